This is an optimization exercise on Yosys and OpenROAD, whose aim is small area and a short achievable clock period, not a production implementation. The RTL was checked by simulation tests, not by an equivalence proof against the original design. Order is by start time. A run may have started before the one above it ended, and the first run may already hold edits. Not every run is shown, and edits may drop behaviour that the tests do not exercise. Power is estimated from default activity; no workload was simulated.

**design.v**
```verilog
module fetchStage2(clk, reset, rddata, rddataPosition, addr, next_stage_rdy, nz, nzposition, valid, 
					next_stage_rdy2, layer_done);
    input						clk, reset, next_stage_rdy, next_stage_rdy2;
    input [31:0]				rddata, rddataPosition;
    output logic [31:0]			nz, nzposition;
    output logic [15:0]			addr;
    output logic				valid, layer_done;
    logic [31:0]				prev_addr;
	integer i;
    always_ff @(posedge clk) begin
		if(reset) begin
			addr<=0;
			prev_addr<=0;
			layer_done<=0;
			nz<=0;
			nzposition<=0;
			valid<=0;
		end else begin
			if(!layer_done) begin
				if(next_stage_rdy & next_stage_rdy2) begin
					nz<=rddata;
					nzposition<=rddataPosition;
					addr<=addr+4;
					prev_addr<=addr;
					valid<=1;
					if(rddataPosition==32'hFFFFFFFF) begin 
						layer_done<=1;
					end
				end else begin
					valid<=0;
				end
			end
		end
	end
endmodule
module depthconv2(clk, reset, new_weight, weight_addr, next_stage_rdy, nz, nzposition, valid_out, rdy,
					outdata, outdataPosition, ksize_side, valid_in, datasize, inmap_out, numOfOutVals, 
					layer_done_in, layer_done_out);
    input						clk, reset, next_stage_rdy, valid_in, layer_done_in;
    input [31:0]				new_weight, nz, nzposition; 
    input [2:0]					ksize_side; 
    input [5:0]					datasize;
    output logic [5:0]			numOfOutVals;
    output logic				valid_out, rdy, layer_done_out;
    output logic [31:0]	outdata, outdataPosition;
    output logic [4:0]			inmap_out;
    output logic [11:0]			weight_addr;
    logic						load_weights, flag0, flag1, flag2, flag3, calculations,
    							k0en, k1en, k2en, k3en, calc_delay;
    logic [4:0]					inmap, prev_inmap;
    logic [26:0]				base_position, newposition;
    logic [16:0][31:0]			kvals; 
    logic [31:0]				k;
    logic [5:0]					prev_count, count, output_count; 
    logic [5:0]				ksize, datasize_reg; 
    logic [5:0]				dMinusK, dMinusKPlus1; 
    logic [11:0]			dMinusKPlus1TimesD;
    integer i;
    always_ff @(posedge clk) begin
		if(reset) begin
			k0en<=1; k1en<=1; k2en<=1; k3en<=1;
			load_weights<=1;
			prev_inmap<=0;
			weight_addr<=0;
			prev_count<=0;
			count<=0;
			output_count<=0;
			calc_delay<=0;
			layer_done_out<=0;
			numOfOutVals<=0;
		end else if(!layer_done_in) begin
			prev_count<=count;
			prev_inmap<=inmap;
			if(prev_inmap!=inmap & !(load_weights)) begin
				load_weights<=1;
				weight_addr<=(inmap | 0)*ksize*4;
				count<=0;
			end
			if(load_weights) begin
				weight_addr<=weight_addr+4;
				count<=count+1;
				if(!(count<ksize-1)) begin
					load_weights<=0;
				end
			end
			kvals[prev_count]<=new_weight;
			if((valid_in | (flag0 & k0en) | (flag1 & k1en) | (flag2 & k2en) | (flag3 & k3en)) & !(load_weights)) begin
				calc_delay<=1;
				if(ksize==4) begin
					if(flag0 & k0en) begin
						k0en<=0;
					end else if(flag1 & k1en) begin
						k1en<=0;
					end else if(flag2 & k2en) begin
						k2en<=0;
					end else if(flag3 & k3en) begin
						k3en<=0;
					end else begin
						calc_delay<=0;
						numOfOutVals<=1; 
					end
				end
			end else begin
				k0en<=1; k1en<=1; k2en<=1; k3en<=1;
				output_count<=0; calc_delay<=0;
			end
		end else
			layer_done_out<=1;
		ksize<=ksize_side*ksize_side;
		dMinusK<=datasize-ksize_side;
		dMinusKPlus1TimesD<=(dMinusK+1)*datasize;
		datasize_reg<=datasize;
	end
	always_comb begin
		base_position=nzposition[26:0];
		if(ksize_side==2) begin
			if((base_position%datasize_reg <= dMinusK) & base_position<dMinusKPlus1TimesD)
				flag0 = 1;
			else
				flag0 = 0;
			if((base_position%datasize_reg > 0) & base_position<dMinusKPlus1TimesD)
				flag1 = 1;
			else
				flag1 = 0;
			if((base_position%datasize_reg <= dMinusK) & base_position>=datasize_reg)
				flag2 = 1;
			else
				flag2 = 0;
			if((base_position%datasize_reg > 0) & base_position>=datasize_reg)
				flag3 = 1;
			else
				flag3 = 0;							
		end else begin
			flag0=0; flag1=0; flag2=0; flag3=0;
		end
		if(valid_in | (flag0 & k0en) | (flag1 & k1en) | (flag2 & k2en) | (flag3 & k3en))
			calculations=1;
		else
			calculations=0;
		inmap=nzposition[31:27];
		inmap_out=inmap;
		if(prev_inmap!=inmap | load_weights | calculations | valid_in) begin
			rdy=0;
		end else
			rdy=1;
		if(ksize==4) begin
			if(flag0 & k0en) begin
				newposition=0;
				k=kvals[0];
			end else if(flag1 & k1en) begin
				newposition=1;
				k=kvals[1];
			end else if(flag2 & k2en) begin
				newposition=datasize;
				k=kvals[2];
			end else if(flag3 & k3en) begin
				newposition=datasize+1;
				k=kvals[3];
			end else begin
				k=0; newposition=0;
			end
		end else begin
			k=0; newposition=0;
		end
		if(calculations) begin
			outdata=k*nz;
			outdataPosition=base_position-newposition;
			valid_out=1;
		end else begin
			outdata=0;
			outdataPosition=0;
			valid_out=0;
		end
	end
endmodule
module pointconv2(clk, reset, new_weight, weight_addr, valid_out, rdy,
					indata, indataPosition, numOfOutmaps, valid_in, inmap_in, numOfInVals, outdata, 
					outposition, layer_done_in, layer_done_out);
    input						clk, reset, valid_in, layer_done_in; 
    input [31:0]				new_weight; 
    input [6:0] 				numOfOutmaps; 
    input [5:0] 				numOfInVals;
    input [31:0]			indata, indataPosition;
    input [4:0]					inmap_in;
    output logic [31:0]			outposition;
    output logic [11:0]			weight_addr;
    output logic				valid_out, rdy, layer_done_out;
    output logic [7:0][31:0]			outdata;
    logic						load_weights, calculations, calc_delay;
    logic [4:0]					prev_inmap;
    logic [16:0][31:0]			outmapfilter; 
    logic [6:0]				prev_count, count, input_count;
    integer i;
    always_ff @(posedge clk) begin
		if(reset) begin
			load_weights<=1;
			prev_inmap<=0;
			weight_addr<=0;
			valid_out<=0;
			prev_count<=0;
			count<=0;
			calculations<=0;
			input_count<=0;
			calc_delay<=0;
			layer_done_out<=0;
		end else if(!layer_done_in) begin
			prev_count<=count;
			prev_inmap<=inmap_in;
			if(prev_inmap!=inmap_in & !(load_weights)) begin
				load_weights<=1;
				weight_addr<=(inmap_in | 0)*numOfOutmaps*4;
				count<=0;
			end
			if(load_weights) begin
				weight_addr<=weight_addr+4;
				count<=count+1;
				if(!(count<numOfOutmaps-1)) begin
					load_weights<=0;
				end
			end
			outmapfilter[prev_count]<=new_weight;
			if(valid_in & !(load_weights) & (prev_inmap==inmap_in)) begin
				outposition<=indataPosition;
				valid_out<=1;
				for(i=0; i<8; i=i+1) 
					outdata[i]<=indata*outmapfilter[i];
			end else
				valid_out<=0;
		end else
			layer_done_out<=1;
	end
	always_comb begin
		if(prev_inmap!=inmap_in | load_weights) begin
			rdy=0;
		end else
			rdy=1;
	end
endmodule
module dsconv_top(clk, reset, datasize, numOfOutmaps,
                  rddataF, rddataAddrF, addrF,
                  rddataweightD, addrweightD,
                  rddataweightP, addrweightP,
                  validP, outaddrP, outdataP, layer_doneP);
    input               clk, reset;
    input [5:0]         datasize;
    input [6:0]         numOfOutmaps;
    input [31:0]        rddataF, rddataAddrF, rddataweightD, rddataweightP;
    output logic [15:0] addrF;
    output logic [11:0] addrweightD, addrweightP;
    output logic        validP, layer_doneP;
    output logic [31:0] outaddrP;
    output logic [255:0] outdataP;
    logic               rdyD, rdyP, layer_doneF, layer_doneD;
    logic [31:0]        nzFD, nzpositionFD;
    logic               validF, validD;
    logic [31:0]        outdataD, outdataAddrD;
    logic [7:0][31:0]   outdataP_w;
    logic [4:0]         inmap_inDP;
    logic [5:0]         numOfOutVals;
    fetchStage2 f0(.clk(clk) , .reset(reset) , .rddata(rddataF) , .rddataPosition(rddataAddrF)
        , .addr(addrF) , .next_stage_rdy(rdyD) , .nz(nzFD) , .nzposition(nzpositionFD) , .valid(validF),
        .next_stage_rdy2(rdyP), .layer_done(layer_doneF));
    depthconv2 d0(.clk(clk) , .reset(reset) , .new_weight(rddataweightD) , .weight_addr(addrweightD) ,
        .next_stage_rdy(1'b0) , .nz(nzFD) , .nzposition(nzpositionFD) , .valid_out(validD) , .rdy(rdyD) ,
        .outdata(outdataD) , .outdataPosition(outdataAddrD) , .ksize_side(3'd2), .valid_in(validF),
        .datasize(datasize), .inmap_out(inmap_inDP), .numOfOutVals(numOfOutVals),
        .layer_done_in(layer_doneF), .layer_done_out(layer_doneD));
    pointconv2 p0(.clk(clk) , .reset(reset) , .new_weight(rddataweightP) ,
        .weight_addr(addrweightP) , .valid_out(validP) , .rdy(rdyP) ,
        .indata(outdataD) , .indataPosition(outdataAddrD) , .numOfOutmaps(numOfOutmaps) , .valid_in(validD) ,
        .inmap_in(inmap_inDP), .numOfInVals(numOfOutVals), .outposition(outaddrP), .outdata(outdataP_w),
        .layer_done_in(layer_doneD), .layer_done_out(layer_doneP));
    assign outdataP = outdataP_w;
endmodule
```
**run.sh**
```bash
#!/bin/bash
# synth_recipe.tcl (not shown) runs the flow's synth.tcl, then flattens the netlist and writes it again
# the make line also repeats each setting of config.mk as NAME=value (left out here)
make -C /OpenROAD-flow-scripts/flow DESIGN_CONFIG=/design/flow/config.mk WORK_HOME=/design/flow/orfs CLKGATE_MAP_FILE= SYNTH_SCRIPT=/design/flow/synth_recipe.tcl finish
```
**config.mk**
```make
export PLATFORM = sky130hd
export DESIGN_NAME = dsconv_top
export DESIGN_NICKNAME = dsconv_top
export VERILOG_FILES = /design/flow/design.v
export SDC_FILE = /design/flow/constraint.sdc
export NUM_CORES = 4
export LEC_CHECK = 0
export CAP_MARGIN = 20
export CORE_MARGIN = 2
export CORE_UTILIZATION = 45
export SLEW_MARGIN = 20
```
**constraint.sdc**
```tcl
create_clock -name core_clock -period 110.0 [get_ports {clk}]
set_input_delay 22.0000 -clock core_clock [delete_from_list [all_inputs] [get_ports {clk}]]
set_output_delay 22.0000 -clock core_clock [all_outputs]
set_load 0.01 [all_outputs]
```
==> impl_results.md, run 1 <==
- Yosys warnings: 3
- Crit end category: flop
- RSZ-0062 raised after global routing: no
- Final net count: around 28000
- Routed wire length: 697 mm
- Top flop regs: p0.outdata x256, p0.outmapfilter x256, d0.kvals x128
- Top delay family on crit path: compound AO/OA/AOI/OAI gates
- Max Clock Freq: about 9.9 MHz
- Slowest cell on crit path: or4_1
- I/O pin count: around 470
- Critical path's most frequent cell: o21a_1
- Count of cell types in the netlist: 154
- Area Overhead vs Synth: 7.28%
- Clk buf depth: 4
- Hold_sp: f0.nz[7]
- Pin count of the biggest net entering global routing: about 180
- Sequential share of the synthesized area: between 10% and 20%
- Yosys reg bits: about 840
- Via count: between 150k and 200k
- Hold-fix buffers, CTS: 0
- Core Footprint: between 400000 and 500000 µm²
- Vias per cell: 5.70
- Asr flop ratio synth: 0%
- Setup CP Type: reg2reg
- Die Y: a little under 700 µm
- Cell Rows: 249
- Final Slew Violations: 0
- RePlAce Congestion: approximately 0.92
- Total CTS buffers: approximately 120
- Top_reg_cell synth: edfxtp_1
- Commonest cells after routing, fill and taps aside: inv_1, fa_1, nand2_1
- Gr ovfl total: 0
- Critical path startpoint: d0.datasize_reg[0]
- Largest cells by area after synthesis: fa_1, edfxtp_1, ha_1
- Final Hold Viols: 0
- Gr usage total: 30.1%
- Setup TNS Final: 0 ns
- HP Class: reg2reg
- Clock latency on the worst-skew pair: 1.01 ns
- Commonest non-fill, non-tap cell in the layout: inv_1
- Router iterations before antenna repair: 6
- First-pass GRT wire length: about 1100 mm
- Final HPWL DP: a little over 500 mm
- Drc violations: 0
- Yosys top cell by area: fa_1
- Area of the multi-input gates: around 160000 µm²
- IO Port Bufs: about 470
- Fin crit period: roughly 100 ns
- Synth Instances: about 23000
- Post-synth EDFFs: between 600 and 700
- Vias in the first global route: approximately 170k
- Initial antenna violation count: 73
- Max-Cap Viols: 0
- Clk sink count: 836
- R2R Path Start: d0.datasize_reg[0]
- Fillers: about 44000
- Setup violators final: 0
- Worst-Margin Slew: about 1.3 ns
- Final period util: between 90 and 100%
- DIE AREA: roughly 470000 µm²
- Syn avg cell area: slightly below 9 µm²
- Share of post-route cells with drive strength above 1: around 6.3%
- Slew HR: between 10% and 20%
- DRT iter0 DRCs: around 15000
- Share of the synthesized area in the top cell type: 35.8%
- Initial Util: a little under half
- Max incr delay on CP: ~0.75 ns
- Max FO, Critical Path: 27
- Status: timing/DRC/antenna clean
- Wire length per cell: 23.9 µm
- Register area: about 23000 µm²
- Die Span X: 683 µm
- Antenna viol nets, final: 0
- CTS tree: done
- Synth Cell Area: 207000 µm²
- Clk slew on worst S/H paths: approximately 0.060 ns
- Worst EP required: between 100 and 150 ns
- CP bufs+invs: 24
- H-tree levels: 3
- Crit path DAT: 102.06 ns
- Root Buffer: clkbuf_16
- Clk_skew: roughly 0.12 ns
- Startpoint types: flop
==> final cells by class <==
| cell class | instances | share of cell area, % |
|---|---|---|
| multi-input cells | 16800 | 73.4 |
| clock buffers | 141 | 1.40 |
| clock inverters | 72 | 0.315 |
| well taps | 6149 | 3.46 |
| repair buffers | 893 | 3.66 |
| inverters | 4197 | 7.08 |
| flip-flops and latches | 836 | 10.5 |
| diodes | 96 | 0.108 |
==> final timing paths <==
path,endpoint,slack (ns),cells after the start
max,p0.outdata[191],8.59,388
min,f0.nz[7],0.46,2
min reg2reg,f0.nz[7],0.46,2
max reg2reg,p0.outdata[191],8.59,388
==> per-stage QoR <==
stage	cells	utilization (%)	hold slack, ns	setup WS [ns]	instance area (µm²)
after floorplan	23200	-	0.435	8.63	207000
after global placement	28900	47.5	0.446	12.08	218000
after detailed placement	28900	47.5	0.450	9.79	218000
after CTS	29100	48.4	0.459	9.39	222000
after global routing	29100	48.4	0.480	0.135	222000
final	29200	48.4	0.456	8.59	222000
==> repair_timing <==
action,4_1_cts,5_1_grt
buffers inserted,0,0
setup endpoints to repair,0,3
resized for setup,0,2
==> cell families (layout without fill, tap and decap cells) <==
| family | Yosys count | in the layout | synth area share, % |
|---|---|---|---|
| buffers and inverters | 5591 | 5303 | 10.2 |
| adder cells (fa/ha/maj) | 5225 | 5225 | 45.0 |
| XOR/XNOR | 1163 | 1163 | 5.02 |
| AND/OR/NAND/NOR | 7456 | 7456 | 17.6 |
| other | 1 | 107 | 0.00181 |
| AO/OA/AOI/OAI | 2385 | 2385 | 7.88 |
| flip-flops | 836 | 836 | 11.3 |
| multiplexers | 579 | 579 | 3.09 |
==> cell usage after synthesis, types with 19 or more instances <==
library cell	n
o31ai_1	112
xnor2_1	936
or3_1	75
o211a_1	26
buf_2	35
o21a_1	217
clkbuf_1	1224
edfxtp_1	668
buf_4	19
o21ai_1	48
and4_1	32
ha_1	1513
nand3_1	190
a211o_1	25
nand4_1	86
a211oi_1	58
or2_2	69
o21bai_1	235
inv_1	4195
nor2b_1	86
dfxtp_1	168
fa_1	3709
a21oi_1	688
o211ai_1	80
a21boi_0	27
a21o_1	115
mux2i_1	105
xor2_1	210
o22ai_1	25
nor3_1	320
buf_1	111
or4_1	39
nand2_1	3535
and3_1	1686
nand2b_1	86
o21ai_0	255
and2_1	357
nor4_1	68
mux2_2	467
nor2_1	637
o31a_1	31
a31oi_1	75
==> worst min-delay path, stage by stage (launching register included) <==
cell and delay, ns:
dfxtp_1 0.31, nand2_1 0.05, a21oi_1 0.05
==> per-layer routing <==
layer	share of wire, %	wire length [µm]	global-route usage, %
met3	9.0	62400	5.66
met1	40	275000	39.1
met5	0.014	95	0
met2	46	321000	48.6
met4	5.5	38300	14.1
Power of run 1 is not shown: default switching activity piles up to over one toggle a cycle in this logic, so the estimate is an artifact.
==> run 2: changes to the inputs <==
==> design.v (replaced) <==
module fetchStage2(clk, reset, rddata, rddataPosition, addr, go, nz, nzposition, valid, layer_done);
    input               clk, reset, go;
    input [31:0]        rddata, rddataPosition;
    output logic [31:0] nz, nzposition;
    output logic [15:0] addr;
    output logic        valid, layer_done;
    logic [13:0]        waddr;
    assign addr = {waddr, 2'b00};
    always_ff @(posedge clk) begin
        if (reset) begin
            waddr <= 0;
            layer_done <= 0;
            nz <= 0;
            nzposition <= 0;
            valid <= 0;
        end else if (!layer_done) begin
            if (go) begin
                nz <= rddata;
                nzposition <= rddataPosition;
                waddr <= waddr + 1'b1;
                valid <= 1;
                if (&rddataPosition) layer_done <= 1;
            end else
                valid <= 0;
        end
    end
endmodule
module depthconv2(clk, reset, new_weight, weight_addr, nz, nzposition, valid_in, datasize,
                  layer_done_in, layer_done_out, rdy, valid_out, outdata, outdataPosition);
    input               clk, reset, valid_in, layer_done_in;
    input [31:0]        new_weight, nz, nzposition;
    input [5:0]         datasize;
    output logic [11:0] weight_addr;
    output logic        rdy, valid_out, layer_done_out;
    output logic [31:0] outdata, outdataPosition;
    logic               load_weights;
    logic [4:0]         prev_inmap;
    logic [9:0]         waddr;
    logic [2:0]         count, prev_count;
    logic [3:0]         en;
    logic [31:0]        kv0, kv1, kv2, kv3;
    logic [5:0]         d;
    logic [6:0]         dp1;
    logic [5:0]         dm1;
    logic [11:0]        dm1d;
    assign weight_addr = {waddr, 2'b00};
    wire [4:0] inmap = nzposition[31:27];
    wire [26:0] pos = nzposition[26:0];
    logic [11:0] r5, r4, r3, r2, r1, r0;
    always_comb begin
        r5 = pos[11:0];
        r4 = (r5 >= {d, 5'b0}) ? r5 - {d, 5'b0} : r5;
        r3 = (r4 >= {1'b0, d, 4'b0}) ? r4 - {1'b0, d, 4'b0} : r4;
        r2 = (r3 >= {2'b0, d, 3'b0}) ? r3 - {2'b0, d, 3'b0} : r3;
        r1 = (r2 >= {3'b0, d, 2'b0}) ? r2 - {3'b0, d, 2'b0} : r2;
        r0 = (r1 >= {4'b0, d, 1'b0}) ? r1 - {4'b0, d, 1'b0} : r1;
    end
    wire [6:0] col = (r0[6:0] >= {1'b0, d}) ? r0[6:0] - {1'b0, d} : r0[6:0];
    wire colfirst = (col == 0);
    wire collast = (col == {1'b0, dm1});
    wire hi = |pos[26:12];
    wire top = !hi & (pos[11:0] < dm1d);
    wire bot = hi | (pos[11:0] >= {6'b0, d});
    wire [3:0] fl = {!colfirst & bot, !collast & bot, !colfirst & top, !collast & top} & en;
    wire s0 = fl[0];
    wire s1 = fl[1] & !fl[0];
    wire s2 = fl[2] & !fl[1] & !fl[0];
    wire s3 = fl[3] & !fl[2] & !fl[1] & !fl[0];
    wire calculations = valid_in | (|fl);
    assign valid_out = calculations;
    assign rdy = !((prev_inmap != inmap) | load_weights | calculations);
    wire [31:0] k = ({32{s0}} & kv0) | ({32{s1}} & kv1) | ({32{s2}} & kv2) | ({32{s3}} & kv3);
    wire [6:0] newposition = ({7{s1}} & 7'd1) | ({7{s2}} & {1'b0, d}) | ({7{s3}} & dp1);
    assign outdataPosition = {5'b0, pos} - {25'b0, newposition};
    bmul m0(.a(nz), .b(k), .p(outdata));
    always_ff @(posedge clk) begin
        if (reset) begin
            en <= 4'hF;
            load_weights <= 1;
            prev_inmap <= 0;
            waddr <= 0;
            prev_count <= 0;
            count <= 0;
            layer_done_out <= 0;
        end else if (!layer_done_in) begin
            prev_count <= count;
            prev_inmap <= inmap;
            if ((prev_inmap != inmap) & !load_weights) begin
                load_weights <= 1;
                waddr <= {3'b0, inmap, 2'b00};
                count <= 0;
            end
            if (load_weights) begin
                waddr <= waddr + 1'b1;
                count <= count + 1'b1;
                if (count >= 3) load_weights <= 0;
            end
            if (calculations & !load_weights) begin
                if (s0) en[0] <= 0;
                else if (s1) en[1] <= 0;
                else if (s2) en[2] <= 0;
                else if (s3) en[3] <= 0;
            end else
                en <= 4'hF;
        end else
            layer_done_out <= 1;
    end
    always_ff @(posedge clk) begin
        if (prev_count == 3'd0) kv0 <= new_weight;
        if (prev_count == 3'd1) kv1 <= new_weight;
        if (prev_count == 3'd2) kv2 <= new_weight;
        if (prev_count == 3'd3) kv3 <= new_weight;
    end
    always_ff @(posedge clk) begin
        d <= datasize;
        dp1 <= {1'b0, d} + 1'b1;
        dm1 <= d - 1'b1;
        dm1d <= ({6'b0, d} - 1'b1) * {6'b0, d};
    end
endmodule
module pointconv2(clk, reset, new_weight, weight_addr, numOfOutmaps, valid_in, indata,
                  indataPosition, inmap_in, layer_done_in, layer_done_out, rdy, valid_out,
                  outposition, outdata);
    input               clk, reset, valid_in, layer_done_in;
    input [31:0]        new_weight, indata, indataPosition;
    input [6:0]         numOfOutmaps;
    input [4:0]         inmap_in;
    output logic [11:0] weight_addr;
    output logic        rdy, valid_out, layer_done_out;
    output logic [31:0] outposition;
    output logic [7:0][31:0] outdata;
    logic               load_weights;
    logic [4:0]         prev_inmap;
    logic [9:0]         waddr;
    logic [6:0]         count, prev_count, nmaps;
    logic [7:0][31:0]   f;
    assign weight_addr = {waddr, 2'b00};
    assign rdy = !((prev_inmap != inmap_in) | load_weights);
    wire take = valid_in & !load_weights & (prev_inmap == inmap_in);
    always_ff @(posedge clk) begin
        if (reset) begin
            load_weights <= 1;
            prev_inmap <= 0;
            waddr <= 0;
            valid_out <= 0;
            prev_count <= 0;
            count <= 0;
            layer_done_out <= 0;
        end else if (!layer_done_in) begin
            prev_count <= count;
            prev_inmap <= inmap_in;
            if ((prev_inmap != inmap_in) & !load_weights) begin
                load_weights <= 1;
                waddr <= inmap_in * nmaps;
                count <= 0;
            end
            if (load_weights) begin
                waddr <= waddr + 1'b1;
                count <= count + 1'b1;
                if (!(count < nmaps - 1)) load_weights <= 0;
            end
            valid_out <= take;
        end else
            layer_done_out <= 1;
    end
    logic [7:0][31:0]   prod;
    for (genvar i = 0; i < 8; i++) begin : g_mul
        bmul m(.a(f[i]), .b(indata), .p(prod[i]));
    end
    always_ff @(posedge clk) begin
        outposition <= indataPosition;
        outdata <= prod;
    end
    always_ff @(posedge clk) begin
        for (int i = 0; i < 8; i++)
            if (prev_count == i) f[i] <= new_weight;
        nmaps <= numOfOutmaps;
    end
endmodule
module dsconv_top(clk, reset, datasize, numOfOutmaps,
                  rddataF, rddataAddrF, addrF,
                  rddataweightD, addrweightD,
                  rddataweightP, addrweightP,
                  validP, outaddrP, outdataP, layer_doneP);
    input               clk, reset;
    input [5:0]         datasize;
    input [6:0]         numOfOutmaps;
    input [31:0]        rddataF, rddataAddrF, rddataweightD, rddataweightP;
    output logic [15:0] addrF;
    output logic [11:0] addrweightD, addrweightP;
    output logic        validP, layer_doneP;
    output logic [31:0] outaddrP;
    output logic [255:0] outdataP;
    logic               rdyD, rdyP, layer_doneF, layer_doneD, validF, validD;
    logic [31:0]        nzFD, nzpositionFD, outdataD, outdataAddrD;
    logic [7:0][31:0]   outdataP_w;
    fetchStage2 f0(.clk(clk), .reset(reset), .rddata(rddataF), .rddataPosition(rddataAddrF),
        .addr(addrF), .go(rdyD & rdyP), .nz(nzFD), .nzposition(nzpositionFD), .valid(validF),
        .layer_done(layer_doneF));
    depthconv2 d0(.clk(clk), .reset(reset), .new_weight(rddataweightD), .weight_addr(addrweightD),
        .nz(nzFD), .nzposition(nzpositionFD), .valid_in(validF), .datasize(datasize),
        .layer_done_in(layer_doneF), .layer_done_out(layer_doneD), .rdy(rdyD),
        .valid_out(validD), .outdata(outdataD), .outdataPosition(outdataAddrD));
    pointconv2 p0(.clk(clk), .reset(reset), .new_weight(rddataweightP), .weight_addr(addrweightP),
        .numOfOutmaps(numOfOutmaps), .valid_in(validD), .indata(outdataD),
        .indataPosition(outdataAddrD), .inmap_in(nzpositionFD[31:27]),
        .layer_done_in(layer_doneD), .layer_done_out(layer_doneP), .rdy(rdyP),
        .valid_out(validP), .outposition(outaddrP), .outdata(outdataP_w));
    assign outdataP = outdataP_w;
endmodule
module bmul(input [31:0] a, input [31:0] b, output [31:0] p);
    logic [15:0][31:0] rows;
    logic [31:0]       negs;
    logic [32:0]       bb;
    always_comb begin
        negs = 0;
        bb = {b, 1'b0};
        for (int j = 0; j < 16; j++) begin
            logic a2, a1, a0, one, two, neg;
            a2 = a[2*j+1]; a1 = a[2*j]; a0 = (j == 0) ? 1'b0 : a[2*j-1];
            one = a1 ^ a0;
            two = (a2 & !a1 & !a0) | (!a2 & a1 & a0);
            neg = a2 & !(a1 & a0);
            rows[j] = 0;
            for (int i = 2*j; i < 32; i++)
                rows[j][i] = ((one & bb[i-2*j+1]) | (two & bb[i-2*j])) ^ neg;
            negs[2*j] = neg;
        end
    end
    assign p = rows[0] + rows[1] + rows[2] + rows[3] + rows[4] + rows[5] + rows[6] + rows[7] +
               rows[8] + rows[9] + rows[10] + rows[11] + rows[12] + rows[13] + rows[14] + rows[15] + negs;
endmodule
==> run 2 against run 1 <==
Effect of this change:
- still clean on timing, DRC and antenna
- hold slack got worse by 0.015 ns
- synthesized cell count fell by 36%
- area after synthesis fell by 32%
- critical path type unchanged
- critical endpoint is now p0.outdata[31]
==> impl_results.md, run 2 <==
- Status: timing/DRC/antenna clean (unchanged)
- Worst-Margin Slew: 1.24 ns (was 1.34 ns)
- Setup violators final: 0 (unchanged)
- Critical path's most frequent cell: xnor2_1 (was o21a_1)
- HP Class: reg2reg (unchanged)
- Share of the synthesized area in the top cell type: 25.9% (was 35.8%)
- WHS Endpoint: d0.en[3] (was f0.nz[7])
- Synth Cell Area: 140000 µm² (was 207000 µm²)
- Hold WS: 0.442 ns (was 0.456 ns)
- Top_reg_cell synth: dfxtp_1 (was edfxtp_1)
- Sequential share of the synthesized area: 14.8% (was 11.3%)
- Final Slew Violations: 0 (unchanged)
- Clk sink count: 843 (was 836)
- Gr usage total: 28.8% (was 30.1%)
- Startpoint types: flop (unchanged)
- Clock latency on the worst-skew pair: 0.91 ns (was 1.01 ns)
- Synth Instances: 14800 (was 23200)
- Top-count cell post-synth: a22oi_1 (was inv_1)
- Post-synth EDFFs: 384 (was 668)
- Setup CP Type: reg2reg (unchanged)
- Reg-to-reg slack, setup: 76.35 ns (was 8.59 ns)
- Syn avg cell area: 9.46 µm² (was 8.92 µm²)
- Max-Cap Viols: 0 (unchanged)
- Max incr delay on CP: 0.87 ns (was 0.75 ns)
- Leakage: 59.1 nW
- Die Y: 562 µm (was 683 µm)
- Clk buf depth: 4 (unchanged)
- Root Buffer: clkbuf_16 (unchanged)
- Max Clock Freq: 29.7 MHz (was 9.86 MHz)
- Router iterations before antenna repair: 8 (was 6)
- Final net count: 17600 (was 28200)
- Hold Crit Depth: 2 (unchanged)
- Vias in the first global route: 111000 (was 171000)
- Final core occ: 49.5% (was 48.4%)
- PD cells: approximately 22 nW/µm²
- First-pass GRT wire length: 700 mm (was 1060 mm)
- Clk slew on worst S/H paths: 0.06 ns (about the same)
- Clk_skew: 0.138 ns (was 0.120 ns)
- Top flop regs: p0.f x256, p0.outdata x256 (was p0.outdata x256, p0.outmapfilter x256, d0.kvals x128)
- RSZ-0062 raised after global routing: no (unchanged)
- RePlAce Congestion: 0.918 (was 0.919)
- Final Non-Filler Cells: 18800 (was 29200)
- R2R depth: 121 (was 388)
- Dpl cells: 18500 (was 28900)
- Die Span X: 562 µm (was 683 µm)
- Core Footprint: 309000 µm² (was 459000 µm²)
- DIE AREA: 316000 µm² (was 466000 µm²)
- Fin crit period: 33.65 ns (was 101.41 ns)
- Final Hold Viols: 0 (unchanged)
- Max FO, Critical Path: 24 (was 27)
- Crit end category: flop (unchanged)
- I/O pin count: 473 (unchanged)
- Reg-to-Reg End: p0.outdata[31] (was p0.outdata[191])
- Via count: 110000 (was 166000)
- Slew HR: 17.0% (was 10.5%)
- Commonest cells after routing, fill and taps aside: a22oi_1, xnor2_1, fa_1 (was inv_1, fa_1, nand2_1)
- H-tree levels: 3 (unchanged)
- IO Port Bufs: 466 (unchanged)
- CTS tree: done (unchanged)
- Initial Util: 45.3% (was 45.1%)
- Routed wire length: 457 mm (was 697 mm)
- Total CTS buffers: 110 (was 117)
- Vias per cell: 5.88 (was 5.70)
- Setup TNS Final: 0 ns (unchanged)
- Worst EP required: 110.77 ns (was 110.65 ns)
- Final period util: 30.6% (was 92.2%)
- R2R Path Start: d0.d[1] (was d0.datasize_reg[0])
- Post-synth top cells: a22oi_1, xnor2_1, fa_1 (was inv_1, fa_1, nand2_1)
- Cell Rows: 204 (was 249)
- Share of post-route cells with drive strength above 1: 5.82% (was 6.28%)
- Pin count of the biggest net entering global routing: 104 (was 177)
- Maximum VDD drop: slightly below 0.09 mV
- Post-CTS Resized: 0 (unchanged)
- Initial antenna violation count: 44 (was 73)
- Final HPWL DP: 324 mm (was 519 mm)
- Asr flop ratio synth: 0% (unchanged)
- Antenna viol nets, final: 0 (unchanged)
- Count of cell types in the netlist: 97 (was 154)
- Post-CTS Setup Bufs: 0 (unchanged)
- Commonest non-fill, non-tap cell in the layout: a22oi_1 (was inv_1)
- Hold_sp: d0.en[3] (was f0.nz[7])
- Largest cells by area after synthesis: fa_1, xnor2_1, a22oi_1 (was fa_1, edfxtp_1, ha_1)
- Wire length per cell: 24.4 µm (was 23.9 µm)
- DRT iter0 DRCs: 10700 (was 15000)
- Gr ovfl total: 0 (unchanged)
- Yosys warnings: 4 (was 3)
- Area Overhead vs Synth: 9.16% (was 7.28%)
- Slowest cell on crit path: xor2_2 (was or4_1)
- Yosys reg bits: 843 (was 836)
- Hold-fix buffers, CTS: 0 (unchanged)
- Drc violations: 0 (unchanged)
- Crit path DAT: 34.42 ns (was 102.06 ns)
- Yosys top cell by area: fa_1 (unchanged)
==> run 2: cell families after synthesis <==
| kind of cell | after synthesis | share of synthesized area, % |
|---|---|---|
| compound gates | 3445 | 17.3 |
| fa+ha+maj | 2927 | 35.9 |
| buf+inv | 2928 | 7.92 |
| other cells | 2 | 0.00536 |
| mux | 133 | 0.984 |
| simple gates | 1754 | 5.75 |
| xor+xnor | 2765 | 17.3 |
| flops | 843 | 14.8 |
==> run 2: stage by stage <==
step,worst slack [ns],power (W),cell area [µm²]
2_1_floorplan,82.00,0.00227,140000
3_3_place_gp,76.93,0.00298,149000
3_5_place_dp,76.55,0.00298,149000
4_1_cts,76.41,0.00340,153000
5_1_grt,73.68,0.00367,153000
6_report,76.35,0.00335,153000
==> run 2: worst max path at each step <==
| stage | start | slack (ns) | cells after the start | endpoint |
|---|---|---|---|---|
| 4_1_cts | d0.d[1] | 76.41 | 121 | p0.outdata[31] |
| 6_report | d0.d[1] | 76.35 | 121 | p0.outdata[31] |
| 3_3_place_gp | d0.d[1] | 76.93 | 120 | p0.outdata[31] |
| 5_1_grt | d0.d[1] | 73.68 | 117 | p0.outdata[31] |
| 3_5_place_dp | d0.d[1] | 76.55 | 119 | p0.outdata[31] |
| 2_1_floorplan | d0.d[4] | 82.00 | 124 | p0.outdata[31] |
==> run 2: final cells by class <==
type	instances	area (µm²)
clock buffers	138	3010
diodes	59	148
inverters	1625	6100
well taps	4120	5150
clock inverters	63	758
repair buffers	885	7930
multi-input cells	11000	109000
fillers	28900	156000
flip-flops and latches	843	20700
==> run 2: critical path: cells and delay by family (launching register included) <==
family                     cells  cell delay (ns)
AOI/OAI and AO/OA             47            11.73
xor gates and xnor gates      20             3.88
adders and majority gates     19             7.54
buffers and inverters          5             1.05
DFF                            1             0.70
muxes                          5             1.91
and+or+nand+nor               25             6.62
==> run 2: where the power goes <==
group / switching, W / internal [W]
clock: 0.000161 / 0.000224
sequential: 0.0000299 / 0.000421
combinational: 0.00138 / 0.00113
total: 0.00157 / 0.00178
==> run 2: routing by layer <==
layer	vias up	share of wire (%)	track usage [%]
li1	49100	-	-
met1	54800	40	38.0
met2	5539	45	45.1
met3	883	10	7.34
met4	20	4.0	11.2
met5	-	0.040	0
==> run 3: changes to the inputs <==
--- a/design.v
+++ b/design.v
@@ -43,3 +43,4 @@
     logic [6:0]         dp1;
-    logic [5:0]         dm1;
+    logic [7:0]         k3;
+    logic [8:0]         k5, k7;
     logic [11:0]        dm1d;
@@ -48,14 +49,31 @@
     wire [26:0] pos = nzposition[26:0];
-    logic [11:0] r5, r4, r3, r2, r1, r0;
+    wire [8:0] ph = pos[11:3];
+    wire [8:0] km [0:8];
+    assign km[0] = 9'd0;
+    assign km[1] = {3'b0, d};
+    assign km[2] = {2'b0, d, 1'b0};
+    assign km[3] = k3;
+    assign km[4] = {1'b0, d, 2'b0};
+    assign km[5] = k5;
+    assign km[6] = {k3[7:0], 1'b0};
+    assign km[7] = k7;
+    assign km[8] = {d, 3'b0};
+    logic [8:0] ksel;
     always_comb begin
-        r5 = pos[11:0];
-        r4 = (r5 >= {d, 5'b0}) ? r5 - {d, 5'b0} : r5;
-        r3 = (r4 >= {1'b0, d, 4'b0}) ? r4 - {1'b0, d, 4'b0} : r4;
-        r2 = (r3 >= {2'b0, d, 3'b0}) ? r3 - {2'b0, d, 3'b0} : r3;
-        r1 = (r2 >= {3'b0, d, 2'b0}) ? r2 - {3'b0, d, 2'b0} : r2;
-        r0 = (r1 >= {4'b0, d, 1'b0}) ? r1 - {4'b0, d, 1'b0} : r1;
-    end
-    wire [6:0] col = (r0[6:0] >= {1'b0, d}) ? r0[6:0] - {1'b0, d} : r0[6:0];
-    wire colfirst = (col == 0);
-    wire collast = (col == {1'b0, dm1});
+        ksel = 0;
+        for (int m = 1; m < 8; m++)
+            if (ph >= km[m]) ksel = km[m];
+    end
+    wire [5:0] r1hi = ph[5:0] - ksel[5:0];
+    wire [8:0] r1 = {r1hi, pos[2:0]};
+    wire [8:0] r1p = r1 + 1'b1;
+    logic colfirst, collast;
+    always_comb begin
+        colfirst = 0;
+        collast = 0;
+        for (int m = 0; m < 8; m++)
+            if (r1 == km[m]) colfirst = 1;
+        for (int m = 1; m < 9; m++)
+            if (r1p == km[m]) collast = 1;
+    end
     wire hi = |pos[26:12];
@@ -116,3 +134,5 @@
         dp1 <= {1'b0, d} + 1'b1;
-        dm1 <= d - 1'b1;
+        k3 <= {1'b0, d, 1'b0} + d;
+        k5 <= {1'b0, d, 2'b0} + d;
+        k7 <= {d, 3'b0} - d;
         dm1d <= ({6'b0, d} - 1'b1) * {6'b0, d};
@@ -211,22 +231,719 @@
 module bmul(input [31:0] a, input [31:0] b, output [31:0] p);
-    logic [15:0][31:0] rows;
-    logic [31:0]       negs;
-    logic [32:0]       bb;
-    always_comb begin
-        negs = 0;
-        bb = {b, 1'b0};
-        for (int j = 0; j < 16; j++) begin
-            logic a2, a1, a0, one, two, neg;
-            a2 = a[2*j+1]; a1 = a[2*j]; a0 = (j == 0) ? 1'b0 : a[2*j-1];
-            one = a1 ^ a0;
-            two = (a2 & !a1 & !a0) | (!a2 & a1 & a0);
-            neg = a2 & !(a1 & a0);
-            rows[j] = 0;
-            for (int i = 2*j; i < 32; i++)
-                rows[j][i] = ((one & bb[i-2*j+1]) | (two & bb[i-2*j])) ^ neg;
-            negs[2*j] = neg;
-        end
+    wire [32:0] bb = {b, 1'b0};
+    wire [32:0] aa = {a, 1'b0};
+    wire [15:0] one, two, neg;
+    for (genvar j = 0; j < 16; j++) begin : g_enc
+        assign one[j] = aa[2*j+1] ^ aa[2*j];
+        assign two[j] = (aa[2*j+2] & !aa[2*j+1] & !aa[2*j]) | (!aa[2*j+2] & aa[2*j+1] & aa[2*j]);
+        assign neg[j] = aa[2*j+2] & !(aa[2*j+1] & aa[2*j]);
     end
-    assign p = rows[0] + rows[1] + rows[2] + rows[3] + rows[4] + rows[5] + rows[6] + rows[7] +
-               rows[8] + rows[9] + rows[10] + rows[11] + rows[12] + rows[13] + rows[14] + rows[15] + negs;
+    wire pp0_0, pp0_1, pp0_2, pp0_3, pp0_4, pp0_5, pp0_6, pp0_7, pp0_8, pp0_9, pp0_10, pp0_11, pp0_12, pp0_13, pp0_14, pp0_15;
+    wire pp0_16, pp0_17, pp0_18, pp0_19, pp0_20, pp0_21, pp0_22, pp0_23, pp0_24, pp0_25, pp0_26, pp0_27, pp0_28, pp0_29, pp0_30, pp0_31;
+    wire pp1_2, pp1_3, pp1_4, pp1_5, pp1_6, pp1_7, pp1_8, pp1_9, pp1_10, pp1_11, pp1_12, pp1_13, pp1_14, pp1_15, pp1_16, pp1_17;
+    wire pp1_18, pp1_19, pp1_20, pp1_21, pp1_22, pp1_23, pp1_24, pp1_25, pp1_26, pp1_27, pp1_28, pp1_29, pp1_30, pp1_31, pp2_4, pp2_5;
+    wire pp2_6, pp2_7, pp2_8, pp2_9, pp2_10, pp2_11, pp2_12, pp2_13, pp2_14, pp2_15, pp2_16, pp2_17, pp2_18, pp2_19, pp2_20, pp2_21;
+    wire pp2_22, pp2_23, pp2_24, pp2_25, pp2_26, pp2_27, pp2_28, pp2_29, pp2_30, pp2_31, pp3_6, pp3_7, pp3_8, pp3_9, pp3_10, pp3_11;
+    wire pp3_12, pp3_13, pp3_14, pp3_15, pp3_16, pp3_17, pp3_18, pp3_19, pp3_20, pp3_21, pp3_22, pp3_23, pp3_24, pp3_25, pp3_26, pp3_27;
+    wire pp3_28, pp3_29, pp3_30, pp3_31, pp4_8, pp4_9, pp4_10, pp4_11, pp4_12, pp4_13, pp4_14, pp4_15, pp4_16, pp4_17, pp4_18, pp4_19;
+    wire pp4_20, pp4_21, pp4_22, pp4_23, pp4_24, pp4_25, pp4_26, pp4_27, pp4_28, pp4_29, pp4_30, pp4_31, pp5_10, pp5_11, pp5_12, pp5_13;
+    wire pp5_14, pp5_15, pp5_16, pp5_17, pp5_18, pp5_19, pp5_20, pp5_21, pp5_22, pp5_23, pp5_24, pp5_25, pp5_26, pp5_27, pp5_28, pp5_29;
+    wire pp5_30, pp5_31, pp6_12, pp6_13, pp6_14, pp6_15, pp6_16, pp6_17, pp6_18, pp6_19, pp6_20, pp6_21, pp6_22, pp6_23, pp6_24, pp6_25;
+    wire pp6_26, pp6_27, pp6_28, pp6_29, pp6_30, pp6_31, pp7_14, pp7_15, pp7_16, pp7_17, pp7_18, pp7_19, pp7_20, pp7_21, pp7_22, pp7_23;
+    wire pp7_24, pp7_25, pp7_26, pp7_27, pp7_28, pp7_29, pp7_30, pp7_31, pp8_16, pp8_17, pp8_18, pp8_19, pp8_20, pp8_21, pp8_22, pp8_23;
+    wire pp8_24, pp8_25, pp8_26, pp8_27, pp8_28, pp8_29, pp8_30, pp8_31, pp9_18, pp9_19, pp9_20, pp9_21, pp9_22, pp9_23, pp9_24, pp9_25;
+    wire pp9_26, pp9_27, pp9_28, pp9_29, pp9_30, pp9_31, pp10_20, pp10_21, pp10_22, pp10_23, pp10_24, pp10_25, pp10_26, pp10_27, pp10_28, pp10_29;
+    wire pp10_30, pp10_31, pp11_22, pp11_23, pp11_24, pp11_25, pp11_26, pp11_27, pp11_28, pp11_29, pp11_30, pp11_31, pp12_24, pp12_25, pp12_26, pp12_27;
+    wire pp12_28, pp12_29, pp12_30, pp12_31, pp13_26, pp13_27, pp13_28, pp13_29, pp13_30, pp13_31, pp14_28, pp14_29, pp14_30, pp14_31, pp15_30, pp15_31;
+    wire s1, c2, s3, c4, s5, c6, s7, c8, s9, c10, s11, c12, s13, c14, s15, c16;
+    wire s17, c18, s19, c20, s21, c22, s23, c24, s25, c26, s27, c28, s29, c30, s31, c32;
+    wire s33, c34, s35, c36, s37, c38, s39, c40, s41, c42, s43, c44, s45, c46, s47, c48;
+    wire s49, c50, s51, c52, s53, c54, s55, c56, s57, c58, s59, c60, s61, c62, s63, c64;
+    wire s65, c66, s67, c68, s69, c70, s71, c72, s73, c74, s75, c76, s77, c78, s79, c80;
+    wire s81, c82, s83, c84, s85, c86, s87, c88, s89, c90, s91, c92, s93, c94, s95, c96;
+    wire s97, c98, s99, c100, s101, c102, s103, c104, s105, c106, s107, c108, s109, c110, s111, c112;
+    wire s113, c114, s115, c116, s117, c118, s119, c120, s121, c122, s123, c124, s125, c126, s127, c128;
+    wire s129, c130, s131, c132, s133, c134, s135, c136, s137, c138, s139, c140, s141, c142, s143, c144;
+    wire s145, c146, s147, c148, s149, c150, s151, c152, s153, c154, s155, c156, s157, c158, s159, c160;
+    wire s161, c162, s163, c164, s165, c166, s167, c168, s169, c170, s171, c172, s173, c174, s175, c176;
+    wire s177, c178, s179, c180, s181, c182, s183, c184, s185, c186, s187, c188, s189, c190, s191, c192;
+    wire s193, c194, s195, c196, s197, c198, s199, c200, s201, c202, s203, c204, s205, c206, s207, c208;
+    wire s209, c210, s211, c212, s213, c214, s215, c216, s217, c218, s219, c220, s221, c222, s223, c224;
+    wire s225, c226, s227, c228, s229, c230, s231, c232, s233, c234, s235, c236, s237, c238, s239, c240;
+    wire s241, c242, s243, c244, s245, c246, s247, c248, s249, c250, s251, c252, s253, c254, s255, c256;
+    wire s257, c258, s259, c260, s261, c262, s263, c264, s265, c266, s267, c268, s269, c270, s271, c272;
+    wire s273, c274, s275, c276, s277, c278, s279, c280, s281, c282, s283, c284, s285, c286, s287, c288;
+    wire s289, c290, s291, c292, s293, c294, s295, c296, s297, c298, s299, c300, s301, c302, s303, c304;
+    wire s305, c306, s307, c308, s309, c310, s311, c312, s313, c314, s315, c316, s317, c318, s319, c320;
+    wire s321, c322, s323, c324, s325, c326, s327, c328, s329, c330, s331, c332, s333, c334, s335, c336;
+    wire s337, c338, s339, c340, s341, c342, s343, c344, s345, c346, s347, c348, s349, c350, s351, c352;
+    wire s353, c354, s355, c356, s357, c358, s359, c360, s361, c362, s363, c364, s365, c366, s367, c368;
+    wire s369, c370, s371, c372, s373, c374, s375, c376, s377, c378, s379, c380, s381, c382, s383, c384;
+    wire s385, c386, s387, c388, s389, c390, s391, c392, s393, c394, s395, c396, s397, c398, s399, c400;
+    wire s401, c402, s403, c404, s405, c406, s407, c408, s409, c410, s411, c412, s413, c414, s415, c416;
+    wire s417, c418, s419, c420, s421, c422, s423, c424, s425, c426, s427, c428, s429, c430, s431, c432;
+    wire s433, c434, s435, c436, s437, c438, s439, c440, s441, c442, s443, c444, s445, c446, s447, c448;
+    wire s449, c450, s451, c452, s453, c454, s455, c456, s457, c458, s459, c460, s461, c462, s463, c464;
+    wire s465, c466, s467, c468, s469, c470, s471, c472, s473, c474, s475, c476, s477, c478, s479, c480;
+    assign pp0_0 = ((one[0] & bb[1]) | (two[0] & bb[0])) ^ neg[0];
+    assign pp0_1 = ((one[0] & bb[2]) | (two[0] & bb[1])) ^ neg[0];
+    assign pp0_2 = ((one[0] & bb[3]) | (two[0] & bb[2])) ^ neg[0];
+    assign pp0_3 = ((one[0] & bb[4]) | (two[0] & bb[3])) ^ neg[0];
+    assign pp0_4 = ((one[0] & bb[5]) | (two[0] & bb[4])) ^ neg[0];
+    assign pp0_5 = ((one[0] & bb[6]) | (two[0] & bb[5])) ^ neg[0];
+    assign pp0_6 = ((one[0] & bb[7]) | (two[0] & bb[6])) ^ neg[0];
+    assign pp0_7 = ((one[0] & bb[8]) | (two[0] & bb[7])) ^ neg[0];
+    assign pp0_8 = ((one[0] & bb[9]) | (two[0] & bb[8])) ^ neg[0];
+    assign pp0_9 = ((one[0] & bb[10]) | (two[0] & bb[9])) ^ neg[0];
+    assign pp0_10 = ((one[0] & bb[11]) | (two[0] & bb[10])) ^ neg[0];
+    assign pp0_11 = ((one[0] & bb[12]) | (two[0] & bb[11])) ^ neg[0];
+    assign pp0_12 = ((one[0] & bb[13]) | (two[0] & bb[12])) ^ neg[0];
+    assign pp0_13 = ((one[0] & bb[14]) | (two[0] & bb[13])) ^ neg[0];
+    assign pp0_14 = ((one[0] & bb[15]) | (two[0] & bb[14])) ^ neg[0];
+    assign pp0_15 = ((one[0] & bb[16]) | (two[0] & bb[15])) ^ neg[0];
+    assign pp0_16 = ((one[0] & bb[17]) | (two[0] & bb[16])) ^ neg[0];
+    assign pp0_17 = ((one[0] & bb[18]) | (two[0] & bb[17])) ^ neg[0];
+    assign pp0_18 = ((one[0] & bb[19]) | (two[0] & bb[18])) ^ neg[0];
+    assign pp0_19 = ((one[0] & bb[20]) | (two[0] & bb[19])) ^ neg[0];
+    assign pp0_20 = ((one[0] & bb[21]) | (two[0] & bb[20])) ^ neg[0];
+    assign pp0_21 = ((one[0] & bb[22]) | (two[0] & bb[21])) ^ neg[0];
+    assign pp0_22 = ((one[0] & bb[23]) | (two[0] & bb[22])) ^ neg[0];
+    assign pp0_23 = ((one[0] & bb[24]) | (two[0] & bb[23])) ^ neg[0];
+    assign pp0_24 = ((one[0] & bb[25]) | (two[0] & bb[24])) ^ neg[0];
+    assign pp0_25 = ((one[0] & bb[26]) | (two[0] & bb[25])) ^ neg[0];
+    assign pp0_26 = ((one[0] & bb[27]) | (two[0] & bb[26])) ^ neg[0];
+    assign pp0_27 = ((one[0] & bb[28]) | (two[0] & bb[27])) ^ neg[0];
+    assign pp0_28 = ((one[0] & bb[29]) | (two[0] & bb[28])) ^ neg[0];
+    assign pp0_29 = ((one[0] & bb[30]) | (two[0] & bb[29])) ^ neg[0];
+    assign pp0_30 = ((one[0] & bb[31]) | (two[0] & bb[30])) ^ neg[0];
+    assign pp0_31 = ((one[0] & bb[32]) | (two[0] & bb[31])) ^ neg[0];
+    assign pp1_2 = ((one[1] & bb[1]) | (two[1] & bb[0])) ^ neg[1];
+    assign pp1_3 = ((one[1] & bb[2]) | (two[1] & bb[1])) ^ neg[1];
+    assign pp1_4 = ((one[1] & bb[3]) | (two[1] & bb[2])) ^ neg[1];
+    assign pp1_5 = ((one[1] & bb[4]) | (two[1] & bb[3])) ^ neg[1];
+    assign pp1_6 = ((one[1] & bb[5]) | (two[1] & bb[4])) ^ neg[1];
+    assign pp1_7 = ((one[1] & bb[6]) | (two[1] & bb[5])) ^ neg[1];
+    assign pp1_8 = ((one[1] & bb[7]) | (two[1] & bb[6])) ^ neg[1];
+    assign pp1_9 = ((one[1] & bb[8]) | (two[1] & bb[7])) ^ neg[1];
+    assign pp1_10 = ((one[1] & bb[9]) | (two[1] & bb[8])) ^ neg[1];
+    assign pp1_11 = ((one[1] & bb[10]) | (two[1] & bb[9])) ^ neg[1];
+    assign pp1_12 = ((one[1] & bb[11]) | (two[1] & bb[10])) ^ neg[1];
+    assign pp1_13 = ((one[1] & bb[12]) | (two[1] & bb[11])) ^ neg[1];
+    assign pp1_14 = ((one[1] & bb[13]) | (two[1] & bb[12])) ^ neg[1];
+    assign pp1_15 = ((one[1] & bb[14]) | (two[1] & bb[13])) ^ neg[1];
+    assign pp1_16 = ((one[1] & bb[15]) | (two[1] & bb[14])) ^ neg[1];
+    assign pp1_17 = ((one[1] & bb[16]) | (two[1] & bb[15])) ^ neg[1];
+    assign pp1_18 = ((one[1] & bb[17]) | (two[1] & bb[16])) ^ neg[1];
+    assign pp1_19 = ((one[1] & bb[18]) | (two[1] & bb[17])) ^ neg[1];
+    assign pp1_20 = ((one[1] & bb[19]) | (two[1] & bb[18])) ^ neg[1];
+    assign pp1_21 = ((one[1] & bb[20]) | (two[1] & bb[19])) ^ neg[1];
+    assign pp1_22 = ((one[1] & bb[21]) | (two[1] & bb[20])) ^ neg[1];
+    assign pp1_23 = ((one[1] & bb[22]) | (two[1] & bb[21])) ^ neg[1];
+    assign pp1_24 = ((one[1] & bb[23]) | (two[1] & bb[22])) ^ neg[1];
+    assign pp1_25 = ((one[1] & bb[24]) | (two[1] & bb[23])) ^ neg[1];
+    assign pp1_26 = ((one[1] & bb[25]) | (two[1] & bb[24])) ^ neg[1];
+    assign pp1_27 = ((one[1] & bb[26]) | (two[1] & bb[25])) ^ neg[1];
+    assign pp1_28 = ((one[1] & bb[27]) | (two[1] & bb[26])) ^ neg[1];
+    assign pp1_29 = ((one[1] & bb[28]) | (two[1] & bb[27])) ^ neg[1];
+    assign pp1_30 = ((one[1] & bb[29]) | (two[1] & bb[28])) ^ neg[1];
+    assign pp1_31 = ((one[1] & bb[30]) | (two[1] & bb[29])) ^ neg[1];
+    assign pp2_4 = ((one[2] & bb[1]) | (two[2] & bb[0])) ^ neg[2];
+    assign pp2_5 = ((one[2] & bb[2]) | (two[2] & bb[1])) ^ neg[2];
+    assign pp2_6 = ((one[2] & bb[3]) | (two[2] & bb[2])) ^ neg[2];
+    assign pp2_7 = ((one[2] & bb[4]) | (two[2] & bb[3])) ^ neg[2];
+    assign pp2_8 = ((one[2] & bb[5]) | (two[2] & bb[4])) ^ neg[2];
+    assign pp2_9 = ((one[2] & bb[6]) | (two[2] & bb[5])) ^ neg[2];
+    assign pp2_10 = ((one[2] & bb[7]) | (two[2] & bb[6])) ^ neg[2];
+    assign pp2_11 = ((one[2] & bb[8]) | (two[2] & bb[7])) ^ neg[2];
+    assign pp2_12 = ((one[2] & bb[9]) | (two[2] & bb[8])) ^ neg[2];
+    assign pp2_13 = ((one[2] & bb[10]) | (two[2] & bb[9])) ^ neg[2];
+    assign pp2_14 = ((one[2] & bb[11]) | (two[2] & bb[10])) ^ neg[2];
+    assign pp2_15 = ((one[2] & bb[12]) | (two[2] & bb[11])) ^ neg[2];
+    assign pp2_16 = ((one[2] & bb[13]) | (two[2] & bb[12])) ^ neg[2];
+    assign pp2_17 = ((one[2] & bb[14]) | (two[2] & bb[13])) ^ neg[2];
+    assign pp2_18 = ((one[2] & bb[15]) | (two[2] & bb[14])) ^ neg[2];
+    assign pp2_19 = ((one[2] & bb[16]) | (two[2] & bb[15])) ^ neg[2];
+    assign pp2_20 = ((one[2] & bb[17]) | (two[2] & bb[16])) ^ neg[2];
+    assign pp2_21 = ((one[2] & bb[18]) | (two[2] & bb[17])) ^ neg[2];
+    assign pp2_22 = ((one[2] & bb[19]) | (two[2] & bb[18])) ^ neg[2];
+    assign pp2_23 = ((one[2] & bb[20]) | (two[2] & bb[19])) ^ neg[2];
+    assign pp2_24 = ((one[2] & bb[21]) | (two[2] & bb[20])) ^ neg[2];
+    assign pp2_25 = ((one[2] & bb[22]) | (two[2] & bb[21])) ^ neg[2];
+    assign pp2_26 = ((one[2] & bb[23]) | (two[2] & bb[22])) ^ neg[2];
+    assign pp2_27 = ((one[2] & bb[24]) | (two[2] & bb[23])) ^ neg[2];
+    assign pp2_28 = ((one[2] & bb[25]) | (two[2] & bb[24])) ^ neg[2];
+    assign pp2_29 = ((one[2] & bb[26]) | (two[2] & bb[25])) ^ neg[2];
+    assign pp2_30 = ((one[2] & bb[27]) | (two[2] & bb[26])) ^ neg[2];
+    assign pp2_31 = ((one[2] & bb[28]) | (two[2] & bb[27])) ^ neg[2];
+    assign pp3_6 = ((one[3] & bb[1]) | (two[3] & bb[0])) ^ neg[3];
+    assign pp3_7 = ((one[3] & bb[2]) | (two[3] & bb[1])) ^ neg[3];
+    assign pp3_8 = ((one[3] & bb[3]) | (two[3] & bb[2])) ^ neg[3];
+    assign pp3_9 = ((one[3] & bb[4]) | (two[3] & bb[3])) ^ neg[3];
+    assign pp3_10 = ((one[3] & bb[5]) | (two[3] & bb[4])) ^ neg[3];
+    assign pp3_11 = ((one[3] & bb[6]) | (two[3] & bb[5])) ^ neg[3];
+    assign pp3_12 = ((one[3] & bb[7]) | (two[3] & bb[6])) ^ neg[3];
+    assign pp3_13 = ((one[3] & bb[8]) | (two[3] & bb[7])) ^ neg[3];
+    assign pp3_14 = ((one[3] & bb[9]) | (two[3] & bb[8])) ^ neg[3];
+    assign pp3_15 = ((one[3] & bb[10]) | (two[3] & bb[9])) ^ neg[3];
+    assign pp3_16 = ((one[3] & bb[11]) | (two[3] & bb[10])) ^ neg[3];
+    assign pp3_17 = ((one[3] & bb[12]) | (two[3] & bb[11])) ^ neg[3];
+    assign pp3_18 = ((one[3] & bb[13]) | (two[3] & bb[12])) ^ neg[3];
+    assign pp3_19 = ((one[3] & bb[14]) | (two[3] & bb[13])) ^ neg[3];
+    assign pp3_20 = ((one[3] & bb[15]) | (two[3] & bb[14])) ^ neg[3];
+    assign pp3_21 = ((one[3] & bb[16]) | (two[3] & bb[15])) ^ neg[3];
+    assign pp3_22 = ((one[3] & bb[17]) | (two[3] & bb[16])) ^ neg[3];
+    assign pp3_23 = ((one[3] & bb[18]) | (two[3] & bb[17])) ^ neg[3];
+    assign pp3_24 = ((one[3] & bb[19]) | (two[3] & bb[18])) ^ neg[3];
+    assign pp3_25 = ((one[3] & bb[20]) | (two[3] & bb[19])) ^ neg[3];
+    assign pp3_26 = ((one[3] & bb[21]) | (two[3] & bb[20])) ^ neg[3];
+    assign pp3_27 = ((one[3] & bb[22]) | (two[3] & bb[21])) ^ neg[3];
+    assign pp3_28 = ((one[3] & bb[23]) | (two[3] & bb[22])) ^ neg[3];
+    assign pp3_29 = ((one[3] & bb[24]) | (two[3] & bb[23])) ^ neg[3];
+    assign pp3_30 = ((one[3] & bb[25]) | (two[3] & bb[24])) ^ neg[3];
+    assign pp3_31 = ((one[3] & bb[26]) | (two[3] & bb[25])) ^ neg[3];
+    assign pp4_8 = ((one[4] & bb[1]) | (two[4] & bb[0])) ^ neg[4];
+    assign pp4_9 = ((one[4] & bb[2]) | (two[4] & bb[1])) ^ neg[4];
+    assign pp4_10 = ((one[4] & bb[3]) | (two[4] & bb[2])) ^ neg[4];
+    assign pp4_11 = ((one[4] & bb[4]) | (two[4] & bb[3])) ^ neg[4];
+    assign pp4_12 = ((one[4] & bb[5]) | (two[4] & bb[4])) ^ neg[4];
+    assign pp4_13 = ((one[4] & bb[6]) | (two[4] & bb[5])) ^ neg[4];
+    assign pp4_14 = ((one[4] & bb[7]) | (two[4] & bb[6])) ^ neg[4];
+    assign pp4_15 = ((one[4] & bb[8]) | (two[4] & bb[7])) ^ neg[4];
+    assign pp4_16 = ((one[4] & bb[9]) | (two[4] & bb[8])) ^ neg[4];
+    assign pp4_17 = ((one[4] & bb[10]) | (two[4] & bb[9])) ^ neg[4];
+    assign pp4_18 = ((one[4] & bb[11]) | (two[4] & bb[10])) ^ neg[4];
+    assign pp4_19 = ((one[4] & bb[12]) | (two[4] & bb[11])) ^ neg[4];
+    assign pp4_20 = ((one[4] & bb[13]) | (two[4] & bb[12])) ^ neg[4];
+    assign pp4_21 = ((one[4] & bb[14]) | (two[4] & bb[13])) ^ neg[4];
+    assign pp4_22 = ((one[4] & bb[15]) | (two[4] & bb[14])) ^ neg[4];
+    assign pp4_23 = ((one[4] & bb[16]) | (two[4] & bb[15])) ^ neg[4];
+    assign pp4_24 = ((one[4] & bb[17]) | (two[4] & bb[16])) ^ neg[4];
+    assign pp4_25 = ((one[4] & bb[18]) | (two[4] & bb[17])) ^ neg[4];
+    assign pp4_26 = ((one[4] & bb[19]) | (two[4] & bb[18])) ^ neg[4];
+    assign pp4_27 = ((one[4] & bb[20]) | (two[4] & bb[19])) ^ neg[4];
+    assign pp4_28 = ((one[4] & bb[21]) | (two[4] & bb[20])) ^ neg[4];
+    assign pp4_29 = ((one[4] & bb[22]) | (two[4] & bb[21])) ^ neg[4];
+    assign pp4_30 = ((one[4] & bb[23]) | (two[4] & bb[22])) ^ neg[4];
+    assign pp4_31 = ((one[4] & bb[24]) | (two[4] & bb[23])) ^ neg[4];
+    assign pp5_10 = ((one[5] & bb[1]) | (two[5] & bb[0])) ^ neg[5];
+    assign pp5_11 = ((one[5] & bb[2]) | (two[5] & bb[1])) ^ neg[5];
+    assign pp5_12 = ((one[5] & bb[3]) | (two[5] & bb[2])) ^ neg[5];
+    assign pp5_13 = ((one[5] & bb[4]) | (two[5] & bb[3])) ^ neg[5];
+    assign pp5_14 = ((one[5] & bb[5]) | (two[5] & bb[4])) ^ neg[5];
+    assign pp5_15 = ((one[5] & bb[6]) | (two[5] & bb[5])) ^ neg[5];
+    assign pp5_16 = ((one[5] & bb[7]) | (two[5] & bb[6])) ^ neg[5];
+    assign pp5_17 = ((one[5] & bb[8]) | (two[5] & bb[7])) ^ neg[5];
+    assign pp5_18 = ((one[5] & bb[9]) | (two[5] & bb[8])) ^ neg[5];
+    assign pp5_19 = ((one[5] & bb[10]) | (two[5] & bb[9])) ^ neg[5];
+    assign pp5_20 = ((one[5] & bb[11]) | (two[5] & bb[10])) ^ neg[5];
+    assign pp5_21 = ((one[5] & bb[12]) | (two[5] & bb[11])) ^ neg[5];
+    assign pp5_22 = ((one[5] & bb[13]) | (two[5] & bb[12])) ^ neg[5];
+    assign pp5_23 = ((one[5] & bb[14]) | (two[5] & bb[13])) ^ neg[5];
+    assign pp5_24 = ((one[5] & bb[15]) | (two[5] & bb[14])) ^ neg[5];
+    assign pp5_25 = ((one[5] & bb[16]) | (two[5] & bb[15])) ^ neg[5];
+    assign pp5_26 = ((one[5] & bb[17]) | (two[5] & bb[16])) ^ neg[5];
+    assign pp5_27 = ((one[5] & bb[18]) | (two[5] & bb[17])) ^ neg[5];
+    assign pp5_28 = ((one[5] & bb[19]) | (two[5] & bb[18])) ^ neg[5];
+    assign pp5_29 = ((one[5] & bb[20]) | (two[5] & bb[19])) ^ neg[5];
+    assign pp5_30 = ((one[5] & bb[21]) | (two[5] & bb[20])) ^ neg[5];
+    assign pp5_31 = ((one[5] & bb[22]) | (two[5] & bb[21])) ^ neg[5];
+    assign pp6_12 = ((one[6] & bb[1]) | (two[6] & bb[0])) ^ neg[6];
+    assign pp6_13 = ((one[6] & bb[2]) | (two[6] & bb[1])) ^ neg[6];
+    assign pp6_14 = ((one[6] & bb[3]) | (two[6] & bb[2])) ^ neg[6];
+    assign pp6_15 = ((one[6] & bb[4]) | (two[6] & bb[3])) ^ neg[6];
+    assign pp6_16 = ((one[6] & bb[5]) | (two[6] & bb[4])) ^ neg[6];
+    assign pp6_17 = ((one[6] & bb[6]) | (two[6] & bb[5])) ^ neg[6];
+    assign pp6_18 = ((one[6] & bb[7]) | (two[6] & bb[6])) ^ neg[6];
+    assign pp6_19 = ((one[6] & bb[8]) | (two[6] & bb[7])) ^ neg[6];
+    assign pp6_20 = ((one[6] & bb[9]) | (two[6] & bb[8])) ^ neg[6];
+    assign pp6_21 = ((one[6] & bb[10]) | (two[6] & bb[9])) ^ neg[6];
+    assign pp6_22 = ((one[6] & bb[11]) | (two[6] & bb[10])) ^ neg[6];
+    assign pp6_23 = ((one[6] & bb[12]) | (two[6] & bb[11])) ^ neg[6];
+    assign pp6_24 = ((one[6] & bb[13]) | (two[6] & bb[12])) ^ neg[6];
+    assign pp6_25 = ((one[6] & bb[14]) | (two[6] & bb[13])) ^ neg[6];
+    assign pp6_26 = ((one[6] & bb[15]) | (two[6] & bb[14])) ^ neg[6];
+    assign pp6_27 = ((one[6] & bb[16]) | (two[6] & bb[15])) ^ neg[6];
+    assign pp6_28 = ((one[6] & bb[17]) | (two[6] & bb[16])) ^ neg[6];
+    assign pp6_29 = ((one[6] & bb[18]) | (two[6] & bb[17])) ^ neg[6];
+    assign pp6_30 = ((one[6] & bb[19]) | (two[6] & bb[18])) ^ neg[6];
+    assign pp6_31 = ((one[6] & bb[20]) | (two[6] & bb[19])) ^ neg[6];
+    assign pp7_14 = ((one[7] & bb[1]) | (two[7] & bb[0])) ^ neg[7];
+    assign pp7_15 = ((one[7] & bb[2]) | (two[7] & bb[1])) ^ neg[7];
+    assign pp7_16 = ((one[7] & bb[3]) | (two[7] & bb[2])) ^ neg[7];
+    assign pp7_17 = ((one[7] & bb[4]) | (two[7] & bb[3])) ^ neg[7];
+    assign pp7_18 = ((one[7] & bb[5]) | (two[7] & bb[4])) ^ neg[7];
+    assign pp7_19 = ((one[7] & bb[6]) | (two[7] & bb[5])) ^ neg[7];
+    assign pp7_20 = ((one[7] & bb[7]) | (two[7] & bb[6])) ^ neg[7];
+    assign pp7_21 = ((one[7] & bb[8]) | (two[7] & bb[7])) ^ neg[7];
+    assign pp7_22 = ((one[7] & bb[9]) | (two[7] & bb[8])) ^ neg[7];
+    assign pp7_23 = ((one[7] & bb[10]) | (two[7] & bb[9])) ^ neg[7];
+    assign pp7_24 = ((one[7] & bb[11]) | (two[7] & bb[10])) ^ neg[7];
+    assign pp7_25 = ((one[7] & bb[12]) | (two[7] & bb[11])) ^ neg[7];
+    assign pp7_26 = ((one[7] & bb[13]) | (two[7] & bb[12])) ^ neg[7];
+    assign pp7_27 = ((one[7] & bb[14]) | (two[7] & bb[13])) ^ neg[7];
+    assign pp7_28 = ((one[7] & bb[15]) | (two[7] & bb[14])) ^ neg[7];
+    assign pp7_29 = ((one[7] & bb[16]) | (two[7] & bb[15])) ^ neg[7];
+    assign pp7_30 = ((one[7] & bb[17]) | (two[7] & bb[16])) ^ neg[7];
+    assign pp7_31 = ((one[7] & bb[18]) | (two[7] & bb[17])) ^ neg[7];
+    assign pp8_16 = ((one[8] & bb[1]) | (two[8] & bb[0])) ^ neg[8];
+    assign pp8_17 = ((one[8] & bb[2]) | (two[8] & bb[1])) ^ neg[8];
+    assign pp8_18 = ((one[8] & bb[3]) | (two[8] & bb[2])) ^ neg[8];
+    assign pp8_19 = ((one[8] & bb[4]) | (two[8] & bb[3])) ^ neg[8];
+    assign pp8_20 = ((one[8] & bb[5]) | (two[8] & bb[4])) ^ neg[8];
+    assign pp8_21 = ((one[8] & bb[6]) | (two[8] & bb[5])) ^ neg[8];
+    assign pp8_22 = ((one[8] & bb[7]) | (two[8] & bb[6])) ^ neg[8];
+    assign pp8_23 = ((one[8] & bb[8]) | (two[8] & bb[7])) ^ neg[8];
+    assign pp8_24 = ((one[8] & bb[9]) | (two[8] & bb[8])) ^ neg[8];
+    assign pp8_25 = ((one[8] & bb[10]) | (two[8] & bb[9])) ^ neg[8];
+    assign pp8_26 = ((one[8] & bb[11]) | (two[8] & bb[10])) ^ neg[8];
+    assign pp8_27 = ((one[8] & bb[12]) | (two[8] & bb[11])) ^ neg[8];
+    assign pp8_28 = ((one[8] & bb[13]) | (two[8] & bb[12])) ^ neg[8];
+    assign pp8_29 = ((one[8] & bb[14]) | (two[8] & bb[13])) ^ neg[8];
+    assign pp8_30 = ((one[8] & bb[15]) | (two[8] & bb[14])) ^ neg[8];
+    assign pp8_31 = ((one[8] & bb[16]) | (two[8] & bb[15])) ^ neg[8];
+    assign pp9_18 = ((one[9] & bb[1]) | (two[9] & bb[0])) ^ neg[9];
+    assign pp9_19 = ((one[9] & bb[2]) | (two[9] & bb[1])) ^ neg[9];
+    assign pp9_20 = ((one[9] & bb[3]) | (two[9] & bb[2])) ^ neg[9];
+    assign pp9_21 = ((one[9] & bb[4]) | (two[9] & bb[3])) ^ neg[9];
+    assign pp9_22 = ((one[9] & bb[5]) | (two[9] & bb[4])) ^ neg[9];
+    assign pp9_23 = ((one[9] & bb[6]) | (two[9] & bb[5])) ^ neg[9];
+    assign pp9_24 = ((one[9] & bb[7]) | (two[9] & bb[6])) ^ neg[9];
+    assign pp9_25 = ((one[9] & bb[8]) | (two[9] & bb[7])) ^ neg[9];
+    assign pp9_26 = ((one[9] & bb[9]) | (two[9] & bb[8])) ^ neg[9];
+    assign pp9_27 = ((one[9] & bb[10]) | (two[9] & bb[9])) ^ neg[9];
+    assign pp9_28 = ((one[9] & bb[11]) | (two[9] & bb[10])) ^ neg[9];
+    assign pp9_29 = ((one[9] & bb[12]) | (two[9] & bb[11])) ^ neg[9];
+    assign pp9_30 = ((one[9] & bb[13]) | (two[9] & bb[12])) ^ neg[9];
+    assign pp9_31 = ((one[9] & bb[14]) | (two[9] & bb[13])) ^ neg[9];
+    assign pp10_20 = ((one[10] & bb[1]) | (two[10] & bb[0])) ^ neg[10];
+    assign pp10_21 = ((one[10] & bb[2]) | (two[10] & bb[1])) ^ neg[10];
+    assign pp10_22 = ((one[10] & bb[3]) | (two[10] & bb[2])) ^ neg[10];
+    assign pp10_23 = ((one[10] & bb[4]) | (two[10] & bb[3])) ^ neg[10];
+    assign pp10_24 = ((one[10] & bb[5]) | (two[10] & bb[4])) ^ neg[10];
+    assign pp10_25 = ((one[10] & bb[6]) | (two[10] & bb[5])) ^ neg[10];
+    assign pp10_26 = ((one[10] & bb[7]) | (two[10] & bb[6])) ^ neg[10];
+    assign pp10_27 = ((one[10] & bb[8]) | (two[10] & bb[7])) ^ neg[10];
+    assign pp10_28 = ((one[10] & bb[9]) | (two[10] & bb[8])) ^ neg[10];
+    assign pp10_29 = ((one[10] & bb[10]) | (two[10] & bb[9])) ^ neg[10];
+    assign pp10_30 = ((one[10] & bb[11]) | (two[10] & bb[10])) ^ neg[10];
+    assign pp10_31 = ((one[10] & bb[12]) | (two[10] & bb[11])) ^ neg[10];
+    assign pp11_22 = ((one[11] & bb[1]) | (two[11] & bb[0])) ^ neg[11];
+    assign pp11_23 = ((one[11] & bb[2]) | (two[11] & bb[1])) ^ neg[11];
+    assign pp11_24 = ((one[11] & bb[3]) | (two[11] & bb[2])) ^ neg[11];
+    assign pp11_25 = ((one[11] & bb[4]) | (two[11] & bb[3])) ^ neg[11];
+    assign pp11_26 = ((one[11] & bb[5]) | (two[11] & bb[4])) ^ neg[11];
+    assign pp11_27 = ((one[11] & bb[6]) | (two[11] & bb[5])) ^ neg[11];
+    assign pp11_28 = ((one[11] & bb[7]) | (two[11] & bb[6])) ^ neg[11];
+    assign pp11_29 = ((one[11] & bb[8]) | (two[11] & bb[7])) ^ neg[11];
+    assign pp11_30 = ((one[11] & bb[9]) | (two[11] & bb[8])) ^ neg[11];
+    assign pp11_31 = ((one[11] & bb[10]) | (two[11] & bb[9])) ^ neg[11];
+    assign pp12_24 = ((one[12] & bb[1]) | (two[12] & bb[0])) ^ neg[12];
+    assign pp12_25 = ((one[12] & bb[2]) | (two[12] & bb[1])) ^ neg[12];
+    assign pp12_26 = ((one[12] & bb[3]) | (two[12] & bb[2])) ^ neg[12];
+    assign pp12_27 = ((one[12] & bb[4]) | (two[12] & bb[3])) ^ neg[12];
+    assign pp12_28 = ((one[12] & bb[5]) | (two[12] & bb[4])) ^ neg[12];
+    assign pp12_29 = ((one[12] & bb[6]) | (two[12] & bb[5])) ^ neg[12];
+    assign pp12_30 = ((one[12] & bb[7]) | (two[12] & bb[6])) ^ neg[12];
+    assign pp12_31 = ((one[12] & bb[8]) | (two[12] & bb[7])) ^ neg[12];
+    assign pp13_26 = ((one[13] & bb[1]) | (two[13] & bb[0])) ^ neg[13];
+    assign pp13_27 = ((one[13] & bb[2]) | (two[13] & bb[1])) ^ neg[13];
+    assign pp13_28 = ((one[13] & bb[3]) | (two[13] & bb[2])) ^ neg[13];
+    assign pp13_29 = ((one[13] & bb[4]) | (two[13] & bb[3])) ^ neg[13];
+    assign pp13_30 = ((one[13] & bb[5]) | (two[13] & bb[4])) ^ neg[13];
+    assign pp13_31 = ((one[13] & bb[6]) | (two[13] & bb[5])) ^ neg[13];
+    assign pp14_28 = ((one[14] & bb[1]) | (two[14] & bb[0])) ^ neg[14];
+    assign pp14_29 = ((one[14] & bb[2]) | (two[14] & bb[1])) ^ neg[14];
+    assign pp14_30 = ((one[14] & bb[3]) | (two[14] & bb[2])) ^ neg[14];
+    assign pp14_31 = ((one[14] & bb[4]) | (two[14] & bb[3])) ^ neg[14];
+    assign pp15_30 = ((one[15] & bb[1]) | (two[15] & bb[0])) ^ neg[15];
+    assign pp15_31 = ((one[15] & bb[2]) | (two[15] & bb[1])) ^ neg[15];
+    dsc_ha us1(.a(neg[12]), .b(pp0_24), .s(s1), .co(c2));
+    dsc_ha us3(.a(pp0_25), .b(pp10_25), .s(s3), .co(c4));
+    dsc_fa us5(.a(neg[13]), .b(pp0_26), .c(pp10_26), .s(s5), .co(c6));
+    dsc_ha us7(.a(pp11_26), .b(pp12_26), .s(s7), .co(c8));
+    dsc_fa us9(.a(pp0_27), .b(pp10_27), .c(pp11_27), .s(s9), .co(c10));
+    dsc_ha us11(.a(pp12_27), .b(pp13_27), .s(s11), .co(c12));
+    dsc_fa us13(.a(neg[14]), .b(pp0_28), .c(pp10_28), .s(s13), .co(c14));
+    dsc_fa us15(.a(pp11_28), .b(pp12_28), .c(pp13_28), .s(s15), .co(c16));
+    dsc_ha us17(.a(pp14_28), .b(pp1_28), .s(s17), .co(c18));
+    dsc_fa us19(.a(pp0_29), .b(pp10_29), .c(pp11_29), .s(s19), .co(c20));
+    dsc_fa us21(.a(pp12_29), .b(pp13_29), .c(pp14_29), .s(s21), .co(c22));
+    dsc_ha us23(.a(pp1_29), .b(pp2_29), .s(s23), .co(c24));
+    dsc_fa us25(.a(neg[15]), .b(pp0_30), .c(pp10_30), .s(s25), .co(c26));
+    dsc_fa us27(.a(pp11_30), .b(pp12_30), .c(pp13_30), .s(s27), .co(c28));
+    dsc_fa us29(.a(pp14_30), .b(pp15_30), .c(pp1_30), .s(s29), .co(c30));
+    dsc_ha us31(.a(pp2_30), .b(pp3_30), .s(s31), .co(c32));
+    dsc_fa us33(.a(pp0_31), .b(pp10_31), .c(pp11_31), .s(s33), .co(c34));
+    dsc_fa us35(.a(pp12_31), .b(pp13_31), .c(pp14_31), .s(s35), .co(c36));
+    dsc_fa us37(.a(pp15_31), .b(pp1_31), .c(pp2_31), .s(s37), .co(c38));
+    dsc_ha us39(.a(pp3_31), .b(pp4_31), .s(s39), .co(c40));
+    dsc_ha us41(.a(neg[8]), .b(pp0_16), .s(s41), .co(c42));
+    dsc_ha us43(.a(pp0_17), .b(pp1_17), .s(s43), .co(c44));
+    dsc_fa us45(.a(neg[9]), .b(pp0_18), .c(pp1_18), .s(s45), .co(c46));
+    dsc_ha us47(.a(pp2_18), .b(pp3_18), .s(s47), .co(c48));
+    dsc_fa us49(.a(pp0_19), .b(pp1_19), .c(pp2_19), .s(s49), .co(c50));
+    dsc_ha us51(.a(pp3_19), .b(pp4_19), .s(s51), .co(c52));
+    dsc_fa us53(.a(neg[10]), .b(pp0_20), .c(pp10_20), .s(s53), .co(c54));
+    dsc_fa us55(.a(pp1_20), .b(pp2_20), .c(pp3_20), .s(s55), .co(c56));
+    dsc_ha us57(.a(pp4_20), .b(pp5_20), .s(s57), .co(c58));
+    dsc_fa us59(.a(pp0_21), .b(pp10_21), .c(pp1_21), .s(s59), .co(c60));
+    dsc_fa us61(.a(pp2_21), .b(pp3_21), .c(pp4_21), .s(s61), .co(c62));
+    dsc_ha us63(.a(pp5_21), .b(pp6_21), .s(s63), .co(c64));
+    dsc_fa us65(.a(neg[11]), .b(pp0_22), .c(pp10_22), .s(s65), .co(c66));
+    dsc_fa us67(.a(pp11_22), .b(pp1_22), .c(pp2_22), .s(s67), .co(c68));
+    dsc_fa us69(.a(pp3_22), .b(pp4_22), .c(pp5_22), .s(s69), .co(c70));
+    dsc_ha us71(.a(pp6_22), .b(pp7_22), .s(s71), .co(c72));
+    dsc_fa us73(.a(pp0_23), .b(pp10_23), .c(pp11_23), .s(s73), .co(c74));
+    dsc_fa us75(.a(pp1_23), .b(pp2_23), .c(pp3_23), .s(s75), .co(c76));
+    dsc_fa us77(.a(pp4_23), .b(pp5_23), .c(pp6_23), .s(s77), .co(c78));
+    dsc_ha us79(.a(pp7_23), .b(pp8_23), .s(s79), .co(c80));
+    dsc_fa us81(.a(pp10_24), .b(pp11_24), .c(pp12_24), .s(s81), .co(c82));
+    dsc_fa us83(.a(pp1_24), .b(pp2_24), .c(pp3_24), .s(s83), .co(c84));
+    dsc_fa us85(.a(pp4_24), .b(pp5_24), .c(pp6_24), .s(s85), .co(c86));
+    dsc_fa us87(.a(pp7_24), .b(pp8_24), .c(pp9_24), .s(s87), .co(c88));
+    dsc_fa us89(.a(pp11_25), .b(pp12_25), .c(pp1_25), .s(s89), .co(c90));
+    dsc_fa us91(.a(pp2_25), .b(pp3_25), .c(pp4_25), .s(s91), .co(c92));
+    dsc_fa us93(.a(pp5_25), .b(pp6_25), .c(pp7_25), .s(s93), .co(c94));
+    dsc_fa us95(.a(pp8_25), .b(pp9_25), .c(c2), .s(s95), .co(c96));
+    dsc_fa us97(.a(pp13_26), .b(pp1_26), .c(pp2_26), .s(s97), .co(c98));
+    dsc_fa us99(.a(pp3_26), .b(pp4_26), .c(pp5_26), .s(s99), .co(c100));
+    dsc_fa us101(.a(pp6_26), .b(pp7_26), .c(pp8_26), .s(s101), .co(c102));
+    dsc_fa us103(.a(pp9_26), .b(c4), .c(s7), .s(s103), .co(c104));
+    dsc_fa us105(.a(pp1_27), .b(pp2_27), .c(pp3_27), .s(s105), .co(c106));
+    dsc_fa us107(.a(pp4_27), .b(pp5_27), .c(pp6_27), .s(s107), .co(c108));
+    dsc_fa us109(.a(pp7_27), .b(pp8_27), .c(pp9_27), .s(s109), .co(c110));
+    dsc_fa us111(.a(c8), .b(c6), .c(s11), .s(s111), .co(c112));
+    dsc_fa us113(.a(pp2_28), .b(pp3_28), .c(pp4_28), .s(s113), .co(c114));
+    dsc_fa us115(.a(pp5_28), .b(pp6_28), .c(pp7_28), .s(s115), .co(c116));
+    dsc_fa us117(.a(pp8_28), .b(pp9_28), .c(c12), .s(s117), .co(c118));
+    dsc_fa us119(.a(c10), .b(s17), .c(s13), .s(s119), .co(c120));
+    dsc_fa us121(.a(pp3_29), .b(pp4_29), .c(pp5_29), .s(s121), .co(c122));
+    dsc_fa us123(.a(pp6_29), .b(pp7_29), .c(pp8_29), .s(s123), .co(c124));
+    dsc_fa us125(.a(pp9_29), .b(c18), .c(c14), .s(s125), .co(c126));
+    dsc_fa us127(.a(c16), .b(s23), .c(s19), .s(s127), .co(c128));
+    dsc_fa us129(.a(pp4_30), .b(pp5_30), .c(pp6_30), .s(s129), .co(c130));
+    dsc_fa us131(.a(pp7_30), .b(pp8_30), .c(pp9_30), .s(s131), .co(c132));
+    dsc_fa us133(.a(c24), .b(c20), .c(c22), .s(s133), .co(c134));
+    dsc_fa us135(.a(s31), .b(s25), .c(s27), .s(s135), .co(c136));
+    dsc_fa us137(.a(pp5_31), .b(pp6_31), .c(pp7_31), .s(s137), .co(c138));
+    dsc_fa us139(.a(pp8_31), .b(pp9_31), .c(c32), .s(s139), .co(c140));
+    dsc_fa us141(.a(c26), .b(c28), .c(c30), .s(s141), .co(c142));
+    dsc_fa us143(.a(s39), .b(s33), .c(s35), .s(s143), .co(c144));
+    dsc_ha us145(.a(neg[5]), .b(pp0_10), .s(s145), .co(c146));
+    dsc_ha us147(.a(pp0_11), .b(pp1_11), .s(s147), .co(c148));
+    dsc_fa us149(.a(neg[6]), .b(pp0_12), .c(pp1_12), .s(s149), .co(c150));
+    dsc_ha us151(.a(pp2_12), .b(pp3_12), .s(s151), .co(c152));
+    dsc_fa us153(.a(pp0_13), .b(pp1_13), .c(pp2_13), .s(s153), .co(c154));
+    dsc_ha us155(.a(pp3_13), .b(pp4_13), .s(s155), .co(c156));
+    dsc_fa us157(.a(neg[7]), .b(pp0_14), .c(pp1_14), .s(s157), .co(c158));
+    dsc_fa us159(.a(pp2_14), .b(pp3_14), .c(pp4_14), .s(s159), .co(c160));
+    dsc_ha us161(.a(pp5_14), .b(pp6_14), .s(s161), .co(c162));
+    dsc_fa us163(.a(pp0_15), .b(pp1_15), .c(pp2_15), .s(s163), .co(c164));
+    dsc_fa us165(.a(pp3_15), .b(pp4_15), .c(pp5_15), .s(s165), .co(c166));
+    dsc_ha us167(.a(pp6_15), .b(pp7_15), .s(s167), .co(c168));
+    dsc_fa us169(.a(pp1_16), .b(pp2_16), .c(pp3_16), .s(s169), .co(c170));
+    dsc_fa us171(.a(pp4_16), .b(pp5_16), .c(pp6_16), .s(s171), .co(c172));
+    dsc_fa us173(.a(pp7_16), .b(pp8_16), .c(s41), .s(s173), .co(c174));
+    dsc_fa us175(.a(pp2_17), .b(pp3_17), .c(pp4_17), .s(s175), .co(c176));
+    dsc_fa us177(.a(pp5_17), .b(pp6_17), .c(pp7_17), .s(s177), .co(c178));
+    dsc_fa us179(.a(pp8_17), .b(c42), .c(s43), .s(s179), .co(c180));
+    dsc_fa us181(.a(pp4_18), .b(pp5_18), .c(pp6_18), .s(s181), .co(c182));
+    dsc_fa us183(.a(pp7_18), .b(pp8_18), .c(pp9_18), .s(s183), .co(c184));
+    dsc_fa us185(.a(c44), .b(s47), .c(s45), .s(s185), .co(c186));
+    dsc_fa us187(.a(pp5_19), .b(pp6_19), .c(pp7_19), .s(s187), .co(c188));
+    dsc_fa us189(.a(pp8_19), .b(pp9_19), .c(c48), .s(s189), .co(c190));
+    dsc_fa us191(.a(c46), .b(s51), .c(s49), .s(s191), .co(c192));
+    dsc_fa us193(.a(pp6_20), .b(pp7_20), .c(pp8_20), .s(s193), .co(c194));
+    dsc_fa us195(.a(pp9_20), .b(c52), .c(c50), .s(s195), .co(c196));
+    dsc_fa us197(.a(s57), .b(s53), .c(s55), .s(s197), .co(c198));
+    dsc_fa us199(.a(pp7_21), .b(pp8_21), .c(pp9_21), .s(s199), .co(c200));
+    dsc_fa us201(.a(c58), .b(c54), .c(c56), .s(s201), .co(c202));
+    dsc_fa us203(.a(s63), .b(s59), .c(s61), .s(s203), .co(c204));
+    dsc_fa us205(.a(pp8_22), .b(pp9_22), .c(c64), .s(s205), .co(c206));
+    dsc_fa us207(.a(c60), .b(c62), .c(s71), .s(s207), .co(c208));
+    dsc_fa us209(.a(s65), .b(s67), .c(s69), .s(s209), .co(c210));
+    dsc_fa us211(.a(pp9_23), .b(c72), .c(c66), .s(s211), .co(c212));
+    dsc_fa us213(.a(c68), .b(c70), .c(s79), .s(s213), .co(c214));
+    dsc_fa us215(.a(s73), .b(s75), .c(s77), .s(s215), .co(c216));
+    dsc_fa us217(.a(c80), .b(c74), .c(c76), .s(s217), .co(c218));
+    dsc_fa us219(.a(c78), .b(s1), .c(s81), .s(s219), .co(c220));
+    dsc_fa us221(.a(s83), .b(s85), .c(s87), .s(s221), .co(c222));
+    dsc_fa us223(.a(c82), .b(c84), .c(c86), .s(s223), .co(c224));
+    dsc_fa us225(.a(c88), .b(s3), .c(s89), .s(s225), .co(c226));
+    dsc_fa us227(.a(s91), .b(s93), .c(s95), .s(s227), .co(c228));
+    dsc_fa us229(.a(c90), .b(c92), .c(c94), .s(s229), .co(c230));
+    dsc_fa us231(.a(c96), .b(s101), .c(s5), .s(s231), .co(c232));
+    dsc_fa us233(.a(s97), .b(s99), .c(s103), .s(s233), .co(c234));
+    dsc_fa us235(.a(c100), .b(c102), .c(c98), .s(s235), .co(c236));
+    dsc_fa us237(.a(s105), .b(s107), .c(s109), .s(s237), .co(c238));
+    dsc_fa us239(.a(s9), .b(c104), .c(s111), .s(s239), .co(c240));
+    dsc_fa us241(.a(c106), .b(c108), .c(c110), .s(s241), .co(c242));
+    dsc_fa us243(.a(s113), .b(s115), .c(s15), .s(s243), .co(c244));
+    dsc_fa us245(.a(c112), .b(s117), .c(s119), .s(s245), .co(c246));
+    dsc_fa us247(.a(c114), .b(c116), .c(c118), .s(s247), .co(c248));
+    dsc_fa us249(.a(s121), .b(s123), .c(s21), .s(s249), .co(c250));
+    dsc_fa us251(.a(c120), .b(s125), .c(s127), .s(s251), .co(c252));
+    dsc_fa us253(.a(c122), .b(c124), .c(s129), .s(s253), .co(c254));
+    dsc_fa us255(.a(s131), .b(s29), .c(c126), .s(s255), .co(c256));
+    dsc_fa us257(.a(c128), .b(s133), .c(s135), .s(s257), .co(c258));
+    dsc_fa us259(.a(c130), .b(c132), .c(s137), .s(s259), .co(c260));
+    dsc_fa us261(.a(s37), .b(c134), .c(s139), .s(s261), .co(c262));
+    dsc_fa us263(.a(c136), .b(s141), .c(s143), .s(s263), .co(c264));
+    dsc_ha us265(.a(neg[3]), .b(pp0_6), .s(s265), .co(c266));
+    dsc_ha us267(.a(pp0_7), .b(pp1_7), .s(s267), .co(c268));
+    dsc_fa us269(.a(neg[4]), .b(pp0_8), .c(pp1_8), .s(s269), .co(c270));
+    dsc_ha us271(.a(pp2_8), .b(pp3_8), .s(s271), .co(c272));
+    dsc_fa us273(.a(pp0_9), .b(pp1_9), .c(pp2_9), .s(s273), .co(c274));
+    dsc_ha us275(.a(pp3_9), .b(pp4_9), .s(s275), .co(c276));
+    dsc_fa us277(.a(pp1_10), .b(pp2_10), .c(pp3_10), .s(s277), .co(c278));
+    dsc_fa us279(.a(pp4_10), .b(pp5_10), .c(s145), .s(s279), .co(c280));
+    dsc_fa us281(.a(pp2_11), .b(pp3_11), .c(pp4_11), .s(s281), .co(c282));
+    dsc_fa us283(.a(pp5_11), .b(c146), .c(s147), .s(s283), .co(c284));
+    dsc_fa us285(.a(pp4_12), .b(pp5_12), .c(pp6_12), .s(s285), .co(c286));
+    dsc_fa us287(.a(c148), .b(s151), .c(s149), .s(s287), .co(c288));
+    dsc_fa us289(.a(pp5_13), .b(pp6_13), .c(c152), .s(s289), .co(c290));
+    dsc_fa us291(.a(c150), .b(s155), .c(s153), .s(s291), .co(c292));
+    dsc_fa us293(.a(pp7_14), .b(c156), .c(c154), .s(s293), .co(c294));
+    dsc_fa us295(.a(s161), .b(s157), .c(s159), .s(s295), .co(c296));
+    dsc_fa us297(.a(c162), .b(c158), .c(c160), .s(s297), .co(c298));
+    dsc_fa us299(.a(s167), .b(s163), .c(s165), .s(s299), .co(c300));
+    dsc_fa us301(.a(c168), .b(c164), .c(c166), .s(s301), .co(c302));
+    dsc_fa us303(.a(s169), .b(s171), .c(s173), .s(s303), .co(c304));
+    dsc_fa us305(.a(c170), .b(c172), .c(s175), .s(s305), .co(c306));
+    dsc_fa us307(.a(s177), .b(c174), .c(s179), .s(s307), .co(c308));
+    dsc_fa us309(.a(c176), .b(c178), .c(s181), .s(s309), .co(c310));
+    dsc_fa us311(.a(s183), .b(c180), .c(s185), .s(s311), .co(c312));
+    dsc_fa us313(.a(c182), .b(c184), .c(s187), .s(s313), .co(c314));
+    dsc_fa us315(.a(s189), .b(c186), .c(s191), .s(s315), .co(c316));
+    dsc_fa us317(.a(c188), .b(c190), .c(s193), .s(s317), .co(c318));
+    dsc_fa us319(.a(c192), .b(s195), .c(s197), .s(s319), .co(c320));
+    dsc_fa us321(.a(c194), .b(s199), .c(c196), .s(s321), .co(c322));
+    dsc_fa us323(.a(c198), .b(s201), .c(s203), .s(s323), .co(c324));
+    dsc_fa us325(.a(c200), .b(c202), .c(s205), .s(s325), .co(c326));
+    dsc_fa us327(.a(c204), .b(s207), .c(s209), .s(s327), .co(c328));
+    dsc_fa us329(.a(c206), .b(c208), .c(c210), .s(s329), .co(c330));
+    dsc_fa us331(.a(s211), .b(s213), .c(s215), .s(s331), .co(c332));
+    dsc_fa us333(.a(c212), .b(c214), .c(c216), .s(s333), .co(c334));
+    dsc_fa us335(.a(s217), .b(s219), .c(s221), .s(s335), .co(c336));
+    dsc_fa us337(.a(c218), .b(c220), .c(c222), .s(s337), .co(c338));
+    dsc_fa us339(.a(s223), .b(s225), .c(s227), .s(s339), .co(c340));
+    dsc_fa us341(.a(c224), .b(c226), .c(s229), .s(s341), .co(c342));
+    dsc_fa us343(.a(c228), .b(s231), .c(s233), .s(s343), .co(c344));
+    dsc_fa us345(.a(c230), .b(c232), .c(s235), .s(s345), .co(c346));
+    dsc_fa us347(.a(s237), .b(c234), .c(s239), .s(s347), .co(c348));
+    dsc_fa us349(.a(c236), .b(c238), .c(s241), .s(s349), .co(c350));
+    dsc_fa us351(.a(s243), .b(c240), .c(s245), .s(s351), .co(c352));
+    dsc_fa us353(.a(c242), .b(c244), .c(s247), .s(s353), .co(c354));
+    dsc_fa us355(.a(s249), .b(c246), .c(s251), .s(s355), .co(c356));
+    dsc_fa us357(.a(c248), .b(c250), .c(s253), .s(s357), .co(c358));
+    dsc_fa us359(.a(s255), .b(c252), .c(s257), .s(s359), .co(c360));
+    dsc_fa us361(.a(c254), .b(c256), .c(s259), .s(s361), .co(c362));
+    dsc_fa us363(.a(s261), .b(c258), .c(s263), .s(s363), .co(c364));
+    dsc_ha us365(.a(neg[2]), .b(pp0_4), .s(s365), .co(c366));
+    dsc_ha us367(.a(pp0_5), .b(pp1_5), .s(s367), .co(c368));
+    dsc_fa us369(.a(pp1_6), .b(pp2_6), .c(pp3_6), .s(s369), .co(c370));
+    dsc_fa us371(.a(pp2_7), .b(pp3_7), .c(c266), .s(s371), .co(c372));
+    dsc_fa us373(.a(pp4_8), .b(c268), .c(s271), .s(s373), .co(c374));
+    dsc_fa us375(.a(c272), .b(c270), .c(s275), .s(s375), .co(c376));
+    dsc_fa us377(.a(c276), .b(c274), .c(s277), .s(s377), .co(c378));
+    dsc_fa us379(.a(c278), .b(s281), .c(c280), .s(s379), .co(c380));
+    dsc_fa us381(.a(c282), .b(s285), .c(c284), .s(s381), .co(c382));
+    dsc_fa us383(.a(c286), .b(s289), .c(c288), .s(s383), .co(c384));
+    dsc_fa us385(.a(c290), .b(c292), .c(s293), .s(s385), .co(c386));
+    dsc_fa us387(.a(c294), .b(c296), .c(s297), .s(s387), .co(c388));
+    dsc_fa us389(.a(c298), .b(c300), .c(s301), .s(s389), .co(c390));
+    dsc_fa us391(.a(c302), .b(s305), .c(c304), .s(s391), .co(c392));
+    dsc_fa us393(.a(c306), .b(s309), .c(c308), .s(s393), .co(c394));
+    dsc_fa us395(.a(c310), .b(s313), .c(c312), .s(s395), .co(c396));
+    dsc_fa us397(.a(c314), .b(s317), .c(c316), .s(s397), .co(c398));
+    dsc_fa us399(.a(c318), .b(s321), .c(c320), .s(s399), .co(c400));
+    dsc_fa us401(.a(c322), .b(s325), .c(c324), .s(s401), .co(c402));
+    dsc_fa us403(.a(c326), .b(c328), .c(s329), .s(s403), .co(c404));
+    dsc_fa us405(.a(c330), .b(c332), .c(s333), .s(s405), .co(c406));
+    dsc_fa us407(.a(c334), .b(c336), .c(s337), .s(s407), .co(c408));
+    dsc_fa us409(.a(c338), .b(s341), .c(c340), .s(s409), .co(c410));
+    dsc_fa us411(.a(c342), .b(s345), .c(c344), .s(s411), .co(c412));
+    dsc_fa us413(.a(c346), .b(s349), .c(c348), .s(s413), .co(c414));
+    dsc_fa us415(.a(c350), .b(s353), .c(c352), .s(s415), .co(c416));
+    dsc_fa us417(.a(c354), .b(s357), .c(c356), .s(s417), .co(c418));
+    dsc_fa us419(.a(c358), .b(s361), .c(c360), .s(s419), .co(c420));
+    dsc_ha us421(.a(neg[1]), .b(pp0_2), .s(s421), .co(c422));
+    dsc_ha us423(.a(pp0_3), .b(pp1_3), .s(s423), .co(c424));
+    dsc_fa us425(.a(pp1_4), .b(pp2_4), .c(s365), .s(s425), .co(c426));
+    dsc_fa us427(.a(pp2_5), .b(c366), .c(s367), .s(s427), .co(c428));
+    dsc_fa us429(.a(c368), .b(s265), .c(s369), .s(s429), .co(c430));
+    dsc_fa us431(.a(c370), .b(s267), .c(s371), .s(s431), .co(c432));
+    dsc_fa us433(.a(c372), .b(s269), .c(s373), .s(s433), .co(c434));
+    dsc_fa us435(.a(s273), .b(c374), .c(s375), .s(s435), .co(c436));
+    dsc_fa us437(.a(c376), .b(s279), .c(s377), .s(s437), .co(c438));
+    dsc_fa us439(.a(c378), .b(s283), .c(s379), .s(s439), .co(c440));
+    dsc_fa us441(.a(c380), .b(s287), .c(s381), .s(s441), .co(c442));
+    dsc_fa us443(.a(c382), .b(s291), .c(s383), .s(s443), .co(c444));
+    dsc_fa us445(.a(s295), .b(c384), .c(s385), .s(s445), .co(c446));
+    dsc_fa us447(.a(s299), .b(c386), .c(s387), .s(s447), .co(c448));
+    dsc_fa us449(.a(c388), .b(s303), .c(s389), .s(s449), .co(c450));
+    dsc_fa us451(.a(c390), .b(s307), .c(s391), .s(s451), .co(c452));
+    dsc_fa us453(.a(c392), .b(s311), .c(s393), .s(s453), .co(c454));
+    dsc_fa us455(.a(c394), .b(s315), .c(s395), .s(s455), .co(c456));
+    dsc_fa us457(.a(s319), .b(c396), .c(s397), .s(s457), .co(c458));
+    dsc_fa us459(.a(s323), .b(c398), .c(s399), .s(s459), .co(c460));
+    dsc_fa us461(.a(s327), .b(c400), .c(s401), .s(s461), .co(c462));
+    dsc_fa us463(.a(s331), .b(c402), .c(s403), .s(s463), .co(c464));
+    dsc_fa us465(.a(s335), .b(c404), .c(s405), .s(s465), .co(c466));
+    dsc_fa us467(.a(c406), .b(s339), .c(s407), .s(s467), .co(c468));
+    dsc_fa us469(.a(c408), .b(s343), .c(s409), .s(s469), .co(c470));
+    dsc_fa us471(.a(c410), .b(s347), .c(s411), .s(s471), .co(c472));
+    dsc_fa us473(.a(c412), .b(s351), .c(s413), .s(s473), .co(c474));
+    dsc_fa us475(.a(c414), .b(s355), .c(s415), .s(s475), .co(c476));
+    dsc_fa us477(.a(s359), .b(c416), .c(s417), .s(s477), .co(c478));
+    dsc_fa us479(.a(s363), .b(c418), .c(s419), .s(s479), .co(c480));
+    wire [31:0] ra = {c478, c476, c474, c472, c470, c468, c466, c464, c462, c460, c458, c456, c454, c452, c450, c448, c446, c444, c442, c440, c438, c436, c434, c432, c430, c428, c426, c424, c422, pp1_2, pp0_1, neg[0]};
+    wire [31:0] rb = {s479, s477, s475, s473, s471, s469, s467, s465, s463, s461, s459, s457, s455, s453, s451, s449, s447, s445, s443, s441, s439, s437, s435, s433, s431, s429, s427, s425, s423, s421, 1'b0, pp0_0};
+    wire [31:0] g0, p0;
+    for (genvar i = 0; i < 32; i++) begin : g_pg
+        dsc_ha u(.a(ra[i]), .b(rb[i]), .s(p0[i]), .co(g0[i]));
+    end
+    wire gg1 = g0[1] | (p0[1] & g0[0]);
+    wire pp1 = p0[1] & p0[0];
+    wire gg2 = g0[3] | (p0[3] & g0[2]);
+    wire pp2 = p0[3] & p0[2];
+    wire gg3 = g0[5] | (p0[5] & g0[4]);
+    wire pp3 = p0[5] & p0[4];
+    wire gg4 = g0[7] | (p0[7] & g0[6]);
+    wire pp4 = p0[7] & p0[6];
+    wire gg5 = g0[9] | (p0[9] & g0[8]);
+    wire pp5 = p0[9] & p0[8];
+    wire gg6 = g0[11] | (p0[11] & g0[10]);
+    wire pp6 = p0[11] & p0[10];
+    wire gg7 = g0[13] | (p0[13] & g0[12]);
+    wire pp7 = p0[13] & p0[12];
+    wire gg8 = g0[15] | (p0[15] & g0[14]);
+    wire pp8 = p0[15] & p0[14];
+    wire gg9 = g0[17] | (p0[17] & g0[16]);
+    wire pp9 = p0[17] & p0[16];
+    wire gg10 = g0[19] | (p0[19] & g0[18]);
+    wire pp10 = p0[19] & p0[18];
+    wire gg11 = g0[21] | (p0[21] & g0[20]);
+    wire pp11 = p0[21] & p0[20];
+    wire gg12 = g0[23] | (p0[23] & g0[22]);
+    wire pp12 = p0[23] & p0[22];
+    wire gg13 = g0[25] | (p0[25] & g0[24]);
+    wire pp13 = p0[25] & p0[24];
+    wire gg14 = g0[27] | (p0[27] & g0[26]);
+    wire pp14 = p0[27] & p0[26];
+    wire gg15 = g0[29] | (p0[29] & g0[28]);
+    wire pp15 = p0[29] & p0[28];
+    wire gg16 = gg2 | (pp2 & gg1);
+    wire pp16 = pp2 & pp1;
+    wire gg17 = gg4 | (pp4 & gg3);
+    wire pp17 = pp4 & pp3;
+    wire gg18 = gg6 | (pp6 & gg5);
+    wire pp18 = pp6 & pp5;
+    wire gg19 = gg8 | (pp8 & gg7);
+    wire pp19 = pp8 & pp7;
+    wire gg20 = gg10 | (pp10 & gg9);
+    wire pp20 = pp10 & pp9;
+    wire gg21 = gg12 | (pp12 & gg11);
+    wire pp21 = pp12 & pp11;
+    wire gg22 = gg14 | (pp14 & gg13);
+    wire pp22 = pp14 & pp13;
+    wire gg23 = gg17 | (pp17 & gg16);
+    wire pp23 = pp17 & pp16;
+    wire gg24 = gg19 | (pp19 & gg18);
+    wire pp24 = pp19 & pp18;
+    wire gg25 = gg21 | (pp21 & gg20);
+    wire pp25 = pp21 & pp20;
+    wire gg26 = gg24 | (pp24 & gg23);
+    wire pp26 = pp24 & pp23;
+    wire gg27 = gg25 | (pp25 & gg26);
+    wire pp27 = pp25 & pp26;
+    wire gg28 = gg18 | (pp18 & gg23);
+    wire pp28 = pp18 & pp23;
+    wire gg29 = gg20 | (pp20 & gg26);
+    wire pp29 = pp20 & pp26;
+    wire gg30 = gg22 | (pp22 & gg27);
+    wire pp30 = pp22 & pp27;
+    wire gg31 = gg3 | (pp3 & gg16);
+    wire pp31 = pp3 & pp16;
+    wire gg32 = gg5 | (pp5 & gg23);
+    wire pp32 = pp5 & pp23;
+    wire gg33 = gg7 | (pp7 & gg28);
+    wire pp33 = pp7 & pp28;
+    wire gg34 = gg9 | (pp9 & gg26);
+    wire pp34 = pp9 & pp26;
+    wire gg35 = gg11 | (pp11 & gg29);
+    wire pp35 = pp11 & pp29;
+    wire gg36 = gg13 | (pp13 & gg27);
+    wire pp36 = pp13 & pp27;
+    wire gg37 = gg15 | (pp15 & gg30);
+    wire pp37 = pp15 & pp30;
+    wire gg38 = g0[2] | (p0[2] & gg1);
+    wire pp38 = p0[2] & pp1;
+    wire gg39 = g0[4] | (p0[4] & gg16);
+    wire pp39 = p0[4] & pp16;
+    wire gg40 = g0[6] | (p0[6] & gg31);
+    wire pp40 = p0[6] & pp31;
+    wire gg41 = g0[8] | (p0[8] & gg23);
+    wire pp41 = p0[8] & pp23;
+    wire gg42 = g0[10] | (p0[10] & gg32);
+    wire pp42 = p0[10] & pp32;
+    wire gg43 = g0[12] | (p0[12] & gg28);
+    wire pp43 = p0[12] & pp28;
+    wire gg44 = g0[14] | (p0[14] & gg33);
+    wire pp44 = p0[14] & pp33;
+    wire gg45 = g0[16] | (p0[16] & gg26);
+    wire pp45 = p0[16] & pp26;
+    wire gg46 = g0[18] | (p0[18] & gg34);
+    wire pp46 = p0[18] & pp34;
+    wire gg47 = g0[20] | (p0[20] & gg29);
+    wire pp47 = p0[20] & pp29;
+    wire gg48 = g0[22] | (p0[22] & gg35);
+    wire pp48 = p0[22] & pp35;
+    wire gg49 = g0[24] | (p0[24] & gg27);
+    wire pp49 = p0[24] & pp27;
+    wire gg50 = g0[26] | (p0[26] & gg36);
+    wire pp50 = p0[26] & pp36;
+    wire gg51 = g0[28] | (p0[28] & gg30);
+    wire pp51 = p0[28] & pp30;
+    wire gg52 = g0[30] | (p0[30] & gg37);
+    wire pp52 = p0[30] & pp37;
+    assign p[0] = p0[0];
+    assign p[1] = p0[1] ^ g0[0];
+    assign p[2] = p0[2] ^ gg1;
+    assign p[3] = p0[3] ^ gg38;
+    assign p[4] = p0[4] ^ gg16;
+    assign p[5] = p0[5] ^ gg39;
+    assign p[6] = p0[6] ^ gg31;
+    assign p[7] = p0[7] ^ gg40;
+    assign p[8] = p0[8] ^ gg23;
+    assign p[9] = p0[9] ^ gg41;
+    assign p[10] = p0[10] ^ gg32;
+    assign p[11] = p0[11] ^ gg42;
+    assign p[12] = p0[12] ^ gg28;
+    assign p[13] = p0[13] ^ gg43;
+    assign p[14] = p0[14] ^ gg33;
+    assign p[15] = p0[15] ^ gg44;
+    assign p[16] = p0[16] ^ gg26;
+    assign p[17] = p0[17] ^ gg45;
+    assign p[18] = p0[18] ^ gg34;
+    assign p[19] = p0[19] ^ gg46;
+    assign p[20] = p0[20] ^ gg29;
+    assign p[21] = p0[21] ^ gg47;
+    assign p[22] = p0[22] ^ gg35;
+    assign p[23] = p0[23] ^ gg48;
+    assign p[24] = p0[24] ^ gg27;
+    assign p[25] = p0[25] ^ gg49;
+    assign p[26] = p0[26] ^ gg36;
+    assign p[27] = p0[27] ^ gg50;
+    assign p[28] = p0[28] ^ gg30;
+    assign p[29] = p0[29] ^ gg51;
+    assign p[30] = p0[30] ^ gg37;
+    assign p[31] = p0[31] ^ gg52;
+endmodule
+module dsc_fa(input a, input b, input c, output s, output co);
+    assign s = a ^ b ^ c;
+    assign co = (a & b) | (a & c) | (b & c);
+endmodule
+module dsc_ha(input a, input b, output s, output co);
+    assign s = a ^ b;
+    assign co = a & b;
 endmodule
--- a/config.mk
+++ b/config.mk
@@ -11 +11,3 @@
 export SLEW_MARGIN = 20
+export SYNTH_HIERARCHICAL = 1
+export SYNTH_MINIMUM_KEEP_SIZE = 0
==> run 3 against run 2 <==
Effect of this change:
- still clean
- synthesized cell count is 8.2% lower
- clock power is 7.0% lower
- sequential share of layout area is 0.77 points higher
- cell count is 7.7% lower
- hold slack better by 0.037 ns
==> impl_results.md, run 3 <==
- Share of post-route cells with drive strength above 1: 5.81% (was 5.82%)
- Sequential share of the synthesized area: 15.5% (was 14.8%)
- Count of cell types in the netlist: 100 (was 97)
- Crit path DAT: 2.02 ns (was 34.42 ns)
- Commonest cells after routing, fill and taps aside: xnor2_1, a22oi_1, fa_1 (was a22oi_1, xnor2_1, fa_1)
- DP Worst Slack: 86.21 ns (was 76.55 ns)
- Reg-to-Reg End: p0.outdata[191] (was p0.outdata[31])
- Design Power: 0.00293 W (was 0.00335 W)
- IO Port Bufs: 466 (unchanged)
- Portion of netlist area occupied by mux cells: 0.345% (was 0.984%)
- CP cell instances: clkdlybuf4s50_1
- Final Non-Filler Cells: 17300 (was 18800)
- Asr flop ratio synth: 0% (unchanged)
- Compound-Gate Fraction of Synth Area: 17.3% (about the same)
- Clock latency on the worst-skew pair: 0.88 ns (was 0.91 ns)
- I/O pin count: 473 (unchanged)
- Yosys warnings: 9 (was 4)
- Root Buffer: clkbuf_16 (unchanged)
- Startpoint types: flop (unchanged)
- Leakage: 53.5 nW (was 59.1 nW)
- Syn avg cell area: 10.0 µm² (was 9.46 µm²)
- Max incr delay on CP: 0.66 ns (was 0.87 ns)
- Setup CP Type: reg2out (was reg2reg)
- Router iterations before antenna repair: 7 (was 8)
- Share of the synthesized area in the top cell type: 28.4% (was 25.9%)
- Hold_sp: f0.nzposition[31] (was d0.en[3])
- Slowest cell on crit path: clkdlybuf4s50_1 (was xor2_2)
- Top flop regs: p0.f x256, p0.outdata x256 (unchanged)
- Vias in the first global route: 109000 (was 111000)
- Initial Util: 45.1% (was 45.3%)
- RSZ-0062 raised after global routing: no (unchanged)
- Top-count cell post-synth: xnor2_1 (was a22oi_1)
- R2R depth: 56 (was 121)
- Setup TNS Final: 0 ns (unchanged)
- Reg-to-reg slack, setup: 90.04 ns (was 76.35 ns)
- Post-synth EDFFs: 384 (unchanged)
- Post-synth top cells: xnor2_1, a22oi_1, fa_1 (was a22oi_1, xnor2_1, fa_1)
- Clk sink count: 864 (was 843)
- Fin crit period: 24.02 ns (was 33.65 ns)
- Hold-fix buffers, CTS: 0 (unchanged)
- Wire length per cell: 27.7 µm (was 24.4 µm)
- CP bufs+invs: 1 (was 5)
- Clk_skew: 0.0934 ns (was 0.138 ns)
- Gr usage total: 30.6% (was 28.8%)
- Worst EP required: 88.00 ns (was 110.77 ns)
- Final Hold Viols: 0 (unchanged)
- Maximum VDD drop: 0.0858 mV (was 0.0882 mV)
- Yosys reg bits: 864 (was 843)
- Initial antenna violation count: 24 (was 44)
- Max FO, Critical Path: 8 (was 24)
- Area Overhead vs Synth: 8.33% (was 9.16%)
- Total CTS buffers: 104 (was 110)
- Synth Cell Area: 136000 µm² (was 140000 µm²)
- Max Clock Freq: 41.6 MHz (was 29.7 MHz)
- Routed wire length: 480 mm (was 457 mm)
- Via count: 107000 (was 110000)
- Status: timing/DRC/antenna clean (unchanged)
- Final period util: 21.8% (was 30.6%)
- Commonest non-fill, non-tap cell in the layout: xnor2_1 (was a22oi_1)
- Largest cells by area after synthesis: fa_1, xnor2_1, a22oi_1 (unchanged)
- Final net count: 16300 (was 17600)
- PD cells: 19.8 nW/µm² (was 21.9 nW/µm²)
- Post-CTS Setup Bufs: 0 (unchanged)
- H-tree levels: 3 (unchanged)
- Max-Cap Viols: 0 (unchanged)
- Vias per cell: 6.20 (was 5.88)
- Setup slack after layout: 85.98 ns (was 76.35 ns)
- Final instance area: 148000 µm² (was 153000 µm²)
- Top_reg_cell synth: dfxtp_1 (unchanged)
- Post-CTS Resized: 0 (unchanged)
- Drc violations: 0 (unchanged)
- Critical path startpoint: p0.waddr[0] (was d0.d[1])
- Die Span X: 554 µm (was 562 µm)
- Slew HR: 22.2% (was 17.0%)
- RePlAce Congestion: 0.949 (was 0.918)
- Synth Area in Simple Gates: 6.05% (was 5.75%)
- Largest family of logic cells by synthesized area: adder cells (unchanged)
- Cell Rows: 202 (was 204)
- Top delay family on crit path: buffers and inverters (was compound AO/OA/AOI/OAI gates)
- Synth Instances: 13600 (was 14800)
- DRT iter0 DRCs: 11800 (was 10700)
- HP Class: reg2reg (unchanged)
- Worst-Margin Slew: 1.17 ns (was 1.24 ns)
- Final Slew Violations: 0 (unchanged)
- Worst Setup EP: addrweightP[2] (was p0.outdata[31])
- Post-synthesis adder-cell area fraction: 37.6% (was 35.9%)
- First-pass GRT wire length: 716 mm (was 700 mm)
- Clk slew on worst S/H paths: 0.06 ns (about the same)
- Crit end category: output pin (was flop)
- Setup violators final: 0 (unchanged)
- DIE AREA: 307000 µm² (was 316000 µm²)
- Clk buf depth: 4 (unchanged)
- Core Footprint: 302000 µm² (was 309000 µm²)
- Crit. path cell count: 1 (was 121)
- Dpl cells: 17100 (was 18500)
- Die Y: 554 µm (was 562 µm)
- Final HPWL DP: 330 mm (was 324 mm)
- Placed inst area: 144000 µm² (was 149000 µm²)
- Gr ovfl total: 0 (unchanged)
- R2R Path Start: d0.d[5] (was d0.d[1])
- Synth Area in XOR/XNOR: 17.8% (was 17.3%)
- CTS tree: done (unchanged)
- Yosys top cell by area: fa_1 (unchanged)
- Pin count of the biggest net entering global routing: 121 (was 104)
- Antenna viol nets, final: 0 (unchanged)
run 3: per-stage QoR:
stage | util [%] | hold WS, ns
2_1_floorplan | - | 0.431
3_5_place_dp | 47.7 | 0.466
4_1_cts | 48.9 | 0.478
3_3_place_gp | 47.7 | 0.442
6_report | 48.9 | 0.479
5_1_grt | 48.9 | 0.495
run 3: power breakdown:
group	total, W	leakage, nW	internal, W	switching, W
Clock	0.000358	1.73	0.000205	0.000153
Combinational	0.00211	44.2	0.000876	0.00123
Sequential	0.000464	7.54	0.000437	0.0000273
Total	0.00293	53.5	0.00152	0.00141
run 3: area by class of cell:
cell class	count	area, µm²
clock buffers	129	2890
diodes	20	50.0
fillers	27800	154000
flip-flops and latches	864	21100
multi-input cells	10900	108000
inverters	613	2300
clock inverters	59	604
repair buffers	791	7200
well taps	3978	4980
run 3: worst min path at each step:
stage                        endpoint  slack, ns  cells after the start
global route        f0.nzposition[31]       0.49                      2
detailed placement       p0.valid_out       0.47                      2
global placement    p0.layer_done_out       0.44                      2
floorplan                    d0.k5[1]       0.43                      0
CTS                 f0.nzposition[31]       0.48                      2
finish              f0.nzposition[31]       0.48                      2
run 3: per-module statistics from Yosys (local to each module, per instance):
module	cells inside	times used	flip-flops and latches	cell area [µm²]
fetchStage2	364	1	80	2940
depthconv2	1408	1	201	14100
dsc_ha	1	558	0	12.5
dsconv_top	1	1	0	6.26
dsc_fa	1	1890	0	20.0
pointconv2	895	1	583	16500
bmul	941	9	0	6440
run 3: cell families after synthesis:
group                      Yosys count
adders and majority gates         2930
xor gates and xnor gates          2753
muxes                               44
buffers and inverters             1847
other                               12
and+or+nand+nor                   1683
AOI/OAI and AO/OA                 3452
DFF                                864
run 3: worst reg2reg max path: cells and delay by family, from the launching register on:
kind | cells | cell delay, ns
AO/OA/AOI/OAI | 20 | 5.12
multiplexers | 3 | 1.00
XOR/XNOR | 5 | 1.75
AND/OR/NAND/NOR | 8 | 1.82
flip-flops | 1 | 0.31
adder cells (fa/ha/maj) | 14 | 6.39
buffers and inverters | 6 | 3.27
run 3: routing by layer:
layer	vias to the layer above	GRT usage, %	wire length (µm)
li1	46100	-	-
met1	54200	40.4	191000
met2	5998	46.8	212000
met3	1107	6.48	46700
met4	10	17.0	30100
met5	-	0	58
==> run 4: too many edits to list; what changed since run 3 <==
design.v: 949 -> 1841 lines; modules unchanged: 4
  depthconv2: edited, 113 -> 130 lines
  pointconv2: edited, 59 -> 63 lines
  benc4: new, 8 lines
  udec4: new, 7 lines
  dsc_x3: new, 9 lines
  bm4c: new, 704 lines, not shown
  bmu: new, 710 lines, shown in part
  dsc_x3f: new, 144 lines
  removed: bmul
==> module depthconv2 as of run 4 <==
module depthconv2(clk, reset, new_weight, weight_addr, nz, nzposition, valid_in, datasize,
                  layer_done_in, layer_done_out, rdy, valid_out, outdata, outdataPosition);
    input               clk, reset, valid_in, layer_done_in;
    input [31:0]        new_weight, nz, nzposition;
    input [5:0]         datasize;
    output logic [11:0] weight_addr;
    output logic        rdy, valid_out, layer_done_out;
    output logic [31:0] outdata, outdataPosition;
    logic               load_weights;
    logic [4:0]         prev_inmap;
    logic [9:0]         waddr;
    logic [2:0]         count, prev_count;
    logic [3:0]         en;
    logic [31:0]        kv0, kv1, kv2, kv3;
    logic [5:0]         d, dm1;
    logic [7:0]         k3;
    logic [8:0]         k5, k7;
    assign weight_addr = {waddr, 2'b00};
    wire [4:0] inmap = nzposition[31:27];
    wire [26:0] pos = nzposition[26:0];
    function automatic logic ge9(input [8:0] a, input [8:0] b);
        logic g;
        g = 1;
        for (int i = 0; i < 9; i++)
            g = (a[i] & !b[i]) | (a[i] & g) | (!b[i] & g);
        ge9 = g;
    endfunction
    wire [8:0] km [0:7];
    assign km[0] = 9'd0;
    assign km[1] = {3'b0, d};
    assign km[2] = {2'b0, d, 1'b0};
    assign km[3] = {1'b0, k3};
    assign km[4] = {1'b0, d, 2'b0};
    assign km[5] = k5;
    assign km[6] = {k3, 1'b0};
    assign km[7] = k7;
    wire [8:0] ph = pos[11:3];
    logic [2:0] qh, ql;
    logic [8:0] ksel1, ksel2;
    always_comb begin
        qh = 0;
        ksel1 = 0;
        for (int m = 1; m < 8; m++)
            if (ge9(ph, km[m])) begin qh = m; ksel1 = km[m]; end
    end
    wire [5:0] r1hi = ph[5:0] - ksel1[5:0];
    wire [8:0] r1 = {r1hi, pos[2:0]};
    always_comb begin
        ql = 0;
        ksel2 = 0;
        for (int m = 1; m < 8; m++)
            if (ge9(r1, km[m])) begin ql = m; ksel2 = km[m]; end
    end
    wire [5:0] col = r1[5:0] - ksel2[5:0];
    wire [5:0] row = {qh, ql};
    wire colfirst = (col == 0);
    wire collast = (col == dm1);
    wire hi = |pos[26:12];
    wire top = !hi & (row < dm1);
    wire bot = hi | (row != 0);
    wire [3:0] fl = {!colfirst & bot, !collast & bot, !colfirst & top, !collast & top} & en;
    wire s0 = fl[0];
    wire s1 = fl[1] & !fl[0];
    wire s2 = fl[2] & !fl[1] & !fl[0];
    wire s3 = fl[3] & !fl[2] & !fl[1] & !fl[0];
    wire calculations = valid_in | (|fl);
    assign valid_out = calculations;
    assign rdy = !((prev_inmap != inmap) | load_weights | calculations);
    wire [31:0] k = ({32{s0}} & kv0) | ({32{s1}} & kv1) | ({32{s2}} & kv2) | ({32{s3}} & kv3);
    wire [6:0] newposition = s1 ? 7'd1 : (s2 | s3) ? {1'b0, d} + {6'b0, s3} : 7'd0;
    function automatic logic [31:0] rsub(input [31:0] x, input [31:0] y);
        logic b;
        b = 0;
        for (int i = 0; i < 32; i++) begin
            rsub[i] = x[i] ^ y[i] ^ b;
            b = (!x[i] & y[i]) | (!x[i] & b) | (y[i] & b);
        end
    endfunction
    assign outdataPosition = rsub({5'b0, pos}, {25'b0, newposition});
    wire [31:0] nz3;
    wire [15:0] u1, u2, u3;
    dsc_x3f x0(.m(nz), .p(nz3));
    udec4 e0(.a(k), .s1(u1), .s2(u2), .s3(u3));
    bmu m0(.s1(u1), .s2(u2), .s3(u3), .m(nz), .m3(nz3), .p(outdata));
    always_ff @(posedge clk) begin
        if (reset) begin
            en <= 4'hF;
            load_weights <= 1;
            prev_inmap <= 0;
            waddr <= 0;
            prev_count <= 0;
            count <= 0;
            layer_done_out <= 0;
        end else if (!layer_done_in) begin
            prev_count <= count;
            prev_inmap <= inmap;
            if ((prev_inmap != inmap) & !load_weights) begin
                load_weights <= 1;
                waddr <= {3'b0, inmap, 2'b00};
                count <= 0;
            end
            if (load_weights) begin
                waddr <= waddr + 1'b1;
                count <= count + 1'b1;
                if (count >= 3) load_weights <= 0;
            end
            if (calculations & !load_weights) begin
                if (s0) en[0] <= 0;
                else if (s1) en[1] <= 0;
                else if (s2) en[2] <= 0;
                else if (s3) en[3] <= 0;
            end else
                en <= 4'hF;
        end else
            layer_done_out <= 1;
    end
    always_ff @(posedge clk) begin
        if (prev_count == 3'd0) kv0 <= new_weight;
        if (prev_count == 3'd1) kv1 <= new_weight;
        if (prev_count == 3'd2) kv2 <= new_weight;
        if (prev_count == 3'd3) kv3 <= new_weight;
    end
    always_ff @(posedge clk) begin
        d <= datasize;
        dm1 <= d - 1'b1;
        k3 <= {1'b0, d, 1'b0} + d;
        k5 <= {1'b0, d, 2'b0} + d;
        k7 <= {d, 3'b0} - d;
    end
endmodule
==> module pointconv2, changes in run 4 <==
@@ -46,4 +46,8 @@
     logic [7:0][31:0]   prod;
+    wire [15:0] s1, s2, s3;
+    udec4 e0(.a(indata), .s1(s1), .s2(s2), .s3(s3));
     for (genvar i = 0; i < 8; i++) begin : g_mul
-        bmul m(.a(f[i]), .b(indata), .p(prod[i]));
+        wire [31:0] f3;
+        dsc_x3 x(.m(f[i]), .p(f3));
+        bmu m(.s1(s1), .s2(s2), .s3(s3), .m(f[i]), .m3(f3), .p(prod[i]));
     end
==> module benc4 as of run 4 <==
module benc4(input [31:0] a, output [15:0] one, output [15:0] two, output [15:0] neg);
    wire [32:0] aa = {a, 1'b0};
    for (genvar j = 0; j < 16; j++) begin : g_enc
        assign one[j] = aa[2*j+1] ^ aa[2*j];
        assign two[j] = (aa[2*j+2] & !aa[2*j+1] & !aa[2*j]) | (!aa[2*j+2] & aa[2*j+1] & aa[2*j]);
        assign neg[j] = aa[2*j+2] & !(aa[2*j+1] & aa[2*j]);
    end
endmodule
==> module udec4 as of run 4 <==
module udec4(input [31:0] a, output [15:0] s1, output [15:0] s2, output [15:0] s3);
    for (genvar j = 0; j < 16; j++) begin : g_d
        assign s1[j] = a[2*j] & !a[2*j+1];
        assign s2[j] = !a[2*j] & a[2*j+1];
        assign s3[j] = a[2*j] & a[2*j+1];
    end
endmodule
==> module dsc_x3 as of run 4 <==
module dsc_x3(input [31:0] m, output [31:0] p);
    wire [31:0] c;
    assign p[0] = m[0];
    dsc_ha u1(.a(m[1]), .b(m[0]), .s(p[1]), .co(c[2]));
    for (genvar i = 2; i < 31; i++) begin : g_r
        dsc_fa u(.a(m[i]), .b(m[i-1]), .c(c[i]), .s(p[i]), .co(c[i+1]));
    end
    assign p[31] = m[31] ^ m[30] ^ c[31];
endmodule
==> module bmu as of run 4, first 14 of 710 lines <==
module bmu(input [15:0] s1, input [15:0] s2, input [15:0] s3, input [31:0] m, input [31:0] m3, output [31:0] p);
    wire [32:0] mm = {m, 1'b0};
    wire pp0_0, pp0_1, pp0_2, pp0_3, pp0_4, pp0_5, pp0_6, pp0_7, pp0_8, pp0_9, pp0_10, pp0_11, pp0_12, pp0_13, pp0_14, pp0_15;
    wire pp0_16, pp0_17, pp0_18, pp0_19, pp0_20, pp0_21, pp0_22, pp0_23, pp0_24, pp0_25, pp0_26, pp0_27, pp0_28, pp0_29, pp0_30, pp0_31;
    wire pp1_2, pp1_3, pp1_4, pp1_5, pp1_6, pp1_7, pp1_8, pp1_9, pp1_10, pp1_11, pp1_12, pp1_13, pp1_14, pp1_15, pp1_16, pp1_17;
    wire pp1_18, pp1_19, pp1_20, pp1_21, pp1_22, pp1_23, pp1_24, pp1_25, pp1_26, pp1_27, pp1_28, pp1_29, pp1_30, pp1_31, pp2_4, pp2_5;
    wire pp2_6, pp2_7, pp2_8, pp2_9, pp2_10, pp2_11, pp2_12, pp2_13, pp2_14, pp2_15, pp2_16, pp2_17, pp2_18, pp2_19, pp2_20, pp2_21;
    wire pp2_22, pp2_23, pp2_24, pp2_25, pp2_26, pp2_27, pp2_28, pp2_29, pp2_30, pp2_31, pp3_6, pp3_7, pp3_8, pp3_9, pp3_10, pp3_11;
    wire pp3_12, pp3_13, pp3_14, pp3_15, pp3_16, pp3_17, pp3_18, pp3_19, pp3_20, pp3_21, pp3_22, pp3_23, pp3_24, pp3_25, pp3_26, pp3_27;
    wire pp3_28, pp3_29, pp3_30, pp3_31, pp4_8, pp4_9, pp4_10, pp4_11, pp4_12, pp4_13, pp4_14, pp4_15, pp4_16, pp4_17, pp4_18, pp4_19;
    wire pp4_20, pp4_21, pp4_22, pp4_23, pp4_24, pp4_25, pp4_26, pp4_27, pp4_28, pp4_29, pp4_30, pp4_31, pp5_10, pp5_11, pp5_12, pp5_13;
    wire pp5_14, pp5_15, pp5_16, pp5_17, pp5_18, pp5_19, pp5_20, pp5_21, pp5_22, pp5_23, pp5_24, pp5_25, pp5_26, pp5_27, pp5_28, pp5_29;
    wire pp5_30, pp5_31, pp6_12, pp6_13, pp6_14, pp6_15, pp6_16, pp6_17, pp6_18, pp6_19, pp6_20, pp6_21, pp6_22, pp6_23, pp6_24, pp6_25;
    wire pp6_26, pp6_27, pp6_28, pp6_29, pp6_30, pp6_31, pp7_14, pp7_15, pp7_16, pp7_17, pp7_18, pp7_19, pp7_20, pp7_21, pp7_22, pp7_23;
==> module dsc_x3f as of run 4 <==
module dsc_x3f(input [31:0] m, output [31:0] p);
    wire [31:0] ra = m;
    wire [31:0] rb = {m[30:0], 1'b0};
    wire [31:0] g0, p0;
    for (genvar i = 0; i < 32; i++) begin : g_pg
        dsc_ha u(.a(ra[i]), .b(rb[i]), .s(p0[i]), .co(g0[i]));
    end
    wire gg1 = g0[1] | (p0[1] & g0[0]);
    wire pq1 = p0[1] & p0[0];
    wire gg2 = g0[3] | (p0[3] & g0[2]);
    wire pq2 = p0[3] & p0[2];
    wire gg3 = g0[5] | (p0[5] & g0[4]);
    wire pq3 = p0[5] & p0[4];
    wire gg4 = g0[7] | (p0[7] & g0[6]);
    wire pq4 = p0[7] & p0[6];
    wire gg5 = g0[9] | (p0[9] & g0[8]);
    wire pq5 = p0[9] & p0[8];
    wire gg6 = g0[11] | (p0[11] & g0[10]);
    wire pq6 = p0[11] & p0[10];
    wire gg7 = g0[13] | (p0[13] & g0[12]);
    wire pq7 = p0[13] & p0[12];
    wire gg8 = g0[15] | (p0[15] & g0[14]);
    wire pq8 = p0[15] & p0[14];
    wire gg9 = g0[17] | (p0[17] & g0[16]);
    wire pq9 = p0[17] & p0[16];
    wire gg10 = g0[19] | (p0[19] & g0[18]);
    wire pq10 = p0[19] & p0[18];
    wire gg11 = g0[21] | (p0[21] & g0[20]);
    wire pq11 = p0[21] & p0[20];
    wire gg12 = g0[23] | (p0[23] & g0[22]);
    wire pq12 = p0[23] & p0[22];
    wire gg13 = g0[25] | (p0[25] & g0[24]);
    wire pq13 = p0[25] & p0[24];
    wire gg14 = g0[27] | (p0[27] & g0[26]);
    wire pq14 = p0[27] & p0[26];
    wire gg15 = g0[29] | (p0[29] & g0[28]);
    wire pq15 = p0[29] & p0[28];
    wire gg16 = gg2 | (pq2 & gg1);
    wire pq16 = pq2 & pq1;
    wire gg17 = gg4 | (pq4 & gg3);
    wire pq17 = pq4 & pq3;
    wire gg18 = gg6 | (pq6 & gg5);
    wire pq18 = pq6 & pq5;
    wire gg19 = gg8 | (pq8 & gg7);
    wire pq19 = pq8 & pq7;
    wire gg20 = gg10 | (pq10 & gg9);
    wire pq20 = pq10 & pq9;
    wire gg21 = gg12 | (pq12 & gg11);
    wire pq21 = pq12 & pq11;
    wire gg22 = gg14 | (pq14 & gg13);
    wire pq22 = pq14 & pq13;
    wire gg23 = gg17 | (pq17 & gg16);
    wire pq23 = pq17 & pq16;
    wire gg24 = gg19 | (pq19 & gg18);
    wire pq24 = pq19 & pq18;
    wire gg25 = gg21 | (pq21 & gg20);
    wire pq25 = pq21 & pq20;
    wire gg26 = gg24 | (pq24 & gg23);
    wire pq26 = pq24 & pq23;
    wire gg27 = gg25 | (pq25 & gg26);
    wire pq27 = pq25 & pq26;
    wire gg28 = gg18 | (pq18 & gg23);
    wire pq28 = pq18 & pq23;
    wire gg29 = gg20 | (pq20 & gg26);
    wire pq29 = pq20 & pq26;
    wire gg30 = gg22 | (pq22 & gg27);
    wire pq30 = pq22 & pq27;
    wire gg31 = gg3 | (pq3 & gg16);
    wire pq31 = pq3 & pq16;
    wire gg32 = gg5 | (pq5 & gg23);
    wire pq32 = pq5 & pq23;
    wire gg33 = gg7 | (pq7 & gg28);
    wire pq33 = pq7 & pq28;
    wire gg34 = gg9 | (pq9 & gg26);
    wire pq34 = pq9 & pq26;
    wire gg35 = gg11 | (pq11 & gg29);
    wire pq35 = pq11 & pq29;
    wire gg36 = gg13 | (pq13 & gg27);
    wire pq36 = pq13 & pq27;
    wire gg37 = gg15 | (pq15 & gg30);
    wire pq37 = pq15 & pq30;
    wire gg38 = g0[2] | (p0[2] & gg1);
    wire pq38 = p0[2] & pq1;
    wire gg39 = g0[4] | (p0[4] & gg16);
    wire pq39 = p0[4] & pq16;
    wire gg40 = g0[6] | (p0[6] & gg31);
    wire pq40 = p0[6] & pq31;
    wire gg41 = g0[8] | (p0[8] & gg23);
    wire pq41 = p0[8] & pq23;
    wire gg42 = g0[10] | (p0[10] & gg32);
    wire pq42 = p0[10] & pq32;
    wire gg43 = g0[12] | (p0[12] & gg28);
    wire pq43 = p0[12] & pq28;
    wire gg44 = g0[14] | (p0[14] & gg33);
    wire pq44 = p0[14] & pq33;
    wire gg45 = g0[16] | (p0[16] & gg26);
    wire pq45 = p0[16] & pq26;
    wire gg46 = g0[18] | (p0[18] & gg34);
    wire pq46 = p0[18] & pq34;
    wire gg47 = g0[20] | (p0[20] & gg29);
    wire pq47 = p0[20] & pq29;
    wire gg48 = g0[22] | (p0[22] & gg35);
    wire pq48 = p0[22] & pq35;
    wire gg49 = g0[24] | (p0[24] & gg27);
    wire pq49 = p0[24] & pq27;
    wire gg50 = g0[26] | (p0[26] & gg36);
    wire pq50 = p0[26] & pq36;
    wire gg51 = g0[28] | (p0[28] & gg30);
    wire pq51 = p0[28] & pq30;
    wire gg52 = g0[30] | (p0[30] & gg37);
    wire pq52 = p0[30] & pq37;
    assign p[0] = p0[0];
    assign p[1] = p0[1] ^ g0[0];
    assign p[2] = p0[2] ^ gg1;
    assign p[3] = p0[3] ^ gg38;
    assign p[4] = p0[4] ^ gg16;
    assign p[5] = p0[5] ^ gg39;
    assign p[6] = p0[6] ^ gg31;
    assign p[7] = p0[7] ^ gg40;
    assign p[8] = p0[8] ^ gg23;
    assign p[9] = p0[9] ^ gg41;
    assign p[10] = p0[10] ^ gg32;
    assign p[11] = p0[11] ^ gg42;
    assign p[12] = p0[12] ^ gg28;
    assign p[13] = p0[13] ^ gg43;
    assign p[14] = p0[14] ^ gg33;
    assign p[15] = p0[15] ^ gg44;
    assign p[16] = p0[16] ^ gg26;
    assign p[17] = p0[17] ^ gg45;
    assign p[18] = p0[18] ^ gg34;
    assign p[19] = p0[19] ^ gg46;
    assign p[20] = p0[20] ^ gg29;
    assign p[21] = p0[21] ^ gg47;
    assign p[22] = p0[22] ^ gg35;
    assign p[23] = p0[23] ^ gg48;
    assign p[24] = p0[24] ^ gg27;
    assign p[25] = p0[25] ^ gg49;
    assign p[26] = p0[26] ^ gg36;
    assign p[27] = p0[27] ^ gg50;
    assign p[28] = p0[28] ^ gg30;
    assign p[29] = p0[29] ^ gg51;
    assign p[30] = p0[30] ^ gg37;
    assign p[31] = p0[31] ^ gg52;
endmodule
removed: run.sh
==> flow/run.sh (new file) <==
#!/bin/bash
# Standard layout, with the port buffers made from the small
# sky130_fd_sc_hd__buf_1 instead of the cell buffer_ports picks by default.
set -o pipefail
export BUFFER_PORTS_ARGS="-buffer_cell sky130_fd_sc_hd__buf_1"
bash standard.sh > standard.log 2>&1
==> standard.sh (new file) <==
#!/bin/bash
# synth_recipe.tcl (not shown) runs the flow's synth.tcl, then flattens the netlist and writes it again
# the make line also repeats each setting of config.mk as NAME=value (left out here)
make -C /OpenROAD-flow-scripts/flow DESIGN_CONFIG=/design/flow/config.mk WORK_HOME=/design/flow/orfs CLKGATE_MAP_FILE= SYNTH_SCRIPT=/design/flow/synth_recipe.tcl "${@:-finish}"
--- a/config.mk
+++ b/config.mk
@@ -10,2 +10,5 @@
 export CORE_UTILIZATION = 45
+export CTS_CLUSTER_DIAMETER = 80
+export CTS_CLUSTER_SIZE = 30
+export PLACE_DENSITY = 0.5
 export SLEW_MARGIN = 20
==> run 4 against run 3 <==
Effect of this change:
- clock skew rose by 0.0073 ns
- die area fell by 12%
- highest routed layer unchanged
- hold slack got worse by 0.023 ns
- first-iteration DRC count rose by 130%
- fmax rose by 1.7%
- cell count fell by 23%
- clock-buffer cell count fell by 51
- still clean on timing, DRC and antenna
- non-clock buffer count rose by 3
==> impl_results.md, run 4 <==
- Total CTS buffers: 75 (was 104)
- Post-synth EDFFs: 384 (unchanged)
- Router iterations before antenna repair: 22 (was 7)
- Status: timing/DRC/antenna clean (unchanged)
- Die Y: 519 µm (was 554 µm)
- HP Class: reg2reg (unchanged)
- Clk sink count: 853 (was 864)
- Crit path DAT: 1.61 ns (was 2.02 ns)
- Pin count of the biggest net entering global routing: 133 (was 121)
- DRT iter0 DRCs: 27700 (was 11800)
- Clk buf depth: 4 (unchanged)
- Via count: 105000 (was 107000)
- Vias per cell: 7.84 (was 6.20)
- Syn avg cell area: 11.6 µm² (was 10.0 µm²)
- Gr ovfl total: 0 (unchanged)
- Worst-Margin Slew: 1.18 ns (was 1.17 ns)
- First-pass GRT wire length: 748 mm (was 716 mm)
- Post-synth top cells: a222oi_1, fa_1, clkbuf_1 (was xnor2_1, a22oi_1, fa_1)
- Core Footprint: 263000 µm² (was 302000 µm²)
- Top-count cell post-synth: a222oi_1 (was xnor2_1)
- Root Buffer: clkbuf_16 (unchanged)
- Placed inst area: 123000 µm² (was 144000 µm²)
- Fin crit period: 23.61 ns (was 24.02 ns)
- Antenna viol nets, final: 0 (unchanged)
- CTS tree: done (unchanged)
- Cell Rows: 188 (was 202)
- CP bufs+invs: 1 (unchanged)
- Hold-fix buffers, CTS: 0 (unchanged)
- Worst EP required: 88.00 ns (about the same)
- Wire length per cell: 38.1 µm (was 27.7 µm)
- Yosys reg bits: 853 (was 864)
- Clock latency on the worst-skew pair: 0.90 ns (was 0.88 ns)
- Largest cells by area after synthesis: fa_1, a222oi_1, edfxtp_1 (was fa_1, xnor2_1, a22oi_1)
- Final HPWL DP: 327 mm (was 330 mm)
- Max-Cap Viols: 0 (unchanged)
- Asr flop ratio synth: 0% (unchanged)
- Final net count: 12900 (was 16300)
- Slew HR: 21.6% (was 22.2%)
- Slowest cell on crit path: dfxtp_1 (was clkdlybuf4s50_1)
- Routed wire length: 510 mm (was 480 mm)
- Final instance area: 126000 µm² (was 148000 µm²)
- Max incr delay on CP: 0.53 ns (was 0.66 ns)
- Commonest non-fill, non-tap cell in the layout: a222oi_1 (was xnor2_1)
- Initial antenna violation count: 33 (was 24)
- Setup CP Type: reg2out (unchanged)
- Final period util: 21.5% (was 21.8%)
- DP Worst Slack: 86.15 ns (was 86.21 ns)
- Sequential share of the synthesized area: 17.6% (was 15.5%)
- RSZ-0062 raised after global routing: no (unchanged)
- Initial Util: 45.3% (was 45.1%)
- Setup violators final: 0 (unchanged)
- Crit end category: output pin (unchanged)
- DIE AREA: 269000 µm² (was 307000 µm²)
- Top delay family on crit path: flip-flops (was buffers and inverters)
- Die Span X: 519 µm (was 554 µm)
- Count of cell types in the netlist: 117 (was 100)
- Fillers: 23800 (was 27800)
- Vias in the first global route: 110000 (was 109000)
- Top flop regs: p0.f x256, p0.outdata x256 (unchanged)
- Setup slack after layout: 86.39 ns (was 85.98 ns)
- Share of the synthesized area in the top cell type: 36.0% (was 28.4%)
- Yosys warnings: 9 (unchanged)
- CP cell instances: buf_1 (was clkdlybuf4s50_1)
- Area Overhead vs Synth: 5.71% (was 8.33%)
- RePlAce Congestion: 0.930 (was 0.949)
- Top_reg_cell synth: dfxtp_1 (unchanged)
- Final Slew Violations: 0 (unchanged)
- I/O pin count: 473 (unchanged)
- H-tree levels: 3 (unchanged)
- Final Hold Viols: 0 (unchanged)
- Synth Cell Area: 119000 µm² (was 136000 µm²)
- Hold WS: 0.456 ns (was 0.479 ns)
- IO Port Bufs: 466 (unchanged)
- Post-CTS Setup Bufs: 0 (unchanged)
- Clk slew on worst S/H paths: 0.10 ns (was 0.06 ns)
- Share of post-route cells with drive strength above 1: 7.24% (was 5.81%)
- Startpoint types: flop (unchanged)
- Commonest cells after routing, fill and taps aside: a222oi_1, fa_1, ha_1 (was xnor2_1, a22oi_1, fa_1)
- Max FO, Critical Path: 7 (was 8)
- Synth Instances: 10200 (was 13600)
- Yosys top cell by area: fa_1 (unchanged)
- Drc violations: 0 (unchanged)
- Clk_skew: 0.101 ns (was 0.0934 ns)
- Max Clock Freq: 42.4 MHz (was 41.6 MHz)
- Setup TNS Final: 0 ns (unchanged)
- Post-CTS Resized: 0 (unchanged)
- Gr usage total: 36.8% (was 30.6%)
run 4: changes by cell type in the layout (fill, tap and decap cells not counted), sizes merged, moves of 155 or more:
| cell | previous run | this run |
|---|---|---|
| xnor2 | 2556 | 77 |
| a222oi | 0 | 2307 |
| a22oi | 2047 | 156 |
| a21oi | 816 | 230 |
| buf | 326 | 793 |
| clkdlybuf4s50 | 465 | 0 |
| nand2 | 598 | 300 |
| fa | 1934 | 2146 |
| ha | 996 | 787 |
| nand2b | 252 | 44 |
| o21ai | 257 | 102 |
run 4: modules after synthesis, one instance, submodules excluded:
module	flops+latches	times used
udec4	0	2
dsc_fa	0	2122
depthconv2	190	1
dsconv_top	0	1
dsc_ha	0	544
dsc_x3	0	8
dsc_x3f	0	1
pointconv2	583	1
fetchStage2	80	1
bmu	0	9
run 4: routing by layer:
metal | global-route usage, % | vias to the layer above | wire, µm
met5 | 0.0889 | - | 196
met4 | 19.2 | 30 | 30200
met3 | 11.7 | 1822 | 72300
met2 | 54.7 | 9774 | 220000
met1 | 47.9 | 52900 | 187000
li1 | - | 40300 | -
run 4: final timing paths:
| kind | endpoint | start | cells past startpoint | slack [ns] |
|---|---|---|---|---|
| worst max-delay path | addrF[2] | f0.waddr[0] | 1 | 86.39 |
| worst min-delay path | d0.en[3] | d0.en[3] | 1 | 0.46 |
| worst max register to register | p0.outdata[63] | f0.nzposition[8] | 70 | 87.26 |
| worst min register to register | d0.en[3] | d0.en[3] | 1 | 0.46 |
run 4: cell type report:
| type | count | area [µm²] | area share [%] |
|---|---|---|---|
| inverters | 428 | 1610 | 1.28 |
| flip-flops and latches | 853 | 20900 | 16.6 |
| diodes | 16 | 40.0 | 0.0318 |
| multi-input cells | 7631 | 91700 | 72.8 |
| clock buffers | 78 | 1890 | 1.50 |
| repair buffers | 794 | 4430 | 3.51 |
| well taps | 3515 | 4400 | 3.49 |
| clock inverters | 55 | 987 | 0.784 |
run 4: cell families after synthesis:
family	share of synthesized area, %
XOR/XNOR	1.87
AND/OR/NAND/NOR	4.46
buffers and inverters	5.89
other	0.0693
AO/OA/AOI/OAI	25.3
adder cells (fa/ha/maj)	44.5
multiplexers	0.328
flip-flops	17.6
run 4: metrics by stage:
| stage | utilization [%] | instances |
|---|---|---|
| final | 47.9 | 13400 |
| after CTS | 47.9 | 13400 |
| after global routing | 47.9 | 13400 |
| after global placement | 46.8 | 13200 |
| after floorplan | - | 10300 |
| after detailed placement | 46.8 | 13200 |
Power of run 4 is not shown: default switching activity piles up to over one toggle a cycle in this logic, so the estimate is an artifact.
==> run 5: changes to the inputs <==
--- a/design.v
+++ b/design.v
@@ -18,3 +18,3 @@
                 nz <= rddata;
-                nzposition <= rddataPosition;
+                nzposition <= {rddataPosition[31:27], 15'b0, rddataPosition[11:0]};
                 waddr <= waddr + 1'b1;
@@ -84,5 +84,4 @@
     wire collast = (col == dm1);
-    wire hi = |pos[26:12];
-    wire top = !hi & (row < dm1);
-    wire bot = hi | (row != 0);
+    wire top = (row < dm1);
+    wire bot = (row != 0);
     wire [3:0] fl = {!colfirst & bot, !collast & bot, !colfirst & top, !collast & top} & en;
@@ -97,6 +96,6 @@
     wire [6:0] newposition = s1 ? 7'd1 : (s2 | s3) ? {1'b0, d} + {6'b0, s3} : 7'd0;
-    function automatic logic [31:0] rsub(input [31:0] x, input [31:0] y);
+    function automatic logic [11:0] rsub(input [11:0] x, input [11:0] y);
         logic b;
         b = 0;
-        for (int i = 0; i < 32; i++) begin
+        for (int i = 0; i < 12; i++) begin
             rsub[i] = x[i] ^ y[i] ^ b;
@@ -105,3 +104,3 @@
     endfunction
-    assign outdataPosition = rsub({5'b0, pos}, {25'b0, newposition});
+    assign outdataPosition = {20'b0, rsub(pos[11:0], {5'b0, newposition})};
     wire [31:0] nz3;
==> run 5 against run 4 <==
Effect of this change:
- register-to-register slack got worse by 0.51 ns
- hold slack improved by 0.017 ns
- global-route usage shrank 0.39 points
- die area decreased by 1.2%
- sequential share of layout area is essentially flat
- area after synthesis shrank 1.2%
- cell area shrank 1.4%
- fmax is essentially flat
- cell count fell by 2.1%
- critical path type unchanged
- critical endpoint is now outdataP[93]
==> impl_results.md, run 5 <==
- Yosys warnings: 9 (unchanged)
- Antenna viol nets, final: 0 (unchanged)
- CTS tree: done (unchanged)
- Die Span X: 516 µm (was 519 µm)
- Top flop regs: p0.f x256, p0.outdata x256 (unchanged)
- Setup TNS Final: 0 ns (unchanged)
- Top delay family on crit path: flip-flops (unchanged)
- Crit path DAT: 1.59 ns (was 1.61 ns)
- Routed wire length: 494 mm (was 510 mm)
- First-pass GRT wire length: 727 mm (was 748 mm)
- Clk buf depth: 4 (unchanged)
- Initial antenna violation count: 28 (was 33)
- Max incr delay on CP: 0.49 ns (was 0.53 ns)
- Synth Instances: 9969 (was 10200)
- CP cell instances: buf_1 (unchanged)
- Router iterations before antenna repair: 22 (unchanged)
- Final net count: 12600 (was 12900)
- Syn avg cell area: 11.8 µm² (was 11.6 µm²)
- Vias in the first global route: 107000 (was 110000)
- Initial Util: 45.3% (about the same)
- Synth Cell Area: 118000 µm² (was 119000 µm²)
- Clk slew on worst S/H paths: 0.09 ns (was 0.10 ns)
- Slew HR: 16.1% (was 21.6%)
- Worst-Margin Slew: 1.26 ns (was 1.18 ns)
- Die Y: 516 µm (was 519 µm)
- Met1 Use GR: 48.9% (was 47.9%)
- Worst EP required: 88.00 ns (about the same)
- Root Buffer: clkbuf_16 (unchanged)
- Final period util: 21.4% (was 21.5%)
- Setup CP Type: reg2out (unchanged)
- H-tree levels: 3 (unchanged)
- I/O pin count: 473 (unchanged)
- Setup violators final: 0 (unchanged)
- RSZ-0062 raised after global routing: no (unchanged)
- Busiest grt layer: met2 (unchanged)
- Post-CTS Setup Bufs: 0 (unchanged)
- GRT met2 Usage: 53.6% (was 54.7%)
- Clock latency on the worst-skew pair: 0.87 ns (was 0.90 ns)
- Gr ovfl total: 0 (unchanged)
- DIE AREA: 266000 µm² (was 269000 µm²)
- Final Slew Violations: 0 (unchanged)
- Max-Cap Viols: 0 (unchanged)
- Pin count of the biggest net entering global routing: 133 (unchanged)
- Commonest cells after routing, fill and taps aside: a222oi_1, fa_1, ha_1 (unchanged)
- DRT iter0 DRCs: 28600 (was 27700)
- CP bufs+invs: 1 (unchanged)
- IO Port Bufs: 466 (unchanged)
- Max FO, Critical Path: 1 (was 7)
- Area Overhead vs Synth: 5.50% (was 5.71%)
- Post-CTS Resized: 0 (unchanged)
- Commonest non-fill, non-tap cell in the layout: a222oi_1 (unchanged)
- Clk_skew: 0.0762 ns (was 0.101 ns)
- Clk sink count: 838 (was 853)
- Startpoint types: flop (unchanged)
- Wire length per cell: 37.8 µm (was 38.1 µm)
- Total CTS buffers: 71 (was 75)
- HP Class: reg2reg (unchanged)
- Final Hold Viols: 0 (unchanged)
- Core Footprint: 260000 µm² (was 263000 µm²)
- Status: timing/DRC/antenna clean (unchanged)
- Fin crit period: 23.59 ns (was 23.61 ns)
- Crit end category: output pin (unchanged)
- Cell Rows: 187 (was 188)
- Via count: 102000 (was 105000)
- Slowest cell on crit path: dfxtp_1 (unchanged)
- Final HPWL DP: 317 mm (was 327 mm)
- Vias per cell: 7.82 (was 7.84)
- Share of post-route cells with drive strength above 1: 7.13% (was 7.24%)
- Gr usage total: 36.4% (was 36.8%)
- Drc violations: 0 (unchanged)
- RePlAce Congestion: 0.936 (was 0.930)
- GR Util met3: 10.4% (was 11.7%)
- Hold-fix buffers, CTS: 0 (unchanged)
- Max Clock Freq: 42.4 MHz (about the same)
-- run 5: stage by stage --
stage / instance area, µm² / setup WS, ns / utilization [%] / instances / hold WS [ns]
floorplan: 118000 / 87.09 / - / 10100 / 0.409
detailed placement: 122000 / 86.38 / 46.8 / 13000 / 0.464
global route: 124000 / 85.78 / 47.8 / 13100 / 0.503
finish: 124000 / 86.41 / 47.8 / 13100 / 0.473
CTS: 124000 / 86.34 / 47.8 / 13100 / 0.477
global placement: 122000 / 86.40 / 46.8 / 13000 / 0.454
-- run 5: worst paths after layout --
kind | from | to | slack (ns) | depth (start not counted)
setup / recovery | p0.outdata[93] | outdataP[93] | 86.41 | 1
hold / removal | f0.valid | f0.valid | 0.47 | 2
setup reg to reg | f0.nzposition[8] | p0.outdata[255] | 86.75 | 71
hold reg to reg | f0.valid | f0.valid | 0.47 | 2
-- run 5: final cells by class --
class,instances,area (µm²)
inverter,363,1360
tap,3496,4370
timing repair buffer,787,4340
multi-input combinational,7476,90900
antenna,9,22.5
clock buffer,79,1880
fill,23400,136000
clock inverter,44,741
sequential,838,20600
-- run 5: metal layers --
metal	vias to the layer above	share of wire, %	wire length [µm]
li1	39400	-	-
met1	51700	37	184000
met2	9469	43	211000
met3	1675	14	69900
met4	38	5.9	29200
met5	-	0.051	250
Power of run 5 is left out for the same reason.

-- separate check: timing with driven ports --
The results above use ideal ports. As a check the final layouts listed here were re-extracted and re-timed, cells and wires unchanged.
Step 1 sets driving cells, clkbuf_16 on the clock port and buf_2 on the other inputs (assumed; they add their load-dependent delay and slew).
Step 2 times the ports against the registers' clock, not the clock port: input delays grow and output delays shrink by t, the midpoint of the rising clock arrivals with the driver on.
a / b / c = ideal / step 1 / step 2; a / b = the first two.
run	t (ns)	setup WS [ns]	hold slack, ns
run 1	1.051	8.589 / 8.589 / 8.589	0.456 / 0.456 / 0.456
run 2	0.956	76.354 / 76.354 / 76.354	0.442 / 0.442 / 0.442
run 3	0.941	85.982 / 85.873 / 86.202	0.479 / 0.479 / 0.479
run 4	0.944	86.392 / 86.302 / 86.102	0.456 / 0.456 / 0.456
run 5	0.932	86.413 / 86.309 / 86.371	0.473 / 0.473 / 0.473
After both steps setup and hold are still met in every run listed. The setup slack of run 4, which loses most, moves by -0.090 ns with the drivers and by -0.290 ns with both steps.
